Context: an optimization exercise on an open-source flow, tuned for small area. The choices shown serve that exercise and are no tape-out recipe.
Function was checked by simulation only, so behaviour that the tests miss may differ from the original.
The runs stand in the order in which they began. Some may have run side by side, so a run need not build on the results above it, and the first need not be the original design.
Some runs may be left out. An edit can pass the tests and still lose a function that they never use.

**flow/run.sh**
```bash
#!/bin/bash
# synth_recipe.tcl (not shown) runs the flow's synth.tcl, then flattens the netlist and writes it again
# the make line also repeats each setting of config.mk as NAME=value (left out here)
make -C /OpenROAD-flow-scripts/flow DESIGN_CONFIG=/design/flow/config.mk WORK_HOME=/design/flow/orfs CLKGATE_MAP_FILE= SYNTH_SCRIPT=/design/flow/synth_recipe.tcl finish
```
**flow/config.mk**
```make
export PLATFORM = sky130hd
export DESIGN_NAME = AES_Masked
export DESIGN_NICKNAME = AES_Masked
export VERILOG_FILES = /design/flow/design.v
export SDC_FILE = /design/flow/constraint.sdc
export NUM_CORES = 4
export LEC_CHECK = 0
export CAP_MARGIN = 20
export CORE_MARGIN = 2
export CORE_UTILIZATION = 40
export SLEW_MARGIN = 20
```
**flow/constraint.sdc**
```tcl
create_clock -name core_clock -period 6.0 [get_ports {io_clk}]
set_input_delay 1.2000 -clock core_clock [delete_from_list [all_inputs] [get_ports {io_clk}]]
set_output_delay 1.2000 -clock core_clock [all_outputs]
set_load 0.01 [all_outputs]
```
**flow/design.v**
```verilog
`timescale 1ns/1ps 
module AES_Masked (
  input               io_clk,
  input               io_reset,
  input               io_enable,
  input               io_pt1_valid,
  output reg          io_pt1_ready,
  input      [31:0]   io_pt1_payload,
  input               io_pt2_valid,
  output reg          io_pt2_ready,
  input      [31:0]   io_pt2_payload,
  input               io_key1_valid,
  output reg          io_key1_ready,
  input      [31:0]   io_key1_payload,
  input               io_key2_valid,
  output reg          io_key2_ready,
  input      [31:0]   io_key2_payload,
  input      [27:0]   io_m,
  output reg          io_ct1_valid,
  input               io_ct1_ready,
  output reg [31:0]   io_ct1_payload,
  output reg          io_ct2_valid,
  input               io_ct2_ready,
  output reg [31:0]   io_ct2_payload,
  output reg          io_done
);
  localparam States2_sIdle = 2'd0;
  localparam States2_sInit = 2'd1;
  localparam States2_sRound = 2'd2;
  localparam States2_sDone = 2'd3;
  reg        [7:0]    r_sbox_io_sbIn0;
  reg        [7:0]    r_sbox_io_sbIn1;
  wire       [7:0]    r_addroundkey1_io_b;
  wire       [7:0]    r_addroundkey2_io_b;
  wire       [7:0]    r_sbox_io_sbOut0;
  wire       [7:0]    r_sbox_io_sbOut1;
  wire       [7:0]    r_mixcolumns1_io_mcOut1;
  wire       [7:0]    r_mixcolumns1_io_mcOut2;
  wire       [7:0]    r_mixcolumns1_io_mcOut3;
  wire       [7:0]    r_mixcolumns1_io_mcOut4;
  wire       [7:0]    r_mixcolumns2_io_mcOut1;
  wire       [7:0]    r_mixcolumns2_io_mcOut2;
  wire       [7:0]    r_mixcolumns2_io_mcOut3;
  wire       [7:0]    r_mixcolumns2_io_mcOut4;
  wire       [3:0]    _zz_r_round_valueNext;
  wire       [0:0]    _zz_r_round_valueNext_1;
  wire       [1:0]    _zz_r_control1_valueNext;
  wire       [0:0]    _zz_r_control1_valueNext_1;
  wire       [1:0]    _zz_r_control2_valueNext;
  wire       [0:0]    _zz_r_control2_valueNext_1;
  wire       [4:0]    _zz_r_control_valueNext;
  wire       [0:0]    _zz_r_control_valueNext_1;
  wire       [7:0]    _zz_r_roundConstant;
  reg        [7:0]    _zz_io_ct1_payload;
  wire       [1:0]    _zz_io_ct1_payload_1;
  reg        [7:0]    _zz_io_ct1_payload_2;
  wire       [1:0]    _zz_io_ct1_payload_3;
  reg        [7:0]    _zz_io_ct1_payload_4;
  wire       [1:0]    _zz_io_ct1_payload_5;
  reg        [7:0]    _zz_io_ct1_payload_6;
  wire       [1:0]    _zz_io_ct1_payload_7;
  reg        [7:0]    _zz_io_ct2_payload;
  wire       [1:0]    _zz_io_ct2_payload_1;
  reg        [7:0]    _zz_io_ct2_payload_2;
  wire       [1:0]    _zz_io_ct2_payload_3;
  reg        [7:0]    _zz_io_ct2_payload_4;
  wire       [1:0]    _zz_io_ct2_payload_5;
  reg        [7:0]    _zz_io_ct2_payload_6;
  wire       [1:0]    _zz_io_ct2_payload_7;
  reg        [7:0]    r_stateReg1_0_0;
  reg        [7:0]    r_stateReg1_0_1;
  reg        [7:0]    r_stateReg1_0_2;
  reg        [7:0]    r_stateReg1_0_3;
  reg        [7:0]    r_stateReg1_1_0;
  reg        [7:0]    r_stateReg1_1_1;
  reg        [7:0]    r_stateReg1_1_2;
  reg        [7:0]    r_stateReg1_1_3;
  reg        [7:0]    r_stateReg1_2_0;
  reg        [7:0]    r_stateReg1_2_1;
  reg        [7:0]    r_stateReg1_2_2;
  reg        [7:0]    r_stateReg1_2_3;
  reg        [7:0]    r_stateReg1_3_0;
  reg        [7:0]    r_stateReg1_3_1;
  reg        [7:0]    r_stateReg1_3_2;
  reg        [7:0]    r_stateReg1_3_3;
  reg        [7:0]    r_stateReg2_0_0;
  reg        [7:0]    r_stateReg2_0_1;
  reg        [7:0]    r_stateReg2_0_2;
  reg        [7:0]    r_stateReg2_0_3;
  reg        [7:0]    r_stateReg2_1_0;
  reg        [7:0]    r_stateReg2_1_1;
  reg        [7:0]    r_stateReg2_1_2;
  reg        [7:0]    r_stateReg2_1_3;
  reg        [7:0]    r_stateReg2_2_0;
  reg        [7:0]    r_stateReg2_2_1;
  reg        [7:0]    r_stateReg2_2_2;
  reg        [7:0]    r_stateReg2_2_3;
  reg        [7:0]    r_stateReg2_3_0;
  reg        [7:0]    r_stateReg2_3_1;
  reg        [7:0]    r_stateReg2_3_2;
  reg        [7:0]    r_stateReg2_3_3;
  reg        [7:0]    r_keyReg1_0_0;
  reg        [7:0]    r_keyReg1_0_1;
  reg        [7:0]    r_keyReg1_0_2;
  reg        [7:0]    r_keyReg1_0_3;
  reg        [7:0]    r_keyReg1_1_0;
  reg        [7:0]    r_keyReg1_1_1;
  reg        [7:0]    r_keyReg1_1_2;
  reg        [7:0]    r_keyReg1_1_3;
  reg        [7:0]    r_keyReg1_2_0;
  reg        [7:0]    r_keyReg1_2_1;
  reg        [7:0]    r_keyReg1_2_2;
  reg        [7:0]    r_keyReg1_2_3;
  reg        [7:0]    r_keyReg1_3_0;
  reg        [7:0]    r_keyReg1_3_1;
  reg        [7:0]    r_keyReg1_3_2;
  reg        [7:0]    r_keyReg1_3_3;
  reg        [7:0]    r_keyReg2_0_0;
  reg        [7:0]    r_keyReg2_0_1;
  reg        [7:0]    r_keyReg2_0_2;
  reg        [7:0]    r_keyReg2_0_3;
  reg        [7:0]    r_keyReg2_1_0;
  reg        [7:0]    r_keyReg2_1_1;
  reg        [7:0]    r_keyReg2_1_2;
  reg        [7:0]    r_keyReg2_1_3;
  reg        [7:0]    r_keyReg2_2_0;
  reg        [7:0]    r_keyReg2_2_1;
  reg        [7:0]    r_keyReg2_2_2;
  reg        [7:0]    r_keyReg2_2_3;
  reg        [7:0]    r_keyReg2_3_0;
  reg        [7:0]    r_keyReg2_3_1;
  reg        [7:0]    r_keyReg2_3_2;
  reg        [7:0]    r_keyReg2_3_3;
  reg        [1:0]    r_fsmState;
  reg                 r_round_willIncrement;
  reg                 r_round_willClear;
  reg        [3:0]    r_round_valueNext;
  reg        [3:0]    r_round_value;
  wire                r_round_willOverflowIfInc;
  wire                r_round_willOverflow;
  reg                 r_control1_willIncrement;
  reg                 r_control1_willClear;
  reg        [1:0]    r_control1_valueNext;
  reg        [1:0]    r_control1_value;
  wire                r_control1_willOverflowIfInc;
  wire                r_control1_willOverflow;
  reg                 r_control2_willIncrement;
  reg                 r_control2_willClear;
  reg        [1:0]    r_control2_valueNext;
  reg        [1:0]    r_control2_value;
  wire                r_control2_willOverflowIfInc;
  wire                r_control2_willOverflow;
  reg                 r_control_willIncrement;
  reg                 r_control_willClear;
  reg        [4:0]    r_control_valueNext;
  reg        [4:0]    r_control_value;
  wire                r_control_willOverflowIfInc;
  wire                r_control_willOverflow;
  reg        [7:0]    r_roundConstant;
  wire                when_AES_Masked_l44;
  reg        [7:0]    r_rc;
  reg                 r_stateRotation;
  reg                 r_shiftRowsRotation;
  reg                 r_mixColumnsRotation;
  reg                 r_keyRotation;
  reg                 r_keyRotation2;
  reg                 r_keySboxRotation;
  reg                 r_keyRCRotation;
  wire                r_finalKeyAdd;
  wire                r_finalRound;
  wire                when_AES_Masked_l83;
  wire                when_AES_Masked_l336;
  wire                io_pt1_fire;
  wire                io_key1_fire;
  wire                io_pt2_fire;
  wire                io_key2_fire;
  wire                when_AES_Masked_l344;
  wire                io_pt1_fire_1;
  wire                io_key1_fire_1;
  wire                when_AES_Masked_l348;
  wire       [3:0]    _zz_1;
  wire       [7:0]    _zz_r_stateReg1_0_0;
  wire       [3:0]    _zz_2;
  wire       [7:0]    _zz_r_stateReg1_1_0;
  wire       [3:0]    _zz_3;
  wire       [7:0]    _zz_r_stateReg1_2_0;
  wire       [3:0]    _zz_4;
  wire       [7:0]    _zz_r_stateReg1_3_0;
  wire       [3:0]    _zz_5;
  wire       [7:0]    _zz_r_keyReg1_0_0;
  wire       [3:0]    _zz_6;
  wire       [7:0]    _zz_r_keyReg1_1_0;
  wire       [3:0]    _zz_7;
  wire       [7:0]    _zz_r_keyReg1_2_0;
  wire       [3:0]    _zz_8;
  wire       [7:0]    _zz_r_keyReg1_3_0;
  wire                io_pt2_fire_1;
  wire                io_key2_fire_1;
  wire                when_AES_Masked_l359;
  wire       [3:0]    _zz_9;
  wire       [7:0]    _zz_r_keyReg2_0_0;
  wire       [3:0]    _zz_10;
  wire       [7:0]    _zz_r_keyReg2_1_0;
  wire       [3:0]    _zz_11;
  wire       [7:0]    _zz_r_keyReg2_2_0;
  wire       [3:0]    _zz_12;
  wire       [7:0]    _zz_r_keyReg2_3_0;
  wire       [3:0]    _zz_13;
  wire       [7:0]    _zz_r_stateReg2_0_0;
  wire       [3:0]    _zz_14;
  wire       [7:0]    _zz_r_stateReg2_1_0;
  wire       [3:0]    _zz_15;
  wire       [7:0]    _zz_r_stateReg2_2_0;
  wire       [3:0]    _zz_16;
  wire       [7:0]    _zz_r_stateReg2_3_0;
  wire                when_AES_Masked_l372;
  wire                when_AES_Masked_l381;
  wire                when_AES_Masked_l383;
  wire                when_AES_Masked_l388;
  wire                when_AES_Masked_l391;
  wire                when_AES_Masked_l394;
  wire                when_AES_Masked_l396;
  wire                when_AES_Masked_l400;
  wire                when_AES_Masked_l403;
  wire                when_AES_Masked_l406;
  wire                when_AES_Masked_l416;
  wire                io_ct1_fire;
  wire                io_ct2_fire;
  wire                when_AES_Masked_l433;
  assign _zz_r_round_valueNext_1 = r_round_willIncrement;
  assign _zz_r_round_valueNext = {3'd0, _zz_r_round_valueNext_1};
  assign _zz_r_control1_valueNext_1 = r_control1_willIncrement;
  assign _zz_r_control1_valueNext = {1'd0, _zz_r_control1_valueNext_1};
  assign _zz_r_control2_valueNext_1 = r_control2_willIncrement;
  assign _zz_r_control2_valueNext = {1'd0, _zz_r_control2_valueNext_1};
  assign _zz_r_control_valueNext_1 = r_control_willIncrement;
  assign _zz_r_control_valueNext = {4'd0, _zz_r_control_valueNext_1};
  assign _zz_r_roundConstant = (r_roundConstant <<< 1);
  assign _zz_io_ct1_payload_1 = r_control1_value[1 : 0];
  assign _zz_io_ct1_payload_3 = r_control1_value[1 : 0];
  assign _zz_io_ct1_payload_5 = r_control1_value[1 : 0];
  assign _zz_io_ct1_payload_7 = r_control1_value[1 : 0];
  assign _zz_io_ct2_payload_1 = r_control2_value[1 : 0];
  assign _zz_io_ct2_payload_3 = r_control2_value[1 : 0];
  assign _zz_io_ct2_payload_5 = r_control2_value[1 : 0];
  assign _zz_io_ct2_payload_7 = r_control2_value[1 : 0];
  AddRoundKey r_addroundkey1 (
    .io_a    (r_stateReg1_0_0[7:0]      ),  
    .io_k    (r_keyReg1_0_0[7:0]        ),  
    .io_b    (r_addroundkey1_io_b[7:0]  )   
  );
  AddRoundKey r_addroundkey2 (
    .io_a    (r_stateReg2_0_0[7:0]      ),  
    .io_k    (r_keyReg2_0_0[7:0]        ),  
    .io_b    (r_addroundkey2_io_b[7:0]  )   
  );
  SBoxMasked r_sbox (
    .io_clk        (io_clk                 ),  
    .io_reset      (io_reset               ),  
    .io_sbIn0      (r_sbox_io_sbIn0[7:0]   ),  
    .io_sbIn1      (r_sbox_io_sbIn1[7:0]   ),  
    .io_m          (io_m[27:0]             ),  
    .io_sbOut0     (r_sbox_io_sbOut0[7:0]  ),  
    .io_sbOut1     (r_sbox_io_sbOut1[7:0]  ),  
    .io_clk_1      (io_clk                 ),  
    .io_reset_1    (io_reset               )   
  );
  MixColumns r_mixcolumns1 (
    .io_mcIn1     (r_stateReg1_0_0[7:0]          ),  
    .io_mcIn2     (r_stateReg1_1_0[7:0]          ),  
    .io_mcIn3     (r_stateReg1_2_0[7:0]          ),  
    .io_mcIn4     (r_stateReg1_3_0[7:0]          ),  
    .io_mcOut1    (r_mixcolumns1_io_mcOut1[7:0]  ),  
    .io_mcOut2    (r_mixcolumns1_io_mcOut2[7:0]  ),  
    .io_mcOut3    (r_mixcolumns1_io_mcOut3[7:0]  ),  
    .io_mcOut4    (r_mixcolumns1_io_mcOut4[7:0]  )   
  );
  MixColumns r_mixcolumns2 (
    .io_mcIn1     (r_stateReg2_0_0[7:0]          ),  
    .io_mcIn2     (r_stateReg2_1_0[7:0]          ),  
    .io_mcIn3     (r_stateReg2_2_0[7:0]          ),  
    .io_mcIn4     (r_stateReg2_3_0[7:0]          ),  
    .io_mcOut1    (r_mixcolumns2_io_mcOut1[7:0]  ),  
    .io_mcOut2    (r_mixcolumns2_io_mcOut2[7:0]  ),  
    .io_mcOut3    (r_mixcolumns2_io_mcOut3[7:0]  ),  
    .io_mcOut4    (r_mixcolumns2_io_mcOut4[7:0]  )   
  );
  always @(*) begin
    case(_zz_io_ct1_payload_1)
      2'b00 : begin
        _zz_io_ct1_payload = r_stateReg1_0_0;
      end
      2'b01 : begin
        _zz_io_ct1_payload = r_stateReg1_0_1;
      end
      2'b10 : begin
        _zz_io_ct1_payload = r_stateReg1_0_2;
      end
      default : begin
        _zz_io_ct1_payload = r_stateReg1_0_3;
      end
    endcase
  end
  always @(*) begin
    case(_zz_io_ct1_payload_3)
      2'b00 : begin
        _zz_io_ct1_payload_2 = r_stateReg1_1_0;
      end
      2'b01 : begin
        _zz_io_ct1_payload_2 = r_stateReg1_1_1;
      end
      2'b10 : begin
        _zz_io_ct1_payload_2 = r_stateReg1_1_2;
      end
      default : begin
        _zz_io_ct1_payload_2 = r_stateReg1_1_3;
      end
    endcase
  end
  always @(*) begin
    case(_zz_io_ct1_payload_5)
      2'b00 : begin
        _zz_io_ct1_payload_4 = r_stateReg1_2_0;
      end
      2'b01 : begin
        _zz_io_ct1_payload_4 = r_stateReg1_2_1;
      end
      2'b10 : begin
        _zz_io_ct1_payload_4 = r_stateReg1_2_2;
      end
      default : begin
        _zz_io_ct1_payload_4 = r_stateReg1_2_3;
      end
    endcase
  end
  always @(*) begin
    case(_zz_io_ct1_payload_7)
      2'b00 : begin
        _zz_io_ct1_payload_6 = r_stateReg1_3_0;
      end
      2'b01 : begin
        _zz_io_ct1_payload_6 = r_stateReg1_3_1;
      end
      2'b10 : begin
        _zz_io_ct1_payload_6 = r_stateReg1_3_2;
      end
      default : begin
        _zz_io_ct1_payload_6 = r_stateReg1_3_3;
      end
    endcase
  end
  always @(*) begin
    case(_zz_io_ct2_payload_1)
      2'b00 : begin
        _zz_io_ct2_payload = r_stateReg2_0_0;
      end
      2'b01 : begin
        _zz_io_ct2_payload = r_stateReg2_0_1;
      end
      2'b10 : begin
        _zz_io_ct2_payload = r_stateReg2_0_2;
      end
      default : begin
        _zz_io_ct2_payload = r_stateReg2_0_3;
      end
    endcase
  end
  always @(*) begin
    case(_zz_io_ct2_payload_3)
      2'b00 : begin
        _zz_io_ct2_payload_2 = r_stateReg2_1_0;
      end
      2'b01 : begin
        _zz_io_ct2_payload_2 = r_stateReg2_1_1;
      end
      2'b10 : begin
        _zz_io_ct2_payload_2 = r_stateReg2_1_2;
      end
      default : begin
        _zz_io_ct2_payload_2 = r_stateReg2_1_3;
      end
    endcase
  end
  always @(*) begin
    case(_zz_io_ct2_payload_5)
      2'b00 : begin
        _zz_io_ct2_payload_4 = r_stateReg2_2_0;
      end
      2'b01 : begin
        _zz_io_ct2_payload_4 = r_stateReg2_2_1;
      end
      2'b10 : begin
        _zz_io_ct2_payload_4 = r_stateReg2_2_2;
      end
      default : begin
        _zz_io_ct2_payload_4 = r_stateReg2_2_3;
      end
    endcase
  end
  always @(*) begin
    case(_zz_io_ct2_payload_7)
      2'b00 : begin
        _zz_io_ct2_payload_6 = r_stateReg2_3_0;
      end
      2'b01 : begin
        _zz_io_ct2_payload_6 = r_stateReg2_3_1;
      end
      2'b10 : begin
        _zz_io_ct2_payload_6 = r_stateReg2_3_2;
      end
      default : begin
        _zz_io_ct2_payload_6 = r_stateReg2_3_3;
      end
    endcase
  end
  always @(*) begin
    r_round_willIncrement = 1'b0;
    if(r_control_willOverflow) begin
      r_round_willIncrement = 1'b1;
    end
  end
  always @(*) begin
    r_round_willClear = 1'b0;
    case(r_fsmState)
      States2_sIdle : begin
        r_round_willClear = 1'b1;
      end
      States2_sInit : begin
      end
      States2_sRound : begin
      end
      default : begin
      end
    endcase
  end
  assign r_round_willOverflowIfInc = (r_round_value == 4'b1011);
  assign r_round_willOverflow = (r_round_willOverflowIfInc && r_round_willIncrement);
  always @(*) begin
    if(r_round_willOverflow) begin
      r_round_valueNext = 4'b0001;
    end else begin
      r_round_valueNext = (r_round_value + _zz_r_round_valueNext);
    end
    if(r_round_willClear) begin
      r_round_valueNext = 4'b0001;
    end
  end
  always @(*) begin
    r_control1_willIncrement = 1'b0;
    case(r_fsmState)
      States2_sIdle : begin
      end
      States2_sInit : begin
        if(when_AES_Masked_l348) begin
          r_control1_willIncrement = 1'b1;
        end
      end
      States2_sRound : begin
      end
      default : begin
        if(io_ct1_fire) begin
          r_control1_willIncrement = 1'b1;
        end
      end
    endcase
  end
  always @(*) begin
    r_control1_willClear = 1'b0;
    case(r_fsmState)
      States2_sIdle : begin
        r_control1_willClear = 1'b1;
      end
      States2_sInit : begin
      end
      States2_sRound : begin
      end
      default : begin
      end
    endcase
  end
  assign r_control1_willOverflowIfInc = (r_control1_value == 2'b11);
  assign r_control1_willOverflow = (r_control1_willOverflowIfInc && r_control1_willIncrement);
  always @(*) begin
    r_control1_valueNext = (r_control1_value + _zz_r_control1_valueNext);
    if(r_control1_willClear) begin
      r_control1_valueNext = 2'b00;
    end
  end
  always @(*) begin
    r_control2_willIncrement = 1'b0;
    case(r_fsmState)
      States2_sIdle : begin
      end
      States2_sInit : begin
        if(when_AES_Masked_l359) begin
          r_control2_willIncrement = 1'b1;
        end
      end
      States2_sRound : begin
      end
      default : begin
        if(!io_ct1_fire) begin
          if(io_ct2_fire) begin
            r_control2_willIncrement = 1'b1;
          end
        end
      end
    endcase
  end
  always @(*) begin
    r_control2_willClear = 1'b0;
    case(r_fsmState)
      States2_sIdle : begin
        r_control2_willClear = 1'b1;
      end
      States2_sInit : begin
      end
      States2_sRound : begin
      end
      default : begin
      end
    endcase
  end
  assign r_control2_willOverflowIfInc = (r_control2_value == 2'b11);
  assign r_control2_willOverflow = (r_control2_willOverflowIfInc && r_control2_willIncrement);
  always @(*) begin
    r_control2_valueNext = (r_control2_value + _zz_r_control2_valueNext);
    if(r_control2_willClear) begin
      r_control2_valueNext = 2'b00;
    end
  end
  always @(*) begin
    r_control_willIncrement = 1'b0;
    case(r_fsmState)
      States2_sIdle : begin
      end
      States2_sInit : begin
        if(when_AES_Masked_l344) begin
          r_control_willIncrement = 1'b1;
        end
      end
      States2_sRound : begin
        r_control_willIncrement = 1'b1;
      end
      default : begin
        if(io_ct1_fire) begin
          r_control_willIncrement = 1'b1;
        end else begin
          if(io_ct2_fire) begin
            r_control_willIncrement = 1'b1;
          end
        end
      end
    endcase
  end
  always @(*) begin
    r_control_willClear = 1'b0;
    case(r_fsmState)
      States2_sIdle : begin
        r_control_willClear = 1'b1;
      end
      States2_sInit : begin
        if(when_AES_Masked_l372) begin
          r_control_willClear = 1'b1;
        end
      end
      States2_sRound : begin
        if(when_AES_Masked_l381) begin
          if(when_AES_Masked_l383) begin
            r_control_willClear = 1'b1;
          end
        end
      end
      default : begin
      end
    endcase
  end
  assign r_control_willOverflowIfInc = (r_control_value == 5'h18);
  assign r_control_willOverflow = (r_control_willOverflowIfInc && r_control_willIncrement);
  always @(*) begin
    if(r_control_willOverflow) begin
      r_control_valueNext = 5'h0;
    end else begin
      r_control_valueNext = (r_control_value + _zz_r_control_valueNext);
    end
    if(r_control_willClear) begin
      r_control_valueNext = 5'h0;
    end
  end
  assign when_AES_Masked_l44 = (r_roundConstant < 8'h80);
  always @(*) begin
    r_rc = 8'h0;
    case(r_fsmState)
      States2_sIdle : begin
      end
      States2_sInit : begin
      end
      States2_sRound : begin
        if(when_AES_Masked_l403) begin
          r_rc = r_roundConstant;
        end
      end
      default : begin
      end
    endcase
  end
  always @(*) begin
    r_stateRotation = 1'b0;
    case(r_fsmState)
      States2_sIdle : begin
      end
      States2_sInit : begin
      end
      States2_sRound : begin
        if(when_AES_Masked_l381) begin
          r_stateRotation = 1'b1;
        end
      end
      default : begin
      end
    endcase
  end
  always @(*) begin
    r_shiftRowsRotation = 1'b0;
    case(r_fsmState)
      States2_sIdle : begin
      end
      States2_sInit : begin
      end
      States2_sRound : begin
        if(when_AES_Masked_l388) begin
          r_shiftRowsRotation = 1'b1;
        end
      end
      default : begin
      end
    endcase
  end
  always @(*) begin
    r_mixColumnsRotation = 1'b0;
    case(r_fsmState)
      States2_sIdle : begin
      end
      States2_sInit : begin
      end
      States2_sRound : begin
        if(when_AES_Masked_l391) begin
          r_mixColumnsRotation = 1'b1;
        end
      end
      default : begin
      end
    endcase
  end
  always @(*) begin
    r_keyRotation = 1'b0;
    case(r_fsmState)
      States2_sIdle : begin
      end
      States2_sInit : begin
      end
      States2_sRound : begin
        if(when_AES_Masked_l394) begin
          r_keyRotation = 1'b1;
        end
      end
      default : begin
      end
    endcase
  end
  always @(*) begin
    r_keyRotation2 = 1'b0;
    case(r_fsmState)
      States2_sIdle : begin
      end
      States2_sInit : begin
      end
      States2_sRound : begin
        if(when_AES_Masked_l394) begin
          if(when_AES_Masked_l396) begin
            r_keyRotation2 = 1'b1;
          end
        end
      end
      default : begin
      end
    endcase
  end
  always @(*) begin
    r_keySboxRotation = 1'b0;
    case(r_fsmState)
      States2_sIdle : begin
      end
      States2_sInit : begin
      end
      States2_sRound : begin
        if(when_AES_Masked_l400) begin
          r_keySboxRotation = 1'b1;
        end
      end
      default : begin
      end
    endcase
  end
  always @(*) begin
    r_keyRCRotation = 1'b0;
    case(r_fsmState)
      States2_sIdle : begin
      end
      States2_sInit : begin
      end
      States2_sRound : begin
        if(when_AES_Masked_l406) begin
          r_keyRCRotation = 1'b1;
        end
      end
      default : begin
      end
    endcase
  end
  assign r_finalKeyAdd = (r_round_value == 4'b1011);
  assign r_finalRound = (r_round_value == 4'b1010);
  assign when_AES_Masked_l83 = (r_control_value < 5'h10);
  always @(*) begin
    if(when_AES_Masked_l83) begin
      r_sbox_io_sbIn0 = r_addroundkey1_io_b;
    end else begin
      r_sbox_io_sbIn0 = r_keyReg1_1_3;
    end
  end
  always @(*) begin
    if(when_AES_Masked_l83) begin
      r_sbox_io_sbIn1 = r_addroundkey2_io_b;
    end else begin
      r_sbox_io_sbIn1 = r_keyReg2_1_3;
    end
  end
  always @(*) begin
    io_pt1_ready = 1'b0;
    case(r_fsmState)
      States2_sIdle : begin
      end
      States2_sInit : begin
        if(when_AES_Masked_l336) begin
          io_pt1_ready = 1'b1;
        end
      end
      States2_sRound : begin
      end
      default : begin
      end
    endcase
  end
  always @(*) begin
    io_pt2_ready = 1'b0;
    case(r_fsmState)
      States2_sIdle : begin
      end
      States2_sInit : begin
        if(!when_AES_Masked_l336) begin
          io_pt2_ready = 1'b1;
        end
      end
      States2_sRound : begin
      end
      default : begin
      end
    endcase
  end
  always @(*) begin
    io_key1_ready = 1'b0;
    case(r_fsmState)
      States2_sIdle : begin
      end
      States2_sInit : begin
        if(when_AES_Masked_l336) begin
          io_key1_ready = 1'b1;
        end
      end
      States2_sRound : begin
      end
      default : begin
      end
    endcase
  end
  always @(*) begin
    io_key2_ready = 1'b0;
    case(r_fsmState)
      States2_sIdle : begin
      end
      States2_sInit : begin
        if(!when_AES_Masked_l336) begin
          io_key2_ready = 1'b1;
        end
      end
      States2_sRound : begin
      end
      default : begin
      end
    endcase
  end
  always @(*) begin
    io_ct1_valid = 1'b0;
    case(r_fsmState)
      States2_sIdle : begin
      end
      States2_sInit : begin
      end
      States2_sRound : begin
      end
      default : begin
        if(when_AES_Masked_l416) begin
          io_ct1_valid = 1'b1;
        end
      end
    endcase
  end
  always @(*) begin
    io_ct2_valid = 1'b0;
    case(r_fsmState)
      States2_sIdle : begin
      end
      States2_sInit : begin
      end
      States2_sRound : begin
      end
      default : begin
        if(!when_AES_Masked_l416) begin
          io_ct2_valid = 1'b1;
        end
      end
    endcase
  end
  always @(*) begin
    io_ct1_payload = 32'h0;
    case(r_fsmState)
      States2_sIdle : begin
      end
      States2_sInit : begin
      end
      States2_sRound : begin
      end
      default : begin
        if(io_ct1_fire) begin
          io_ct1_payload = {{{_zz_io_ct1_payload,_zz_io_ct1_payload_2},_zz_io_ct1_payload_4},_zz_io_ct1_payload_6};
        end
      end
    endcase
  end
  always @(*) begin
    io_ct2_payload = 32'h0;
    case(r_fsmState)
      States2_sIdle : begin
      end
      States2_sInit : begin
      end
      States2_sRound : begin
      end
      default : begin
        if(!io_ct1_fire) begin
          if(io_ct2_fire) begin
            io_ct2_payload = {{{_zz_io_ct2_payload,_zz_io_ct2_payload_2},_zz_io_ct2_payload_4},_zz_io_ct2_payload_6};
          end
        end
      end
    endcase
  end
  always @(*) begin
    io_done = 1'b0;
    case(r_fsmState)
      States2_sIdle : begin
      end
      States2_sInit : begin
      end
      States2_sRound : begin
      end
      default : begin
        io_done = 1'b1;
      end
    endcase
  end
  assign when_AES_Masked_l336 = (r_control_value < 5'h04);
  assign io_pt1_fire = (io_pt1_valid && io_pt1_ready);
  assign io_key1_fire = (io_key1_valid && io_key1_ready);
  assign io_pt2_fire = (io_pt2_valid && io_pt2_ready);
  assign io_key2_fire = (io_key2_valid && io_key2_ready);
  assign when_AES_Masked_l344 = ((io_pt1_fire && io_key1_fire) || (io_pt2_fire && io_key2_fire));
  assign io_pt1_fire_1 = (io_pt1_valid && io_pt1_ready);
  assign io_key1_fire_1 = (io_key1_valid && io_key1_ready);
  assign when_AES_Masked_l348 = (io_pt1_fire_1 && io_key1_fire_1);
  assign _zz_1 = ({3'd0,1'b1} <<< r_control1_value[1 : 0]);
  assign _zz_r_stateReg1_0_0 = io_pt1_payload[31 : 24];
  assign _zz_2 = ({3'd0,1'b1} <<< r_control1_value[1 : 0]);
  assign _zz_r_stateReg1_1_0 = io_pt1_payload[23 : 16];
  assign _zz_3 = ({3'd0,1'b1} <<< r_control1_value[1 : 0]);
  assign _zz_r_stateReg1_2_0 = io_pt1_payload[15 : 8];
  assign _zz_4 = ({3'd0,1'b1} <<< r_control1_value[1 : 0]);
  assign _zz_r_stateReg1_3_0 = io_pt1_payload[7 : 0];
  assign _zz_5 = ({3'd0,1'b1} <<< r_control1_value[1 : 0]);
  assign _zz_r_keyReg1_0_0 = io_key1_payload[31 : 24];
  assign _zz_6 = ({3'd0,1'b1} <<< r_control1_value[1 : 0]);
  assign _zz_r_keyReg1_1_0 = io_key1_payload[23 : 16];
  assign _zz_7 = ({3'd0,1'b1} <<< r_control1_value[1 : 0]);
  assign _zz_r_keyReg1_2_0 = io_key1_payload[15 : 8];
  assign _zz_8 = ({3'd0,1'b1} <<< r_control1_value[1 : 0]);
  assign _zz_r_keyReg1_3_0 = io_key1_payload[7 : 0];
  assign io_pt2_fire_1 = (io_pt2_valid && io_pt2_ready);
  assign io_key2_fire_1 = (io_key2_valid && io_key2_ready);
  assign when_AES_Masked_l359 = (io_pt2_fire_1 && io_key2_fire_1);
  assign _zz_9 = ({3'd0,1'b1} <<< r_control2_value[1 : 0]);
  assign _zz_r_keyReg2_0_0 = io_key2_payload[31 : 24];
  assign _zz_10 = ({3'd0,1'b1} <<< r_control2_value[1 : 0]);
  assign _zz_r_keyReg2_1_0 = io_key2_payload[23 : 16];
  assign _zz_11 = ({3'd0,1'b1} <<< r_control2_value[1 : 0]);
  assign _zz_r_keyReg2_2_0 = io_key2_payload[15 : 8];
  assign _zz_12 = ({3'd0,1'b1} <<< r_control2_value[1 : 0]);
  assign _zz_r_keyReg2_3_0 = io_key2_payload[7 : 0];
  assign _zz_13 = ({3'd0,1'b1} <<< r_control2_value[1 : 0]);
  assign _zz_r_stateReg2_0_0 = io_pt2_payload[31 : 24];
  assign _zz_14 = ({3'd0,1'b1} <<< r_control2_value[1 : 0]);
  assign _zz_r_stateReg2_1_0 = io_pt2_payload[23 : 16];
  assign _zz_15 = ({3'd0,1'b1} <<< r_control2_value[1 : 0]);
  assign _zz_r_stateReg2_2_0 = io_pt2_payload[15 : 8];
  assign _zz_16 = ({3'd0,1'b1} <<< r_control2_value[1 : 0]);
  assign _zz_r_stateReg2_3_0 = io_pt2_payload[7 : 0];
  assign when_AES_Masked_l372 = (r_control_value == 5'h07);
  assign when_AES_Masked_l381 = (r_control_value < 5'h14);
  assign when_AES_Masked_l383 = ((r_control_value == 5'h0f) && (r_round_value == 4'b1011));
  assign when_AES_Masked_l388 = (r_control_value == 5'h14);
  assign when_AES_Masked_l391 = (5'h14 < r_control_value);
  assign when_AES_Masked_l394 = (r_control_value < 5'h10);
  assign when_AES_Masked_l396 = ((r_control_value < 5'h0c) && (4'b0001 < r_round_value));
  assign when_AES_Masked_l400 = ((5'h10 <= r_control_value) && (r_control_value < 5'h14));
  assign when_AES_Masked_l403 = (r_control_value == 5'h14);
  assign when_AES_Masked_l406 = ((5'h14 <= r_control_value) && (r_control_value < 5'h18));
  assign when_AES_Masked_l416 = (r_control_value < 5'h04);
  assign io_ct1_fire = (io_ct1_valid && io_ct1_ready);
  assign io_ct2_fire = (io_ct2_valid && io_ct2_ready);
  assign when_AES_Masked_l433 = (r_control_value == 5'h08);
  always @(posedge io_clk or posedge io_reset) begin
    if(io_reset) begin
      r_stateReg1_0_0 <= 8'h0;
      r_stateReg1_0_1 <= 8'h0;
      r_stateReg1_0_2 <= 8'h0;
      r_stateReg1_0_3 <= 8'h0;
      r_stateReg1_1_0 <= 8'h0;
      r_stateReg1_1_1 <= 8'h0;
      r_stateReg1_1_2 <= 8'h0;
      r_stateReg1_1_3 <= 8'h0;
      r_stateReg1_2_0 <= 8'h0;
      r_stateReg1_2_1 <= 8'h0;
      r_stateReg1_2_2 <= 8'h0;
      r_stateReg1_2_3 <= 8'h0;
      r_stateReg1_3_0 <= 8'h0;
      r_stateReg1_3_1 <= 8'h0;
      r_stateReg1_3_2 <= 8'h0;
      r_stateReg1_3_3 <= 8'h0;
      r_stateReg2_0_0 <= 8'h0;
      r_stateReg2_0_1 <= 8'h0;
      r_stateReg2_0_2 <= 8'h0;
      r_stateReg2_0_3 <= 8'h0;
      r_stateReg2_1_0 <= 8'h0;
      r_stateReg2_1_1 <= 8'h0;
      r_stateReg2_1_2 <= 8'h0;
      r_stateReg2_1_3 <= 8'h0;
      r_stateReg2_2_0 <= 8'h0;
      r_stateReg2_2_1 <= 8'h0;
      r_stateReg2_2_2 <= 8'h0;
      r_stateReg2_2_3 <= 8'h0;
      r_stateReg2_3_0 <= 8'h0;
      r_stateReg2_3_1 <= 8'h0;
      r_stateReg2_3_2 <= 8'h0;
      r_stateReg2_3_3 <= 8'h0;
      r_keyReg1_0_0 <= 8'h0;
      r_keyReg1_0_1 <= 8'h0;
      r_keyReg1_0_2 <= 8'h0;
      r_keyReg1_0_3 <= 8'h0;
      r_keyReg1_1_0 <= 8'h0;
      r_keyReg1_1_1 <= 8'h0;
      r_keyReg1_1_2 <= 8'h0;
      r_keyReg1_1_3 <= 8'h0;
      r_keyReg1_2_0 <= 8'h0;
      r_keyReg1_2_1 <= 8'h0;
      r_keyReg1_2_2 <= 8'h0;
      r_keyReg1_2_3 <= 8'h0;
      r_keyReg1_3_0 <= 8'h0;
      r_keyReg1_3_1 <= 8'h0;
      r_keyReg1_3_2 <= 8'h0;
      r_keyReg1_3_3 <= 8'h0;
      r_keyReg2_0_0 <= 8'h0;
      r_keyReg2_0_1 <= 8'h0;
      r_keyReg2_0_2 <= 8'h0;
      r_keyReg2_0_3 <= 8'h0;
      r_keyReg2_1_0 <= 8'h0;
      r_keyReg2_1_1 <= 8'h0;
      r_keyReg2_1_2 <= 8'h0;
      r_keyReg2_1_3 <= 8'h0;
      r_keyReg2_2_0 <= 8'h0;
      r_keyReg2_2_1 <= 8'h0;
      r_keyReg2_2_2 <= 8'h0;
      r_keyReg2_2_3 <= 8'h0;
      r_keyReg2_3_0 <= 8'h0;
      r_keyReg2_3_1 <= 8'h0;
      r_keyReg2_3_2 <= 8'h0;
      r_keyReg2_3_3 <= 8'h0;
      r_fsmState <= States2_sIdle;
      r_round_value <= 4'b0001;
      r_control1_value <= 2'b00;
      r_control2_value <= 2'b00;
      r_control_value <= 5'h0;
      r_roundConstant <= 8'h01;
    end else begin
      r_round_value <= r_round_valueNext;
      r_control1_value <= r_control1_valueNext;
      r_control2_value <= r_control2_valueNext;
      r_control_value <= r_control_valueNext;
      if(r_control_willOverflow) begin
        if(when_AES_Masked_l44) begin
          r_roundConstant <= (r_roundConstant <<< 1);
        end else begin
          r_roundConstant <= (_zz_r_roundConstant ^ 8'h1b);
        end
      end
      if(r_stateRotation) begin
        r_stateReg1_0_0 <= r_stateReg1_1_0;
        r_stateReg1_1_0 <= r_stateReg1_2_0;
        r_stateReg1_2_0 <= r_stateReg1_3_0;
        r_stateReg1_3_0 <= r_stateReg1_0_1;
        r_stateReg1_0_1 <= r_stateReg1_1_1;
        r_stateReg1_1_1 <= r_stateReg1_2_1;
        r_stateReg1_2_1 <= r_stateReg1_3_1;
        r_stateReg1_3_1 <= r_stateReg1_0_2;
        r_stateReg1_0_2 <= r_stateReg1_1_2;
        r_stateReg1_1_2 <= r_stateReg1_2_2;
        r_stateReg1_2_2 <= r_stateReg1_3_2;
        r_stateReg1_3_2 <= r_stateReg1_0_3;
        r_stateReg1_0_3 <= r_stateReg1_1_3;
        r_stateReg1_1_3 <= r_stateReg1_2_3;
        r_stateReg1_2_3 <= r_stateReg1_3_3;
        r_stateReg1_3_3 <= r_sbox_io_sbOut0;
        if(r_finalKeyAdd) begin
          r_stateReg1_3_3 <= r_addroundkey1_io_b;
        end
        r_stateReg2_0_0 <= r_stateReg2_1_0;
        r_stateReg2_1_0 <= r_stateReg2_2_0;
        r_stateReg2_2_0 <= r_stateReg2_3_0;
        r_stateReg2_3_0 <= r_stateReg2_0_1;
        r_stateReg2_0_1 <= r_stateReg2_1_1;
        r_stateReg2_1_1 <= r_stateReg2_2_1;
        r_stateReg2_2_1 <= r_stateReg2_3_1;
        r_stateReg2_3_1 <= r_stateReg2_0_2;
        r_stateReg2_0_2 <= r_stateReg2_1_2;
        r_stateReg2_1_2 <= r_stateReg2_2_2;
        r_stateReg2_2_2 <= r_stateReg2_3_2;
        r_stateReg2_3_2 <= r_stateReg2_0_3;
        r_stateReg2_0_3 <= r_stateReg2_1_3;
        r_stateReg2_1_3 <= r_stateReg2_2_3;
        r_stateReg2_2_3 <= r_stateReg2_3_3;
        r_stateReg2_3_3 <= r_sbox_io_sbOut1;
        if(r_finalKeyAdd) begin
          r_stateReg2_3_3 <= r_addroundkey2_io_b;
        end
      end else begin
        if(r_shiftRowsRotation) begin
          r_stateReg1_0_0 <= r_stateReg1_0_0;
          r_stateReg1_0_1 <= r_stateReg1_0_1;
          r_stateReg1_0_2 <= r_stateReg1_0_2;
          r_stateReg1_0_3 <= r_stateReg1_0_3;
          r_stateReg1_1_0 <= r_stateReg1_1_1;
          r_stateReg1_1_1 <= r_stateReg1_1_2;
          r_stateReg1_1_2 <= r_stateReg1_1_3;
          r_stateReg1_1_3 <= r_stateReg1_1_0;
          r_stateReg1_2_0 <= r_stateReg1_2_2;
          r_stateReg1_2_1 <= r_stateReg1_2_3;
          r_stateReg1_2_2 <= r_stateReg1_2_0;
          r_stateReg1_2_3 <= r_stateReg1_2_1;
          r_stateReg1_3_0 <= r_stateReg1_3_3;
          r_stateReg1_3_1 <= r_stateReg1_3_0;
          r_stateReg1_3_2 <= r_stateReg1_3_1;
          r_stateReg1_3_3 <= r_stateReg1_3_2;
          r_stateReg2_0_0 <= r_stateReg2_0_0;
          r_stateReg2_0_1 <= r_stateReg2_0_1;
          r_stateReg2_0_2 <= r_stateReg2_0_2;
          r_stateReg2_0_3 <= r_stateReg2_0_3;
          r_stateReg2_1_0 <= r_stateReg2_1_1;
          r_stateReg2_1_1 <= r_stateReg2_1_2;
          r_stateReg2_1_2 <= r_stateReg2_1_3;
          r_stateReg2_1_3 <= r_stateReg2_1_0;
          r_stateReg2_2_0 <= r_stateReg2_2_2;
          r_stateReg2_2_1 <= r_stateReg2_2_3;
          r_stateReg2_2_2 <= r_stateReg2_2_0;
          r_stateReg2_2_3 <= r_stateReg2_2_1;
          r_stateReg2_3_0 <= r_stateReg2_3_3;
          r_stateReg2_3_1 <= r_stateReg2_3_0;
          r_stateReg2_3_2 <= r_stateReg2_3_1;
          r_stateReg2_3_3 <= r_stateReg2_3_2;
        end else begin
          if(r_mixColumnsRotation) begin
            r_stateReg1_0_0 <= r_stateReg1_0_1;
            r_stateReg1_1_0 <= r_stateReg1_1_1;
            r_stateReg1_2_0 <= r_stateReg1_2_1;
            r_stateReg1_3_0 <= r_stateReg1_3_1;
            r_stateReg1_0_1 <= r_stateReg1_0_2;
            r_stateReg1_1_1 <= r_stateReg1_1_2;
            r_stateReg1_2_1 <= r_stateReg1_2_2;
            r_stateReg1_3_1 <= r_stateReg1_3_2;
            r_stateReg1_0_2 <= r_stateReg1_0_3;
            r_stateReg1_1_2 <= r_stateReg1_1_3;
            r_stateReg1_2_2 <= r_stateReg1_2_3;
            r_stateReg1_3_2 <= r_stateReg1_3_3;
            r_stateReg1_0_3 <= r_mixcolumns1_io_mcOut1;
            r_stateReg1_1_3 <= r_mixcolumns1_io_mcOut2;
            r_stateReg1_2_3 <= r_mixcolumns1_io_mcOut3;
            r_stateReg1_3_3 <= r_mixcolumns1_io_mcOut4;
            if(r_finalRound) begin
              r_stateReg1_0_3 <= r_stateReg1_0_0;
              r_stateReg1_1_3 <= r_stateReg1_1_0;
              r_stateReg1_2_3 <= r_stateReg1_2_0;
              r_stateReg1_3_3 <= r_stateReg1_3_0;
            end
            r_stateReg2_0_0 <= r_stateReg2_0_1;
            r_stateReg2_1_0 <= r_stateReg2_1_1;
            r_stateReg2_2_0 <= r_stateReg2_2_1;
            r_stateReg2_3_0 <= r_stateReg2_3_1;
            r_stateReg2_0_1 <= r_stateReg2_0_2;
            r_stateReg2_1_1 <= r_stateReg2_1_2;
            r_stateReg2_2_1 <= r_stateReg2_2_2;
            r_stateReg2_3_1 <= r_stateReg2_3_2;
            r_stateReg2_0_2 <= r_stateReg2_0_3;
            r_stateReg2_1_2 <= r_stateReg2_1_3;
            r_stateReg2_2_2 <= r_stateReg2_2_3;
            r_stateReg2_3_2 <= r_stateReg2_3_3;
            r_stateReg2_0_3 <= r_mixcolumns2_io_mcOut1;
            r_stateReg2_1_3 <= r_mixcolumns2_io_mcOut2;
            r_stateReg2_2_3 <= r_mixcolumns2_io_mcOut3;
            r_stateReg2_3_3 <= r_mixcolumns2_io_mcOut4;
            if(r_finalRound) begin
              r_stateReg2_0_3 <= r_stateReg2_0_0;
              r_stateReg2_1_3 <= r_stateReg2_1_0;
              r_stateReg2_2_3 <= r_stateReg2_2_0;
              r_stateReg2_3_3 <= r_stateReg2_3_0;
            end
          end
        end
      end
      if(r_keyRotation) begin
        r_keyReg1_0_0 <= r_keyReg1_1_0;
        r_keyReg1_1_0 <= r_keyReg1_2_0;
        r_keyReg1_2_0 <= r_keyReg1_3_0;
        r_keyReg1_0_1 <= r_keyReg1_1_1;
        r_keyReg1_1_1 <= r_keyReg1_2_1;
        r_keyReg1_2_1 <= r_keyReg1_3_1;
        r_keyReg1_0_2 <= r_keyReg1_1_2;
        r_keyReg1_1_2 <= r_keyReg1_2_2;
        r_keyReg1_2_2 <= r_keyReg1_3_2;
        r_keyReg1_0_3 <= r_keyReg1_1_3;
        r_keyReg1_1_3 <= r_keyReg1_2_3;
        r_keyReg1_2_3 <= r_keyReg1_3_3;
        r_keyReg1_3_0 <= r_keyReg1_0_1;
        r_keyReg1_3_1 <= r_keyReg1_0_2;
        r_keyReg1_3_2 <= r_keyReg1_0_3;
        r_keyReg1_3_3 <= r_keyReg1_0_0;
        r_keyReg2_0_0 <= r_keyReg2_1_0;
        r_keyReg2_1_0 <= r_keyReg2_2_0;
        r_keyReg2_2_0 <= r_keyReg2_3_0;
        r_keyReg2_0_1 <= r_keyReg2_1_1;
        r_keyReg2_1_1 <= r_keyReg2_2_1;
        r_keyReg2_2_1 <= r_keyReg2_3_1;
        r_keyReg2_0_2 <= r_keyReg2_1_2;
        r_keyReg2_1_2 <= r_keyReg2_2_2;
        r_keyReg2_2_2 <= r_keyReg2_3_2;
        r_keyReg2_0_3 <= r_keyReg2_1_3;
        r_keyReg2_1_3 <= r_keyReg2_2_3;
        r_keyReg2_2_3 <= r_keyReg2_3_3;
        r_keyReg2_3_0 <= r_keyReg2_0_1;
        r_keyReg2_3_1 <= r_keyReg2_0_2;
        r_keyReg2_3_2 <= r_keyReg2_0_3;
        r_keyReg2_3_3 <= r_keyReg2_0_0;
        if(r_keyRotation2) begin
          r_keyReg1_3_0 <= (r_keyReg1_0_0 ^ r_keyReg1_0_1);
          r_keyReg1_3_1 <= r_keyReg1_0_2;
          r_keyReg1_3_2 <= r_keyReg1_0_3;
          r_keyReg1_3_3 <= r_keyReg1_0_0;
          r_keyReg2_3_0 <= (r_keyReg2_0_0 ^ r_keyReg2_0_1);
          r_keyReg2_3_1 <= r_keyReg2_0_2;
          r_keyReg2_3_2 <= r_keyReg2_0_3;
          r_keyReg2_3_3 <= r_keyReg2_0_0;
        end
      end else begin
        if(r_keySboxRotation) begin
          r_keyReg1_1_3 <= r_keyReg1_2_3;
          r_keyReg1_2_3 <= r_keyReg1_3_3;
          r_keyReg1_3_3 <= r_keyReg1_0_3;
          r_keyReg1_0_3 <= r_keyReg1_1_3;
          r_keyReg2_1_3 <= r_keyReg2_2_3;
          r_keyReg2_2_3 <= r_keyReg2_3_3;
          r_keyReg2_3_3 <= r_keyReg2_0_3;
          r_keyReg2_0_3 <= r_keyReg2_1_3;
        end else begin
          if(r_keyRCRotation) begin
            r_keyReg1_0_0 <= r_keyReg1_1_0;
            r_keyReg1_1_0 <= r_keyReg1_2_0;
            r_keyReg1_2_0 <= r_keyReg1_3_0;
            r_keyReg1_3_0 <= ((r_sbox_io_sbOut0 ^ r_keyReg1_0_0) ^ r_rc);
            r_keyReg2_0_0 <= r_keyReg2_1_0;
            r_keyReg2_1_0 <= r_keyReg2_2_0;
            r_keyReg2_2_0 <= r_keyReg2_3_0;
            r_keyReg2_3_0 <= (r_sbox_io_sbOut1 ^ r_keyReg2_0_0);
          end
        end
      end
      case(r_fsmState)
        States2_sIdle : begin
          r_fsmState <= States2_sIdle;
          r_stateReg1_0_0 <= 8'h0;
          r_stateReg1_0_1 <= 8'h0;
          r_stateReg1_0_2 <= 8'h0;
          r_stateReg1_0_3 <= 8'h0;
          r_stateReg1_1_0 <= 8'h0;
          r_stateReg1_1_1 <= 8'h0;
          r_stateReg1_1_2 <= 8'h0;
          r_stateReg1_1_3 <= 8'h0;
          r_stateReg1_2_0 <= 8'h0;
          r_stateReg1_2_1 <= 8'h0;
          r_stateReg1_2_2 <= 8'h0;
          r_stateReg1_2_3 <= 8'h0;
          r_stateReg1_3_0 <= 8'h0;
          r_stateReg1_3_1 <= 8'h0;
          r_stateReg1_3_2 <= 8'h0;
          r_stateReg1_3_3 <= 8'h0;
          r_stateReg2_0_0 <= 8'h0;
          r_stateReg2_0_1 <= 8'h0;
          r_stateReg2_0_2 <= 8'h0;
          r_stateReg2_0_3 <= 8'h0;
          r_stateReg2_1_0 <= 8'h0;
          r_stateReg2_1_1 <= 8'h0;
          r_stateReg2_1_2 <= 8'h0;
          r_stateReg2_1_3 <= 8'h0;
          r_stateReg2_2_0 <= 8'h0;
          r_stateReg2_2_1 <= 8'h0;
          r_stateReg2_2_2 <= 8'h0;
          r_stateReg2_2_3 <= 8'h0;
          r_stateReg2_3_0 <= 8'h0;
          r_stateReg2_3_1 <= 8'h0;
          r_stateReg2_3_2 <= 8'h0;
          r_stateReg2_3_3 <= 8'h0;
          r_keyReg1_0_0 <= 8'h0;
          r_keyReg1_0_1 <= 8'h0;
          r_keyReg1_0_2 <= 8'h0;
          r_keyReg1_0_3 <= 8'h0;
          r_keyReg1_1_0 <= 8'h0;
          r_keyReg1_1_1 <= 8'h0;
          r_keyReg1_1_2 <= 8'h0;
          r_keyReg1_1_3 <= 8'h0;
          r_keyReg1_2_0 <= 8'h0;
          r_keyReg1_2_1 <= 8'h0;
          r_keyReg1_2_2 <= 8'h0;
          r_keyReg1_2_3 <= 8'h0;
          r_keyReg1_3_0 <= 8'h0;
          r_keyReg1_3_1 <= 8'h0;
          r_keyReg1_3_2 <= 8'h0;
          r_keyReg1_3_3 <= 8'h0;
          r_keyReg2_0_0 <= 8'h0;
          r_keyReg2_0_1 <= 8'h0;
          r_keyReg2_0_2 <= 8'h0;
          r_keyReg2_0_3 <= 8'h0;
          r_keyReg2_1_0 <= 8'h0;
          r_keyReg2_1_1 <= 8'h0;
          r_keyReg2_1_2 <= 8'h0;
          r_keyReg2_1_3 <= 8'h0;
          r_keyReg2_2_0 <= 8'h0;
          r_keyReg2_2_1 <= 8'h0;
          r_keyReg2_2_2 <= 8'h0;
          r_keyReg2_2_3 <= 8'h0;
          r_keyReg2_3_0 <= 8'h0;
          r_keyReg2_3_1 <= 8'h0;
          r_keyReg2_3_2 <= 8'h0;
          r_keyReg2_3_3 <= 8'h0;
          r_roundConstant <= 8'h01;
          if(io_enable) begin
            r_fsmState <= States2_sInit;
          end
        end
        States2_sInit : begin
          r_fsmState <= States2_sInit;
          if(when_AES_Masked_l348) begin
            if(_zz_1[0]) begin
              r_stateReg1_0_0 <= _zz_r_stateReg1_0_0;
            end
            if(_zz_1[1]) begin
              r_stateReg1_0_1 <= _zz_r_stateReg1_0_0;
            end
            if(_zz_1[2]) begin
              r_stateReg1_0_2 <= _zz_r_stateReg1_0_0;
            end
            if(_zz_1[3]) begin
              r_stateReg1_0_3 <= _zz_r_stateReg1_0_0;
            end
            if(_zz_2[0]) begin
              r_stateReg1_1_0 <= _zz_r_stateReg1_1_0;
            end
            if(_zz_2[1]) begin
              r_stateReg1_1_1 <= _zz_r_stateReg1_1_0;
            end
            if(_zz_2[2]) begin
              r_stateReg1_1_2 <= _zz_r_stateReg1_1_0;
            end
            if(_zz_2[3]) begin
              r_stateReg1_1_3 <= _zz_r_stateReg1_1_0;
            end
            if(_zz_3[0]) begin
              r_stateReg1_2_0 <= _zz_r_stateReg1_2_0;
            end
            if(_zz_3[1]) begin
              r_stateReg1_2_1 <= _zz_r_stateReg1_2_0;
            end
            if(_zz_3[2]) begin
              r_stateReg1_2_2 <= _zz_r_stateReg1_2_0;
            end
            if(_zz_3[3]) begin
              r_stateReg1_2_3 <= _zz_r_stateReg1_2_0;
            end
            if(_zz_4[0]) begin
              r_stateReg1_3_0 <= _zz_r_stateReg1_3_0;
            end
            if(_zz_4[1]) begin
              r_stateReg1_3_1 <= _zz_r_stateReg1_3_0;
            end
            if(_zz_4[2]) begin
              r_stateReg1_3_2 <= _zz_r_stateReg1_3_0;
            end
            if(_zz_4[3]) begin
              r_stateReg1_3_3 <= _zz_r_stateReg1_3_0;
            end
            if(_zz_5[0]) begin
              r_keyReg1_0_0 <= _zz_r_keyReg1_0_0;
            end
            if(_zz_5[1]) begin
              r_keyReg1_0_1 <= _zz_r_keyReg1_0_0;
            end
            if(_zz_5[2]) begin
              r_keyReg1_0_2 <= _zz_r_keyReg1_0_0;
            end
            if(_zz_5[3]) begin
              r_keyReg1_0_3 <= _zz_r_keyReg1_0_0;
            end
            if(_zz_6[0]) begin
              r_keyReg1_1_0 <= _zz_r_keyReg1_1_0;
            end
            if(_zz_6[1]) begin
              r_keyReg1_1_1 <= _zz_r_keyReg1_1_0;
            end
            if(_zz_6[2]) begin
              r_keyReg1_1_2 <= _zz_r_keyReg1_1_0;
            end
            if(_zz_6[3]) begin
              r_keyReg1_1_3 <= _zz_r_keyReg1_1_0;
            end
            if(_zz_7[0]) begin
              r_keyReg1_2_0 <= _zz_r_keyReg1_2_0;
            end
            if(_zz_7[1]) begin
              r_keyReg1_2_1 <= _zz_r_keyReg1_2_0;
            end
            if(_zz_7[2]) begin
              r_keyReg1_2_2 <= _zz_r_keyReg1_2_0;
            end
            if(_zz_7[3]) begin
              r_keyReg1_2_3 <= _zz_r_keyReg1_2_0;
            end
            if(_zz_8[0]) begin
              r_keyReg1_3_0 <= _zz_r_keyReg1_3_0;
            end
            if(_zz_8[1]) begin
              r_keyReg1_3_1 <= _zz_r_keyReg1_3_0;
            end
            if(_zz_8[2]) begin
              r_keyReg1_3_2 <= _zz_r_keyReg1_3_0;
            end
            if(_zz_8[3]) begin
              r_keyReg1_3_3 <= _zz_r_keyReg1_3_0;
            end
          end
          if(when_AES_Masked_l359) begin
            if(_zz_9[0]) begin
              r_keyReg2_0_0 <= _zz_r_keyReg2_0_0;
            end
            if(_zz_9[1]) begin
              r_keyReg2_0_1 <= _zz_r_keyReg2_0_0;
            end
            if(_zz_9[2]) begin
              r_keyReg2_0_2 <= _zz_r_keyReg2_0_0;
            end
            if(_zz_9[3]) begin
              r_keyReg2_0_3 <= _zz_r_keyReg2_0_0;
            end
            if(_zz_10[0]) begin
              r_keyReg2_1_0 <= _zz_r_keyReg2_1_0;
            end
            if(_zz_10[1]) begin
              r_keyReg2_1_1 <= _zz_r_keyReg2_1_0;
            end
            if(_zz_10[2]) begin
              r_keyReg2_1_2 <= _zz_r_keyReg2_1_0;
            end
            if(_zz_10[3]) begin
              r_keyReg2_1_3 <= _zz_r_keyReg2_1_0;
            end
            if(_zz_11[0]) begin
              r_keyReg2_2_0 <= _zz_r_keyReg2_2_0;
            end
            if(_zz_11[1]) begin
              r_keyReg2_2_1 <= _zz_r_keyReg2_2_0;
            end
            if(_zz_11[2]) begin
              r_keyReg2_2_2 <= _zz_r_keyReg2_2_0;
            end
            if(_zz_11[3]) begin
              r_keyReg2_2_3 <= _zz_r_keyReg2_2_0;
            end
            if(_zz_12[0]) begin
              r_keyReg2_3_0 <= _zz_r_keyReg2_3_0;
            end
            if(_zz_12[1]) begin
              r_keyReg2_3_1 <= _zz_r_keyReg2_3_0;
            end
            if(_zz_12[2]) begin
              r_keyReg2_3_2 <= _zz_r_keyReg2_3_0;
            end
            if(_zz_12[3]) begin
              r_keyReg2_3_3 <= _zz_r_keyReg2_3_0;
            end
            if(_zz_13[0]) begin
              r_stateReg2_0_0 <= _zz_r_stateReg2_0_0;
            end
            if(_zz_13[1]) begin
              r_stateReg2_0_1 <= _zz_r_stateReg2_0_0;
            end
            if(_zz_13[2]) begin
              r_stateReg2_0_2 <= _zz_r_stateReg2_0_0;
            end
            if(_zz_13[3]) begin
              r_stateReg2_0_3 <= _zz_r_stateReg2_0_0;
            end
            if(_zz_14[0]) begin
              r_stateReg2_1_0 <= _zz_r_stateReg2_1_0;
            end
            if(_zz_14[1]) begin
              r_stateReg2_1_1 <= _zz_r_stateReg2_1_0;
            end
            if(_zz_14[2]) begin
              r_stateReg2_1_2 <= _zz_r_stateReg2_1_0;
            end
            if(_zz_14[3]) begin
              r_stateReg2_1_3 <= _zz_r_stateReg2_1_0;
            end
            if(_zz_15[0]) begin
              r_stateReg2_2_0 <= _zz_r_stateReg2_2_0;
            end
            if(_zz_15[1]) begin
              r_stateReg2_2_1 <= _zz_r_stateReg2_2_0;
            end
            if(_zz_15[2]) begin
              r_stateReg2_2_2 <= _zz_r_stateReg2_2_0;
            end
            if(_zz_15[3]) begin
              r_stateReg2_2_3 <= _zz_r_stateReg2_2_0;
            end
            if(_zz_16[0]) begin
              r_stateReg2_3_0 <= _zz_r_stateReg2_3_0;
            end
            if(_zz_16[1]) begin
              r_stateReg2_3_1 <= _zz_r_stateReg2_3_0;
            end
            if(_zz_16[2]) begin
              r_stateReg2_3_2 <= _zz_r_stateReg2_3_0;
            end
            if(_zz_16[3]) begin
              r_stateReg2_3_3 <= _zz_r_stateReg2_3_0;
            end
          end
          if(when_AES_Masked_l372) begin
            r_fsmState <= States2_sRound;
          end
        end
        States2_sRound : begin
          r_fsmState <= States2_sRound;
          if(when_AES_Masked_l381) begin
            if(when_AES_Masked_l383) begin
              r_fsmState <= States2_sDone;
            end
          end
        end
        default : begin
          r_fsmState <= States2_sDone;
          if(when_AES_Masked_l433) begin
            r_fsmState <= States2_sIdle;
          end
        end
      endcase
    end
  end
endmodule
module MixColumns (
  input      [7:0]    io_mcIn1,
  input      [7:0]    io_mcIn2,
  input      [7:0]    io_mcIn3,
  input      [7:0]    io_mcIn4,
  output     [7:0]    io_mcOut1,
  output     [7:0]    io_mcOut2,
  output     [7:0]    io_mcOut3,
  output     [7:0]    io_mcOut4
);
  wire       [8:0]    _zz__zz_io_mcOut1;
  wire       [8:0]    _zz__zz_io_mcOut1_1;
  wire       [8:0]    _zz__zz_io_mcOut2;
  wire       [8:0]    _zz__zz_io_mcOut2_1;
  wire       [8:0]    _zz__zz_io_mcOut3;
  wire       [8:0]    _zz__zz_io_mcOut3_1;
  wire       [8:0]    _zz__zz_io_mcOut4;
  wire       [8:0]    _zz__zz_io_mcOut4_1;
  wire       [7:0]    a1;
  wire       [7:0]    a2;
  wire       [7:0]    a3;
  wire       [7:0]    a0;
  reg        [8:0]    _zz_io_mcOut1;
  wire                when_MixColumns_l26;
  reg        [8:0]    _zz_io_mcOut1_1;
  wire                when_MixColumns_l26_1;
  reg        [8:0]    _zz_io_mcOut2;
  wire                when_MixColumns_l26_2;
  reg        [8:0]    _zz_io_mcOut2_1;
  wire                when_MixColumns_l26_3;
  reg        [8:0]    _zz_io_mcOut3;
  wire                when_MixColumns_l26_4;
  reg        [8:0]    _zz_io_mcOut3_1;
  wire                when_MixColumns_l26_5;
  reg        [8:0]    _zz_io_mcOut4;
  wire                when_MixColumns_l26_6;
  reg        [8:0]    _zz_io_mcOut4_1;
  wire                when_MixColumns_l26_7;
  assign _zz__zz_io_mcOut1 = ({1'd0,a0} <<< 1);
  assign _zz__zz_io_mcOut1_1 = ({1'd0,a1} <<< 1);
  assign _zz__zz_io_mcOut2 = ({1'd0,a1} <<< 1);
  assign _zz__zz_io_mcOut2_1 = ({1'd0,a2} <<< 1);
  assign _zz__zz_io_mcOut3 = ({1'd0,a2} <<< 1);
  assign _zz__zz_io_mcOut3_1 = ({1'd0,a3} <<< 1);
  assign _zz__zz_io_mcOut4 = ({1'd0,a0} <<< 1);
  assign _zz__zz_io_mcOut4_1 = ({1'd0,a3} <<< 1);
  assign a0 = io_mcIn1;
  assign a1 = io_mcIn2;
  assign a2 = io_mcIn3;
  assign a3 = io_mcIn4;
  assign when_MixColumns_l26 = a0[7];
  always @(*) begin
    if(when_MixColumns_l26) begin
      _zz_io_mcOut1 = (_zz__zz_io_mcOut1 ^ 9'h11b);
    end else begin
      _zz_io_mcOut1 = ({1'd0,a0} <<< 1);
    end
  end
  assign when_MixColumns_l26_1 = a1[7];
  always @(*) begin
    if(when_MixColumns_l26_1) begin
      _zz_io_mcOut1_1 = (_zz__zz_io_mcOut1_1 ^ 9'h11b);
    end else begin
      _zz_io_mcOut1_1 = ({1'd0,a1} <<< 1);
    end
  end
  assign io_mcOut1 = (((_zz_io_mcOut1[7 : 0] ^ (_zz_io_mcOut1_1[7 : 0] ^ a1)) ^ a2) ^ a3);
  assign when_MixColumns_l26_2 = a1[7];
  always @(*) begin
    if(when_MixColumns_l26_2) begin
      _zz_io_mcOut2 = (_zz__zz_io_mcOut2 ^ 9'h11b);
    end else begin
      _zz_io_mcOut2 = ({1'd0,a1} <<< 1);
    end
  end
  assign when_MixColumns_l26_3 = a2[7];
  always @(*) begin
    if(when_MixColumns_l26_3) begin
      _zz_io_mcOut2_1 = (_zz__zz_io_mcOut2_1 ^ 9'h11b);
    end else begin
      _zz_io_mcOut2_1 = ({1'd0,a2} <<< 1);
    end
  end
  assign io_mcOut2 = (((a0 ^ _zz_io_mcOut2[7 : 0]) ^ (_zz_io_mcOut2_1[7 : 0] ^ a2)) ^ a3);
  assign when_MixColumns_l26_4 = a2[7];
  always @(*) begin
    if(when_MixColumns_l26_4) begin
      _zz_io_mcOut3 = (_zz__zz_io_mcOut3 ^ 9'h11b);
    end else begin
      _zz_io_mcOut3 = ({1'd0,a2} <<< 1);
    end
  end
  assign when_MixColumns_l26_5 = a3[7];
  always @(*) begin
    if(when_MixColumns_l26_5) begin
      _zz_io_mcOut3_1 = (_zz__zz_io_mcOut3_1 ^ 9'h11b);
    end else begin
      _zz_io_mcOut3_1 = ({1'd0,a3} <<< 1);
    end
  end
  assign io_mcOut3 = (((a0 ^ a1) ^ _zz_io_mcOut3[7 : 0]) ^ (_zz_io_mcOut3_1[7 : 0] ^ a3));
  assign when_MixColumns_l26_6 = a0[7];
  always @(*) begin
    if(when_MixColumns_l26_6) begin
      _zz_io_mcOut4 = (_zz__zz_io_mcOut4 ^ 9'h11b);
    end else begin
      _zz_io_mcOut4 = ({1'd0,a0} <<< 1);
    end
  end
  assign when_MixColumns_l26_7 = a3[7];
  always @(*) begin
    if(when_MixColumns_l26_7) begin
      _zz_io_mcOut4_1 = (_zz__zz_io_mcOut4_1 ^ 9'h11b);
    end else begin
      _zz_io_mcOut4_1 = ({1'd0,a3} <<< 1);
    end
  end
  assign io_mcOut4 = ((((_zz_io_mcOut4[7 : 0] ^ a0) ^ a1) ^ a2) ^ _zz_io_mcOut4_1[7 : 0]);
endmodule
module SBoxMasked (
  input               io_clk,
  input               io_reset,
  input      [7:0]    io_sbIn0,
  input      [7:0]    io_sbIn1,
  input      [27:0]   io_m,
  output     [7:0]    io_sbOut0,
  output     [7:0]    io_sbOut1,
  input               io_clk_1,
  input               io_reset_1
);
  wire       [7:0]    convert0_io_output;
  wire       [7:0]    convert1_io_output;
  wire       [7:0]    convert2_io_output;
  wire       [7:0]    convert3_io_output;
  wire       [7:0]    inv_io_z_0;
  wire       [7:0]    inv_io_z_1;
  reg                 dummy;
  NewBasis convert0 (
    .io_input        (io_sbIn0[7:0]            ),  
    .io_direction    (1'b0                     ),  
    .io_output       (convert0_io_output[7:0]  ),  
    .io_clk          (io_clk_1                 ),  
    .io_reset        (io_reset_1               )   
  );
  NewBasis convert1 (
    .io_input        (io_sbIn1[7:0]            ),  
    .io_direction    (1'b0                     ),  
    .io_output       (convert1_io_output[7:0]  ),  
    .io_clk          (io_clk_1                 ),  
    .io_reset        (io_reset_1               )   
  );
  NewBasis convert2 (
    .io_input        (inv_io_z_0[7:0]          ),  
    .io_direction    (1'b1                     ),  
    .io_output       (convert2_io_output[7:0]  ),  
    .io_clk          (io_clk_1                 ),  
    .io_reset        (io_reset_1               )   
  );
  NewBasis convert3 (
    .io_input        (inv_io_z_1[7:0]          ),  
    .io_direction    (1'b1                     ),  
    .io_output       (convert3_io_output[7:0]  ),  
    .io_clk          (io_clk_1                 ),  
    .io_reset        (io_reset_1               )   
  );
  G256Inv2Shares5Stages inv (
    .io_clk      (io_clk                   ),  
    .io_reset    (io_reset                 ),  
    .io_x_0      (convert0_io_output[7:0]  ),  
    .io_x_1      (convert1_io_output[7:0]  ),  
    .io_m        (io_m[27:0]               ),  
    .io_z_0      (inv_io_z_0[7:0]          ),  
    .io_z_1      (inv_io_z_1[7:0]          )   
  );
  assign io_sbOut0 = (convert2_io_output ^ 8'h63);
  assign io_sbOut1 = convert3_io_output;
endmodule
module AddRoundKey (
  input      [7:0]    io_a,
  input      [7:0]    io_k,
  output     [7:0]    io_b
);
  assign io_b = (io_a ^ io_k);
endmodule
module G256Inv2Shares5Stages (
  input               io_clk,
  input               io_reset,
  input      [7:0]    io_x_0,
  input      [7:0]    io_x_1,
  input      [27:0]   io_m,
  output     [7:0]    io_z_0,
  output     [7:0]    io_z_1
);
  wire       [7:0]    r_mul1_io_m;
  wire       [3:0]    r_mul2_io_m;
  wire       [3:0]    r_mul3_io_m;
  wire       [3:0]    r_inv_io_x_0;
  wire       [3:0]    r_inv_io_x_1;
  wire       [11:0]   r_inv_io_m;
  wire       [3:0]    g16SqSc_2_io_t;
  wire       [3:0]    g16SqSc_3_io_t;
  wire       [3:0]    r_mul1_io_z_0;
  wire       [3:0]    r_mul1_io_z_1;
  wire       [3:0]    r_mul2_io_z_0;
  wire       [3:0]    r_mul2_io_z_1;
  wire       [3:0]    r_mul3_io_z_0;
  wire       [3:0]    r_mul3_io_z_1;
  wire       [3:0]    r_inv_io_z_0;
  wire       [3:0]    r_inv_io_z_1;
  wire       [3:0]    g16SqSc_2_io_x;
  wire       [3:0]    g16SqSc_3_io_x;
  wire       [3:0]    r_a_0;
  wire       [3:0]    r_a_1;
  wire       [3:0]    r_b_0;
  wire       [3:0]    r_b_1;
  wire       [3:0]    r_d_0;
  wire       [3:0]    r_d_1;
  wire       [3:0]    r_e_0;
  wire       [3:0]    r_e_1;
  wire       [3:0]    r_f_0;
  wire       [3:0]    r_f_1;
  wire       [3:0]    r_p_0;
  wire       [3:0]    r_p_1;
  wire       [3:0]    r_q_0;
  wire       [3:0]    r_q_1;
  reg        [3:0]    r_a1_0;
  reg        [3:0]    r_a1_1;
  reg        [3:0]    r_a2_0;
  reg        [3:0]    r_a2_1;
  reg        [3:0]    r_a3_0;
  reg        [3:0]    r_a3_1;
  reg        [3:0]    r_b1_0;
  reg        [3:0]    r_b1_1;
  reg        [3:0]    r_b2_0;
  reg        [3:0]    r_b2_1;
  reg        [3:0]    r_b3_0;
  reg        [3:0]    r_b3_1;
  reg        [3:0]    r_c_0;
  reg        [3:0]    r_c_1;
  G16Mul2SharesDepMul r_mul1 (
    .io_clk        (io_clk              ),  
    .io_reset      (io_reset            ),  
    .io_x_0        (r_a_0[3:0]          ),  
    .io_x_1        (r_a_1[3:0]          ),  
    .io_y_0        (r_b_0[3:0]          ),  
    .io_y_1        (r_b_1[3:0]          ),  
    .io_m          (r_mul1_io_m[7:0]    ),  
    .io_z_0        (r_mul1_io_z_0[3:0]  ),  
    .io_z_1        (r_mul1_io_z_1[3:0]  ),  
    .io_clk_1      (io_clk              ),  
    .io_reset_1    (io_reset            )   
  );
  G16Mul2SharesIndepMul r_mul2 (
    .io_clk      (io_clk              ),  
    .io_reset    (io_reset            ),  
    .io_x_0      (r_b3_0[3:0]         ),  
    .io_x_1      (r_b3_1[3:0]         ),  
    .io_y_0      (r_f_0[3:0]          ),  
    .io_y_1      (r_f_1[3:0]          ),  
    .io_m        (r_mul2_io_m[3:0]    ),  
    .io_z_0      (r_mul2_io_z_0[3:0]  ),  
    .io_z_1      (r_mul2_io_z_1[3:0]  )   
  );
  G16Mul2SharesIndepMul r_mul3 (
    .io_clk      (io_clk              ),  
    .io_reset    (io_reset            ),  
    .io_x_0      (r_a3_0[3:0]         ),  
    .io_x_1      (r_a3_1[3:0]         ),  
    .io_y_0      (r_f_0[3:0]          ),  
    .io_y_1      (r_f_1[3:0]          ),  
    .io_m        (r_mul3_io_m[3:0]    ),  
    .io_z_0      (r_mul3_io_z_0[3:0]  ),  
    .io_z_1      (r_mul3_io_z_1[3:0]  )   
  );
  G16Inv2SharesDep r_inv (
    .io_clk        (io_clk             ),  
    .io_reset      (io_reset           ),  
    .io_x_0        (r_inv_io_x_0[3:0]  ),  
    .io_x_1        (r_inv_io_x_1[3:0]  ),  
    .io_m          (r_inv_io_m[11:0]   ),  
    .io_z_0        (r_inv_io_z_0[3:0]  ),  
    .io_z_1        (r_inv_io_z_1[3:0]  ),  
    .io_clk_1      (io_clk             ),  
    .io_reset_1    (io_reset           )   
  );
  G16SqSc g16SqSc_2 (
    .io_t    (g16SqSc_2_io_t[3:0]  ),  
    .io_x    (g16SqSc_2_io_x[3:0]  )   
  );
  G16SqSc g16SqSc_3 (
    .io_t    (g16SqSc_3_io_t[3:0]  ),  
    .io_x    (g16SqSc_3_io_x[3:0]  )   
  );
  assign r_a_0 = io_x_0[7 : 4];
  assign r_b_0 = io_x_0[3 : 0];
  assign r_a_1 = io_x_1[7 : 4];
  assign r_b_1 = io_x_1[3 : 0];
  assign g16SqSc_2_io_t = (r_a_0 ^ r_b_0);
  assign g16SqSc_3_io_t = (r_a_1 ^ r_b_1);
  assign r_mul1_io_m = io_m[27 : 20];
  assign r_d_0 = r_mul1_io_z_0;
  assign r_d_1 = r_mul1_io_z_1;
  assign r_inv_io_x_0 = (r_c_0 ^ r_d_0);
  assign r_inv_io_x_1 = (r_c_1 ^ r_d_1);
  assign r_inv_io_m = io_m[19 : 8];
  assign r_f_0 = r_inv_io_z_0;
  assign r_f_1 = r_inv_io_z_1;
  assign r_mul2_io_m = io_m[7 : 4];
  assign r_p_0 = r_mul2_io_z_0;
  assign r_p_1 = r_mul2_io_z_1;
  assign r_mul3_io_m = io_m[3 : 0];
  assign r_q_0 = r_mul3_io_z_0;
  assign r_q_1 = r_mul3_io_z_1;
  assign io_z_0 = {r_p_0,r_q_0};
  assign io_z_1 = {r_p_1,r_q_1};
  always @(posedge io_clk or posedge io_reset) begin
    if(io_reset) begin
      r_a1_0 <= 4'b0000;
      r_a1_1 <= 4'b0000;
      r_a2_0 <= 4'b0000;
      r_a2_1 <= 4'b0000;
      r_a3_0 <= 4'b0000;
      r_a3_1 <= 4'b0000;
      r_b1_0 <= 4'b0000;
      r_b1_1 <= 4'b0000;
      r_b2_0 <= 4'b0000;
      r_b2_1 <= 4'b0000;
      r_b3_0 <= 4'b0000;
      r_b3_1 <= 4'b0000;
      r_c_0 <= 4'b0000;
      r_c_1 <= 4'b0000;
    end else begin
      r_a1_0 <= r_a_0;
      r_a2_0 <= r_a1_0;
      r_a3_0 <= r_a2_0;
      r_b1_0 <= r_b_0;
      r_b2_0 <= r_b1_0;
      r_b3_0 <= r_b2_0;
      r_a1_1 <= r_a_1;
      r_a2_1 <= r_a1_1;
      r_a3_1 <= r_a2_1;
      r_b1_1 <= r_b_1;
      r_b2_1 <= r_b1_1;
      r_b3_1 <= r_b2_1;
      r_c_0 <= g16SqSc_2_io_x;
      r_c_1 <= g16SqSc_3_io_x;
    end
  end
endmodule
module NewBasis (
  input      [7:0]    io_input,
  input               io_direction,
  output reg [7:0]    io_output,
  input               io_clk,
  input               io_reset
);
  wire                dummy;
  wire       [7:0]    a;
  reg        [7:0]    b;
  reg        [7:0]    c;
  wire                when_NewBasis_l35;
  assign dummy = 1'b0;
  assign a = io_input;
  always @(*) begin
    b[7] = (((((a[7] ^ a[6]) ^ a[5]) ^ a[2]) ^ a[1]) ^ a[0]);
    b[6] = (((a[6] ^ a[5]) ^ a[4]) ^ a[0]);
    b[5] = (((a[6] ^ a[5]) ^ a[1]) ^ a[0]);
    b[4] = (((a[7] ^ a[6]) ^ a[5]) ^ a[0]);
    b[3] = ((((a[7] ^ a[4]) ^ a[3]) ^ a[1]) ^ a[0]);
    b[2] = a[0];
    b[1] = ((a[6] ^ a[5]) ^ a[0]);
    b[0] = ((((a[6] ^ a[3]) ^ a[2]) ^ a[1]) ^ a[0]);
  end
  always @(*) begin
    c[7] = (a[5] ^ a[3]);
    c[6] = (a[7] ^ a[3]);
    c[5] = (a[6] ^ a[0]);
    c[4] = ((a[7] ^ a[5]) ^ a[3]);
    c[3] = ((((a[7] ^ a[6]) ^ a[5]) ^ a[4]) ^ a[3]);
    c[2] = ((((a[6] ^ a[5]) ^ a[3]) ^ a[2]) ^ a[0]);
    c[1] = ((a[5] ^ a[4]) ^ a[1]);
    c[0] = ((a[6] ^ a[4]) ^ a[1]);
  end
  assign when_NewBasis_l35 = (! io_direction);
  always @(*) begin
    if(when_NewBasis_l35) begin
      io_output = b;
    end else begin
      io_output = c;
    end
  end
endmodule
module G16SqSc (
  input      [3:0]    io_t,
  output     [3:0]    io_x
);
  wire       [1:0]    square1_io_t;
  wire       [1:0]    square1_io_x;
  wire       [1:0]    square2_io_x;
  wire       [1:0]    scale_io_x;
  wire       [1:0]    a;
  wire       [1:0]    b;
  wire       [1:0]    c;
  wire       [1:0]    p;
  wire       [1:0]    q;
  G4Sq square1 (
    .io_t    (square1_io_t[1:0]  ),  
    .io_x    (square1_io_x[1:0]  )   
  );
  G4Sq square2 (
    .io_t    (b[1:0]             ),  
    .io_x    (square2_io_x[1:0]  )   
  );
  G4ScaleN2 scale (
    .io_t    (c[1:0]           ),  
    .io_x    (scale_io_x[1:0]  )   
  );
  assign square1_io_t = (a ^ b);
  assign p = square1_io_x;
  assign c = square2_io_x;
  assign q = scale_io_x;
  assign a = io_t[3 : 2];
  assign b = io_t[1 : 0];
  assign io_x = {p,q};
endmodule
module G16Inv2SharesDep (
  input               io_clk,
  input               io_reset,
  input      [3:0]    io_x_0,
  input      [3:0]    io_x_1,
  input      [11:0]   io_m,
  output     [3:0]    io_z_0,
  output     [3:0]    io_z_1,
  input               io_clk_1,
  input               io_reset_1
);
  wire       [3:0]    g4Mul2SharesDepMul_3_io_m;
  wire       [3:0]    g4Mul2SharesDepMul_4_io_m;
  wire       [3:0]    g4Mul2SharesDepMul_5_io_m;
  wire       [1:0]    g4Sq_8_io_t;
  wire       [1:0]    g4Sq_9_io_t;
  wire       [1:0]    g4Sq_10_io_t;
  wire       [1:0]    g4Sq_11_io_t;
  wire       [1:0]    g4Mul2SharesDepMul_3_io_z_0;
  wire       [1:0]    g4Mul2SharesDepMul_3_io_z_1;
  wire       [1:0]    g4Mul2SharesDepMul_4_io_z_0;
  wire       [1:0]    g4Mul2SharesDepMul_4_io_z_1;
  wire       [1:0]    g4Mul2SharesDepMul_5_io_z_0;
  wire       [1:0]    g4Mul2SharesDepMul_5_io_z_1;
  wire       [1:0]    g4Sq_8_io_x;
  wire       [1:0]    g4ScaleN_16_io_x;
  wire       [1:0]    g4Sq_9_io_x;
  wire       [1:0]    g4Sq_10_io_x;
  wire       [1:0]    g4ScaleN_17_io_x;
  wire       [1:0]    g4Sq_11_io_x;
  wire       [1:0]    _zz_io_x_0;
  wire       [1:0]    _zz_io_x_1;
  wire       [1:0]    _zz_io_y_0;
  wire       [1:0]    _zz_io_y_1;
  wire       [1:0]    _zz_io_y_0_1;
  wire       [1:0]    _zz_io_y_1_1;
  reg        [1:0]    _zz_io_t;
  reg        [1:0]    _zz_io_t_1;
  reg        [1:0]    _zz_io_x_0_1;
  reg        [1:0]    _zz_io_x_1_1;
  reg        [1:0]    _zz_io_x_0_2;
  reg        [1:0]    _zz_io_x_1_2;
  G4Mul2SharesDepMul g4Mul2SharesDepMul_3 (
    .io_clk        (io_clk                            ),  
    .io_reset      (io_reset                          ),  
    .io_x_0        (_zz_io_x_0[1:0]                   ),  
    .io_x_1        (_zz_io_x_1[1:0]                   ),  
    .io_y_0        (_zz_io_y_0[1:0]                   ),  
    .io_y_1        (_zz_io_y_1[1:0]                   ),  
    .io_m          (g4Mul2SharesDepMul_3_io_m[3:0]    ),  
    .io_z_0        (g4Mul2SharesDepMul_3_io_z_0[1:0]  ),  
    .io_z_1        (g4Mul2SharesDepMul_3_io_z_1[1:0]  ),  
    .io_clk_1      (io_clk_1                          ),  
    .io_reset_1    (io_reset_1                        )   
  );
  G4Mul2SharesDepMul g4Mul2SharesDepMul_4 (
    .io_clk        (io_clk                            ),  
    .io_reset      (io_reset                          ),  
    .io_x_0        (_zz_io_x_0_2[1:0]                 ),  
    .io_x_1        (_zz_io_x_1_2[1:0]                 ),  
    .io_y_0        (_zz_io_y_0_1[1:0]                 ),  
    .io_y_1        (_zz_io_y_1_1[1:0]                 ),  
    .io_m          (g4Mul2SharesDepMul_4_io_m[3:0]    ),  
    .io_z_0        (g4Mul2SharesDepMul_4_io_z_0[1:0]  ),  
    .io_z_1        (g4Mul2SharesDepMul_4_io_z_1[1:0]  ),  
    .io_clk_1      (io_clk_1                          ),  
    .io_reset_1    (io_reset_1                        )   
  );
  G4Mul2SharesDepMul g4Mul2SharesDepMul_5 (
    .io_clk        (io_clk                            ),  
    .io_reset      (io_reset                          ),  
    .io_x_0        (_zz_io_x_0_1[1:0]                 ),  
    .io_x_1        (_zz_io_x_1_1[1:0]                 ),  
    .io_y_0        (_zz_io_y_0_1[1:0]                 ),  
    .io_y_1        (_zz_io_y_1_1[1:0]                 ),  
    .io_m          (g4Mul2SharesDepMul_5_io_m[3:0]    ),  
    .io_z_0        (g4Mul2SharesDepMul_5_io_z_0[1:0]  ),  
    .io_z_1        (g4Mul2SharesDepMul_5_io_z_1[1:0]  ),  
    .io_clk_1      (io_clk_1                          ),  
    .io_reset_1    (io_reset_1                        )   
  );
  G4Sq g4Sq_8 (
    .io_t    (g4Sq_8_io_t[1:0]  ),  
    .io_x    (g4Sq_8_io_x[1:0]  )   
  );
  G4ScaleN g4ScaleN_16 (
    .io_t    (g4Sq_8_io_x[1:0]       ),  
    .io_x    (g4ScaleN_16_io_x[1:0]  )   
  );
  G4Sq g4Sq_9 (
    .io_t    (g4Sq_9_io_t[1:0]  ),  
    .io_x    (g4Sq_9_io_x[1:0]  )   
  );
  G4Sq g4Sq_10 (
    .io_t    (g4Sq_10_io_t[1:0]  ),  
    .io_x    (g4Sq_10_io_x[1:0]  )   
  );
  G4ScaleN g4ScaleN_17 (
    .io_t    (g4Sq_10_io_x[1:0]      ),  
    .io_x    (g4ScaleN_17_io_x[1:0]  )   
  );
  G4Sq g4Sq_11 (
    .io_t    (g4Sq_11_io_t[1:0]  ),  
    .io_x    (g4Sq_11_io_x[1:0]  )   
  );
  assign _zz_io_x_0 = io_x_0[3 : 2];
  assign _zz_io_y_0 = io_x_0[1 : 0];
  assign g4Sq_8_io_t = (_zz_io_x_0 ^ _zz_io_y_0);
  assign g4Sq_9_io_t = (_zz_io_t ^ g4Mul2SharesDepMul_3_io_z_0);
  assign _zz_io_y_0_1 = g4Sq_9_io_x;
  assign _zz_io_x_1 = io_x_1[3 : 2];
  assign _zz_io_y_1 = io_x_1[1 : 0];
  assign g4Sq_10_io_t = (_zz_io_x_1 ^ _zz_io_y_1);
  assign g4Sq_11_io_t = (_zz_io_t_1 ^ g4Mul2SharesDepMul_3_io_z_1);
  assign _zz_io_y_1_1 = g4Sq_11_io_x;
  assign g4Mul2SharesDepMul_3_io_m = io_m[11 : 8];
  assign g4Mul2SharesDepMul_4_io_m = io_m[7 : 4];
  assign g4Mul2SharesDepMul_5_io_m = io_m[3 : 0];
  assign io_z_0 = {g4Mul2SharesDepMul_4_io_z_0,g4Mul2SharesDepMul_5_io_z_0};
  assign io_z_1 = {g4Mul2SharesDepMul_4_io_z_1,g4Mul2SharesDepMul_5_io_z_1};
  always @(posedge io_clk_1 or posedge io_reset_1) begin
    if(io_reset_1) begin
      _zz_io_t <= 2'b00;
      _zz_io_t_1 <= 2'b00;
      _zz_io_x_0_1 <= 2'b00;
      _zz_io_x_1_1 <= 2'b00;
      _zz_io_x_0_2 <= 2'b00;
      _zz_io_x_1_2 <= 2'b00;
    end else begin
      _zz_io_x_0_1 <= _zz_io_x_0;
      _zz_io_x_0_2 <= _zz_io_y_0;
      _zz_io_t <= g4ScaleN_16_io_x;
      _zz_io_x_1_1 <= _zz_io_x_1;
      _zz_io_x_1_2 <= _zz_io_y_1;
      _zz_io_t_1 <= g4ScaleN_17_io_x;
    end
  end
endmodule
module G16Mul2SharesIndepMul (
  input               io_clk,
  input               io_reset,
  input      [3:0]    io_x_0,
  input      [3:0]    io_x_1,
  input      [3:0]    io_y_0,
  input      [3:0]    io_y_1,
  input      [3:0]    io_m,
  output     [3:0]    io_z_0,
  output     [3:0]    io_z_1
);
  wire       [3:0]    r_mul1_io_x;
  wire       [3:0]    r_mul2_io_x;
  wire       [3:0]    r_mul3_io_x;
  wire       [3:0]    r_mul4_io_x;
  reg        [3:0]    r_r0;
  reg        [3:0]    r_r1;
  reg        [3:0]    r_r2;
  reg        [3:0]    r_r3;
  G16Mul r_mul1 (
    .io_a    (io_x_0[3:0]       ),  
    .io_b    (io_y_0[3:0]       ),  
    .io_x    (r_mul1_io_x[3:0]  )   
  );
  G16Mul r_mul2 (
    .io_a    (io_x_0[3:0]       ),  
    .io_b    (io_y_1[3:0]       ),  
    .io_x    (r_mul2_io_x[3:0]  )   
  );
  G16Mul r_mul3 (
    .io_a    (io_x_1[3:0]       ),  
    .io_b    (io_y_0[3:0]       ),  
    .io_x    (r_mul3_io_x[3:0]  )   
  );
  G16Mul r_mul4 (
    .io_a    (io_x_1[3:0]       ),  
    .io_b    (io_y_1[3:0]       ),  
    .io_x    (r_mul4_io_x[3:0]  )   
  );
  assign io_z_0 = (r_r0 ^ r_r1);
  assign io_z_1 = (r_r2 ^ r_r3);
  always @(posedge io_clk or posedge io_reset) begin
    if(io_reset) begin
      r_r0 <= 4'b0000;
      r_r1 <= 4'b0000;
      r_r2 <= 4'b0000;
      r_r3 <= 4'b0000;
    end else begin
      r_r0 <= r_mul1_io_x;
      r_r1 <= (r_mul2_io_x ^ io_m);
      r_r2 <= (r_mul3_io_x ^ io_m);
      r_r3 <= r_mul4_io_x;
    end
  end
endmodule
module G16Mul2SharesDepMul (
  input               io_clk,
  input               io_reset,
  input      [3:0]    io_x_0,
  input      [3:0]    io_x_1,
  input      [3:0]    io_y_0,
  input      [3:0]    io_y_1,
  input      [7:0]    io_m,
  output     [3:0]    io_z_0,
  output     [3:0]    io_z_1,
  input               io_clk_1,
  input               io_reset_1
);
  wire       [3:0]    g16Mul_18_io_b;
  wire       [3:0]    g16Mul_19_io_b;
  wire       [3:0]    g16Mul_14_io_x;
  wire       [3:0]    g16Mul_15_io_x;
  wire       [3:0]    g16Mul_16_io_x;
  wire       [3:0]    g16Mul_17_io_x;
  wire       [3:0]    g16Mul_18_io_x;
  wire       [3:0]    g16Mul_19_io_x;
  reg        [3:0]    _zz_io_b;
  reg        [3:0]    _zz_io_b_1;
  reg        [3:0]    _zz_io_z_0;
  reg        [3:0]    _zz_io_z_1;
  reg        [3:0]    _zz_io_a;
  reg        [3:0]    _zz_io_a_1;
  reg        [3:0]    _zz_io_b_2;
  reg        [3:0]    _zz_io_b_3;
  G16Mul g16Mul_14 (
    .io_a    (_zz_io_a[3:0]        ),  
    .io_b    (_zz_io_b[3:0]        ),  
    .io_x    (g16Mul_14_io_x[3:0]  )   
  );
  G16Mul g16Mul_15 (
    .io_a    (_zz_io_a_1[3:0]      ),  
    .io_b    (_zz_io_b_1[3:0]      ),  
    .io_x    (g16Mul_15_io_x[3:0]  )   
  );
  G16Mul g16Mul_16 (
    .io_a    (_zz_io_a[3:0]        ),  
    .io_b    (_zz_io_b_2[3:0]      ),  
    .io_x    (g16Mul_16_io_x[3:0]  )   
  );
  G16Mul g16Mul_17 (
    .io_a    (_zz_io_a_1[3:0]      ),  
    .io_b    (_zz_io_b_3[3:0]      ),  
    .io_x    (g16Mul_17_io_x[3:0]  )   
  );
  G16Mul g16Mul_18 (
    .io_a    (io_x_0[3:0]          ),  
    .io_b    (g16Mul_18_io_b[3:0]  ),  
    .io_x    (g16Mul_18_io_x[3:0]  )   
  );
  G16Mul g16Mul_19 (
    .io_a    (io_x_1[3:0]          ),  
    .io_b    (g16Mul_19_io_b[3:0]  ),  
    .io_x    (g16Mul_19_io_x[3:0]  )   
  );
  assign io_z_0 = ((g16Mul_16_io_x ^ g16Mul_14_io_x) ^ _zz_io_z_0);
  assign io_z_1 = ((g16Mul_17_io_x ^ g16Mul_15_io_x) ^ _zz_io_z_1);
  assign g16Mul_18_io_b = io_m[7 : 4];
  assign g16Mul_19_io_b = io_m[7 : 4];
  always @(posedge io_clk_1 or posedge io_reset_1) begin
    if(io_reset_1) begin
      _zz_io_b <= 4'b0000;
      _zz_io_b_1 <= 4'b0000;
      _zz_io_z_0 <= 4'b0000;
      _zz_io_z_1 <= 4'b0000;
      _zz_io_a <= 4'b0000;
      _zz_io_a_1 <= 4'b0000;
      _zz_io_b_2 <= 4'b0000;
      _zz_io_b_3 <= 4'b0000;
    end else begin
      _zz_io_a <= io_x_0;
      _zz_io_a_1 <= io_x_1;
      _zz_io_b_2 <= io_y_0;
      _zz_io_b_3 <= io_y_1;
      _zz_io_b <= (io_y_1 ^ io_m[7 : 4]);
      _zz_io_b_1 <= (io_y_0 ^ io_m[7 : 4]);
      _zz_io_z_0 <= (g16Mul_18_io_x ^ io_m[3 : 0]);
      _zz_io_z_1 <= (g16Mul_19_io_x ^ io_m[3 : 0]);
    end
  end
endmodule
module G4ScaleN2 (
  input      [1:0]    io_t,
  output     [1:0]    io_x
);
  assign io_x = {(io_t[1] ^ io_t[0]),io_t[1]};
endmodule
module G4Sq (
  input      [1:0]    io_t,
  output     [1:0]    io_x
);
  assign io_x = {io_t[0],io_t[1]};
endmodule
module G4Mul2SharesDepMul (
  input               io_clk,
  input               io_reset,
  input      [1:0]    io_x_0,
  input      [1:0]    io_x_1,
  input      [1:0]    io_y_0,
  input      [1:0]    io_y_1,
  input      [3:0]    io_m,
  output     [1:0]    io_z_0,
  output     [1:0]    io_z_1,
  input               io_clk_1,
  input               io_reset_1
);
  wire       [1:0]    g4Mul_64_io_b;
  wire       [1:0]    g4Mul_65_io_b;
  wire       [1:0]    g4Mul_60_io_x;
  wire       [1:0]    g4Mul_61_io_x;
  wire       [1:0]    g4Mul_62_io_x;
  wire       [1:0]    g4Mul_63_io_x;
  wire       [1:0]    g4Mul_64_io_x;
  wire       [1:0]    g4Mul_65_io_x;
  reg        [1:0]    _zz_io_b;
  reg        [1:0]    _zz_io_b_1;
  reg        [1:0]    _zz_io_z_0;
  reg        [1:0]    _zz_io_z_1;
  reg        [1:0]    _zz_io_a;
  reg        [1:0]    _zz_io_a_1;
  reg        [1:0]    _zz_io_b_2;
  reg        [1:0]    _zz_io_b_3;
  G4Mul g4Mul_60 (
    .io_a    (_zz_io_a[1:0]       ),  
    .io_b    (_zz_io_b[1:0]       ),  
    .io_x    (g4Mul_60_io_x[1:0]  )   
  );
  G4Mul g4Mul_61 (
    .io_a    (_zz_io_a_1[1:0]     ),  
    .io_b    (_zz_io_b_1[1:0]     ),  
    .io_x    (g4Mul_61_io_x[1:0]  )   
  );
  G4Mul g4Mul_62 (
    .io_a    (_zz_io_a[1:0]       ),  
    .io_b    (_zz_io_b_2[1:0]     ),  
    .io_x    (g4Mul_62_io_x[1:0]  )   
  );
  G4Mul g4Mul_63 (
    .io_a    (_zz_io_a_1[1:0]     ),  
    .io_b    (_zz_io_b_3[1:0]     ),  
    .io_x    (g4Mul_63_io_x[1:0]  )   
  );
  G4Mul g4Mul_64 (
    .io_a    (io_x_0[1:0]         ),  
    .io_b    (g4Mul_64_io_b[1:0]  ),  
    .io_x    (g4Mul_64_io_x[1:0]  )   
  );
  G4Mul g4Mul_65 (
    .io_a    (io_x_1[1:0]         ),  
    .io_b    (g4Mul_65_io_b[1:0]  ),  
    .io_x    (g4Mul_65_io_x[1:0]  )   
  );
  assign io_z_0 = ((g4Mul_62_io_x ^ g4Mul_60_io_x) ^ _zz_io_z_0);
  assign io_z_1 = ((g4Mul_63_io_x ^ g4Mul_61_io_x) ^ _zz_io_z_1);
  assign g4Mul_64_io_b = io_m[3 : 2];
  assign g4Mul_65_io_b = io_m[3 : 2];
  always @(posedge io_clk_1 or posedge io_reset_1) begin
    if(io_reset_1) begin
      _zz_io_b <= 2'b00;
      _zz_io_b_1 <= 2'b00;
      _zz_io_z_0 <= 2'b00;
      _zz_io_z_1 <= 2'b00;
      _zz_io_a <= 2'b00;
      _zz_io_a_1 <= 2'b00;
      _zz_io_b_2 <= 2'b00;
      _zz_io_b_3 <= 2'b00;
    end else begin
      _zz_io_a <= io_x_0;
      _zz_io_a_1 <= io_x_1;
      _zz_io_b_2 <= io_y_0;
      _zz_io_b_3 <= io_y_1;
      _zz_io_b <= (io_y_1 ^ io_m[3 : 2]);
      _zz_io_b_1 <= (io_y_0 ^ io_m[3 : 2]);
      _zz_io_z_0 <= (g4Mul_64_io_x ^ io_m[1 : 0]);
      _zz_io_z_1 <= (g4Mul_65_io_x ^ io_m[1 : 0]);
    end
  end
endmodule
module G16Mul (
  input      [3:0]    io_a,
  input      [3:0]    io_b,
  output     [3:0]    io_x
);
  wire       [1:0]    mul1_io_a;
  wire       [1:0]    mul1_io_b;
  wire       [1:0]    mul1_io_x;
  wire       [1:0]    mul2_io_x;
  wire       [1:0]    mul3_io_x;
  wire       [1:0]    scale_io_x;
  wire       [1:0]    a;
  wire       [1:0]    b;
  wire       [1:0]    c;
  wire       [1:0]    d;
  wire       [1:0]    e;
  wire       [1:0]    f;
  wire       [1:0]    p;
  wire       [1:0]    q;
  G4Mul mul1 (
    .io_a    (mul1_io_a[1:0]  ),  
    .io_b    (mul1_io_b[1:0]  ),  
    .io_x    (mul1_io_x[1:0]  )   
  );
  G4Mul mul2 (
    .io_a    (a[1:0]          ),  
    .io_b    (c[1:0]          ),  
    .io_x    (mul2_io_x[1:0]  )   
  );
  G4Mul mul3 (
    .io_a    (b[1:0]          ),  
    .io_b    (d[1:0]          ),  
    .io_x    (mul3_io_x[1:0]  )   
  );
  G4ScaleN scale (
    .io_t    (e[1:0]           ),  
    .io_x    (scale_io_x[1:0]  )   
  );
  assign mul1_io_a = (a ^ b);
  assign mul1_io_b = (c ^ d);
  assign e = mul1_io_x;
  assign f = scale_io_x;
  assign p = (mul2_io_x ^ f);
  assign q = (mul3_io_x ^ f);
  assign a = io_a[3 : 2];
  assign b = io_a[1 : 0];
  assign c = io_b[3 : 2];
  assign d = io_b[1 : 0];
  assign io_x = {p,q};
endmodule
module G4ScaleN (
  input      [1:0]    io_t,
  output     [1:0]    io_x
);
  assign io_x = {io_t[0],(io_t[1] ^ io_t[0])};
endmodule
module G4Mul (
  input      [1:0]    io_a,
  input      [1:0]    io_b,
  output     [1:0]    io_x
);
  wire       [0:0]    a;
  wire       [0:0]    b;
  wire       [0:0]    c;
  wire       [0:0]    d;
  wire       [0:0]    e;
  wire       [0:0]    p;
  wire       [0:0]    q;
  assign a = io_a[1];
  assign b = io_a[0];
  assign c = io_b[1];
  assign d = io_b[0];
  assign e = ((a ^ b) & (c ^ d));
  assign p = ((a & c) ^ e);
  assign q = ((b & d) ^ e);
  assign io_x = {p,q};
endmodule
```
==> results.py, run 1 <==
metrics = {
    "detailed_routing": {
        "wl_um": 149000,
        "drt-initial-drc-count": 3885,
        "drcViolationCount": 0,
        "firstDrtPassIters": 6,
        "routedWlPerCell_um": 23.4,
        "postRouteAntennaNets": 0,
        "via_count": 37333,
        "viasPerCell": 5.85,
    },
    "clock_tree": {
        "cts_made_buffers": 81,
        "clockRootBuffer": "clkbuf_16",
        "cts_tree": "done",
        "h-tree-depth": 3,
        "clkSinkCount": 687,
        "clk_latency_ps": 690,
        "clock_path_buffers": 3,
        "post_cts_buffers": 0,
        "cts_resized": 0,
        "clkTransAtPathRegs_ps": 60,
        "cts_hold_buf": 0,
    },
    "logic_synthesis": {
        "synth_edf_count": 0,
        "yosysUniqueCellTypes": 69,
        "synthArstFlopShare_pct": 100,
        "synth-seq-area-share_pct": 40.1,
        "synth_common_cells": "868 x nand2_1, 685 x dfrtp_1, 523 x o21ai_0",
        "synth_area_leaders": "dfrtp_1 40%, xnor2_1 7.7%, nand2_1 7.6%",
        "synth.net_count": 5128,
        "synth_top_area_share_pct": 40.0,
        "yosys_warnings": 8,
        "avgSynthCellArea_um2": 8.65,
        "yosysMostFrequentCell": "nand2_1",
        "ys.flop_type": "dfrtp_1",
        "netlist_instances": 4957,
        "yosysTopAreaCell": "dfrtp_1",
        "synth-seq-cells": 687,
        "netlist_area_um2": 42900,
    },
    "floorplan": {
        "fp.dieW_um": 331,
        "initial_core_util_pct": 40.2,
        "die_y_um": 331,
        "core_um2": 107000,
        "ios": 236,
        "dieArea_um2": 110000,
        "rows": 120,
    },
    "sta": {
        "period_minus_slack_ps": 4600,
        "fmax_ghz": 0.218,
        "drv_slew": 0,
        "rsz0062_at_grt": "false",
        "setup_viol": 0,
        "tightest_slew_ps": 1150,
        "fin_crit_sh_pct": 76.6,
        "hold_viol": 0,
        "skew_ps": 30.3,
        "slew_headroom_pct": 22.8,
    },
    "grt": {
        "grt_antenna_before_repair": 10,
        "grt_pass1_vias": 36016,
        "overflow": 0,
        "grt_pass1_wl_um": 228000,
        "grt_max_degree": 235,
        "grtUsageTotal_pct": 26.7,
    },
    "finish": {
        "final_util_pct": 46.0,
        "fin_nets": 5079,
        "fillerInstances": 10274,
        "drive_above_1_share_pct": 7.38,
        "area_delta_synth_final_pct": 14.4,
        "stdcell_area_um2": 49000,
    },
    "place": {
        "place_hpwl_um": 98700,
        "gp_congestion": 0.898,
        "io_buffers": 235,
        "place_area_um2": 46200,
    },
    "critical_path": {
        "worst_ep_arrival_time_ps": 3400,
        "worstPathRequired_ps": 4800,
        "slowest_delay_ps": 870,
        "path_max_fanout": 24,
        "startpoint_type": "flip-flop",
        "crit_type": "reg -> out",
        "crit_chain": "buf_4 -> mux4_2 -> nor2b_1 -> clkdlybuf4s50_1",
        "endpoint_kind": "primary output",
        "cp_slowest_cell": "dfrtp_2",
    },
    "run": {
        "cap_violations": 0,
    },
    "outcome": {
        "outcome": "finished clean",
    },
    "hold_path": {
        "worstHoldPathType": "reg -> reg",
    },
}
==> cells in the final DEF, fill, tap and decap left out, types with 106 or more instances in the layout <==
cell type / instances
nand2_1: 867
nor3_1: 106
dfrtp_1: 680
xnor2_1: 375
xor2_1: 206
a21oi_1: 490
clkdlybuf4s50_1: 235
o21ai_0: 523
nor2_1: 284
mux2i_1: 227
==> final timing paths <==
check                                          start  cells past startpoint              endpoint  slack [ps]
worst max register to register    r_control_value[3]                      7    r_stateReg2_1_1[6]        2100
worst min-delay path            r_sbox.inv.r_b2_1[3]                      0  r_sbox.inv.r_b3_1[3]         350
worst max-delay path             r_control2_value[0]                      4    io_ct2_payload[22]        1400
worst min register to register  r_sbox.inv.r_b2_1[3]                      0  r_sbox.inv.r_b3_1[3]         350
min in group asynchronous                   io_reset                      2      r_keyReg1_3_1[6]        1020
max in group asynchronous                   io_reset                      3    r_stateReg2_1_1[5]        3690
==> routing by layer <==
layer / wire length, um / track usage [%] / up-vias
met2: 69700 / 43.0 / 1526
li1: - / - / 17033
met3: 9980 / 4.07 / 315
met4: 6290 / 11.0 / 12
met1: 63300 / 35.9 / 18447
met5: 72 / 0 / -
==> critical path: cells and delay by family (launching register included) <==
family                 cells  cell delay (ps)
DFF                        1              870
muxes                      1              670
and+or+nand+nor            1              170
buffers and inverters      2              970
==> through the flow <==
step	instances	setup slack (ps)	hold slack [ps]	TNS [ps]
2_1_floorplan	4957	-4600	331	-3153850
5_1_grt	6378	1310	354	0
3_5_place_dp	6228	1300	335	0
6_report	6381	1400	347	0
3_3_place_gp	6228	1370	335	0
4_1_cts	6378	1290	348	0
==> cells by family (layout without fill, tap and decap cells) <==
kind of cell	Yosys count	after routing	synth area share, %
compound gates	1372	1372	18.4
xor+xnor	601	601	12.9
fa+ha+maj	6	6	0.175
buf+inv	481	499	4.34
flops	687	687	40.1
mux	318	318	9.42
other cells	0	3	0
simple gates	1492	1492	14.7
==> area by class of cell <==
cell class | instances | area (um2) | area share, %
repair buffers | 312 | 3080 | 6.28
flip-flops and latches | 687 | 17200 | 35.1
diodes | 3 | 7.51 | 0.0153
clock inverters | 37 | 458 | 0.934
multi-input cells | 3789 | 24000 | 49.0
inverters | 37 | 143 | 0.291
clock buffers | 113 | 2360 | 4.81
well taps | 1403 | 1760 | 3.58
Power of run 1 is not shown: the default activity estimate is doubtful for this run.
==> inputs of run 2 (changes only) <==
==> flow/design.v (replaced) <==
`timescale 1ns/1ps
module AES_Masked (
  input               io_clk,
  input               io_reset,
  input               io_enable,
  input               io_pt1_valid,
  output              io_pt1_ready,
  input      [31:0]   io_pt1_payload,
  input               io_pt2_valid,
  output              io_pt2_ready,
  input      [31:0]   io_pt2_payload,
  input               io_key1_valid,
  output              io_key1_ready,
  input      [31:0]   io_key1_payload,
  input               io_key2_valid,
  output              io_key2_ready,
  input      [31:0]   io_key2_payload,
  input      [27:0]   io_m,
  output              io_ct1_valid,
  input               io_ct1_ready,
  output     [31:0]   io_ct1_payload,
  output              io_ct2_valid,
  input               io_ct2_ready,
  output     [31:0]   io_ct2_payload,
  output              io_done
);
  localparam S_IDLE = 2'd0;
  localparam S_INIT = 2'd1;
  localparam S_ROUND = 2'd2;
  localparam S_DONE = 2'd3;
  reg  [1:0] fsm;
  reg  [4:0] cnt;
  reg  [3:0] round;
  reg  [127:0] st1, st2, ky1, ky2;
  wire idle  = (fsm == S_IDLE);
  wire init  = (fsm == S_INIT);
  wire rnd   = (fsm == S_ROUND);
  wire done  = (fsm == S_DONE);
  wire lo4   = (cnt < 5'd4);
  assign io_pt1_ready  = init & lo4;
  assign io_key1_ready = init & lo4;
  assign io_pt2_ready  = init & ~lo4;
  assign io_key2_ready = init & ~lo4;
  assign io_ct1_valid  = done & lo4;
  assign io_ct2_valid  = done & ~lo4;
  assign io_done       = done;
  wire take1 = init & lo4 & io_pt1_valid & io_key1_valid;
  wire take2 = init & ~lo4 & io_pt2_valid & io_key2_valid;
  wire last  = (cnt == 5'd7);
  wire ct1_fire = done & lo4 & io_ct1_ready;
  wire ct2_fire = done & ~lo4 & io_ct2_ready;
  assign io_ct1_payload = {st1[7:0], st1[15:8], st1[23:16], st1[31:24]} & {32{ct1_fire}};
  assign io_ct2_payload = {st2[7:0], st2[15:8], st2[23:16], st2[31:24]} & {32{ct2_fire}};
  wire c_lt16 = (cnt < 5'd16);
  wire c_lt20 = (cnt < 5'd20);
  wire c_eq20 = (cnt == 5'd20);
  wire c_lt24 = (cnt < 5'd24);
  wire fka    = (round == 4'd11);    
  wire fin    = (round == 4'd10);    
  wire ph_ch  = rnd & c_lt20;              
  wire ph_sr  = rnd & c_eq20;              
  wire ph_mx  = rnd & ~c_lt20 & ~c_eq20;   
  wire k_ch   = rnd & c_lt16;              
  wire k_sb   = rnd & ~c_lt16 & c_lt20;    
  wire k_rc   = rnd & ~c_lt20 & c_lt24;    
  wire k_x    = k_ch & (cnt < 5'd12) & (round > 4'd1);
  wire ld1    = take1;
  wire ld2    = take2 | (init & last);
  reg short;
  always @(posedge io_clk) if (init & last) short <= ~take2;
  wire dr2 = ct2_fire | (short & ct1_fire & (cnt != 5'd3));
  always @(posedge io_clk or posedge io_reset) begin
    if (io_reset) begin
      fsm   <= S_IDLE;
      cnt   <= 5'd0;
      round <= 4'd1;
    end else begin
      case (fsm)
        S_IDLE: begin
          cnt   <= 5'd0;
          round <= 4'd1;
          if (io_enable) fsm <= S_INIT;
        end
        S_INIT: begin
          if (last) begin
            cnt <= 5'd0;
            fsm <= S_ROUND;
          end else if (take1 | take2) begin
            cnt <= cnt + 5'd1;
          end
        end
        S_ROUND: begin
          if (cnt == 5'd24) begin
            cnt   <= 5'd0;
            round <= round + 4'd1;
          end else if (fka & (cnt == 5'd15)) begin
            cnt <= 5'd0;
            fsm <= S_DONE;
          end else begin
            cnt <= cnt + 5'd1;
          end
        end
        default: begin
          if (cnt == 5'd8) fsm <= S_IDLE;
          if (ct1_fire | ct2_fire) cnt <= cnt + 5'd1;
        end
      endcase
    end
  end
  reg [7:0] rcon;
  always @(*) begin
    case (round)
      4'd1: rcon = 8'h01;
      4'd2: rcon = 8'h02;
      4'd3: rcon = 8'h04;
      4'd4: rcon = 8'h08;
      4'd5: rcon = 8'h10;
      4'd6: rcon = 8'h20;
      4'd7: rcon = 8'h40;
      4'd8: rcon = 8'h80;
      4'd9: rcon = 8'h1b;
      default: rcon = 8'h36;
    endcase
  end
  wire [7:0] rc = c_eq20 ? rcon : 8'h00;
  wire [7:0] ark1 = st1[7:0] ^ ky1[7:0];
  wire [7:0] ark2 = st2[7:0] ^ ky2[7:0];
  wire [7:0] sb_in1 = c_lt16 ? ark1 : ky1[111:104];
  wire [7:0] sb_in2 = c_lt16 ? ark2 : ky2[111:104];
  wire [7:0] sb_out1, sb_out2;
  SBoxMasked sbox (
    .io_clk   (io_clk),
    .io_sbIn0 (sb_in1),
    .io_sbIn1 (sb_in2),
    .io_m     (io_m),
    .io_sbOut0(sb_out1),
    .io_sbOut1(sb_out2)
  );
  wire [31:0] mc1, mc2;
  MixColumns mix1 (.a(st1[31:0]), .b(mc1));
  MixColumns mix2 (.a(st2[31:0]), .b(mc2));
  wire [127:0] st1_n, st2_n, ky1_n, ky2_n;
  StateNext sn1 (
    .s(st1), .tail(fka ? ark1 : sb_out1), .mc(mc1),
    .pl({io_pt1_payload[7:0], io_pt1_payload[15:8], io_pt1_payload[23:16], io_pt1_payload[31:24]}),
    .ph_ch(ph_ch), .ph_sr(ph_sr), .ph_mx(ph_mx), .fin(fin),
    .ld(ld1), .ldv(take1), .dr(ct1_fire), .n(st1_n));
  StateNext sn2 (
    .s(st2), .tail(fka ? ark2 : sb_out2), .mc(mc2),
    .pl({io_pt2_payload[7:0], io_pt2_payload[15:8], io_pt2_payload[23:16], io_pt2_payload[31:24]}),
    .ph_ch(ph_ch), .ph_sr(ph_sr), .ph_mx(ph_mx), .fin(fin),
    .ld(ld2), .ldv(take2), .dr(dr2), .n(st2_n));
  KeyNext kn1 (
    .k(ky1), .sb(sb_out1 ^ rc),
    .pl({io_key1_payload[7:0], io_key1_payload[15:8], io_key1_payload[23:16], io_key1_payload[31:24]}),
    .k_ch(k_ch), .k_sb(k_sb), .k_rc(k_rc), .k_x(k_x),
    .ld(ld1), .ldv(take1), .n(ky1_n));
  KeyNext kn2 (
    .k(ky2), .sb(sb_out2),
    .pl({io_key2_payload[7:0], io_key2_payload[15:8], io_key2_payload[23:16], io_key2_payload[31:24]}),
    .k_ch(k_ch), .k_sb(k_sb), .k_rc(k_rc), .k_x(k_x),
    .ld(ld2), .ldv(take2), .n(ky2_n));
  always @(posedge io_clk) begin
    st1 <= st1_n;
    st2 <= st2_n;
    ky1 <= ky1_n;
    ky2 <= ky2_n;
  end
endmodule
module StateNext (
  input  [127:0] s,
  input  [7:0]   tail,
  input  [31:0]  mc,
  input  [31:0]  pl,
  input          ph_ch,
  input          ph_sr,
  input          ph_mx,
  input          fin,
  input          ld,
  input          ldv,
  input          dr,
  output [127:0] n
);
  wire cs    = ld | ph_mx | dr;    
  wire hold  = ~(ph_ch | ph_sr | cs);
  wire y_pl  = ld & ldv;
  wire y_mc  = ph_mx & ~fin;
  wire y_rot = (ph_mx & fin) | dr;
  genvar i;
  generate
    for (i = 0; i < 16; i = i + 1) begin : g
      localparam integer R = i % 4;
      localparam integer C = i / 4;
      wire [7:0] q  = s[8*i +: 8];
      wire [7:0] ch = (i == 15) ? tail : s[8*((i + 1) % 16) +: 8];
      wire [7:0] y;
      if (C == 3) begin : c3
        assign y = ({8{y_pl}} & pl[8*R +: 8]) | ({8{y_mc}} & mc[8*R +: 8]) |
                   ({8{y_rot | (ph_sr & (R == 1))}} & s[8*R +: 8]);
      end else begin : cx
        assign y = s[8*(i + 4) +: 8];
      end
      if (R == 0) begin : r0
        assign n[8*i +: 8] = ({8{ph_ch}} & ch) | ({8{cs}} & y) | ({8{hold | ph_sr}} & q);
      end else if (R == 1) begin : r1
        assign n[8*i +: 8] = ({8{ph_ch}} & ch) | ({8{cs | ph_sr}} & y) | ({8{hold}} & q);
      end else begin : r23
        wire [7:0] sr = s[8*(4*((C + R) % 4) + R) +: 8];
        assign n[8*i +: 8] = ({8{ph_ch}} & ch) | ({8{ph_sr}} & sr) | ({8{cs}} & y) |
                             ({8{hold}} & q);
      end
    end
  endgenerate
endmodule
module KeyNext (
  input  [127:0] k,
  input  [7:0]   sb,
  input  [31:0]  pl,
  input          k_ch,
  input          k_sb,
  input          k_rc,
  input          k_x,
  input          ld,
  input          ldv,
  output [127:0] n
);
  wire hold = ~(k_ch | k_sb | k_rc | ld);
  wire y_pl = ld & ldv;
  genvar i;
  generate
    for (i = 0; i < 16; i = i + 1) begin : g
      wire [7:0] q = k[8*i +: 8];
      wire [7:0] y = (i >= 12) ? ({8{y_pl}} & pl[8*(i - 12) +: 8]) : k[8*(i + 4) +: 8];
      if (i < 3) begin : c0
        assign n[8*i +: 8] = ({8{k_ch | k_rc}} & k[8*(i + 1) +: 8]) | ({8{ld}} & y) |
                             ({8{hold | k_sb}} & q);
      end else if (i == 3) begin : r3c0
        assign n[8*i +: 8] = ({8{k_ch}} & (k[39:32] ^ ({8{k_x}} & k[7:0]))) |
                             ({8{k_rc}} & (sb ^ k[7:0])) | ({8{ld}} & y) |
                             ({8{hold | k_sb}} & q);
      end else if (i < 12) begin : mid
        assign n[8*i +: 8] = ({8{k_ch}} & k[8*(i + 1) +: 8]) | ({8{ld}} & y) |
                             ({8{hold | k_sb | k_rc}} & q);
      end else if (i < 15) begin : c3
        assign n[8*i +: 8] = ({8{k_ch | k_sb}} & k[8*(i + 1) +: 8]) | ({8{ld}} & y) |
                             ({8{hold | k_rc}} & q);
      end else begin : r3c3
        assign n[8*i +: 8] = ({8{k_ch}} & k[7:0]) | ({8{k_sb}} & k[103:96]) | ({8{ld}} & y) |
                             ({8{hold | k_rc}} & q);
      end
    end
  endgenerate
endmodule
module MixColumns (
  input  [31:0] a,
  output [31:0] b
);
  wire [7:0] a0 = a[7:0], a1 = a[15:8], a2 = a[23:16], a3 = a[31:24];
  wire [7:0] s01 = a0 ^ a1, s12 = a1 ^ a2, s23 = a2 ^ a3, s30 = a3 ^ a0;
  wire [7:0] t = s01 ^ s23;
  function [7:0] xt(input [7:0] v);
    xt = {v[6:0], 1'b0} ^ (v[7] ? 8'h1b : 8'h00);
  endfunction
  assign b[7:0]   = a0 ^ t ^ xt(s01);
  assign b[15:8]  = a1 ^ t ^ xt(s12);
  assign b[23:16] = a2 ^ t ^ xt(s23);
  assign b[31:24] = a3 ^ t ^ xt(s30);
endmodule
module SBoxMasked (
  input          io_clk,
  input  [7:0]   io_sbIn0,
  input  [7:0]   io_sbIn1,
  input  [27:0]  io_m,
  output [7:0]   io_sbOut0,
  output [7:0]   io_sbOut1
);
  function [1:0] g4mul(input [1:0] x, input [1:0] y);
    reg e;
    begin
      e = (x[1] ^ x[0]) & (y[1] ^ y[0]);
      g4mul = {(x[1] & y[1]) ^ e, (x[0] & y[0]) ^ e};
    end
  endfunction
  function [1:0] g4scn(input [1:0] t);
    g4scn = {t[0], t[1] ^ t[0]};
  endfunction
  function [1:0] g4scn2(input [1:0] t);
    g4scn2 = {t[1] ^ t[0], t[1]};
  endfunction
  function [1:0] g4sq(input [1:0] t);
    g4sq = {t[0], t[1]};
  endfunction
  function [3:0] g16mul(input [3:0] x, input [3:0] y);
    reg [1:0] f;
    begin
      f = g4scn(g4mul(x[3:2] ^ x[1:0], y[3:2] ^ y[1:0]));
      g16mul = {g4mul(x[3:2], y[3:2]) ^ f, g4mul(x[1:0], y[1:0]) ^ f};
    end
  endfunction
  function [3:0] g16sqsc(input [3:0] t);
    g16sqsc = {g4sq(t[3:2] ^ t[1:0]), g4scn2(g4sq(t[1:0]))};
  endfunction
  function [7:0] nb(input [7:0] a);
    nb = {a[7] ^ a[6] ^ a[5] ^ a[2] ^ a[1] ^ a[0],
          a[6] ^ a[5] ^ a[4] ^ a[0],
          a[6] ^ a[5] ^ a[1] ^ a[0],
          a[7] ^ a[6] ^ a[5] ^ a[0],
          a[7] ^ a[4] ^ a[3] ^ a[1] ^ a[0],
          a[0],
          a[6] ^ a[5] ^ a[0],
          a[6] ^ a[3] ^ a[2] ^ a[1] ^ a[0]};
  endfunction
  function [7:0] nbi(input [7:0] a);
    nbi = {a[5] ^ a[3],
           a[7] ^ a[3],
           a[6] ^ a[0],
           a[7] ^ a[5] ^ a[3],
           a[7] ^ a[6] ^ a[5] ^ a[4] ^ a[3],
           a[6] ^ a[5] ^ a[3] ^ a[2] ^ a[0],
           a[5] ^ a[4] ^ a[1],
           a[6] ^ a[4] ^ a[1]};
  endfunction
  wire [7:0] x0 = nb(io_sbIn0);
  wire [7:0] x1 = nb(io_sbIn1);
  wire [3:0] mh1 = io_m[27:24];
  wire [3:0] ml1 = io_m[23:20];
  reg  [3:0] a1_0, a1_1, b1_0, b1_1, bs1, w1_0, w1_1;
  wire [3:0] X0 = w1_0 ^ g16mul(a1_0, bs1);
  wire [3:0] X1 = w1_1 ^ g16mul(a1_1, bs1);
  wire [1:0] mh2 = io_m[19:18];
  wire [1:0] ml2 = io_m[17:16];
  reg  [3:0] a2_0, a2_1, b2_0, b2_1;
  reg  [1:0] p2_0, p2_1, q2_0, q2_1, qs2, u2_0, u2_1;
  wire [1:0] e0 = g4sq(u2_0 ^ g4mul(p2_0, qs2));
  wire [1:0] e1 = g4sq(u2_1 ^ g4mul(p2_1, qs2));
  wire [1:0] mh4 = io_m[15:14];
  wire [1:0] ml4 = io_m[13:12];
  wire [1:0] mh5 = io_m[11:10];
  wire [1:0] ml5 = io_m[9:8];
  reg  [3:0] a3_0, a3_1, b3_0, b3_1;
  reg  [1:0] q3_0, q3_1, p3_0, p3_1, es4, es5, z4_0, z4_1, z5_0, z5_1;
  wire [3:0] f0 = {g4mul(q3_0, es4) ^ z4_0, g4mul(p3_0, es5) ^ z5_0};
  wire [3:0] f1 = {g4mul(q3_1, es4) ^ z4_1, g4mul(p3_1, es5) ^ z5_1};
  reg  [3:0] r0, r1, r2, r3, r4, r5, r6, r7;
  always @(posedge io_clk) begin
    a1_0 <= x0[7:4];
    a1_1 <= x1[7:4];
    b1_0 <= x0[3:0];
    b1_1 <= x1[3:0];
    bs1  <= x0[3:0] ^ x1[3:0] ^ mh1;
    w1_0 <= g16sqsc(x0[7:4] ^ x0[3:0]) ^ g16mul(x0[7:4], mh1) ^ ml1;
    w1_1 <= g16sqsc(x1[7:4] ^ x1[3:0]) ^ g16mul(x1[7:4], mh1) ^ ml1;
    a2_0 <= a1_0;
    a2_1 <= a1_1;
    b2_0 <= b1_0;
    b2_1 <= b1_1;
    p2_0 <= X0[3:2];
    p2_1 <= X1[3:2];
    q2_0 <= X0[1:0];
    q2_1 <= X1[1:0];
    qs2  <= X0[1:0] ^ X1[1:0] ^ mh2;
    u2_0 <= g4scn(g4sq(X0[3:2] ^ X0[1:0])) ^ g4mul(X0[3:2], mh2) ^ ml2;
    u2_1 <= g4scn(g4sq(X1[3:2] ^ X1[1:0])) ^ g4mul(X1[3:2], mh2) ^ ml2;
    a3_0 <= a2_0;
    a3_1 <= a2_1;
    b3_0 <= b2_0;
    b3_1 <= b2_1;
    q3_0 <= q2_0;
    q3_1 <= q2_1;
    p3_0 <= p2_0;
    p3_1 <= p2_1;
    es4  <= e0 ^ e1 ^ mh4;
    es5  <= e0 ^ e1 ^ mh5;
    z4_0 <= g4mul(q2_0, mh4) ^ ml4;
    z4_1 <= g4mul(q2_1, mh4) ^ ml4;
    z5_0 <= g4mul(p2_0, mh5) ^ ml5;
    z5_1 <= g4mul(p2_1, mh5) ^ ml5;
    r0 <= g16mul(b3_0, f0);
    r1 <= g16mul(b3_0, f1) ^ io_m[7:4];
    r2 <= g16mul(b3_1, f0) ^ io_m[7:4];
    r3 <= g16mul(b3_1, f1);
    r4 <= g16mul(a3_0, f0);
    r5 <= g16mul(a3_0, f1) ^ io_m[3:0];
    r6 <= g16mul(a3_1, f0) ^ io_m[3:0];
    r7 <= g16mul(a3_1, f1);
  end
  assign io_sbOut0 = nbi({r0 ^ r1, r4 ^ r5}) ^ 8'h63;
  assign io_sbOut1 = nbi({r2 ^ r3, r6 ^ r7});
endmodule
==> run 2 against run 1 <==
Net effect: non-clock buffer count is 43 lower; clock skew is 15 ps lower; largest cell class unchanged; count of clock-buffer cells in the layout is 3 lower; cell area is 25% lower; critical path type unchanged.
==> results.py, run 2 <==
metrics = {
    "critical_path": {
        "path_max_fanout": 35,
        "worstPathRequired_ps": 4800,
        "endpoint_kind": "primary output",
        "startpoint_type": "flip-flop",
        "ff2ff_path_depth": 9,
        "r2r_setup_slack_ps": 1860,
        "reg2reg_to": "ky1[84]",
        "cp-endpoint": "io_ct2_payload[4]",
        "crit_type": "reg -> out",
        "critical_path.startpoint": "cnt[4]",
        "worst_ep_arrival_time_ps": 3310,
        "r2r-start": "fsm[1]",
    },
    "clock_tree": {
        "clkSinkCount": 650,
        "clkTransAtPathRegs_ps": 60,
        "cts_tree": "done",
        "cts_hold_buf": 0,
        "h-tree-depth": 3,
        "clockRootBuffer": "clkbuf_16",
        "clk_latency_ps": 620,
        "clock_path_buffers": 3,
        "post_cts_buffers": 0,
        "cts_made_buffers": 73,
        "cts_resized": 0,
    },
    "hold_path": {
        "worstHoldPathType": "reg -> reg",
    },
    "sta": {
        "tightest_slew_ps": 1020,
        "tns_ps": 0,
        "hold_viol": 0,
        "setup_viol": 0,
        "skew_ps": 15.0,
        "slew_headroom_pct": 31.9,
        "rsz0062_at_grt": "false",
        "fmax_ghz": 0.222,
        "period_minus_slack_ps": 4510,
        "drv_slew": 0,
        "fin_crit_sh_pct": 75.2,
    },
    "logic_synthesis": {
        "synthArstFlopShare_pct": 1.69,
        "synth_top_area_share_pct": 40.3,
        "netlist_area_um2": 31700,
        "yosysTopAreaCell": "dfxtp_1",
        "yosysUniqueCellTypes": 71,
        "synth_common_cells": "638 x dfxtp_1, 452 x nand2_1, 443 x a222oi_1",
        "yosys_warnings": 3,
        "synth.net_count": 3625,
        "synth_edf_count": 1,
        "ys.flop_type": "dfxtp_1",
        "yosysMostFrequentCell": "dfxtp_1",
        "avgSynthCellArea_um2": 9.19,
        "synth-seq-area-share_pct": 41.3,
        "synth_area_leaders": "dfxtp_1 40%, a222oi_1 14%, xnor2_1 10%",
        "synth-seq-cells": 650,
        "netlist_instances": 3446,
    },
    "grt": {
        "grt_antenna_before_repair": 3,
        "grt_pass1_wl_um": 145000,
        "grtUsageTotal_pct": 22.3,
        "grt_max_degree": 124,
        "overflow": 0,
        "grt_pass1_vias": 24205,
    },
    "detailed_routing": {
        "drt-initial-drc-count": 4335,
        "drcViolationCount": 0,
        "wl_um": 95000,
        "viasPerCell": 5.77,
        "firstDrtPassIters": 15,
        "routedWlPerCell_um": 20.7,
        "via_count": 26431,
        "postRouteAntennaNets": 0,
    },
    "finish": {
        "fillerInstances": 7436,
        "final_cell_mix": "638 x dfxtp_1, 451 x nand2_1, 443 x a222oi_1",
        "fin_nets": 3652,
        "mostFrequentLayoutCell": "dfxtp_1",
        "area_delta_synth_final_pct": 16.6,
        "drive_above_1_share_pct": 6.46,
    },
    "floorplan": {
        "rows": 103,
        "ios": 236,
        "fp.dieW_um": 285,
        "initial_core_util_pct": 40.2,
        "core_um2": 78700,
        "die_y_um": 285,
        "dieArea_um2": 81500,
    },
    "place": {
        "io_buffers": 235,
        "place_hpwl_um": 64300,
        "gp_congestion": 0.855,
    },
    "outcome": {
        "outcome": "finished clean",
    },
    "run": {
        "cap_violations": 0,
    },
}
## run 2: cell type report
| class | count | area, um2 | area share (%) |
|---|---|---|---|
| Tap cell | 1050 | 1310 | 3.56 |
| Inverter | 300 | 1130 | 3.06 |
| Antenna cell | 2 | 5.00 | 0.0135 |
| Clock buffer | 110 | 2260 | 6.12 |
| Clock inverter | 20 | 265 | 0.718 |
| Multi-Input combinational cell | 2179 | 16300 | 44.0 |
| Timing Repair Buffer | 269 | 2630 | 7.13 |
| Sequential cell | 650 | 13100 | 35.4 |
## run 2: how the worst min path moves through the flow
stage	startpoint	to	slack [ps]	depth (start not counted)
after global placement	sbox.b1_0[2]	sbox.b2_0[2]	310	0
final	sbox.b2_1[1]	sbox.b3_1[1]	320	0
after floorplan	sbox.a2_0[0]	sbox.a3_0[0]	310	0
after CTS	sbox.b1_0[2]	sbox.b2_0[2]	330	0
after detailed placement	sbox.b1_0[2]	sbox.b2_0[2]	310	0
after global routing	sbox.b2_0[1]	sbox.b3_0[1]	330	0
## run 2: worst max-delay path, stage by stage, from the launching register on
cell             delay [ps]
dfrtp_1                 910
or3_1                   360
and3_2                  630
and2_1                  220
clkdlybuf4s50_1         550
## run 2: routing by layer
layer	part of all wire (%)	global-route usage [%]	routed length, um	up-vias
li1	-	-	-	12555
met1	45	31.2	42300	12656
met2	46	35.4	43500	1080
met3	7.1	3.44	6780	140
met4	2.5	6.79	2380	0
met5	0	0	0	-
## run 2: cells by family (layout without fill, tap and decap cells)
group           after synthesis  count (layout)  synth area share (%)
xor+xnor                    554             554                  15.8
mux                          60              60                  2.21
flops                       650             650                  41.3
compound gates              831             831                  22.5
buf+inv                     617             699                  7.71
fa+ha+maj                    14              14                 0.553
simple gates                720             720                  9.98
other cells                   0               2                     0
## run 2: stage by stage
step	area, um2	hold WS [ps]	cells	utilization [%]	setup slack, ps
floorplan	31700	310	3446	-	2860
global placement	34400	310	4448	43.7	1360
detailed placement	34400	312	4448	43.7	1310
CTS	36900	325	4578	46.9	1120
global route	36900	335	4578	46.9	1380
finish	36900	324	4580	46.9	1490
Power of run 2 is not shown: the default activity estimate is doubtful for this run.
==> inputs of run 3 (changes only) <==
==> flow/flow/run.sh (new file) <==
#!/bin/bash
# Layout flow: the standard ORFS flow (standard.sh) with smaller port
# buffers and a lighter clock tree. Each step's full output goes to the ORFS
# logs under orfs/logs/; make's own output goes to flow_make.log here.
set -euo pipefail
cd "$(dirname "$0")/.."
bash standard.sh \
  "BUFFER_PORTS_ARGS=-buffer_cell sky130_fd_sc_hd__buf_1" \
  "CTS_ARGS=-sink_clustering_enable -repair_clock_nets -dont_use_dummy_load -buf_list {sky130_fd_sc_hd__clkbuf_4 sky130_fd_sc_hd__clkbuf_8} -sink_clustering_size 20 -sink_clustering_max_diameter 60" \
  finish > flow_make.log 2>&1
==> flow/standard.sh (new file) <==
#!/bin/bash
# synth_recipe.tcl (not shown) runs the flow's synth.tcl, then flattens the netlist and writes it again
# the make line also repeats each setting of config.mk as NAME=value (left out here)
make -C /OpenROAD-flow-scripts/flow DESIGN_CONFIG=/design/flow/config.mk WORK_HOME=/design/flow/orfs CLKGATE_MAP_FILE= SYNTH_SCRIPT=/design/flow/synth_recipe.tcl "${@:-finish}"
removed: flow/run.sh
==> run 3 against run 2 <==
Net effect: still clean; clock skew increased by 64 ps; area after synthesis unchanged; global-route usage decreased by 0.47 points; sequential share of layout area increased by 3.4 points; maximum frequency increased by 5.4%; cell area decreased by 8.8%; flip-flop and latch count unchanged; final cell count decreased by 1.7%.
==> results.py, run 3 <==
metrics = {
    "grt": {
        "overflow": 0,
        "grt_pass1_vias": 23937,
        "grt_max_degree": 149,
        "grt_antenna_before_repair": 4,
        "grt_pass1_wl_um": 142000,
        "grtUsageTotal_pct": 21.8,
    },
    "sta": {
        "tightest_slew_ps": 1060,
        "fin_crit_sh_pct": 71.3,
        "tns_ps": 0,
        "hold_viol": 0,
        "rsz0062_at_grt": "false",
        "period_minus_slack_ps": 4280,
        "fmax_ghz": 0.234,
        "slew_headroom_pct": 29.1,
        "setup_viol": 0,
        "drv_slew": 0,
        "skew_ps": 79.1,
    },
    "critical_path": {
        "cp_slowest_cell": "dfrtp_1",
        "worstPathRequired_ps": 6520,
        "slowest_delay_ps": 830,
        "startpoint_type": "flip-flop",
        "worst_ep_arrival_time_ps": 4800,
        "critPathMostFrequentCell": "buf_4",
        "crit_type": "reg -> reg",
        "path_max_fanout": 98,
        "endpoint_kind": "flip-flop",
        "crit_chain": "or3_1 -> and2_1 -> and3_2 -> inv_2 -> o21ai_4 -> buf_4 -> nand3b_1 -> nand2b_1 -> buf_4 -> nor2_4 -> buf_12 -> a221oi_1 -> o21ai_0",
    },
    "detailed_routing": {
        "viasPerCell": 5.82,
        "drt-initial-drc-count": 4710,
        "wl_met2_um": 42600,
        "routedWlPerCell_um": 20.7,
        "postRouteAntennaNets": 0,
        "route.met3.wl_um": 6830,
        "wl_um": 93400,
        "drcViolationCount": 0,
        "top_layer": "met5",
        "firstDrtPassIters": 14,
        "via_count": 26208,
        "met1_length_um": 41600,
    },
    "logic_synthesis": {
        "synth_mux_area_share_pct": 2.21,
        "synth_compound_area_share_pct": 22.5,
        "netlist_area_um2": 31700,
        "yosys.area_share.simple_pct": 9.98,
        "yosysMostFrequentCell": "dfxtp_1",
        "synth_top_family_by_area": "compound AO/OA/AOI/OAI gates",
        "synth_common_cells": "638 x dfxtp_1, 452 x nand2_1, 443 x a222oi_1",
        "yosysTopAreaCell": "dfxtp_1",
        "synth_area_leaders": "dfxtp_1 40%, a222oi_1 14%, xnor2_1 10%",
        "ys.flop_type": "dfxtp_1",
        "synthArstFlopShare_pct": 1.69,
        "avgSynthCellArea_um2": 9.19,
        "yosys.area_share.adder_pct": 0.553,
        "yosysUniqueCellTypes": 71,
        "synth_edf_count": 1,
        "netlist_instances": 3446,
        "synth-seq-cells": 650,
        "synth.net_count": 3625,
        "yosys_warnings": 3,
        "synth-seq-area-share_pct": 41.3,
        "synth_top_area_share_pct": 40.3,
        "synthXorXnorAreaFrac_pct": 15.8,
    },
    "finish": {
        "final_cell_mix": "638 x dfxtp_1, 451 x nand2_1, 443 x a222oi_1",
        "drive_above_1_share_pct": 4.64,
        "area_delta_synth_final_pct": 6.33,
        "mostFrequentLayoutCell": "dfxtp_1",
        "fin_nets": 3629,
    },
    "place": {
        "gp_congestion": 0.847,
        "io_buffers": 235,
        "place_hpwl_um": 64000,
    },
    "clock_tree": {
        "cts_hold_buf": 0,
        "post_cts_buffers": 0,
        "clk_latency_ps": 710,
        "clockRootBuffer": "clkbuf_8",
        "cts_tree": "done",
        "cts_made_buffers": 54,
        "h-tree-depth": 2,
        "clkTransAtPathRegs_ps": 110,
        "clkSinkCount": 650,
        "cts_resized": 0,
        "clock_path_buffers": 3,
    },
    "floorplan": {
        "initial_core_util_pct": 40.2,
        "core_um2": 78700,
        "rows": 103,
        "ios": 236,
        "die_y_um": 285,
        "dieArea_um2": 81500,
        "fp.dieW_um": 285,
    },
    "outcome": {
        "outcome": "finished clean",
    },
    "hold_path": {
        "worstHoldPathType": "reg -> reg",
    },
    "run": {
        "cap_violations": 0,
    },
}
run 3: metrics by stage:
stage	util, %	setup slack, ps	cells	hold WS (ps)	area [um2]
2_1_floorplan	-	2860	3446	310	31700
3_3_place_gp	41.8	1570	4443	310	32900
3_5_place_dp	41.8	1590	4443	312	32900
4_1_cts	42.7	1510	4497	306	33700
5_1_grt	42.8	1400	4501	311	33700
6_report	42.8	1720	4501	303	33700
run 3: layout make-up:
type                       instances  area [um2]
tap                             1050        1310
inverter                         300        1130
clock buffer                      54         743
fill                            7821       45100
sequential                       650       13100
antenna                            3        7.51
multi-input combinational       2179       16300
timing repair buffer             265        1160
run 3: cells by family (layout without fill, tap and decap cells):
| kind of cell | after synthesis | after routing |
|---|---|---|
| AOI/OAI and AO/OA | 831 | 831 |
| and+or+nand+nor | 720 | 720 |
| muxes | 60 | 60 |
| other | 0 | 3 |
| DFF | 650 | 650 |
| adders and majority gates | 14 | 14 |
| buffers and inverters | 617 | 619 |
| xor gates and xnor gates | 554 | 554 |
run 3: path summary, 6_finish.rpt:
kind | start | end | slack [ps] | cells after the start
max | cnt[4] | st2[123] | 1720 | 13
min | sbox.a2_0[2] | sbox.a3_0[2] | 300 | 0
max reg2reg | cnt[4] | st2[123] | 1720 | 13
min reg2reg | sbox.a2_0[2] | sbox.a3_0[2] | 300 | 0
max in group asynchronous | io_reset | fsm[0] | 5040 | 2
min in group asynchronous | io_reset | round[1] | 570 | 2
run 3: worst max-delay path, delay by kind of cell, from the launching register on:
family / cells / cell delay [ps]
compound gates: 3 / 520
buf+inv: 4 / 1430
flops: 1 / 830
simple gates: 6 / 1290
run 3: per-layer routing:
layer | track usage, % | vias up
met5 | 0 | -
met4 | 6.44 | 2
met3 | 3.08 | 122
met2 | 34.8 | 1085
met1 | 30.7 | 12571
li1 | - | 12428
Power of run 3 is not shown: the default activity estimate is doubtful for this run.
==> inputs of run 4 (changes only) <==
==> flow/flow/run.sh (replaced) <==
#!/bin/bash
# Layout flow: the standard ORFS flow (standard.sh) with three changes:
#  - synthesis is the standard flow's own script except that ABC maps for area
#    (flow/synth.tcl, flow/area.abc); registers are untouched,
#  - port buffers are the smallest buffer cell,
#  - a lighter clock tree (smaller buffers, no dummy loads).
# Each step's full output goes to the ORFS logs under orfs/logs/; make's own
# output goes to flow_make.log here.
set -euo pipefail
cd "$(dirname "$0")/.."
export MY_ABC_SCRIPT="$PWD/flow/area.abc"
bash standard.sh \
  "SYNTH_SCRIPT=$PWD/flow/synth.tcl" \
  "BUFFER_PORTS_ARGS=-buffer_cell sky130_fd_sc_hd__buf_1" \
  "CTS_ARGS=-sink_clustering_enable -repair_clock_nets -dont_use_dummy_load -buf_list {sky130_fd_sc_hd__clkbuf_8} -sink_clustering_size 16 -sink_clustering_max_diameter 45" \
  finish > flow_make.log 2>&1
==> flow/flow/area.abc (new file) <==
&get -n
&st
&dch
&nf -R 1000
&put
==> flow/flow/synth.tcl (new file) <==
# synth_recipe.tcl (the standard synthesis) with one change: ABC maps the
# combinational logic with an area-oriented script (flow/area.abc).
proc synth {args} { yosys synth -nofsm -noshare {*}$args }
proc abc {args} {
  set i [lsearch -exact $args -script]
  if { $i >= 0 } {
    set args [lreplace $args [expr {$i + 1}] [expr {$i + 1}] $::env(MY_ABC_SCRIPT)]
  }
  yosys abc {*}$args
}
source $::env(SCRIPTS_DIR)/synth.tcl
# left out here: clear keep_hierarchy, flatten, clean up, hide names made inside functions, write 1_2_yosys.v
==> run 4 against run 3 <==
Net effect: still clean on timing, DRC and antenna; sequential share of layout area up 0.83 points; global-route usage up 1.2 points; synthesized cell count down 11%; via count down 3.2%; wire length down 3.0%; utilization up 2.5 points; clock skew down 3.6 ps; count of clock-buffer cells in the layout up 25; critical path depth down 9; non-clock buffer count up 5.
==> results.py, run 4 <==
metrics = {
    "outcome": {
        "outcome": "finished clean",
    },
    "floorplan": {
        "ios": 236,
        "fp.dieW_um": 275,
        "dieArea_um2": 75700,
        "rows": 99,
        "die_y_um": 275,
        "initial_core_util_pct": 40.4,
        "core_um2": 72800,
    },
    "place": {
        "place_hpwl_um": 61600,
        "gp_congestion": 0.912,
        "place_inst": 4300,
        "io_buffers": 235,
    },
    "logic_synthesis": {
        "synth-seq-area-share_pct": 44.5,
        "netlist_instances": 3073,
        "netlist_area_um2": 29400,
        "yosysUniqueCellTypes": 39,
        "synth_top_area_share_pct": 43.5,
        "synth-seq-cells": 650,
        "synth_common_cells": "638 x dfxtp_1, 502 x nand2_1, 418 x xnor2_1",
        "avgSynthCellArea_um2": 9.56,
        "synth_area_leaders": "dfxtp_1 43%, a222oi_1 14%, xnor2_1 12%",
        "synthArstFlopShare_pct": 1.69,
        "yosys_warnings": 3,
        "ys.flop_type": "dfxtp_1",
        "synth.net_count": 3252,
        "synth_edf_count": 1,
        "yosysTopAreaCell": "dfxtp_1",
        "yosysMostFrequentCell": "dfxtp_1",
    },
    "grt": {
        "grt_max_degree": 182,
        "grt_antenna_before_repair": 7,
        "grt_pass1_wl_um": 137000,
        "overflow": 0,
        "grt_pass1_vias": 23223,
        "grtUsageTotal_pct": 23.0,
    },
    "critical_path": {
        "crit_chain": "nor3_1 -> and3_2 -> and2_0 -> buf_1",
        "crit_type": "reg -> out",
        "worstPathRequired_ps": 4800,
        "endpoint_kind": "primary output",
        "path_max_fanout": 36,
        "slowest_delay_ps": 930,
        "cp_slowest_cell": "nor3_1",
        "worst_ep_arrival_time_ps": 3510,
        "startpoint_type": "flip-flop",
    },
    "detailed_routing": {
        "postRouteAntennaNets": 0,
        "wl_um": 90600,
        "drcViolationCount": 0,
        "firstDrtPassIters": 14,
        "viasPerCell": 5.79,
        "routedWlPerCell_um": 20.7,
        "drt-initial-drc-count": 4548,
        "via_count": 25373,
    },
    "finish": {
        "fin_nets": 3601,
        "final_cell_mix": "638 x dfxtp_1, 501 x nand2_1, 418 x xnor2_1",
        "stdcell_count": 4382,
        "area_delta_synth_final_pct": 12.2,
        "drive_above_1_share_pct": 4.15,
        "mostFrequentLayoutCell": "dfxtp_1",
    },
    "sta": {
        "period_minus_slack_ps": 4710,
        "slew_headroom_pct": 26.8,
        "hold_viol": 0,
        "rsz0062_at_grt": "false",
        "tightest_slew_ps": 1100,
        "tns_ps": 0,
        "drv_slew": 0,
        "fmax_ghz": 0.212,
        "skew_ps": 75.5,
        "setup_viol": 0,
        "fin_crit_sh_pct": 78.6,
    },
    "clock_tree": {
        "post_cts_buffers": 0,
        "h-tree-depth": 3,
        "cts_hold_buf": 0,
        "clkSinkCount": 650,
        "cts_resized": 0,
        "clockRootBuffer": "clkbuf_8",
        "clock_path_buffers": 3,
        "cts_tree": "done",
        "clk_latency_ps": 690,
        "clkTransAtPathRegs_ps": 90,
        "cts_made_buffers": 79,
    },
    "hold_path": {
        "worstHoldPathType": "reg -> reg",
    },
    "run": {
        "cap_violations": 0,
    },
}
-- run 4: cells by family (layout without fill, tap and decap cells) --
logic type                 after synthesis  after routing  share of synthesized area [%]
AOI/OAI and AO/OA                      756            756                           21.8
DFF                                    650            650                           44.5
other                                    0              3                              0
muxes                                    2              2                         0.0681
adders and majority gates               14             14                          0.596
and+or+nand+nor                        733            733                           10.7
xor gates and xnor gates               625            625                           18.6
buffers and inverters                  293            640                           3.77
-- run 4: worst max-delay path: cells and delay by family (launching register included) --
family / cells / cell delay, ps
buffers and inverters: 1 / 170
AND/OR/NAND/NOR: 3 / 2030
flip-flops: 1 / 640
-- run 4: final timing paths --
check                                     endpoint    startpoint  slack (ps)  cells after the start
worst max-delay path            io_ct1_payload[23]        cnt[4]        1290                      4
worst min-delay path                  sbox.b2_0[1]  sbox.b1_0[1]         300                      0
worst max register to register              cnt[4]        cnt[4]        1320                      8
worst min register to register        sbox.b2_0[1]  sbox.b1_0[1]         300                      0
max in group asynchronous                 round[0]      io_reset        5220                      2
min in group asynchronous                   fsm[1]      io_reset         480                      2
-- run 4: area by class of cell --
class | count | area [um2]
fillers | 7135 | 39900
multi-input cells | 2130 | 15400
flip-flops and latches | 650 | 13100
well taps | 959 | 1200
repair buffers | 270 | 1160
inverters | 291 | 1090
clock buffers | 79 | 1090
diodes | 3 | 7.51
-- run 4: layer usage --
metal  track usage, %  vias to the layer above  share of wire, %
li1                 -                    12064                 -
met4             8.22                        8               3.2
met5                0                        -             0.049
met3             4.22                      166               7.5
met1             32.8                    12139                46
met2             34.6                      996                44
-- run 4: per-stage QoR --
step / worst slack, ps / util, % / hold WS [ps] / instance area (um2)
2_1_floorplan: 17.4 / - / 310 / 29400
3_3_place_gp: 1500 / 43.8 / 311 / 31900
3_5_place_dp: 1390 / 43.8 / 312 / 31900
4_1_cts: 1330 / 45.3 / 302 / 33000
5_1_grt: 785 / 45.3 / 309 / 33000
6_report: 1290 / 45.3 / 300 / 33000
Power of run 4 is not shown: the default activity estimate is doubtful for this run.
==> inputs of run 5 (changes only) <==
--- a/flow/flow/run.sh
+++ b/flow/flow/run.sh
@@ -13,4 +13,4 @@
   "SYNTH_SCRIPT=$PWD/flow/synth.tcl" \
   "BUFFER_PORTS_ARGS=-buffer_cell sky130_fd_sc_hd__buf_1" \
-  "CTS_ARGS=-sink_clustering_enable -repair_clock_nets -dont_use_dummy_load -buf_list {sky130_fd_sc_hd__clkbuf_8} -sink_clustering_size 16 -sink_clustering_max_diameter 45" \
+  "CTS_ARGS=-sink_clustering_enable -repair_clock_nets -dont_use_dummy_load -buf_list {sky130_fd_sc_hd__clkbuf_8} -sink_clustering_size 20 -sink_clustering_max_diameter 50" \
   finish > flow_make.log 2>&1
==> run 5 against run 4 <==
Net effect: still clean; critical path depth up 7; cell area down 0.77%; clock skew down 8.4 ps; maximum frequency down 0.93%; register-to-register slack worse by 80 ps; final cell count down 0.46%; setup slack worse by 44 ps; highest routed layer unchanged.
==> results.py, run 5 <==
metrics = {
    "floorplan": {
        "die_y_um": 275,
        "dieArea_um2": 75700,
        "initial_core_util_pct": 40.4,
        "rows": 99,
        "core_um2": 72800,
        "ios": 236,
        "fp.dieW_um": 275,
    },
    "logic_synthesis": {
        "netlist_area_um2": 29400,
        "yosys.area_share.simple_pct": 10.7,
        "yosysMostFrequentCell": "dfxtp_1",
        "synthXorXnorAreaFrac_pct": 18.6,
        "synth-seq-area-share_pct": 44.5,
        "yosys.area_share.adder_pct": 0.596,
        "synth_mux_area_share_pct": 0.0681,
        "ys.flop_type": "dfxtp_1",
        "synth.net_count": 3252,
        "yosysUniqueCellTypes": 39,
        "synth_edf_count": 1,
        "netlist_instances": 3073,
        "synthArstFlopShare_pct": 1.69,
        "yosysTopAreaCell": "dfxtp_1",
        "synth_top_family_by_area": "compound AO/OA/AOI/OAI gates",
        "synth_compound_area_share_pct": 21.8,
        "yosys_warnings": 3,
        "synth_common_cells": "638 x dfxtp_1, 502 x nand2_1, 418 x xnor2_1",
        "synth_area_leaders": "dfxtp_1 43%, a222oi_1 14%, xnor2_1 12%",
        "avgSynthCellArea_um2": 9.56,
        "synth-seq-cells": 650,
        "synth_top_area_share_pct": 43.5,
    },
    "critical_path": {
        "endpoint_kind": "flip-flop",
        "worst_ep_arrival_time_ps": 5380,
        "crit_chain": "clkinv_1 -> o21ai_0 -> xnor2_1 -> xor2_1 -> xnor2_1 -> xnor2_1 -> nor2_1 -> xnor2_1 -> xnor2_1 -> xnor2_1 -> xnor2_1",
        "slowest_delay_ps": 970,
        "cp_slowest_cell": "o21ai_0",
        "crit_family": "XOR/XNOR gates",
        "critPathMostFrequentCell": "xnor2_1",
        "worstPathRequired_ps": 6620,
        "cp_num_buf_inv": 1,
        "path_max_fanout": 26,
        "startpoint_type": "flip-flop",
        "crit_type": "reg -> reg",
    },
    "detailed_routing": {
        "wl_um": 89900,
        "via_count": 25319,
        "viasPerCell": 5.80,
        "drcViolationCount": 0,
        "routedWlPerCell_um": 20.6,
        "firstDrtPassIters": 15,
        "drt-initial-drc-count": 4705,
        "postRouteAntennaNets": 0,
    },
    "place": {
        "gp_congestion": 0.912,
        "io_buffers": 235,
        "place_hpwl_um": 61600,
    },
    "sta": {
        "skew_ps": 67.1,
        "fmax_ghz": 0.210,
        "tightest_slew_ps": 1100,
        "rsz0062_at_grt": "false",
        "hold_viol": 0,
        "tns_ps": 0,
        "drv_slew": 0,
        "period_minus_slack_ps": 4760,
        "setup_viol": 0,
        "fin_crit_sh_pct": 79.3,
        "slew_headroom_pct": 26.5,
    },
    "finish": {
        "area_delta_synth_final_pct": 11.4,
        "fillerInstances": 7174,
        "final_cell_mix": "638 x dfxtp_1, 501 x nand2_1, 418 x xnor2_1",
        "fin_nets": 3583,
        "final_util_pct": 44.9,
        "drive_above_1_share_pct": 3.64,
        "mostFrequentLayoutCell": "dfxtp_1",
    },
    "grt": {
        "grt_antenna_before_repair": 8,
        "grtUsageTotal_pct": 22.8,
        "overflow": 0,
        "met1_usage_pct": 32.5,
        "met3_usage_pct": 3.88,
        "use_met2_pct": 35.1,
        "grt.busiest_layer": "met2",
        "grt_pass1_vias": 22998,
        "grt_max_degree": 182,
        "grt_pass1_wl_um": 137000,
    },
    "clock_tree": {
        "cts_resized": 0,
        "cts_hold_buf": 0,
        "cts_tree": "done",
        "h-tree-depth": 2,
        "clock_path_buffers": 3,
        "post_cts_buffers": 0,
        "clkSinkCount": 650,
        "cts_made_buffers": 61,
        "clockRootBuffer": "clkbuf_8",
        "clk_latency_ps": 720,
        "clkTransAtPathRegs_ps": 100,
    },
    "run": {
        "cap_violations": 0,
    },
    "outcome": {
        "outcome": "finished clean",
    },
    "hold_path": {
        "worstHoldPathType": "reg -> reg",
    },
}
[run 5: cell counts after synthesis]
No cell type changed its count.
[run 5: kinds of logic (layout without fill, tap and decap cells)]
logic type | count (synthesis) | in the layout
mux | 2 | 2
buf+inv | 293 | 622
fa+ha+maj | 14 | 14
xor+xnor | 625 | 625
simple gates | 733 | 733
compound gates | 756 | 756
flops | 650 | 650
other cells | 0 | 1
[run 5: through the flow]
| stage | setup WS, ps | hold WS [ps] | cells | instance area (um2) |
|---|---|---|---|---|
| after floorplan | 17.4 | 310 | 3073 | 29400 |
| after global placement | 1500 | 311 | 4300 | 31900 |
| after detailed placement | 1390 | 312 | 4300 | 31900 |
| after CTS | 1270 | 301 | 4361 | 32700 |
| after global routing | 742 | 304 | 4362 | 32700 |
| final | 1240 | 303 | 4362 | 32700 |
[run 5: layout make-up]
class | instances | area, um2 | area share (%)
multi-input combinational | 2130 | 15400 | 46.9
sequential | 650 | 13100 | 40.0
tap | 959 | 1200 | 3.67
timing repair buffer | 270 | 1160 | 3.54
inverter | 291 | 1090 | 3.34
clock buffer | 61 | 840 | 2.56
antenna | 1 | 2.50 | 0.00765
[run 5: path summary, 6_finish.rpt]
kind | startpoint | to | slack, ps | cells past startpoint
min reg2reg | sbox.b1_0[1] | sbox.b2_0[1] | 300 | 0
min | sbox.b1_0[1] | sbox.b2_0[1] | 300 | 0
max reg2reg | cnt[4] | sbox.w1_1[2] | 1240 | 11
max | cnt[4] | sbox.w1_1[2] | 1240 | 11
min in group asynchronous | io_reset | cnt[0] | 450 | 2
max in group asynchronous | io_reset | round[0] | 5220 | 2
[run 5: layer usage]
| layer | part of all wire [%] | routed length, um |
|---|---|---|
| met5 | 0.048 | 43 |
| met4 | 2.8 | 2510 |
| met3 | 7.7 | 6960 |
| met2 | 44 | 39600 |
| met1 | 45 | 40800 |
Power of run 5 is not shown: the default activity estimate is doubtful for this run.
==> inputs of run 6 (changes only) <==
--- a/flow/flow/run.sh
+++ b/flow/flow/run.sh
@@ -13,4 +13,4 @@
   "SYNTH_SCRIPT=$PWD/flow/synth.tcl" \
   "BUFFER_PORTS_ARGS=-buffer_cell sky130_fd_sc_hd__buf_1" \
-  "CTS_ARGS=-sink_clustering_enable -repair_clock_nets -dont_use_dummy_load -buf_list {sky130_fd_sc_hd__clkbuf_8} -sink_clustering_size 20 -sink_clustering_max_diameter 50" \
+  "CTS_ARGS=-sink_clustering_enable -repair_clock_nets -dont_use_dummy_load -buf_list {sky130_fd_sc_hd__clkbuf_8} -sink_clustering_size 24 -sink_clustering_max_diameter 55" \
   finish > flow_make.log 2>&1
==> flow/flow/area.abc (replaced) <==
&get -n
&st
&dch -f
&nf -R 1000 -C 32 -F 8 -p -a
&put
==> run 6 against run 5 <==
Net effect: still clean on timing, DRC and antenna; cell area fell by 0.54%; first-iteration DRC count fell by 11%; sequential share of layout area rose by 0.22 points; critical path depth rose by 1; wire length fell by 7.7%; die area fell by 0.33%; worst hold slack improved by 21 ps; count of clock-buffer cells in the layout fell by 3; final cell count fell by 1.3%; area after synthesis fell by 0.34%; clock skew rose by 50 ps; non-clock buffer count did not move.
==> results.py, run 6 <==
metrics = {
    "finish": {
        "register_area_um2": 13100,
        "drive_above_1_share_pct": 3.44,
        "mostFrequentLayoutCell": "dfxtp_1",
        "stdcell_area_um2": 32600,
        "multi_input_area_um2": 15200,
        "final_cell_mix": "638 x dfxtp_1, 538 x nand2_1, 489 x xnor2_1",
        "fin_nets": 3524,
        "area_delta_synth_final_pct": 11.1,
        "fillerInstances": 7015,
    },
    "clock_tree": {
        "cts_tree": "done",
        "clkSinkCount": 650,
        "h-tree-depth": 2,
        "clk_latency_ps": 740,
        "clockRootBuffer": "clkbuf_8",
        "cts_resized": 0,
        "cts_made_buffers": 58,
        "post_cts_buffers": 0,
        "clock_path_buffers": 3,
        "cts_hold_buf": 0,
        "clkTransAtPathRegs_ps": 100,
    },
    "logic_synthesis": {
        "synth.net_count": 3196,
        "netlist_area_um2": 29300,
        "ys.flop_type": "dfxtp_1",
        "synth-seq-area-share_pct": 44.6,
        "yosysTopAreaCell": "dfxtp_1",
        "yosysMostFrequentCell": "dfxtp_1",
        "synth_area_leaders": "dfxtp_1 44%, a222oi_1 17%, xnor2_1 15%",
        "synth_edf_count": 1,
        "yosysUniqueCellTypes": 39,
        "synth-seq-cells": 650,
        "synth_common_cells": "638 x dfxtp_1, 539 x nand2_1, 489 x xnor2_1",
        "avgSynthCellArea_um2": 9.71,
        "synth_top_area_share_pct": 43.6,
        "synthArstFlopShare_pct": 1.69,
        "netlist_instances": 3017,
        "yosys_warnings": 3,
    },
    "critical_path": {
        "crit_type": "reg -> reg",
        "path_max_fanout": 96,
        "r2r-start": "cnt[4]",
        "cp_num_buf_inv": 4,
        "startpoint_type": "flip-flop",
        "worst_ep_arrival_time_ps": 5020,
        "crit_chain": "buf_4 -> nor3_2 -> and2_0 -> and3_4 -> buf_4 -> nand3b_1 -> or2_1 -> buf_4 -> nor2_4 -> buf_4 -> a222oi_1 -> nand2_1",
        "slowest_delay_ps": 720,
        "endpoint_kind": "flip-flop",
        "critical_path.startpoint": "cnt[4]",
        "worstPathRequired_ps": 6550,
        "critPathMostFrequentCell": "buf_4",
        "crit_family": "buffers and inverters",
        "cp_slowest_cell": "buf_4",
    },
    "place": {
        "io_buffers": 235,
        "gp_congestion": 0.882,
        "place_area_um2": 31700,
        "place_hpwl_um": 56900,
    },
    "sta": {
        "fin_crit_sh_pct": 74.5,
        "slew_headroom_pct": 23.8,
        "period_minus_slack_ps": 4470,
        "whs_ps": 324,
        "fmax_ghz": 0.224,
        "hold_viol": 0,
        "setup_viol": 0,
        "rsz0062_at_grt": "false",
        "tightest_slew_ps": 1110,
        "skew_ps": 117,
        "drv_slew": 0,
    },
    "hold_path": {
        "worstHoldPathType": "reg -> reg",
        "holdCritStartpoint": "sbox.a2_1[3]",
    },
    "detailed_routing": {
        "routedWlPerCell_um": 19.3,
        "firstDrtPassIters": 15,
        "drt-initial-drc-count": 4169,
        "postRouteAntennaNets": 0,
        "viasPerCell": 5.74,
        "wl_um": 83000,
        "drcViolationCount": 0,
        "via_count": 24702,
    },
    "floorplan": {
        "dieArea_um2": 75400,
        "rows": 99,
        "fp.dieW_um": 275,
        "initial_core_util_pct": 40.3,
        "core_um2": 72700,
        "ios": 236,
        "die_y_um": 275,
    },
    "grt": {
        "grt_pass1_vias": 22382,
        "overflow": 0,
        "grt_pass1_wl_um": 129000,
        "grt_max_degree": 110,
        "grt_antenna_before_repair": 3,
        "grtUsageTotal_pct": 21.0,
    },
    "run": {
        "cap_violations": 0,
    },
    "outcome": {
        "outcome": "finished clean",
    },
}
## run 6: area by class of cell
type	instances	area share [%]
Multi-Input combinational cell	2075	46.8
Sequential cell	650	40.2
Tap cell	959	3.69
Timing Repair Buffer	270	3.57
Inverter	290	3.34
Clock buffer	58	2.45
Antenna cell	2	0.0154
## run 6: routing by layer
layer	vias up	global-route usage (%)	part of all wire, %
met5	-	0	0
met4	0	7.17	2.8
met3	126	2.78	6.6
met2	883	33.2	46
met1	11851	29.5	45
li1	11842	-	-
## run 6: worst reg2reg max path: stages (launching register included)
cell and delay, ps:
dfrtp_1 610, buf_4 330, nor3_2 420, and2_0 250, and3_4 240, buf_4 720
nand3b_1 240, or2_1 120, buf_4 330, nor2_4 70, buf_4 420, a222oi_1 490
nand2_1 80
## run 6: kinds of logic (layout without fill, tap and decap cells)
family / Yosys count / after routing / synth area share (%)
simple gates: 744 / 744 / 10.6
xor+xnor: 668 / 668 / 20.0
flops: 650 / 650 / 44.6
compound gates: 641 / 641 / 20.1
buf+inv: 292 / 618 / 3.77
fa+ha+maj: 14 / 14 / 0.598
mux: 8 / 8 / 0.273
other cells: 0 / 2 / 0
## run 6: worst paths after layout
check,to,slack [ps],cells past startpoint
hold reg to reg,sbox.a3_1[3],320,0
setup / recovery,st1[113],1530,12
max in group asynchronous,cnt[2],5180,2
hold / removal,sbox.a3_1[3],320,0
min in group asynchronous,cnt[1],500,2
setup reg to reg,st1[113],1530,12
## run 6: through the flow
stage          worst slack (ps)  util (%)  instances  TNS, ps
2_1_floorplan             -2190         -       3017  -386480
3_3_place_gp               1660      43.7       4244        0
3_5_place_dp               1570      43.7       4244        0
4_1_cts                    1490      44.8       4302        0
5_1_grt                    1180      44.8       4304        0
6_report                   1530      44.8       4304        0
Power of run 6 is not shown: the default activity estimate is doubtful for this run.
==> inputs of run 7 (changes only) <==
--- a/flow/design.v
+++ b/flow/design.v
@@ -236,6 +236,6 @@
                              ({8{hold | k_sb}} & q);
       end else if (i == 3) begin : r3c0
-        assign n[8*i +: 8] = ({8{k_ch}} & (k[39:32] ^ ({8{k_x}} & k[7:0]))) |
-                             ({8{k_rc}} & (sb ^ k[7:0])) | ({8{ld}} & y) |
+        assign n[8*i +: 8] = ((({8{k_ch}} & k[39:32]) | ({8{k_rc}} & sb)) ^
+                              ({8{k_x | k_rc}} & k[7:0])) | ({8{ld}} & y) |
                              ({8{hold | k_sb}} & q);
       end else if (i < 12) begin : mid
--- a/flow/flow/run.sh
+++ b/flow/flow/run.sh
@@ -13,4 +13,4 @@
   "SYNTH_SCRIPT=$PWD/flow/synth.tcl" \
   "BUFFER_PORTS_ARGS=-buffer_cell sky130_fd_sc_hd__buf_1" \
-  "CTS_ARGS=-sink_clustering_enable -repair_clock_nets -dont_use_dummy_load -buf_list {sky130_fd_sc_hd__clkbuf_8} -sink_clustering_size 24 -sink_clustering_max_diameter 55" \
+  "CTS_ARGS=-sink_clustering_enable -repair_clock_nets -dont_use_dummy_load -buf_list {sky130_fd_sc_hd__clkbuf_8} -sink_clustering_size 20 -sink_clustering_max_diameter 50" \
   finish > flow_make.log 2>&1
==> run 7 against run 6 <==
Net effect: count of clock-buffer cells in the layout up 12; final cell count up 0.39%; utilization rose by 0.19 points; first-iteration DRC count fell by 6.9%; critical endpoint is now st2[68]; critical path depth shrank 2; register-to-register slack improved by 360 ps; sequential share of layout area decreased by 0.093 points; non-clock buffer count rose by 3.
==> results.py, run 7 <==
metrics = {
    "detailed_routing": {
        "firstDrtPassIters": 12,
        "wl_um": 84600,
        "viasPerCell": 5.74,
        "via_count": 24821,
        "drt-initial-drc-count": 3881,
        "routedWlPerCell_um": 19.6,
        "drcViolationCount": 0,
        "postRouteAntennaNets": 0,
    },
    "floorplan": {
        "ios": 236,
        "rows": 99,
        "die_y_um": 274,
        "fp.dieW_um": 274,
        "dieArea_um2": 75200,
        "initial_core_util_pct": 40.2,
        "core_um2": 72600,
    },
    "finish": {
        "register_area_um2": 13100,
        "drive_above_1_share_pct": 3.87,
        "fin_nets": 3542,
        "final_util_pct": 45.0,
        "area_delta_synth_final_pct": 11.8,
        "mostFrequentLayoutCell": "dfxtp_1",
        "final_cell_mix": "638 x dfxtp_1, 533 x nand2_1, 472 x xnor2_1",
        "multi_input_area_um2": 15100,
        "fillerInstances": 7172,
    },
    "sta": {
        "whs_ps": 323,
        "hold_viol": 0,
        "slew_headroom_pct": 23.0,
        "fmax_ghz": 0.243,
        "tightest_slew_ps": 1150,
        "rsz0062_at_grt": "false",
        "drv_slew": 0,
        "period_minus_slack_ps": 4110,
        "fin_crit_sh_pct": 68.5,
        "skew_ps": 104,
        "setup_viol": 0,
    },
    "logic_synthesis": {
        "yosys_warnings": 3,
        "synth-seq-cells": 650,
        "synthArstFlopShare_pct": 1.69,
        "avgSynthCellArea_um2": 9.67,
        "synth_common_cells": "638 x dfxtp_1, 533 x nand2_1, 472 x xnor2_1",
        "ys.flop_type": "dfxtp_1",
        "synth_area_leaders": "dfxtp_1 44%, a222oi_1 16%, xnor2_1 14%",
        "synth_edf_count": 1,
        "yosysMostFrequentCell": "dfxtp_1",
        "yosysUniqueCellTypes": 41,
        "yosysTopAreaCell": "dfxtp_1",
        "synth-seq-area-share_pct": 44.8,
        "netlist_instances": 3020,
        "netlist_area_um2": 29200,
        "synth_top_area_share_pct": 43.8,
        "synth.net_count": 3199,
    },
    "place": {
        "gp_congestion": 0.878,
        "io_buffers": 235,
        "place_hpwl_um": 58100,
    },
    "clock_tree": {
        "cts_resized": 0,
        "post_cts_buffers": 0,
        "cts_made_buffers": 70,
        "clock_path_buffers": 3,
        "clockRootBuffer": "clkbuf_8",
        "clk_latency_ps": 720,
        "clkTransAtPathRegs_ps": 100,
        "cts_tree": "done",
        "h-tree-depth": 3,
        "clkSinkCount": 650,
        "cts_hold_buf": 0,
    },
    "critical_path": {
        "endpoint_kind": "flip-flop",
        "r2r-start": "cnt[4]",
        "ff2ff_path_depth": 10,
        "path_max_fanout": 69,
        "r2r_setup_slack_ps": 1890,
        "worstPathRequired_ps": 6500,
        "critical_path.startpoint": "cnt[4]",
        "startpoint_type": "flip-flop",
        "crit_type": "reg -> reg",
        "reg2reg_to": "st2[68]",
        "worst_ep_arrival_time_ps": 4610,
    },
    "grt": {
        "met3_usage_pct": 3.43,
        "grt_max_degree": 98,
        "use_met2_pct": 34.6,
        "overflow": 0,
        "grtUsageTotal_pct": 21.8,
        "grt_pass1_vias": 22997,
        "grt_pass1_wl_um": 132000,
        "grt.busiest_layer": "met2",
        "met1_usage_pct": 29.9,
        "grt_antenna_before_repair": 3,
    },
    "hold_path": {
        "hold_depth": 0,
        "holdPathEnd": "sbox.a3_0[0]",
        "holdCritStartpoint": "sbox.a2_0[0]",
        "worstHoldPathType": "reg -> reg",
    },
    "outcome": {
        "outcome": "finished clean",
    },
    "run": {
        "cap_violations": 0,
    },
}
run 7: changes by cell type after synthesis, moves of 2 or more:
cell and change:
nand2_1 -6, xor2_1 -13, o21ai_0 -14, a22oi_1 +10, a221o_1 +3, a32oi_1 +13, a222oi_1 -18, a221oi_1 +2
a21oi_1 +37, o211ai_1 +2, nor2_1 +5, mux2i_1 -3, xnor2_1 -17
run 7: how the worst max path moves through the flow:
stage | slack, ps | cells after the start | to
after global placement | 2040 | 10 | st2[34]
after detailed placement | 1920 | 10 | st2[66]
final | 1890 | 10 | st2[68]
after floorplan | -2200 | 8 | st2[103]
after global routing | 1610 | 10 | st2[37]
after CTS | 1930 | 10 | st2[37]
run 7: cell families (layout without fill, tap and decap cells):
logic type	count (synthesis)	after routing	synth area share, %
AOI/OAI and AO/OA	676	676	20.8
xor gates and xnor gates	638	638	19.1
muxes	5	5	0.171
other	0	1	0
adders and majority gates	14	14	0.600
and+or+nand+nor	745	745	10.7
DFF	650	650	44.8
buffers and inverters	292	633	3.78
run 7: stage by stage:
| stage | setup slack [ps] | area [um2] | setup TNS [ps] | std cells |
|---|---|---|---|---|
| after floorplan | -2200 | 29200 | -385550 | 3020 |
| after global placement | 2040 | 31700 | 0 | 4250 |
| after detailed placement | 1920 | 31700 | 0 | 4250 |
| after CTS | 1930 | 32600 | 0 | 4320 |
| after global routing | 1610 | 32600 | 0 | 4321 |
| final | 1890 | 32600 | 0 | 4321 |
run 7: layout make-up:
cell class / count / area share [%]
tap: 959 / 3.68
inverter: 290 / 3.34
antenna: 1 / 0.00767
timing repair buffer: 273 / 3.62
sequential: 650 / 40.1
multi-input combinational: 2078 / 46.3
clock buffer: 70 / 2.95
run 7: metal layers:
metal | routed length (um) | vias up
met4 | 2340 | 4
met2 | 38900 | 894
met5 | 19 | -
met1 | 37500 | 11870
met3 | 5860 | 128
li1 | - | 11925
run 7: critical path: stages (launching register included):
cell and delay [ps]:
dfrtp_2 820, nand4b_1 180, nor2_1 520, and2_4 730
or2_1 190, buf_4 350, nor2_4 190, or2_1 290
buf_4 250, a222oi_1 300, clkinv_1 100
Power of run 7 is not shown: the default activity estimate is doubtful for this run.

[static timing again, ports no longer ideal]
In the flow no input, the clock included, has a driving cell. The finished layouts below were timed again as built, in two steps.
Step 1 sets driving cells, clkbuf_16 on the clock port and buf_2 on the other inputs (assumed; they add their load-dependent delay and slew).
Step 2 times the ports against the registers' clock, not the clock port: input delays grow and output delays shrink by t, the midpoint of the rising clock arrivals with the driver on.
Slacks: no drivers / after step 1 / after step 2; pairs: no drivers / after step 1.
run	t, ns	slack for setup (ns)	latest minus earliest clock arrival (ns)	worst slew at a driven data input, ns
run 1	0.756	1.404 / 1.322 / 1.736	0.031 / 0.030	0.17
run 2	0.676	1.488 / 1.428 / 1.569	0.018 / 0.018	0.07
run 3	0.726	1.720 / 1.720 / 1.720	0.089 / 0.089	0.09
run 4	0.716	1.286 / 1.226 / 1.322	0.080 / 0.081	0.10
run 5	0.744	1.241 / 1.189 / 1.241	0.067 / 0.067	0.10
run 6	0.733	1.530 / 1.518 / 1.530	0.137 / 0.137	0.10
run 7	0.724	1.891 / 1.891 / 1.891	0.113 / 0.113	0.12
After both steps setup and hold are still met in every run listed.
